From an optimization exercise on the open Yosys and OpenROAD flow, aimed at small area and a short achievable clock period; shortcuts taken in it are not production practice. Function was checked by simulation only, so behaviour that the tests miss may differ from the original. Order is by start time. A run may have started before the one above it ended, and the first run may already hold edits. Not every run is shown, and edits may drop behaviour that the tests do not exercise.

===== design/flow/run.sh =====
#!/bin/bash
# synth_recipe.tcl (not shown) runs the flow's synth.tcl, then flattens the netlist and writes it again
# the make line also repeats each setting of config.mk as NAME=value (left out here)
make -C /OpenROAD-flow-scripts/flow DESIGN_CONFIG=/design/flow/config.mk WORK_HOME=/design/flow/orfs CLKGATE_MAP_FILE= SYNTH_SCRIPT=/design/flow/synth_recipe.tcl finish

===== design/flow/config.mk =====
export PLATFORM = sky130hd
export DESIGN_NAME = fp64_mul
export DESIGN_NICKNAME = fp64_mul
export VERILOG_FILES = /design/flow/design.v
export SDC_FILE = /design/flow/constraint.sdc
export NUM_CORES = 4
export LEC_CHECK = 0
export CAP_MARGIN = 20
export CORE_MARGIN = 2
export CORE_UTILIZATION = 50
export CTS_CLUSTER_DIAMETER = 60
export CTS_CLUSTER_SIZE = 10
export SLEW_MARGIN = 20

===== design/flow/constraint.sdc =====
create_clock -name core_clock -period 30.0 [get_ports {clk}]
set_input_delay 6.0000 -clock core_clock [delete_from_list [all_inputs] [get_ports {clk}]]
set_output_delay 6.0000 -clock core_clock [all_outputs]
set_load 0.01 [all_outputs]

===== design/flow/design.v =====
module FA_Structural(a,b,cin,sum,cout);
	input a,b,cin;
    output sum,cout;
    wire x,y,z;
    xor(x,a,b);
    xor(sum,x,cin);
    and(y,cin,x);
    and(z,a,b);
    or(cout,y,z);
endmodule
module RPA(a,b,cin,sum,cout);
	input [63:0] a,b;
    input cin;
    output wire [63:0] sum;
    output wire cout;
	wire c0,c1,c2,c3,c4,c5,c6,c7,c8,c9,c10,c11,c12,c13,c14,c15,c16,c17,c18,c19,c20,c21,c22,c23,c24,c25,c26,c27,c28,c29,c30,c31,c32,c33,c34,c35,c36,c37,c38,c39,c40,c41,c42,c43,c44,c45,c46,c47,c48,c49,c50,c51,c52,c53,c54,c55,c56,c57,c58,c59,c60,c61,c62;
	FA_Structural fa1(a[0],b[0],cin,sum[0],c0);
	FA_Structural fa2(a[1],b[1],c0,sum[1],c1);
	FA_Structural fa3(a[2],b[2],c1,sum[2],c2);
	FA_Structural fa4(a[3],b[3],c2,sum[3],c3);
    FA_Structural fa5(a[4],b[4],c3,sum[4],c4);
    FA_Structural fa6(a[5],b[5],c4,sum[5],c5);
    FA_Structural fa7(a[6],b[6],c5,sum[6],c6);
    FA_Structural fa8(a[7],b[7],c6,sum[7],c7);
    FA_Structural fa9(a[8],b[8],c7,sum[8],c8);
    FA_Structural fa10(a[9],b[9],c8,sum[9],c9);
    FA_Structural fa11(a[10],b[10],c9,sum[10],c10);
    FA_Structural fa12(a[11],b[11],c10,sum[11],c11);
    FA_Structural fa13(a[12],b[12],c11,sum[12],c12);
    FA_Structural fa14(a[13],b[13],c12,sum[13],c13);
    FA_Structural fa15(a[14],b[14],c13,sum[14],c14);
    FA_Structural fa16(a[15],b[15],c14,sum[15],c15);
    FA_Structural fa17(a[16],b[16],c15,sum[16],c16);
    FA_Structural fa18(a[17],b[17],c16,sum[17],c17);
    FA_Structural fa19(a[18],b[18],c17,sum[18],c18);
    FA_Structural fa20(a[19],b[19],c18,sum[19],c19);
    FA_Structural fa21(a[20],b[20],c19,sum[20],c20);
    FA_Structural fa22(a[21],b[21],c20,sum[21],c21);
    FA_Structural fa23(a[22],b[22],c21,sum[22],c22);
    FA_Structural fa24(a[23],b[23],c22,sum[23],c23);
    FA_Structural fa25(a[24],b[24],c23,sum[24],c24);
    FA_Structural fa26(a[25],b[25],c24,sum[25],c25);
    FA_Structural fa27(a[26],b[26],c25,sum[26],c26);
    FA_Structural fa28(a[27],b[27],c26,sum[27],c27);
    FA_Structural fa29(a[28],b[28],c27,sum[28],c28);
    FA_Structural fa30(a[29],b[29],c28,sum[29],c29);
    FA_Structural fa31(a[30],b[30],c29,sum[30],c30);
    FA_Structural fa32(a[31],b[31],c30,sum[31],c31);
    FA_Structural fa33(a[32],b[32],c31,sum[32],c32);
    FA_Structural fa34(a[33],b[33],c32,sum[33],c33);
    FA_Structural fa35(a[34],b[34],c33,sum[34],c34);
    FA_Structural fa36(a[35],b[35],c34,sum[35],c35);
    FA_Structural fa37(a[36],b[36],c35,sum[36],c36);	
    FA_Structural fa38(a[37],b[37],c36,sum[37],c37);
    FA_Structural fa39(a[38],b[38],c37,sum[38],c38);
    FA_Structural fa40(a[39],b[39],c38,sum[39],c39);
    FA_Structural fa41(a[40],b[40],c39,sum[40],c40);
    FA_Structural fa42(a[41],b[41],c40,sum[41],c41);
    FA_Structural fa43(a[42],b[42],c41,sum[42],c42);
    FA_Structural fa44(a[43],b[43],c42,sum[43],c43);
    FA_Structural fa45(a[44],b[44],c43,sum[44],c44);
    FA_Structural fa46(a[45],b[45],c44,sum[45],c45);
    FA_Structural fa47(a[46],b[46],c45,sum[46],c46);
    FA_Structural fa48(a[47],b[47],c46,sum[47],c47);
    FA_Structural fa49(a[48],b[48],c47,sum[48],c48);
    FA_Structural fa50(a[49],b[49],c48,sum[49],c49);
    FA_Structural fa51(a[50],b[50],c49,sum[50],c50);
    FA_Structural fa52(a[51],b[51],c50,sum[51],c51);
    FA_Structural fa53(a[52],b[52],c51,sum[52],c52);
    FA_Structural fa54(a[53],b[53],c52,sum[53],c53);
    FA_Structural fa55(a[54],b[54],c53,sum[54],c54);
    FA_Structural fa56(a[55],b[55],c54,sum[55],c55);
    FA_Structural fa57(a[56],b[56],c55,sum[56],c56);
    FA_Structural fa58(a[57],b[57],c56,sum[57],c57);
    FA_Structural fa59(a[58],b[58],c57,sum[58],c58);
    FA_Structural fa60(a[59],b[59],c58,sum[59],c59);
    FA_Structural fa61(a[60],b[60],c59,sum[60],c60);
    FA_Structural fa62(a[61],b[61],c60,sum[61],c61);
    FA_Structural fa63(a[62],b[62],c61,sum[62],c62);
    FA_Structural fa64(a[63],b[63],c62,sum[63],cout);
endmodule
module FullAdder(A,B,Cin, Sum);
	input A,B, Cin;
	output Sum;
	assign Sum= A^B^Cin;
endmodule
module partial_products (
	input [63:0]a,
	input [63:0]b,
	output reg [63:0][127:0]p_prods
);
	integer i;
	always @(a or b)
	begin
		for(i=0; i<64; i=i+1)begin
			if(b[i] == 1)begin
				p_prods[i] = a << i;
			end
			else
				p_prods[i] = 128'h00000000;
		end
	end
endmodule
module FA (
	input [127:0] x,
	input [127:0] y,
	input [127:0] z,
	output[127:0] u,
	output[127:0] v);
assign u = x^y^z;
assign v[0] = 0;
assign v[127:1] = (x&y) | (y&z) | (z&x);
endmodule
module wallace (
	input [63:0] a,
	input [63:0] b,
	output[127:0] out
);
	wire [63:0][127:0]p_prods;
	integer i;
	partial_products pp (a, b, p_prods);
	wire [127:0] u_l11, v_l11, u_l12, v_l12, u_l13, v_l13, u_l14, v_l14, u_l15, v_l15, u_l16, v_l16, u_l17, v_l17, u_l18, v_l18, u_l19, v_l19, u_l110, v_l110 ,
				 u_l111 ,v_l111 ,u_l112 ,v_l112 ,u_l113 ,v_l113 ,u_l114 ,v_l114 ,u_l115 ,v_l115 ,u_l116 ,v_l116 ,u_l117 ,v_l117 ,u_l118 ,v_l118 ,u_l119 ,v_l119 ,u_l120 ,v_l120,u_l121 ,v_l121 ;
	FA l11  (p_prods[0 ][127:0], p_prods[1 ][127:0], p_prods[2 ][127:0], u_l11[127:0],   v_l11[127:0]);
	FA l12  (p_prods[3 ][127:0], p_prods[4 ][127:0], p_prods[5 ][127:0], u_l12[127:0],   v_l12[127:0]);
	FA l13  (p_prods[6 ][127:0], p_prods[7 ][127:0], p_prods[8 ][127:0], u_l13[127:0],   v_l13[127:0]);
	FA l14  (p_prods[9 ][127:0], p_prods[10][127:0], p_prods[11][127:0], u_l14[127:0],   v_l14[127:0]);
	FA l15  (p_prods[12][127:0], p_prods[13][127:0], p_prods[14][127:0], u_l15[127:0],   v_l15[127:0]);
	FA l16  (p_prods[15][127:0], p_prods[16][127:0], p_prods[17][127:0], u_l16[127:0],   v_l16[127:0]);
	FA l17  (p_prods[18][127:0], p_prods[19][127:0], p_prods[20][127:0], u_l17[127:0],   v_l17[127:0]);
	FA l18  (p_prods[21][127:0], p_prods[22][127:0], p_prods[23][127:0], u_l18[127:0],   v_l18[127:0]);
	FA l19  (p_prods[24][127:0], p_prods[25][127:0], p_prods[26][127:0], u_l19[127:0],   v_l19[127:0]);
	FA l110 (p_prods[27][127:0], p_prods[28][127:0], p_prods[29][127:0], u_l110[127:0], v_l110[127:0]);
	FA l111 (p_prods[30][127:0], p_prods[31][127:0], p_prods[32][127:0], u_l111[127:0], v_l111[127:0]);
	FA l112 (p_prods[33][127:0], p_prods[34][127:0], p_prods[35][127:0], u_l112[127:0], v_l112[127:0]);
	FA l113 (p_prods[36][127:0], p_prods[37][127:0], p_prods[38][127:0], u_l113[127:0], v_l113[127:0]);
	FA l114 (p_prods[39][127:0], p_prods[40][127:0], p_prods[41][127:0], u_l114[127:0], v_l114[127:0]);
	FA l115 (p_prods[42][127:0], p_prods[43][127:0], p_prods[44][127:0], u_l115[127:0], v_l115[127:0]);
	FA l116 (p_prods[45][127:0], p_prods[46][127:0], p_prods[47][127:0], u_l116[127:0], v_l116[127:0]);
	FA l117 (p_prods[48][127:0], p_prods[49][127:0], p_prods[50][127:0], u_l117[127:0], v_l117[127:0]);
	FA l118 (p_prods[51][127:0], p_prods[52][127:0], p_prods[53][127:0], u_l118[127:0], v_l118[127:0]);
	FA l119 (p_prods[54][127:0], p_prods[55][127:0], p_prods[56][127:0], u_l119[127:0], v_l119[127:0]);
	FA l120 (p_prods[57][127:0], p_prods[58][127:0], p_prods[59][127:0], u_l120[127:0], v_l120[127:0]);
	FA l121 (p_prods[60][127:0], p_prods[61][127:0], p_prods[62][127:0], u_l121[127:0], v_l121[127:0]);
	wire [127:0] u_l21, v_l21, u_l22, v_l22, u_l23, v_l23, u_l24, v_l24, u_l25, v_l25, u_l26, v_l26, u_l27, v_l27, u_l28, v_l28, u_l29, v_l29, u_l210, v_l210 ,
				 u_l211 ,v_l211 ,u_l212 ,v_l212 ,u_l213 ,v_l213 ,u_l214 ,v_l214 ;
	FA l21 (u_l11 [127:0], v_l11[127:0],  u_l12[127:0],  u_l21[127:0],  v_l21[127:0]);
	FA l22 (v_l12 [127:0], u_l13[127:0],  v_l13[127:0],  u_l22[127:0],  v_l22[127:0]);
	FA l23 (u_l14 [127:0], v_l14[127:0],  u_l15[127:0],  u_l23[127:0],  v_l23[127:0]);
	FA l24 (v_l15 [127:0], u_l16[127:0],  v_l16[127:0],  u_l24[127:0],  v_l24[127:0]);
	FA l25 (u_l17 [127:0], v_l17[127:0],  u_l18[127:0],  u_l25[127:0],  v_l25[127:0]);
	FA l26 (v_l18 [127:0], u_l19[127:0],  v_l19[127:0],  u_l26[127:0],  v_l26[127:0]);
	FA l27 (u_l110[127:0], v_l110[127:0], u_l111[127:0], u_l27[127:0],  v_l27[127:0]);
	FA l28 (v_l111[127:0], u_l112[127:0], v_l112[127:0], u_l28[127:0],  v_l28[127:0]);
	FA l29 (u_l113[127:0], v_l113[127:0], u_l114[127:0], u_l29[127:0],  v_l29[127:0]);
	FA l210(v_l114[127:0], u_l115[127:0], v_l115[127:0], u_l210[127:0], v_l210[127:0]);
	FA l211(u_l116[127:0], v_l116[127:0], u_l117[127:0], u_l211[127:0], v_l211[127:0]);
	FA l212(v_l117[127:0], u_l118[127:0], v_l118[127:0], u_l212[127:0], v_l212[127:0]);
	FA l213(u_l119[127:0], v_l119[127:0], u_l120[127:0], u_l213[127:0], v_l213[127:0]);
	FA l214(v_l120[127:0], u_l121[127:0], v_l121[127:0], u_l214[127:0], v_l214[127:0]);
	wire [127:0] u_l31, v_l31, u_l32, v_l32, u_l33, v_l33, u_l34, v_l34, u_l35, v_l35, u_l36, v_l36, u_l37, v_l37, u_l38, v_l38, u_l39, v_l39;
	FA l31 (u_l21[127:0],  v_l21[127:0],   u_l22[127:0], u_l31[127:0], v_l31[127:0]);
	FA l32 (v_l22[127:0],  u_l23[127:0],   v_l23[127:0], u_l32[127:0], v_l32[127:0]);
	FA l33 (u_l24[127:0],  v_l24[127:0],   u_l25[127:0], u_l33[127:0], v_l33[127:0]);
	FA l34 (v_l25[127:0],  u_l26[127:0],   v_l26[127:0], u_l34[127:0], v_l34[127:0]);
	FA l35 (u_l27[127:0],  v_l27[127:0],   u_l28[127:0], u_l35[127:0], v_l35[127:0]);
	FA l36 (v_l28[127:0],  u_l29[127:0],   v_l29[127:0], u_l36[127:0], v_l36[127:0]);
	FA l37 (u_l210[127:0], v_l210[127:0], u_l211[127:0], u_l37[127:0], v_l37[127:0]);
	FA l38 (v_l211[127:0], u_l212[127:0], v_l212[127:0], u_l38[127:0], v_l38[127:0]);
	FA l39 (u_l213[127:0], v_l213[127:0], u_l214[127:0], u_l39[127:0], v_l39[127:0]);
	wire [127:0] u_l41, v_l41, u_l42, v_l42, u_l43, v_l43, u_l44, v_l44, u_l45, v_l45, u_l46, v_l46;
	FA l41 (u_l31[127:0], v_l31[127:0], u_l32[127:0], u_l41[127:0], v_l41[127:0]);
	FA l42 (v_l32[127:0], u_l33[127:0], v_l33[127:0], u_l42[127:0], v_l42[127:0]);
	FA l43 (u_l34[127:0], v_l34[127:0], u_l35[127:0], u_l43[127:0], v_l43[127:0]);
	FA l44 (v_l35[127:0], u_l36[127:0], v_l36[127:0], u_l44[127:0], v_l44[127:0]);
	FA l45 (u_l37[127:0], v_l37[127:0], u_l38[127:0], u_l45[127:0], v_l45[127:0]);
	FA l46 (v_l38[127:0], u_l39[127:0], v_l39[127:0], u_l46[127:0], v_l46[127:0]);
	wire [127:0] u_l51, v_l51, u_l52, v_l52, u_l53, v_l53, u_l54, v_l54, u_l55, v_l55;
	FA l51 (u_l41[127:0], v_l41[127:0], u_l42[127:0], u_l51[127:0], v_l51[127:0]);
	FA l52 (v_l42[127:0], u_l43[127:0], v_l43[127:0], u_l52[127:0], v_l52[127:0]);
	FA l53 (u_l44[127:0], v_l44[127:0], u_l45[127:0], u_l53[127:0], v_l53[127:0]);
	FA l54 (v_l45[127:0], u_l46[127:0], v_l46[127:0], u_l54[127:0], v_l54[127:0]);
	wire [127:0] u_l61, v_l61, u_l62, v_l62, u_l63, v_l63, u_l64, v_l64;
	FA l61 (u_l51[127:0], v_l51[127:0], u_l52[127:0], u_l61[127:0], v_l61[127:0]);
	FA l62 (v_l52[127:0], u_l53[127:0], v_l53[127:0], u_l62[127:0], v_l62[127:0]);
	FA l63(u_l54[127:0],v_l54[127:0],p_prods[63][127:0],u_l63[127:0],v_l63[127:0]);
	wire [127:0] u_l71, v_l71, u_l72, v_l72;
	FA l71 (u_l61[127:0], v_l61[127:0], u_l62[127:0], u_l71[127:0], v_l71[127:0]);
	FA l72 (v_l62[127:0], u_l63[127:0], v_l63[127:0], u_l72[127:0], v_l72[127:0]);
	wire [127:0] u_l81, v_l81 , u_l82, v_l82,u;
	FA l81 (u_l71[127:0],v_l71[127:0], u_l72[127:0], u_l81[127:0], v_l81[127:0]);
	wire [127:0] u_l91, v_l91;
	FA l91 (u_l81[127:0], v_l81[127:0], v_l72[127:0], u_l91[127:0], v_l91[127:0]);
    wire [127:0] u_l101, v_l101;
	FA l101 (u_l91[127:0], v_l91[127:0], v_l214[127:0], u_l101[127:0], v_l101[127:0]);
	wire c;
	RPA l1111 (u_l101[63:0]  , v_l101[63:0], 1'b0,out[63:0],  c);
	RPA l1112 (u_l101[127:64], v_l101[127:64],c,out[127:64],  );
endmodule
module Split(input [63:0]A, output sign, output [10:0]exp, output [51:0]man);
    assign sign = A[63];
    assign exp  = A[62:52];
    assign man  = A[51:0];
endmodule
module dpm(input [63:0] Exp1, input [63:0] Exp2, output reg [63:0] Final_exp);
    wire S1,S2,S3;           
    wire [10:0] E1,E2;        
    wire [51:0] M1,M2;       
    reg [51:0]M3;        
    reg [10:0]E3;         
    Split SP1(Exp1,S1,E1,M1);
    Split SP2(Exp2,S2,E2,M2);
    wire [63:0] N1,N2;    
	wire [127:0] N3;
    wire [10:0] temp_E3;
    assign N1 = {{11'b0},|E1,M1};    
    assign N2 = {{11'b0},|E2,M2};    
    assign temp_E3=E1+E2-1023;  
    assign S3=S1^S2;  
    wallace w(N2,N1,N3);
	always@(*)	
	begin
		if(N3[105]==1)
		begin
            M3=N3[104:53];  
            E3=temp_E3+1;  
        end
        else
        begin
            M3=N3[103:52];  
            E3=temp_E3;
        end
        if(temp_E3>=2047)
            E3=11'b11111111111;
	end
    always@(*)
    begin
        if(&E1 == 1'b1 && |M1 == 1'b0)               
            Final_exp={1'b0,11'b11111111111,52'b0};
        else if(&E2 == 1'b1 && |M2 == 1'b0)          
            Final_exp={1'b0,11'b11111111111,52'b0};
        else if(|E1 == 1'b0 && |M1 == 1'b0)          
            Final_exp={64'b0};
        else if(|E2 == 1'b0 && |M2 == 1'b0)          
            Final_exp={64'b0};
        else                                         
            Final_exp={S3,E3,M3};
    end
endmodule
module fp64_mul(input clk, input [63:0] a, input [63:0] b, output reg [63:0] p);
    reg  [63:0] a_q, b_q;
    wire [63:0] prod;
    dpm u_dpm(.Exp1(a_q), .Exp2(b_q), .Final_exp(prod));
    always @(posedge clk) begin
        a_q <= a;
        b_q <= b;
        p   <= prod;
    end
endmodule

==> impl_metrics.env, run 1 <==
export IMPL_crit_slowest_cell="fa_1"
export IMPL_setup_viol=0
export IMPL_portBuffers=192
export IMPL_max_clock_path_buffers=2
export IMPL_die_x_um=445
export IMPL_area_growth_pct=9.35
export IMPL_vias_per_cell=5.16
export IMPL_worst_slew_pin_slew_ns=1.03
export IMPL_num_fill_cells=17600
export IMPL_period_share=0.975
export IMPL_rows=161
export IMPL_synth_cell_area_um2=97100
export IMPL_drt_initial_drc_count=3618
export IMPL_multi_input_comb_area_um2=79500
export IMPL_worstSetupStartpointType="flop"
export IMPL_root_buffer="clkbuf_16"
export IMPL_antenna_found_initial=22
export IMPL_dp_cells=13000
export IMPL_drv_slew=0
export IMPL_grt_ovfl_total=0
export IMPL_core_um2=193000
export IMPL_crit_path_end_kind="flop"
export IMPL_min_delay_path_class="reg2reg"
export IMPL_maxCapViolCount=0
export IMPL_drive_above_1_share=0.0671
export IMPL_grt_max_degree=53
export IMPL_syn_area_per_cell_um2=9.37
export IMPL_stdcell_count=13100
export IMPL_drc=0
export IMPL_syn_instance_count=10400
export IMPL_die_h_um=445
export IMPL_path_max_fanout=36
export IMPL_cts_setup_buffers=0
export IMPL_design_area_um2=106000
export IMPL_dr_pass1_iters=5
export IMPL_seqCellArea_um2=4000
export IMPL_wl_per_cell_um=22.6
export IMPL_clk_pin_slew_ns=0.10
export IMPL_boundaryPins=193
export IMPL_dp_slack_ns=-0.704
export IMPL_synthDistinctLibCells=51
export IMPL_relSlewSlack=0.306
export IMPL_clock_latency_ns=0.59
export IMPL_criticalPathCategory="reg2reg"
export IMPL_fin_skew_ns=0.0342
export IMPL_cts_tree="done"
export IMPL_async_flop_share=0
export IMPL_finalCriticalPeriod_ns=29.26
export IMPL_htreeDepth=4
export IMPL_grt_use_total=0.315
export IMPL_vias=67400
export IMPL_synth_edf_count=0
export IMPL_clock_sinks=192
export IMPL_ant_nets=0
export IMPL_fin_ws_ns=0.743
export IMPL_grt_setup_unrepaired="false"
export IMPL_die_area_um2=198000
export IMPL_gp_congestion=0.937
export IMPL_nets=13900
export IMPL_dp_hpwl_um=246000
export IMPL_synth_seq_area_share=0.0396
export IMPL_cp_arrival_ns=29.72
export IMPL_hold_violations=0
export IMPL_synth_seq_cells=192
export IMPL_cp_data_required_time_ns=30.47
export IMPL_outcome="timing/DRC/antenna clean"
export IMPL_fmax_mhz=34.2
export IMPL_placed_cell_area_um2=105000
export IMPL_start_util=0.504
export IMPL_cts_inserted_buffers=17
export IMPL_ys_flop_type="dfxtp_1"
export IMPL_cpPeakStageDelay_ns=0.56
export IMPL_path_common_cell="fa_1"
export IMPL_drt_wl_total_um=295000
export IMPL_yosys_warnings=3
export IMPL_grt_pass1_vias=77100
export IMPL_grt_pass1_wl_um=462000
==> worst max-delay path, delay by kind of cell, from the launching register on <==
family	cells	cell delay (ns)
XOR/XNOR	3	0.48
AO/OA/AOI/OAI	4	0.40
buffers and inverters	12	1.36
AND/OR/NAND/NOR	4	0.62
flip-flops	1	0.40
adder cells (fa/ha/maj)	64	25.75
==> layer usage <==
metal | up-vias | routed length (um) | track usage
li1 | 28700 | - | -
met1 | 35800 | 108000 | 0.373
met2 | 2199 | 153000 | 0.554
met3 | 760 | 16000 | 0.0425
met4 | 12 | 18500 | 0.173
met5 | - | 77 | 0
==> stage by stage <==
stage | hold slack, ns | util | TNS [ns]
after floorplan | 0.563 | - | 0
after global placement | 0.573 | 0.546 | -15.98
after detailed placement | 0.588 | 0.546 | -33.93
after CTS | 0.602 | 0.550 | 0
after global routing | 0.617 | 0.550 | 0
final | 0.596 | 0.551 | 0
==> state kept, by name (all words and copies together) (netlist names) <==
signal and flops:
a_q 64, b_q 64, p 64
==> repair_timing <==
| item | in CTS | in global routing |
|---|---|---|
| setup endpoints to repair | 63 | 63 |
| hold buffers | 0 | 0 |
| pin swaps | 3 | 8 |
| gates resized for setup | 19 | 19 |
| cloned | 0 | 0 |
==> synthesized netlist by cell type (2+ instances only) <==
cell,n,area [um^2]
fa_1,2661,53300
o21ai_1,8,40.0
a2111oi_0,7,61.3
a21oi_1,14,70.1
and3_1,54,338
nand4_1,14,87.6
o21a_1,9,67.6
o2111ai_1,6,52.6
o21ai_0,8,40.0
nor2b_1,4,25.0
inv_1,3078,11600
ha_1,628,7860
clkbuf_1,611,2290
nand3_1,9,45.0
xor2_1,8,70.1
xnor2_1,15,131
o31ai_1,2,15.0
and2_1,2208,13800
nor4_1,34,213
a211o_1,2,17.5
dfxtp_1,192,3840
nor2_1,18,67.6
nor3_1,7,35.0
a22oi_1,2,15.0
buf_1,2,7.51
nor3b_1,2,15.0
nand2_1,718,2700
nand2b_1,2,12.5
a211oi_1,3,22.5
a21o_1,8,60.1
==> placed cells by master, fill, tap and decap left out, types with 3 or more instances in the layout <==
master	instances
ha_1	628
diode_2	32
xnor2_1	13
and3_1	53
inv_8	5
clkinv_8	3
fa_1	2640
clkbuf_16	17
dfxtp_1	88
and2_1	2207
nor2b_1	4
buf_12	106
nor2_1	18
o21ai_1	8
dfxtp_2	95
nor4_1	34
nand4_1	14
o21ai_0	8
fa_2	21
a21oi_1	14
a211oi_1	3
nand3_1	7
buf_4	424
inv_1	3078
nand2_1	717
o21a_1	9
a21o_1	8
dfxtp_4	9
nor3_1	5
o2111ai_1	5
xor2_1	7
a2111oi_0	6
clkdlybuf4s50_1	192
==> cell families after synthesis <==
family | count (synthesis) | share of synthesized area
buf+inv | 3693 | 0.143
fa+ha+maj | 3289 | 0.630
simple gates | 3075 | 0.179
flops | 192 | 0.0396
compound gates | 83 | 0.00648
xor+xnor | 23 | 0.00208
==> cell type report <==
| class | count | area share |
|---|---|---|
| diodes | 32 | 0.000754 |
| clock buffers | 17 | 0.00401 |
| clock inverters | 14 | 0.00196 |
| inverters | 3078 | 0.109 |
| multi-input cells | 6470 | 0.749 |
| flip-flops and latches | 192 | 0.0377 |
| well taps | 2526 | 0.0298 |
| repair buffers | 723 | 0.0682 |
==> path summary, 6_finish.rpt <==
check	to	startpoint	depth (start not counted)	slack, ns
min	p[63]$_SDFF_PP0_	a_q[63]$_DFF_P_	2	0.60
min reg2reg	p[63]$_SDFF_PP0_	a_q[63]$_DFF_P_	2	0.60
max	p[15]$_SDFF_PP0_	b_q[7]$_DFF_P_	87	0.74
max reg2reg	p[15]$_SDFF_PP0_	b_q[7]$_DFF_P_	87	0.74
Power of run 1 is left out: the tool's default activity adds up to more than one toggle a clock period on the data nets, which glitch-free logic cannot reach.
--- run 2: outline of the changes from run 1 ---
design/flow/design.v: 259 -> 6682 lines; modules unchanged: 0
  fa: new, 4 lines
  ha: new, 4 lines
  pgn: new, 4 lines
  bsel: new, 3 lines
  mul53: new, 6619 lines, shown in part
  dpm: edited, 45 -> 11 lines
  booth_enc: new, 10 lines
  fp64_mul: edited, 10 -> 27 lines
  removed: FA_Structural, RPA, FullAdder, partial_products, FA, wallace, Split
==> module fa as of run 2 <==
module fa(input a, input b, input ci, output s, output co);
    assign s  = a ^ b ^ ci;
    assign co = (a & b) | (ci & (a ^ b));
endmodule
==> module ha as of run 2 <==
module ha(input a, input b, output s, output co);
    assign s  = ~(a ^ b);
    assign co = a | b;
endmodule
==> module pgn as of run 2 <==
module pgn(input a, input b, output g, output p);
    assign g = ~(a | b);
    assign p = a ^ b;
endmodule
==> module bsel as of run 2 <==
module bsel(input one, input two, input x1, input x0, output y);
    assign y = ~((one & x1) | (two & x0));
endmodule
==> module mul53 as of run 2, first 61 of 6619 lines <==
module mul53(input [52:0] A, input [26:0] ONE, input [26:0] TWO, input [26:0] NEG, output [105:0] P);
  wire one0 = ONE[0];
  wire two0 = TWO[0];
  wire neg0 = NEG[0];
  wire [53:0] x0 = {1'b0, A} ^ {54{neg0}};
  wire one1 = ONE[1];
  wire two1 = TWO[1];
  wire neg1 = NEG[1];
  wire [53:0] x1 = {1'b0, A} ^ {54{neg1}};
  wire one2 = ONE[2];
  wire two2 = TWO[2];
  wire neg2 = NEG[2];
  wire [53:0] x2 = {1'b0, A} ^ {54{neg2}};
  wire one3 = ONE[3];
  wire two3 = TWO[3];
  wire neg3 = NEG[3];
  wire [53:0] x3 = {1'b0, A} ^ {54{neg3}};
  wire one4 = ONE[4];
  wire two4 = TWO[4];
  wire neg4 = NEG[4];
  wire [53:0] x4 = {1'b0, A} ^ {54{neg4}};
  wire one5 = ONE[5];
  wire two5 = TWO[5];
  wire neg5 = NEG[5];
  wire [53:0] x5 = {1'b0, A} ^ {54{neg5}};
  wire one6 = ONE[6];
  wire two6 = TWO[6];
  wire neg6 = NEG[6];
  wire [53:0] x6 = {1'b0, A} ^ {54{neg6}};
  wire one7 = ONE[7];
  wire two7 = TWO[7];
  wire neg7 = NEG[7];
  wire [53:0] x7 = {1'b0, A} ^ {54{neg7}};
  wire one8 = ONE[8];
  wire two8 = TWO[8];
  wire neg8 = NEG[8];
  wire [53:0] x8 = {1'b0, A} ^ {54{neg8}};
  wire one9 = ONE[9];
  wire two9 = TWO[9];
  wire neg9 = NEG[9];
  wire [53:0] x9 = {1'b0, A} ^ {54{neg9}};
  wire one10 = ONE[10];
  wire two10 = TWO[10];
  wire neg10 = NEG[10];
  wire [53:0] x10 = {1'b0, A} ^ {54{neg10}};
  wire one11 = ONE[11];
  wire two11 = TWO[11];
  wire neg11 = NEG[11];
  wire [53:0] x11 = {1'b0, A} ^ {54{neg11}};
  wire one12 = ONE[12];
  wire two12 = TWO[12];
  wire neg12 = NEG[12];
  wire [53:0] x12 = {1'b0, A} ^ {54{neg12}};
  wire one13 = ONE[13];
  wire two13 = TWO[13];
  wire neg13 = NEG[13];
  wire [53:0] x13 = {1'b0, A} ^ {54{neg13}};
  wire one14 = ONE[14];
  wire two14 = TWO[14];
  wire neg14 = NEG[14];
  wire [53:0] x14 = {1'b0, A} ^ {54{neg14}};
==> module dpm as of run 2 <==
module dpm(input [52:0] A, input [26:0] ONE, input [26:0] TWO, input [26:0] NEG,
           input [10:0] T, input S, input INF, input ZERO, output [63:0] Final_exp);
    wire [105:0] N3;
    mul53 u_mul(.A(A), .ONE(ONE), .TWO(TWO), .NEG(NEG), .P(N3));
    wire [10:0] T1 = T + 11'd1;
    wire [51:0] M3 = N3[105] ? N3[104:53] : N3[103:52];
    wire [10:0] E3 = (&T) ? 11'h7ff : (N3[105] ? T1 : T);
    assign Final_exp = INF  ? {1'b0, 11'h7ff, 52'd0} :
                       ZERO ? 64'd0 :
                              {S, E3, M3};
endmodule
==> module booth_enc as of run 2 <==
module booth_enc(input [52:0] y, output [26:0] one, output [26:0] two, output [26:0] neg);
    wire [55:0] z = {2'b00, y, 1'b0};
    genvar j;
    generate for (j = 0; j < 27; j = j + 1) begin : g
        wire y2 = z[2*j+2], y1 = z[2*j+1], y0 = z[2*j];
        assign one[j] = y1 ^ y0;
        assign two[j] = (y2 & ~y1 & ~y0) | (~y2 & y1 & y0);
        assign neg[j] = y2 & ~(y1 & y0);
    end endgenerate
endmodule
==> module fp64_mul as of run 2 <==
module fp64_mul(input clk, input [63:0] a, input [63:0] b, output reg [63:0] p);
    wire [10:0] ea = a[62:52], eb = b[62:52];
    wire [51:0] ma = a[51:0],  mb = b[51:0];
    wire [26:0] one, two, neg;
    booth_enc u_enc(.y({|eb, mb}), .one(one), .two(two), .neg(neg));
    wire inf  = ((&ea) & ~(|ma)) | ((&eb) & ~(|mb));
    wire zero = (~(|ea) & ~(|ma)) | (~(|eb) & ~(|mb));
    reg  [52:0] a_q;
    reg  [26:0] one_q, two_q;
    reg  [25:0] neg_q;
    reg  [10:0] t_q;
    reg         s_q, inf_q, zero_q;
    wire [63:0] prod;
    dpm u_dpm(.A(a_q), .ONE(one_q), .TWO(two_q), .NEG({1'b0, neg_q}),
              .T(t_q), .S(s_q), .INF(inf_q), .ZERO(zero_q), .Final_exp(prod));
    always @(posedge clk) begin
        a_q    <= {|ea, ma};
        one_q  <= one;
        two_q  <= two;
        neg_q  <= neg[25:0];
        t_q    <= ea + eb - 11'd1023;
        s_q    <= a[63] ^ b[63];
        inf_q  <= inf;
        zero_q <= zero;
        p      <= prod;
    end
endmodule
removed: design/flow/run.sh
==> design/flow/flow/run.sh (new file) <==
#!/bin/bash
# Own layout flow: the standard ORFS flow, with two changes.
#  1. Before synthesis, the generated leaf modules fa and bsel get the
#     library full adder / AND-OR-invert cell as their body (premap.py), so
#     synthesis keeps them instead of re-deriving them from gates.
#  2. Optional repair knobs (knobs.txt) are passed to ORFS's make.
# Every tool's output goes to a log file in this folder.
set -euo pipefail
cd "$(dirname "$0")/.."
W=$PWD
python3 flow/premap.py design.v design_premap.v > premap.log 2>&1
{
  echo "include $W/config.mk"
  echo "export VERILOG_FILES = $W/design_premap.v"
} > config_own.mk
KNOBS=""
if [[ -f flow/knobs.txt ]]; then KNOBS=$(grep -v '^#' flow/knobs.txt | tr '\n' ' '); fi
sed -e "s|DESIGN_CONFIG=[^ ]*|DESIGN_CONFIG=$W/config_own.mk $KNOBS|" standard.sh > standard_own.sh
bash standard_own.sh finish > flow.log 2>&1
test -f out/final.def
==> design/flow/flow/knobs.txt (new file) <==
SETUP_SLACK_MARGIN=21
==> design/flow/flow/premap.py (new file) <==
#!/usr/bin/env python3
"""Replace the bodies of the generated leaf modules (fa, bsel) in design.v with
instances of the matching sky130_fd_sc_hd cells, so synthesis keeps them as is."""
import re, sys
src, dst = sys.argv[1], sys.argv[2]
txt = open(src).read()
BODIES = {
    'fa': "  sky130_fd_sc_hd__fa_1 u_c (.A(a), .B(b), .CIN(ci), .SUM(s), .COUT(co));\n",
    'bsel_n': "  sky130_fd_sc_hd__a22oi_1 u_c (.A1(one), .A2(x1), .B1(two), .B2(x0), .Y(y));\n",
    'bsel_p': "  sky130_fd_sc_hd__a22o_1 u_c (.A1(one), .A2(x1), .B1(two), .B2(x0), .X(y));\n",
}
def repl(m):
    name, ports, body = m.group(1), m.group(2), m.group(3)
    if name == 'fa':
        b = BODIES['fa']
    elif name == 'pgn':
        b = ("  sky130_fd_sc_hd__nor2_1 u_g (.A(a), .B(b), .Y(g));\n"
             "  sky130_fd_sc_hd__xor2_1 u_p (.A(a), .B(b), .X(p));\n")
    elif name == 'ha' and '~' in body:
        b = ("  sky130_fd_sc_hd__xnor2_1 u_s (.A(a), .B(b), .Y(s));\n"
             "  sky130_fd_sc_hd__or2_1 u_c (.A(a), .B(b), .X(co));\n")
    elif name == 'bsel':
        b = BODIES['bsel_n'] if '~' in body else BODIES['bsel_p']
    else:
        return m.group(0)
    return f"module {name}({ports});\n{b}endmodule"
out = re.sub(r"module\s+(\w+)\s*\((.*?)\);(.*?)endmodule", repl, txt, flags=re.S)
open(dst, 'w').write(out)
==> design/flow/standard.sh (new file) <==
#!/bin/bash
# synth_recipe.tcl (not shown) runs the flow's synth.tcl, then flattens the netlist and writes it again
# the make line also repeats each setting of config.mk as NAME=value (left out here)
make -C /OpenROAD-flow-scripts/flow DESIGN_CONFIG=/design/flow/config.mk WORK_HOME=/design/flow/orfs CLKGATE_MAP_FILE= SYNTH_SCRIPT=/design/flow/synth_recipe.tcl "${@:-finish}"
--- a/design/flow/config.mk
+++ b/design/flow/config.mk
@@ -5,9 +5,10 @@
 export SDC_FILE = /design/flow/constraint.sdc
 export NUM_CORES = 4
 export LEC_CHECK = 0
+export ABC_AREA = 1
 export CAP_MARGIN = 20
 export CORE_MARGIN = 2
-export CORE_UTILIZATION = 50
+export CORE_UTILIZATION = 60
 export CTS_CLUSTER_DIAMETER = 60
 export CTS_CLUSTER_SIZE = 10
 export SLEW_MARGIN = 20
==> run 2 against run 1 <==
Compared with the run above:
- die area is 44% lower
- register-to-register slack better by 20 ns
- largest cell class unchanged
- still clean on timing, DRC and antenna
- sequential cell count up 19
- cell count shrank 39%
- wire length fell by 7.3%
- highest routed layer unchanged
- maximum frequency rose to 3.3 times the previous value
==> impl_metrics.env, run 2 <==
export IMPL_final_util=0.649
export IMPL_whs_path_depth=2
export IMPL_final_common_cell="xor2_1"
export IMPL_max_clock_path_buffers=3
export IMPL_start_util=0.603
export IMPL_finalCriticalPeriod_ns=8.91
export IMPL_multi_input_comb_area_um2=57800
export IMPL_die_x_um=331
export IMPL_fin_skew_ns=0.0191
export IMPL_synth_largest_area_cell="fa_1"
export IMPL_hold_buffers=0
export IMPL_period_share=0.297
export IMPL_largest_reg_flops=64
export IMPL_drt_wl_total_um=274000
export IMPL_relSlewSlack=0.260
export IMPL_fmax_mhz=112
export IMPL_crit_slowest_cell="xor2_1"
export IMPL_criticalPathCategory="reg2reg"
export IMPL_ant_nets=0
export IMPL_grt_use_total=0.490
export IMPL_die_h_um=331
export IMPL_path_max_fanout=54
export IMPL_top_regs="p x64, a_q x53"
export IMPL_synth_cell_area_um2=64300
export IMPL_dr_pass1_iters=15
export IMPL_path_delay_family="adder cells"
export IMPL_grt_setup_unrepaired="false"
export IMPL_placed_cell_area_um2=67900
export IMPL_synth_seq_cells=211
export IMPL_clock_sinks=211
export IMPL_grt_max_degree=58
export IMPL_synth_seq_area_share=0.0657
export IMPL_synth_commonest_cells="xor2_1 (1520), a22oi_1 (1404), fa_1 (1326)"
export IMPL_hp_start="s_q$_DFF_P_"
export IMPL_drt_initial_drc_count=11200
export IMPL_core_um2=107000
export IMPL_grt_pass1_vias=59400
export IMPL_num_fill_cells=8943
export IMPL_wl_per_cell_um=34.6
export IMPL_root_buffer="clkbuf_16"
export IMPL_htreeDepth=2
export IMPL_drv_slew=0
export IMPL_cp_num_buf_inv=1
export IMPL_synth_edf_count=0
export IMPL_synthDistinctLibCells=51
export IMPL_synthTopCellsByArea="fa_1 (41%), xor2_1 (21%), a22oi_1 (16%)"
export IMPL_clk_pin_slew_ns=0.05
export IMPL_outcome="timing/DRC/antenna clean"
export IMPL_regMostFlops="p"
export IMPL_ff2ff_path_depth=27
export IMPL_syn_area_per_cell_um2=10.0
export IMPL_yosys_cell_count_top_type="xor2_1"
export IMPL_cp_data_required_time_ns=30.52
export IMPL_design_area_um2=69200
export IMPL_crit_path_end_kind="flop"
export IMPL_vias_per_cell=7.39
export IMPL_critical_path_startpoint="a_q[30]$_DFF_P_"
export IMPL_r2r_start="a_q[30]$_DFF_P_"
export IMPL_worst_slew_pin_slew_ns=1.10
export IMPL_rows=120
export IMPL_cp_arrival_ns=9.43
export IMPL_async_flop_share=0
export IMPL_area_growth_pct=7.67
export IMPL_seqCellArea_um2=4460
export IMPL_drive_above_1_share=0.0619
export IMPL_antenna_found_initial=6
export IMPL_drc=0
export IMPL_nets=7970
export IMPL_cts_tree="done"
export IMPL_clock_latency_ns=0.60
export IMPL_final_setup_tns_ns=0
export IMPL_hold_violations=0
export IMPL_setup_viol=0
export IMPL_die_area_um2=110000
export IMPL_gp_congestion=0.998
export IMPL_dp_hpwl_um=192000
export IMPL_boundaryPins=193
export IMPL_cts_inserted_buffers=34
export IMPL_portBuffers=192
export IMPL_ys_flop_type="dfxtp_1"
export IMPL_layout_common_cells="xor2_1 (1518), a22oi_1 (1404), fa_1 (1326), nand2_1 (358), nor2_1 (270)"
export IMPL_grt_ovfl_total=0
export IMPL_maxCapViolCount=0
export IMPL_worstSetupStartpointType="flop"
export IMPL_vias=58400
export IMPL_yosys_warnings=1
export IMPL_min_delay_path_class="reg2reg"
export IMPL_grt_pass1_wl_um=395000
export IMPL_syn_instance_count=6426
export IMPL_cpPeakStageDelay_ns=0.68
export IMPL_cp_depth=27
export IMPL_synthDominantCellAreaShare=0.413
[run 2: changes by cell type in the layout (fill, tap and decap cells not counted), moves of 68 or more]
| cell | previous run | this run |
|---|---|---|
| ha_1 | 628 | 47 |
| inv_1 | 3078 | 256 |
| a21oi_1 | 14 | 101 |
| or2_1 | 1 | 76 |
| nor2_1 | 18 | 270 |
| a22oi_1 | 2 | 1404 |
| fa_1 | 2640 | 1326 |
| xnor2_1 | 13 | 81 |
| nand3_1 | 7 | 152 |
| xor2_1 | 7 | 1518 |
| nand2_1 | 717 | 358 |
| buf_4 | 424 | 126 |
| buf_12 | 106 | 3 |
| and2_1 | 2207 | 1 |
[run 2: path summary, 6_finish.rpt]
kind / endpoint / slack [ns]
worst max-delay path: p[6]$_SDFF_PP0_ / 21.09
worst min-delay path: p[63]$_SDFF_PP0_ / 0.41
worst max register to register: p[6]$_SDFF_PP0_ / 21.09
worst min register to register: p[63]$_SDFF_PP0_ / 0.41
[run 2: cell families (layout without fill, tap and decap cells)]
logic type	Yosys count	count (layout)	share of synthesized area
simple gates	993	993	0.0711
fa+ha+maj	1373	1373	0.422
compound gates	1623	1623	0.184
buf+inv	619	657	0.0378
xor+xnor	1605	1605	0.219
other cells	2	34	0.000117
flops	211	211	0.0657
[run 2: worst reg2reg max path, cell delays in order, from the launching register on]
cell and delay, ns:
dfxtp_2 0.31, buf_4 0.65, xor2_1 0.70, a22oi_1 0.33
fa_1 0.49, fa_1 0.43, fa_1 0.51, fa_1 0.58
fa_1 0.51, fa_1 0.53, fa_1 0.46, or2_1 0.27
xor2_1 0.19, nand2_1 0.09, nand2_1 0.08, nand2_1 0.07
nand2_1 0.30, nand2_1 0.19, nand3_2 0.17, nand2_1 0.11
nand2_1 0.19, nor2_4 0.25, nand2_8 0.21, nand2_2 0.22
nand3_2 0.25, nand2_8 0.39, o21ai_0 0.21, nor2_1 0.16
[run 2: layout make-up]
| cell class | count | share of cell area |
|---|---|---|
| antenna | 5 | 0.000181 |
| clock buffer | 42 | 0.0132 |
| multi-input combinational | 5623 | 0.835 |
| timing repair buffer | 333 | 0.0444 |
| clock inverter | 17 | 0.00298 |
| tap | 1403 | 0.0254 |
| sequential | 211 | 0.0645 |
| inverter | 265 | 0.0145 |
[run 2: through the flow]
stage	hold WS [ns]	std cells	setup slack (ns)
after floorplan	0.394	6453	22.20
after global placement	0.395	7833	21.06
after detailed placement	0.404	7833	20.90
after CTS	0.411	7892	21.02
after global routing	0.438	7897	21.08
final	0.409	7899	21.09
[run 2: timing repair]
item,4_1_cts,5_1_grt
pin swaps,0,0
endpoints found under the setup margin,53,62
buffers inserted,0,2
resized for setup,5,24
[run 2: metal layers]
metal  vias up  GRT usage  share of wire
li1      22300          -              -
met3      1391      0.261           0.18
met4        30      0.272          0.074
met5         -     0.0343         0.0024
met2      6145      0.661           0.39
met1     28500      0.624           0.36
Power of run 2 is left out for the same reason.
## Run 3: large edit since run 2, in outline
design/flow/design.v: 6682 -> 7002 lines; modules unchanged: 5
  gcn_g: new, 3 lines
  gcn_p: new, 3 lines
  gcp_g: new, 3 lines
  gcp_p: new, 3 lines
  mul53: edited, 6619 -> 6916 lines, shown in part
  dpm: edited, 11 -> 8 lines
  fp64_mul: edited, 27 -> 41 lines
==> module gcn_g as of run 3 <==
module gcn_g(input gh, input ph, input gl, output g);
    assign g = ~(gh | (ph & gl));
endmodule
==> module gcn_p as of run 3 <==
module gcn_p(input ph, input pl, output p);
    assign p = ~(ph & pl);
endmodule
==> module gcp_g as of run 3 <==
module gcp_g(input gh, input ph, input gl, output g);
    assign g = ~(gh & (ph | gl));
endmodule
==> module gcp_p as of run 3 <==
module gcp_p(input ph, input pl, output p);
    assign p = ~(ph | pl);
endmodule
==> module mul53, changes in run 3, first 42 of 4867 lines <==
@@ -3026,55 +3026,55 @@
   wire hs1, hc1;
   ha u_ha2 (.a(bn3), .b(bn57), .s(hs1), .co(hc1));
   wire s0, c0;
-  fa u_fa1 (.a(bn166), .b(bn112), .ci(bn4), .s(s0), .co(c0));
+  fa u_fa1 (.a(bn166), .b(bn4), .ci(bn58), .s(s0), .co(c0));
   wire hs2, hc2;
-  ha u_ha3 (.a(bn58), .b(hc1), .s(hs2), .co(hc2));
+  ha u_ha3 (.a(bn112), .b(hc1), .s(hs2), .co(hc2));
   wire s1, c1;
-  fa u_fa2 (.a(bn113), .b(bn5), .ci(bn59), .s(s1), .co(c1));
+  fa u_fa2 (.a(bn5), .b(bn59), .ci(bn113), .s(s1), .co(c1));
   wire hs3, hc3;
-  ha u_ha4 (.a(c0), .b(hc2), .s(hs3), .co(hc3));
+  ha u_ha4 (.a(c0), .b(s1), .s(hs3), .co(hc3));
   wire s2, c2;
-  fa u_fa3 (.a(bn222), .b(bn114), .ci(bn168), .s(s2), .co(c2));
+  fa u_fa3 (.a(bn222), .b(bn6), .ci(bn60), .s(s2), .co(c2));
   wire s3, c3;
-  fa u_fa4 (.a(bn6), .b(bn60), .ci(c1), .s(s3), .co(c3));
+  fa u_fa4 (.a(bn114), .b(bn168), .ci(c1), .s(s3), .co(c3));
   wire hs4, hc4;
   ha u_ha5 (.a(s2), .b(hc3), .s(hs4), .co(hc4));
   wire s4, c4;
-  fa u_fa5 (.a(bn115), .b(bn169), .ci(bn61), .s(s4), .co(c4));
+  fa u_fa5 (.a(bn7), .b(bn61), .ci(bn115), .s(s4), .co(c4));
   wire s5, c5;
-  fa u_fa6 (.a(bn7), .b(c2), .ci(s4), .s(s5), .co(c5));
+  fa u_fa6 (.a(bn169), .b(c2), .ci(s4), .s(s5), .co(c5));
   wire hs5, hc5;
   ha u_ha6 (.a(c3), .b(hc4), .s(hs5), .co(hc5));
   wire s6, c6;
-  fa u_fa7 (.a(bn278), .b(bn116), .ci(bn170), .s(s6), .co(c6));
+  fa u_fa7 (.a(bn278), .b(bn8), .ci(bn62), .s(s6), .co(c6));
   wire s7, c7;
-  fa u_fa8 (.a(bn224), .b(bn62), .ci(bn8), .s(s7), .co(c7));
+  fa u_fa8 (.a(bn116), .b(bn170), .ci(bn224), .s(s7), .co(c7));
   wire s8, c8;
   fa u_fa9 (.a(c4), .b(s6), .ci(s7), .s(s8), .co(c8));
   wire hs6, hc6;
   ha u_ha7 (.a(c5), .b(s8), .s(hs6), .co(hc6));
   wire s9, c9;
==> module dpm as of run 3 <==
module dpm(input [52:0] A, input [26:0] ONE, input [26:0] TWO, input [26:0] NEG,
           input [10:0] T, output [53:0] MH, output [10:0] E0, output [10:0] E1);
    wire [105:0] N3;
    mul53 u_mul(.A(A), .ONE(ONE), .TWO(TWO), .NEG(NEG), .P(N3));
    assign MH = N3[105:52];
    assign E0 = (&T) ? 11'h7ff : T;
    assign E1 = (&T) ? 11'h7ff : T + 11'd1;
endmodule
==> module fp64_mul as of run 3 <==
module fp64_mul(input clk, input [63:0] a, input [63:0] b, output [63:0] p);
    wire [10:0] ea = a[62:52], eb = b[62:52];
    wire [51:0] ma = a[51:0],  mb = b[51:0];
    wire [26:0] one, two, neg;
    booth_enc u_enc(.y({|eb, mb}), .one(one), .two(two), .neg(neg));
    wire inf  = ((&ea) & ~(|ma)) | ((&eb) & ~(|mb));
    wire zero = (~(|ea) & ~(|ma)) | (~(|eb) & ~(|mb));
    reg  [52:0] a_q;
    reg  [26:0] one_q, two_q;
    reg  [25:0] neg_q;
    reg  [10:0] t_q;
    reg         s_q, inf_q, zero_q;
    wire [53:0] mh;
    wire [10:0] e0, e1;
    dpm u_dpm(.A(a_q), .ONE(one_q), .TWO(two_q), .NEG({1'b0, neg_q}),
              .T(t_q), .MH(mh), .E0(e0), .E1(e1));
    reg  [53:0] mh_q;
    reg  [10:0] e0_q, e1_q;
    reg         s2_q, inf2_q, zero2_q;
    always @(posedge clk) begin
        a_q     <= {|ea, ma};
        one_q   <= one;
        two_q   <= two;
        neg_q   <= neg[25:0];
        t_q     <= ea + eb - 11'd1023;
        s_q     <= a[63] ^ b[63];
        inf_q   <= inf;
        zero_q  <= zero;
        mh_q    <= mh;
        e0_q    <= e0;
        e1_q    <= e1;
        s2_q    <= s_q;
        inf2_q  <= inf_q;
        zero2_q <= zero_q;
    end
    wire [51:0] m3 = mh_q[53] ? mh_q[52:1] : mh_q[51:0];
    wire [10:0] e3 = mh_q[53] ? e1_q : e0_q;
    assign p = inf2_q  ? {1'b0, 11'h7ff, 52'd0} :
               zero2_q ? 64'd0 :
                         {s2_q, e3, m3};
endmodule
==> design/flow/flow/knobs.txt (replaced) <==
SETUP_SLACK_MARGIN=22.5
--- a/design/flow/flow/premap.py
+++ b/design/flow/flow/premap.py
@@ -19,6 +19,14 @@
     elif name == 'ha' and '~' in body:
         b = ("  sky130_fd_sc_hd__xnor2_1 u_s (.A(a), .B(b), .Y(s));\n"
              "  sky130_fd_sc_hd__or2_1 u_c (.A(a), .B(b), .X(co));\n")
+    elif name == 'gcn_g':
+        b = "  sky130_fd_sc_hd__a21oi_1 u_c (.A1(ph), .A2(gl), .B1(gh), .Y(g));\n"
+    elif name == 'gcp_g':
+        b = "  sky130_fd_sc_hd__o21ai_1 u_c (.A1(ph), .A2(gl), .B1(gh), .Y(g));\n"
+    elif name == 'gcn_p':
+        b = "  sky130_fd_sc_hd__nand2_1 u_c (.A(ph), .B(pl), .Y(p));\n"
+    elif name == 'gcp_p':
+        b = "  sky130_fd_sc_hd__nor2_1 u_c (.A(ph), .B(pl), .Y(p));\n"
     elif name == 'bsel':
         b = BODIES['bsel_n'] if '~' in body else BODIES['bsel_p']
     else:
--- a/design/flow/config.mk
+++ b/design/flow/config.mk
@@ -5,10 +5,9 @@
 export SDC_FILE = /design/flow/constraint.sdc
 export NUM_CORES = 4
 export LEC_CHECK = 0
-export ABC_AREA = 1
 export CAP_MARGIN = 20
 export CORE_MARGIN = 2
-export CORE_UTILIZATION = 60
+export CORE_UTILIZATION = 55
 export CTS_CLUSTER_DIAMETER = 60
 export CTS_CLUSTER_SIZE = 10
 export SLEW_MARGIN = 20
==> run 3 against run 2 <==
Compared with the run above:
- synthesized cell count decreased by 5.3%
- final area increased by 4.9%
- critical path depth decreased by 21
- register-to-register slack improved by 1.4 ns
- sequential share of layout area increased by 0.21 points
- still clean
- first-iteration DRC count decreased by 20%
- non-clock buffer count increased by 176
==> impl_metrics.env, run 3 <==
export IMPL_top_regs="mh_q x54, a_q x53"
export IMPL_gp_congestion=1.00
export IMPL_largest_reg_flops=54
export IMPL_synth_edf_count=0
export IMPL_fmax_mhz=127
export IMPL_vias=57200
export IMPL_maxCapViolCount=0
export IMPL_die_area_um2=119000
export IMPL_yosys_warnings=1
export IMPL_drive_above_1_share=0.105
export IMPL_cts_inserted_buffers=35
export IMPL_hold_violations=0
export IMPL_period_share=0.263
export IMPL_path_max_fanout=7
export IMPL_hold_end="zero2_q$_DFF_P_"
export IMPL_ff2ff_path_depth=23
export IMPL_grt_pass1_vias=60200
export IMPL_finalCriticalPeriod_ns=7.90
export IMPL_setup_viol=0
export IMPL_final_setup_tns_ns=0
export IMPL_drt_initial_drc_count=8939
export IMPL_boundaryPins=193
export IMPL_seqCellArea_um2=4830
export IMPL_synth_largest_area_cell="fa_1"
export IMPL_hold_buffers=0
export IMPL_r2r_start="neg_q[5]$_DFF_P_"
export IMPL_met2_usage=0.717
export IMPL_vias_per_cell=7.29
export IMPL_grt_setup_unrepaired="true"
export IMPL_area_growth_pct=13.5
export IMPL_final_common_cell="xor2_1"
export IMPL_drv_slew=0
export IMPL_clk_pin_slew_ns=0.06
export IMPL_dp_hpwl_um=188000
export IMPL_cts_tree="done"
export IMPL_synth_seq_cells=226
export IMPL_dr_pass1_iters=14
export IMPL_crit_path_end_kind="output port"
export IMPL_cp_data_required_time_ns=24.00
export IMPL_clock_sinks=226
export IMPL_synthTopCellsByArea="fa_1 (42%), xor2_1 (21%), a22oi_1 (17%)"
export IMPL_synth_seq_area_share=0.0708
export IMPL_grt_pass1_wl_um=404000
export IMPL_regMostFlops="mh_q"
export IMPL_grt_met3_usage=0.178
export IMPL_yosys_cell_count_top_type="xor2_1"
export IMPL_rows=125
export IMPL_wl_per_cell_um=36.7
export IMPL_start_util=0.552
export IMPL_htreeDepth=2
export IMPL_grt_max_degree=58
export IMPL_synth_commonest_cells="xor2_1 (1517), a22oi_1 (1456), fa_1 (1326)"
export IMPL_synth_cell_area_um2=63900
export IMPL_design_area_um2=72600
export IMPL_drc=0
export IMPL_outcome="timing/DRC/antenna clean"
export IMPL_layout_common_cells="xor2_1 (1486), a22oi_1 (1454), fa_1 (1323), nor2_1 (227), a21oi_1 (145)"
export IMPL_rr_endpoint="mh_q[52]$_DFF_P_"
export IMPL_worstSetupStartpointType="flop"
export IMPL_syn_area_per_cell_um2=10.5
export IMPL_r2r_slack_ns=22.48
export IMPL_worst_slew_pin_slew_ns=0.962
export IMPL_placed_cell_area_um2=67600
export IMPL_syn_instance_count=6088
export IMPL_die_h_um=345
export IMPL_root_buffer="clkbuf_16"
export IMPL_clock_latency_ns=0.64
export IMPL_max_clock_path_buffers=3
export IMPL_antenna_found_initial=3
export IMPL_synthDominantCellAreaShare=0.415
export IMPL_async_flop_share=0
export IMPL_whs_path_depth=0
export IMPL_synthDistinctLibCells=40
export IMPL_grt_use_total=0.474
export IMPL_criticalPathCategory="reg2out"
export IMPL_ys_flop_type="dfxtp_1"
export IMPL_relSlewSlack=0.354
export IMPL_die_x_um=345
export IMPL_fin_skew_ns=0.0552
export IMPL_nets=7811
export IMPL_grt_use_met1=0.552
export IMPL_min_delay_path_class="reg2reg"
export IMPL_grt_ovfl_total=0
export IMPL_num_fill_cells=9719
export IMPL_multi_input_comb_area_um2=58100
export IMPL_hp_start="zero_q$_DFF_P_"
export IMPL_portBuffers=192
export IMPL_grt_busiest_layer="met2"
export IMPL_ant_nets=0
export IMPL_core_um2=116000
export IMPL_cp_arrival_ns=1.90
export IMPL_drt_wl_total_um=288000
==> run 3: cell types whose count changed after synthesis, sizes merged, moves of 44 or more <==
cell	change
a22oi	+52
buf	+109
clkbuf	-110
inv	-169
mux2i	+63
nand2	-257
nand3	-153
nor2	-44
o21ai	+100
o22ai	-49
==> run 3: worst max path at each step <==
stage	end	from
floorplan	t_q[8]$_DFF_P_	a[54]
global placement	mh_q[44]$_DFF_P_	neg_q[0]$_DFF_P_
detailed placement	mh_q[48]$_DFF_P_	neg_q[0]$_DFF_P_
CTS	p[11]	mh_q[53]$_DFF_P_
global route	p[24]	mh_q[53]$_DFF_P_
finish	p[5]	mh_q[53]$_DFF_P_
==> run 3: logic make-up (layout without fill, tap and decap cells) <==
logic type               Yosys count  after routing  share of synthesized area
adder cells (fa/ha/maj)         1372           1372                      0.424
multiplexers                      63             63                    0.00986
XOR/XNOR                        1631           1631                      0.223
AO/OA/AOI/OAI                   1756           1756                      0.195
flip-flops                       226            226                     0.0708
other                              2             30                   0.000117
buffers and inverters            444            658                     0.0318
AND/OR/NAND/NOR                  594            595                     0.0443
==> run 3: metrics by stage <==
| stage | setup WS (ns) | instances | hold slack [ns] | util |
|---|---|---|---|---|
| after detailed placement | 21.33 | 7619 | 0.315 | 0.584 |
| after CTS | 22.11 | 7774 | 0.328 | 0.613 |
| after floorplan | 22.46 | 6115 | 0.310 | - |
| final | 22.10 | 7855 | 0.335 | 0.627 |
| after global placement | 21.37 | 7619 | 0.311 | 0.584 |
| after global routing | 22.07 | 7854 | 0.331 | 0.627 |
==> run 3: final cells by class <==
cell class,count,area share
repair buffers,509,0.0860
well taps,1524,0.0263
clock inverters,12,0.00205
clock buffers,45,0.0133
flip-flops and latches,226,0.0666
multi-input cells,5446,0.801
inverters,91,0.00476
diodes,1,0.0000345
repair inverters,1,0.000103
==> run 3: critical path, cell delays in order, from the launching register on <==
cell and delay, ns:
dfxtp_4 0.41, buf_12 0.12, buf_16 0.11, buf_16 0.18
mux2i_2 0.25, nor2_1 0.06, buf_2 0.14
==> run 3: routing by layer <==
layer  wire [um]  up-vias
met3       39200     1607
met1       96100    28800
met2      126000     4936
met5         163        -
met4       26700        6
li1            -    21900
==> run 3: repair_timing <==
| action | CTS | global route |
|---|---|---|
| pin swaps | 9 | 21 |
| setup buffers | 86 | 73 |
| gates resized for setup | 469 | 206 |
| cloned | 12 | 7 |
| setup endpoints to repair | 111 | 109 |
Power of run 3 is left out for the same reason.
==> run 4, diff against run 3 <==
--- a/design/flow/design.v
+++ b/design/flow/design.v
@@ -6942,12 +6942,17 @@
   assign P[51:0] = pa[51:0] + pb[51:0];
 endmodule
 module dpm(input [52:0] A, input [26:0] ONE, input [26:0] TWO, input [26:0] NEG,
-           input [10:0] T, output [53:0] MH, output [10:0] E0, output [10:0] E1);
+           input [10:0] T, input S, input INF, input ZERO,
+           output [53:0] MH, output [10:0] E0, output [10:0] E1, output SO);
     wire [105:0] N3;
     mul53 u_mul(.A(A), .ONE(ONE), .TWO(TWO), .NEG(NEG), .P(N3));
-    assign MH = N3[105:52];
-    assign E0 = (&T) ? 11'h7ff : T;
-    assign E1 = (&T) ? 11'h7ff : T + 11'd1;
+    wire kill = INF | ZERO;
+    wire [10:0] ex0 = (&T) ? 11'h7ff : T;
+    wire [10:0] ex1 = (&T) ? 11'h7ff : T + 11'd1;
+    assign MH = kill ? 54'd0 : N3[105:52];
+    assign E0 = INF ? 11'h7ff : ZERO ? 11'd0 : ex0;
+    assign E1 = INF ? 11'h7ff : ZERO ? 11'd0 : ex1;
+    assign SO = S & ~kill;
 endmodule
 module booth_enc(input [52:0] y, output [26:0] one, output [26:0] two, output [26:0] neg);
     wire [55:0] z = {2'b00, y, 1'b0};
@@ -6973,11 +6978,13 @@
     reg         s_q, inf_q, zero_q;
     wire [53:0] mh;
     wire [10:0] e0, e1;
+    wire        so;
     dpm u_dpm(.A(a_q), .ONE(one_q), .TWO(two_q), .NEG({1'b0, neg_q}),
-              .T(t_q), .MH(mh), .E0(e0), .E1(e1));
+              .T(t_q), .S(s_q), .INF(inf_q), .ZERO(zero_q),
+              .MH(mh), .E0(e0), .E1(e1), .SO(so));
     reg  [53:0] mh_q;
     reg  [10:0] e0_q, e1_q;
-    reg         s2_q, inf2_q, zero2_q;
+    reg         s2_q;
     always @(posedge clk) begin
         a_q     <= {|ea, ma};
         one_q   <= one;
@@ -6990,13 +6997,9 @@
         mh_q    <= mh;
         e0_q    <= e0;
         e1_q    <= e1;
-        s2_q    <= s_q;
-        inf2_q  <= inf_q;
-        zero2_q <= zero_q;
+        s2_q    <= so;
     end
     wire [51:0] m3 = mh_q[53] ? mh_q[52:1] : mh_q[51:0];
     wire [10:0] e3 = mh_q[53] ? e1_q : e0_q;
-    assign p = inf2_q  ? {1'b0, 11'h7ff, 52'd0} :
-               zero2_q ? 64'd0 :
-                         {s2_q, e3, m3};
+    assign p = {s2_q, e3, m3};
 endmodule
==> design/flow/config.mk (replaced) <==
export PLATFORM = sky130hd
export DESIGN_NAME = fp64_mul
export DESIGN_NICKNAME = fp64_mul
export VERILOG_FILES = /design/flow/design.v
export SDC_FILE = /design/flow/constraint.sdc
export NUM_CORES = 4
export LEC_CHECK = 0
export CAP_MARGIN = 40
export CORE_MARGIN = 2
export CORE_UTILIZATION = 60
export CTS_CLUSTER_DIAMETER = 60
export CTS_CLUSTER_SIZE = 10
export SLEW_MARGIN = 30
==> run 4 against run 3 <==
Compared with the run above:
- final area decreased by 1.3%
- worst setup slack got worse by 0.21 ns
- global-route usage is 0.77 points higher
- synthesized cell count unchanged
- first-iteration DRC count fell by 0.53%
- sequential cell count decreased by 2
- clock-buffer cell count fell by 5
- die area shrank 8.1%
- utilization grew 5.1 points
- still clean
- maximum frequency is 2.6% lower
- non-clock buffer count is 26 lower
- register-to-register slack better by 0.19 ns
- critical endpoint is now p[40]
==> impl_metrics.env, run 4 <==
export IMPL_outcome="timing/DRC/antenna clean"
export IMPL_drt_initial_drc_count=8892
export IMPL_drc=0
export IMPL_rows=119
export IMPL_whs_ns=0.417
export IMPL_vias_per_cell=7.39
export IMPL_synthDistinctLibCells=40
export IMPL_regMostFlops="mh_q"
export IMPL_synthTopCellsByArea="fa_1 (41%), xor2_1 (21%), a22oi_1 (17%)"
export IMPL_final_util=0.678
export IMPL_clock_sinks=224
export IMPL_top_regs="mh_q x54, a_q x53"
export IMPL_root_buffer="clkbuf_16"
export IMPL_yosys_warnings=1
export IMPL_clock_latency_ns=0.63
export IMPL_crit_path_end_kind="output port"
export IMPL_antenna_found_initial=1
export IMPL_grt_use_total=0.481
export IMPL_worstSetupStartpointType="flop"
export IMPL_wl_per_cell_um=34.6
export IMPL_dr_pass1_iters=10
export IMPL_synth_cell_area_um2=64000
export IMPL_grt_setup_unrepaired="true"
export IMPL_largest_reg_flops=54
export IMPL_drv_slew=0
export IMPL_die_area_um2=109000
export IMPL_final_setup_tns_ns=0
export IMPL_die_h_um=331
export IMPL_fmax_mhz=123
export IMPL_maxCapViolCount=0
export IMPL_grt_max_degree=55
export IMPL_area_growth_pct=11.9
export IMPL_placed_cell_area_um2=67500
export IMPL_grt_ovfl_total=0
export IMPL_syn_area_per_cell_um2=10.5
export IMPL_hold_violations=0
export IMPL_cp_arrival_ns=2.11
export IMPL_synthDominantCellAreaShare=0.415
export IMPL_path_max_fanout=16
export IMPL_ant_nets=0
export IMPL_cp_data_required_time_ns=24.00
export IMPL_fin_skew_ns=0.0229
export IMPL_gp_congestion=1.08
export IMPL_synth_seq_cells=224
export IMPL_htreeDepth=1
export IMPL_min_delay_path_class="reg2reg"
export IMPL_grt_pass1_vias=59700
export IMPL_synth_commonest_cells="xor2_1 (1518), a22oi_1 (1456), fa_1 (1326)"
export IMPL_boundaryPins=193
export IMPL_period_share=0.270
export IMPL_setup_viol=0
export IMPL_synth_edf_count=0
export IMPL_design_area_um2=71600
export IMPL_vias=56800
export IMPL_clk_pin_slew_ns=0.06
export IMPL_finalCriticalPeriod_ns=8.11
export IMPL_ys_flop_type="dfxtp_1"
export IMPL_async_flop_share=0
export IMPL_die_x_um=331
export IMPL_relSlewSlack=0.380
export IMPL_core_um2=106000
export IMPL_worst_slew_pin_slew_ns=0.930
export IMPL_grt_pass1_wl_um=384000
export IMPL_synth_largest_area_cell="fa_1"
export IMPL_dp_hpwl_um=178000
export IMPL_portBuffers=192
export IMPL_cts_inserted_buffers=30
export IMPL_yosys_cell_count_top_type="xor2_1"
export IMPL_start_util=0.606
export IMPL_nets=7786
export IMPL_hold_buffers=0
export IMPL_criticalPathCategory="reg2out"
export IMPL_max_clock_path_buffers=3
export IMPL_layout_common_cells="xor2_1 (1503), a22oi_1 (1455), fa_1 (1323), nor2_1 (244), clkdlybuf4s50_1 (170)"
export IMPL_cts_tree="done"
export IMPL_drive_above_1_share=0.0948
export IMPL_drt_wl_total_um=266000
export IMPL_synth_seq_area_share=0.0701
export IMPL_syn_instance_count=6088
export IMPL_final_common_cell="xor2_1"
==> run 4: cell types whose count changed in the layout (fill, tap and decap cells not counted), moves of 16 or more <==
cell | previous run | this run
mux2i_1 | 53 | 1
xor2_1 | 1486 | 1503
clkdlybuf4s50_1 | 105 | 170
xor2_2 | 31 | 15
nor2_1 | 227 | 244
buf_2 | 48 | 0
mux2_2 | 0 | 49
==> run 4: timing repair <==
action	in CTS	in global routing
gates resized for setup	198	285
setup buffers	38	95
cloned	1	7
setup endpoints to repair	113	110
pin swaps	1	2
==> run 4: cell type report <==
type	count	area [um^2]
Clock inverter	7	100
Sequential cell	224	4770
Multi-Input combinational cell	5456	57900
Antenna cell	1	2.50
Timing Repair Buffer	483	5840
Fill cell	8473	34000
Tap cell	1391	1740
Inverter	90	343
Clock buffer	40	852
==> run 4: worst paths after layout <==
path	startpoint	endpoint	slack (ns)	cells after the start
min	s_q$_DFF_P_	s2_q$_DFF_P_	0.42	2
min reg2reg	s_q$_DFF_P_	s2_q$_DFF_P_	0.42	2
max reg2reg	a_q[10]$_DFF_P_	mh_q[21]$_SDFF_PP0_	22.67	23
max	mh_q[53]$_SDFF_PP0_	p[40]	21.89	3
==> run 4: cells by family (layout without fill, tap and decap cells) <==
group,Yosys count,after routing,share of synthesized area
xor gates and xnor gates,1631,1631,0.223
buffers and inverters,435,620,0.0315
DFF,224,224,0.0701
and+or+nand+nor,597,597,0.0443
AOI/OAI and AO/OA,1763,1763,0.196
other,2,30,0.000117
muxes,64,64,0.0112
adders and majority gates,1372,1372,0.424
==> run 4: per-stage QoR <==
stage                     instances  worst slack (ns)
after floorplan                6115             22.50
after global placement         7500             21.20
after detailed placement       7502             21.61
after CTS                      7588             21.88
after global routing           7691             21.85
final                          7692             21.89
==> run 4: worst max-delay path: stages, from the launching register on <==
cell and delay [ns]:
dfxtp_4 0.41, buf_12 0.21, mux2_2 0.35, clkdlybuf4s50_1 0.50
==> run 4: per-layer routing <==
layer	track usage	vias up	routed length (um)
li1	-	21800	-
met1	0.567	28100	89400
met2	0.718	5324	115000
met3	0.194	1552	37900
met4	0.338	2	23200
met5	0	-	16
Power of run 4 is left out for the same reason.
==> run 5, diff against run 4 <==
--- a/design/flow/design.v
+++ b/design/flow/design.v
@@ -5963,983 +5963,686 @@
   pgn u_pg103 (.a(ra[103]), .b(rb[103]), .g(g0[103]), .p(p0[103]));
   pgn u_pg104 (.a(ra[104]), .b(rb[104]), .g(g0[104]), .p(p0[104]));
   pgn u_pg105 (.a(ra[105]), .b(rb[105]), .g(g0[105]), .p(p0[105]));
-  wire cg3;
-  gcn_g u_cg3 (.gh(g0[51]), .ph(p0[51]), .gl(g0[50]), .g(cg3));
-  wire cp3;
-  gcn_p u_cp3 (.ph(p0[51]), .pl(p0[50]), .p(cp3));
-  wire cg4;
-  gcn_g u_cg4 (.gh(g0[49]), .ph(p0[49]), .gl(g0[48]), .g(cg4));
-  wire cp4;
-  gcn_p u_cp4 (.ph(p0[49]), .pl(p0[48]), .p(cp4));
-  wire cg2;
-  gcp_g u_cg2 (.gh(cg3), .ph(cp3), .gl(cg4), .g(cg2));
-  wire cp2;
-  gcp_p u_cp2 (.ph(cp3), .pl(cp4), .p(cp2));
-  wire cg8;
-  gcn_g u_cg8 (.gh(g0[47]), .ph(p0[47]), .gl(g0[46]), .g(cg8));
-  wire cp8;
-  gcn_p u_cp8 (.ph(p0[47]), .pl(p0[46]), .p(cp8));
-  wire cg9;
-  gcn_g u_cg9 (.gh(g0[45]), .ph(p0[45]), .gl(g0[44]), .g(cg9));
-  wire cp9;
-  gcn_p u_cp9 (.ph(p0[45]), .pl(p0[44]), .p(cp9));
-  wire cg7;
-  gcp_g u_cg7 (.gh(cg8), .ph(cp8), .gl(cg9), .g(cg7));
-  wire cp7;
-  gcp_p u_cp7 (.ph(cp8), .pl(cp9), .p(cp7));
-  wire cg11;
-  gcn_g u_cg11 (.gh(g0[43]), .ph(p0[43]), .gl(g0[42]), .g(cg11));
-  wire cp11;
-  gcn_p u_cp11 (.ph(p0[43]), .pl(p0[42]), .p(cp11));
-  wire cg12;
-  gcn_g u_cg12 (.gh(g0[41]), .ph(p0[41]), .gl(g0[40]), .g(cg12));
-  wire cp12;
-  gcn_p u_cp12 (.ph(p0[41]), .pl(p0[40]), .p(cp12));
-  wire cg10;
-  gcp_g u_cg10 (.gh(cg11), .ph(cp11), .gl(cg12), .g(cg10));
-  wire cp10;
-  gcp_p u_cp10 (.ph(cp11), .pl(cp12), .p(cp10));
-  wire cg6;
-  gcn_g u_cg6 (.gh(cg7), .ph(cp7), .gl(cg10), .g(cg6));
-  wire cp6;
-  gcn_p u_cp6 (.ph(cp7), .pl(cp10), .p(cp6));
-  wire cg15;
-  gcn_g u_cg15 (.gh(g0[39]), .ph(p0[39]), .gl(g0[38]), .g(cg15));
-  wire cp15;
-  gcn_p u_cp15 (.ph(p0[39]), .pl(p0[38]), .p(cp15));
-  wire cg16;
-  gcn_g u_cg16 (.gh(g0[37]), .ph(p0[37]), .gl(g0[36]), .g(cg16));
-  wire cp16;
-  gcn_p u_cp16 (.ph(p0[37]), .pl(p0[36]), .p(cp16));
-  wire cg14;
-  gcp_g u_cg14 (.gh(cg15), .ph(cp15), .gl(cg16), .g(cg14));
-  wire cp14;
-  gcp_p u_cp14 (.ph(cp15), .pl(cp16), .p(cp14));
-  wire cg18;
-  gcn_g u_cg18 (.gh(g0[35]), .ph(p0[35]), .gl(g0[34]), .g(cg18));
-  wire cp18;
-  gcn_p u_cp18 (.ph(p0[35]), .pl(p0[34]), .p(cp18));
-  wire cg19;
-  gcn_g u_cg19 (.gh(g0[33]), .ph(p0[33]), .gl(g0[32]), .g(cg19));
-  wire cp19;
-  gcn_p u_cp19 (.ph(p0[33]), .pl(p0[32]), .p(cp19));
-  wire cg17;
-  gcp_g u_cg17 (.gh(cg18), .ph(cp18), .gl(cg19), .g(cg17));
-  wire cp17;
-  gcp_p u_cp17 (.ph(cp18), .pl(cp19), .p(cp17));
-  wire cg13;
-  gcn_g u_cg13 (.gh(cg14), .ph(cp14), .gl(cg17), .g(cg13));
-  wire cp13;
-  gcn_p u_cp13 (.ph(cp14), .pl(cp17), .p(cp13));
-  wire cg5;
-  gcp_g u_cg5 (.gh(cg6), .ph(cp6), .gl(cg13), .g(cg5));
-  wire cp5;
-  gcp_p u_cp5 (.ph(cp6), .pl(cp13), .p(cp5));
-  wire cg1;
-  gcn_g u_cg1 (.gh(cg2), .ph(cp2), .gl(cg5), .g(cg1));
-  wire cp1;
-  gcn_p u_cp1 (.ph(cp2), .pl(cp5), .p(cp1));
-  wire cg24;
-  gcn_g u_cg24 (.gh(g0[31]), .ph(p0[31]), .gl(g0[30]), .g(cg24));
-  wire cp24;
-  gcn_p u_cp24 (.ph(p0[31]), .pl(p0[30]), .p(cp24));
-  wire cg25;
-  gcn_g u_cg25 (.gh(g0[29]), .ph(p0[29]), .gl(g0[28]), .g(cg25));
-  wire cp25;
-  gcn_p u_cp25 (.ph(p0[29]), .pl(p0[28]), .p(cp25));
-  wire cg23;
-  gcp_g u_cg23 (.gh(cg24), .ph(cp24), .gl(cg25), .g(cg23));
-  wire cp23;
-  gcp_p u_cp23 (.ph(cp24), .pl(cp25), .p(cp23));
-  wire cg27;
-  gcn_g u_cg27 (.gh(g0[27]), .ph(p0[27]), .gl(g0[26]), .g(cg27));
-  wire cp27;
-  gcn_p u_cp27 (.ph(p0[27]), .pl(p0[26]), .p(cp27));
-  wire cg28;
-  gcn_g u_cg28 (.gh(g0[25]), .ph(p0[25]), .gl(g0[24]), .g(cg28));
-  wire cp28;
-  gcn_p u_cp28 (.ph(p0[25]), .pl(p0[24]), .p(cp28));
-  wire cg26;
-  gcp_g u_cg26 (.gh(cg27), .ph(cp27), .gl(cg28), .g(cg26));
-  wire cp26;
-  gcp_p u_cp26 (.ph(cp27), .pl(cp28), .p(cp26));
-  wire cg22;
-  gcn_g u_cg22 (.gh(cg23), .ph(cp23), .gl(cg26), .g(cg22));
-  wire cp22;
-  gcn_p u_cp22 (.ph(cp23), .pl(cp26), .p(cp22));
-  wire cg31;
-  gcn_g u_cg31 (.gh(g0[23]), .ph(p0[23]), .gl(g0[22]), .g(cg31));
-  wire cp31;
-  gcn_p u_cp31 (.ph(p0[23]), .pl(p0[22]), .p(cp31));
-  wire cg32;
-  gcn_g u_cg32 (.gh(g0[21]), .ph(p0[21]), .gl(g0[20]), .g(cg32));
-  wire cp32;
-  gcn_p u_cp32 (.ph(p0[21]), .pl(p0[20]), .p(cp32));
-  wire cg30;
-  gcp_g u_cg30 (.gh(cg31), .ph(cp31), .gl(cg32), .g(cg30));
-  wire cp30;
-  gcp_p u_cp30 (.ph(cp31), .pl(cp32), .p(cp30));
-  wire cg34;
-  gcn_g u_cg34 (.gh(g0[19]), .ph(p0[19]), .gl(g0[18]), .g(cg34));
-  wire cp34;
-  gcn_p u_cp34 (.ph(p0[19]), .pl(p0[18]), .p(cp34));
-  wire cg35;
-  gcn_g u_cg35 (.gh(g0[17]), .ph(p0[17]), .gl(g0[16]), .g(cg35));
-  wire cp35;
-  gcn_p u_cp35 (.ph(p0[17]), .pl(p0[16]), .p(cp35));
-  wire cg33;
-  gcp_g u_cg33 (.gh(cg34), .ph(cp34), .gl(cg35), .g(cg33));
-  wire cp33;
-  gcp_p u_cp33 (.ph(cp34), .pl(cp35), .p(cp33));
-  wire cg29;
-  gcn_g u_cg29 (.gh(cg30), .ph(cp30), .gl(cg33), .g(cg29));
-  wire cp29;
-  gcn_p u_cp29 (.ph(cp30), .pl(cp33), .p(cp29));
-  wire cg21;
-  gcp_g u_cg21 (.gh(cg22), .ph(cp22), .gl(cg29), .g(cg21));
-  wire cp21;
-  gcp_p u_cp21 (.ph(cp22), .pl(cp29), .p(cp21));
-  wire cg39;
-  gcn_g u_cg39 (.gh(g0[15]), .ph(p0[15]), .gl(g0[14]), .g(cg39));
-  wire cp39;
-  gcn_p u_cp39 (.ph(p0[15]), .pl(p0[14]), .p(cp39));
-  wire cg40;
-  gcn_g u_cg40 (.gh(g0[13]), .ph(p0[13]), .gl(g0[12]), .g(cg40));
-  wire cp40;
-  gcn_p u_cp40 (.ph(p0[13]), .pl(p0[12]), .p(cp40));
-  wire cg38;
-  gcp_g u_cg38 (.gh(cg39), .ph(cp39), .gl(cg40), .g(cg38));
-  wire cp38;
-  gcp_p u_cp38 (.ph(cp39), .pl(cp40), .p(cp38));
-  wire cg42;
-  gcn_g u_cg42 (.gh(g0[11]), .ph(p0[11]), .gl(g0[10]), .g(cg42));
-  wire cp42;
-  gcn_p u_cp42 (.ph(p0[11]), .pl(p0[10]), .p(cp42));
-  wire cg43;
-  gcn_g u_cg43 (.gh(g0[9]), .ph(p0[9]), .gl(g0[8]), .g(cg43));
-  wire cp43;
-  gcn_p u_cp43 (.ph(p0[9]), .pl(p0[8]), .p(cp43));
-  wire cg41;
-  gcp_g u_cg41 (.gh(cg42), .ph(cp42), .gl(cg43), .g(cg41));
-  wire cp41;
-  gcp_p u_cp41 (.ph(cp42), .pl(cp43), .p(cp41));
-  wire cg37;
-  gcn_g u_cg37 (.gh(cg38), .ph(cp38), .gl(cg41), .g(cg37));
-  wire cp37;
-  gcn_p u_cp37 (.ph(cp38), .pl(cp41), .p(cp37));
-  wire cg46;
-  gcn_g u_cg46 (.gh(g0[7]), .ph(p0[7]), .gl(g0[6]), .g(cg46));
-  wire cp46;
-  gcn_p u_cp46 (.ph(p0[7]), .pl(p0[6]), .p(cp46));
-  wire cg47;
-  gcn_g u_cg47 (.gh(g0[5]), .ph(p0[5]), .gl(g0[4]), .g(cg47));
-  wire cp47;
-  gcn_p u_cp47 (.ph(p0[5]), .pl(p0[4]), .p(cp47));
-  wire cg45;
-  gcp_g u_cg45 (.gh(cg46), .ph(cp46), .gl(cg47), .g(cg45));
-  wire cp45;
-  gcp_p u_cp45 (.ph(cp46), .pl(cp47), .p(cp45));
-  wire cg49;
-  gcn_g u_cg49 (.gh(g0[3]), .ph(p0[3]), .gl(g0[2]), .g(cg49));
-  wire cp49;
-  gcn_p u_cp49 (.ph(p0[3]), .pl(p0[2]), .p(cp49));
-  wire cg50;
-  gcn_g u_cg50 (.gh(g0[1]), .ph(p0[1]), .gl(g0[0]), .g(cg50));
-  wire cg48;
-  gcp_g u_cg48 (.gh(cg49), .ph(cp49), .gl(cg50), .g(cg48));
-  wire cg44;
-  gcn_g u_cg44 (.gh(cg45), .ph(cp45), .gl(cg48), .g(cg44));
-  wire cg36;
-  gcp_g u_cg36 (.gh(cg37), .ph(cp37), .gl(cg44), .g(cg36));
-  wire cg20;
-  gcn_g u_cg20 (.gh(cg21), .ph(cp21), .gl(cg36), .g(cg20));
-  wire cg0;
-  gcp_g u_cg0 (.gh(cg1), .ph(cp1), .gl(cg20), .g(cg0));
-  assign P[52] = p0[52] ^ cg0;
-  wire cg53;
-  gcn_g u_cg53 (.gh(g0[52]), .ph(p0[52]), .gl(cg2), .g(cg53));
-  wire cp53;
-  gcn_p u_cp53 (.ph(p0[52]), .pl(cp2), .p(cp53));
-  wire ig54 = ~cg5;
-  wire ip54 = ~cp5;
-  wire cg52;
-  gcp_g u_cg52 (.gh(cg53), .ph(cp53), .gl(ig54), .g(cg52));
-  wire cp52;
-  gcp_p u_cp52 (.ph(cp53), .pl(ip54), .p(cp52));
-  wire ig55 = ~cg20;
-  wire cg51;
-  gcn_g u_cg51 (.gh(cg52), .ph(cp52), .gl(ig55), .g(cg51));
-  assign P[53] = ~(p0[53] ^ cg51);
-  wire cg59;
-  gcn_g u_cg59 (.gh(g0[53]), .ph(p0[53]), .gl(g0[52]), .g(cg59));
-  wire cp59;
-  gcn_p u_cp59 (.ph(p0[53]), .pl(p0[52]), .p(cp59));
-  wire ig60 = ~cg2;
-  wire ip60 = ~cp2;
-  wire cg58;
-  gcp_g u_cg58 (.gh(cg59), .ph(cp59), .gl(ig60), .g(cg58));
-  wire cp58;
-  gcp_p u_cp58 (.ph(cp59), .pl(ip60), .p(cp58));
-  wire cg57;
-  gcn_g u_cg57 (.gh(cg58), .ph(cp58), .gl(cg5), .g(cg57));
-  wire cp57;
-  gcn_p u_cp57 (.ph(cp58), .pl(cp5), .p(cp57));
-  wire cg56;
-  gcp_g u_cg56 (.gh(cg57), .ph(cp57), .gl(cg20), .g(cg56));
-  assign P[54] = p0[54] ^ cg56;
-  wire ig65 = ~cg59;
-  wire ip65 = ~cp59;
-  wire cg64;
-  gcn_g u_cg64 (.gh(g0[54]), .ph(p0[54]), .gl(ig65), .g(cg64));
-  wire cp64;
-  gcn_p u_cp64 (.ph(p0[54]), .pl(ip65), .p(cp64));
-  wire cg63;
-  gcp_g u_cg63 (.gh(cg64), .ph(cp64), .gl(ig60), .g(cg63));
-  wire cp63;
-  gcp_p u_cp63 (.ph(cp64), .pl(ip60), .p(cp63));
-  wire cg62;
-  gcn_g u_cg62 (.gh(cg63), .ph(cp63), .gl(cg5), .g(cg62));
-  wire cp62;
-  gcn_p u_cp62 (.ph(cp63), .pl(cp5), .p(cp62));
-  wire cg61;
-  gcp_g u_cg61 (.gh(cg62), .ph(cp62), .gl(cg20), .g(cg61));
-  assign P[55] = p0[55] ^ cg61;
-  wire cg70;
-  gcn_g u_cg70 (.gh(g0[55]), .ph(p0[55]), .gl(g0[54]), .g(cg70));
-  wire cp70;
-  gcn_p u_cp70 (.ph(p0[55]), .pl(p0[54]), .p(cp70));
-  wire cg69;
-  gcp_g u_cg69 (.gh(cg70), .ph(cp70), .gl(cg59), .g(cg69));
-  wire cp69;
-  gcp_p u_cp69 (.ph(cp70), .pl(cp59), .p(cp69));
-  wire cg68;
-  gcn_g u_cg68 (.gh(cg69), .ph(cp69), .gl(cg2), .g(cg68));
-  wire cp68;
-  gcn_p u_cp68 (.ph(cp69), .pl(cp2), .p(cp68));
-  wire cg67;
-  gcp_g u_cg67 (.gh(cg68), .ph(cp68), .gl(ig54), .g(cg67));
-  wire cp67;
-  gcp_p u_cp67 (.ph(cp68), .pl(ip54), .p(cp67));
-  wire cg66;
-  gcn_g u_cg66 (.gh(cg67), .ph(cp67), .gl(ig55), .g(cg66));
-  assign P[56] = ~(p0[56] ^ cg66);
-  wire ig74 = ~cg68;
-  wire ip74 = ~cp68;
-  wire cg73;
-  gcn_g u_cg73 (.gh(g0[56]), .ph(p0[56]), .gl(ig74), .g(cg73));
-  wire cp73;
-  gcn_p u_cp73 (.ph(p0[56]), .pl(ip74), .p(cp73));
-  wire cg72;
-  gcp_g u_cg72 (.gh(cg73), .ph(cp73), .gl(ig54), .g(cg72));
-  wire cp72;
-  gcp_p u_cp72 (.ph(cp73), .pl(ip54), .p(cp72));
-  wire cg71;
-  gcn_g u_cg71 (.gh(cg72), .ph(cp72), .gl(ig55), .g(cg71));
-  assign P[57] = ~(p0[57] ^ cg71);
-  wire cg78;
-  gcn_g u_cg78 (.gh(g0[57]), .ph(p0[57]), .gl(g0[56]), .g(cg78));
-  wire cp78;
-  gcn_p u_cp78 (.ph(p0[57]), .pl(p0[56]), .p(cp78));
-  wire cg77;
-  gcp_g u_cg77 (.gh(cg78), .ph(cp78), .gl(cg68), .g(cg77));
-  wire cp77;
-  gcp_p u_cp77 (.ph(cp78), .pl(cp68), .p(cp77));
-  wire cg76;
-  gcn_g u_cg76 (.gh(cg77), .ph(cp77), .gl(cg5), .g(cg76));
-  wire cp76;
-  gcn_p u_cp76 (.ph(cp77), .pl(cp5), .p(cp76));
-  wire cg75;
-  gcp_g u_cg75 (.gh(cg76), .ph(cp76), .gl(cg20), .g(cg75));
-  assign P[58] = p0[58] ^ cg75;
-  wire ig83 = ~cg78;
-  wire ip83 = ~cp78;
-  wire cg82;
-  gcn_g u_cg82 (.gh(g0[58]), .ph(p0[58]), .gl(ig83), .g(cg82));
-  wire cp82;
-  gcn_p u_cp82 (.ph(p0[58]), .pl(ip83), .p(cp82));
-  wire cg81;
-  gcp_g u_cg81 (.gh(cg82), .ph(cp82), .gl(cg68), .g(cg81));
-  wire cp81;
-  gcp_p u_cp81 (.ph(cp82), .pl(cp68), .p(cp81));
-  wire cg80;
-  gcn_g u_cg80 (.gh(cg81), .ph(cp81), .gl(cg5), .g(cg80));
-  wire cp80;
-  gcn_p u_cp80 (.ph(cp81), .pl(cp5), .p(cp80));
-  wire cg79;
-  gcp_g u_cg79 (.gh(cg80), .ph(cp80), .gl(cg20), .g(cg79));
-  assign P[59] = p0[59] ^ cg79;
-  wire cg88;
-  gcn_g u_cg88 (.gh(g0[59]), .ph(p0[59]), .gl(g0[58]), .g(cg88));
-  wire cp88;
-  gcn_p u_cp88 (.ph(p0[59]), .pl(p0[58]), .p(cp88));
-  wire cg87;
-  gcp_g u_cg87 (.gh(cg88), .ph(cp88), .gl(cg78), .g(cg87));
-  wire cp87;
-  gcp_p u_cp87 (.ph(cp88), .pl(cp78), .p(cp87));
-  wire cg86;
-  gcn_g u_cg86 (.gh(cg87), .ph(cp87), .gl(ig74), .g(cg86));
-  wire cp86;
-  gcn_p u_cp86 (.ph(cp87), .pl(ip74), .p(cp86));
-  wire cg85;
-  gcp_g u_cg85 (.gh(cg86), .ph(cp86), .gl(ig54), .g(cg85));
-  wire cp85;
-  gcp_p u_cp85 (.ph(cp86), .pl(ip54), .p(cp85));
-  wire cg84;
-  gcn_g u_cg84 (.gh(cg85), .ph(cp85), .gl(ig55), .g(cg84));
-  assign P[60] = ~(p0[60] ^ cg84);
-  wire cg92;
-  gcn_g u_cg92 (.gh(g0[60]), .ph(p0[60]), .gl(cg87), .g(cg92));
-  wire cp92;
-  gcn_p u_cp92 (.ph(p0[60]), .pl(cp87), .p(cp92));
-  wire cg91;
-  gcp_g u_cg91 (.gh(cg92), .ph(cp92), .gl(cg68), .g(cg91));
-  wire cp91;
-  gcp_p u_cp91 (.ph(cp92), .pl(cp68), .p(cp91));
-  wire cg90;
-  gcn_g u_cg90 (.gh(cg91), .ph(cp91), .gl(cg5), .g(cg90));
-  wire cp90;
-  gcn_p u_cp90 (.ph(cp91), .pl(cp5), .p(cp90));
-  wire cg89;
-  gcp_g u_cg89 (.gh(cg90), .ph(cp90), .gl(cg20), .g(cg89));
-  assign P[61] = p0[61] ^ cg89;
-  wire cg97;
-  gcn_g u_cg97 (.gh(g0[61]), .ph(p0[61]), .gl(g0[60]), .g(cg97));
-  wire cp97;
-  gcn_p u_cp97 (.ph(p0[61]), .pl(p0[60]), .p(cp97));
-  wire ig98 = ~cg87;
-  wire ip98 = ~cp87;
-  wire cg96;
-  gcp_g u_cg96 (.gh(cg97), .ph(cp97), .gl(ig98), .g(cg96));
-  wire cp96;
-  gcp_p u_cp96 (.ph(cp97), .pl(ip98), .p(cp96));
-  wire cg95;
-  gcn_g u_cg95 (.gh(cg96), .ph(cp96), .gl(ig74), .g(cg95));
-  wire cp95;
-  gcn_p u_cp95 (.ph(cp96), .pl(ip74), .p(cp95));
-  wire cg94;
-  gcp_g u_cg94 (.gh(cg95), .ph(cp95), .gl(ig54), .g(cg94));
-  wire cp94;
-  gcp_p u_cp94 (.ph(cp95), .pl(ip54), .p(cp94));
-  wire cg93;
-  gcn_g u_cg93 (.gh(cg94), .ph(cp94), .gl(ig55), .g(cg93));
-  assign P[62] = ~(p0[62] ^ cg93);
-  wire ig104 = ~cg97;
-  wire ip104 = ~cp97;
-  wire cg103;
-  gcn_g u_cg103 (.gh(g0[62]), .ph(p0[62]), .gl(ig104), .g(cg103));
-  wire cp103;
-  gcn_p u_cp103 (.ph(p0[62]), .pl(ip104), .p(cp103));
-  wire cg102;
-  gcp_g u_cg102 (.gh(cg103), .ph(cp103), .gl(ig98), .g(cg102));
-  wire cp102;
-  gcp_p u_cp102 (.ph(cp103), .pl(ip98), .p(cp102));
-  wire cg101;
-  gcn_g u_cg101 (.gh(cg102), .ph(cp102), .gl(ig74), .g(cg101));
-  wire cp101;
-  gcn_p u_cp101 (.ph(cp102), .pl(ip74), .p(cp101));
-  wire cg100;
-  gcp_g u_cg100 (.gh(cg101), .ph(cp101), .gl(ig54), .g(cg100));
-  wire cp100;
-  gcp_p u_cp100 (.ph(cp101), .pl(ip54), .p(cp100));
-  wire cg99;
-  gcn_g u_cg99 (.gh(cg100), .ph(cp100), .gl(ig55), .g(cg99));
-  assign P[63] = ~(p0[63] ^ cg99);
-  wire cg110;
-  gcn_g u_cg110 (.gh(g0[63]), .ph(p0[63]), .gl(g0[62]), .g(cg110));
-  wire cp110;
-  gcn_p u_cp110 (.ph(p0[63]), .pl(p0[62]), .p(cp110));
-  wire cg109;
-  gcp_g u_cg109 (.gh(cg110), .ph(cp110), .gl(cg97), .g(cg109));
-  wire cp109;
-  gcp_p u_cp109 (.ph(cp110), .pl(cp97), .p(cp109));
-  wire cg108;
-  gcn_g u_cg108 (.gh(cg109), .ph(cp109), .gl(cg87), .g(cg108));
-  wire cp108;
-  gcn_p u_cp108 (.ph(cp109), .pl(cp87), .p(cp108));
-  wire cg107;
-  gcp_g u_cg107 (.gh(cg108), .ph(cp108), .gl(cg68), .g(cg107));
-  wire cp107;
-  gcp_p u_cp107 (.ph(cp108), .pl(cp68), .p(cp107));
-  wire cg106;
-  gcn_g u_cg106 (.gh(cg107), .ph(cp107), .gl(cg5), .g(cg106));
-  wire cp106;
-  gcn_p u_cp106 (.ph(cp107), .pl(cp5), .p(cp106));
-  wire cg105;
-  gcp_g u_cg105 (.gh(cg106), .ph(cp106), .gl(cg20), .g(cg105));
-  assign P[64] = p0[64] ^ cg105;
-  wire cg111;
-  gcn_g u_cg111 (.gh(g0[64]), .ph(p0[64]), .gl(cg105), .g(cg111));
-  assign P[65] = ~(p0[65] ^ cg111);
-  wire cg113;
-  gcn_g u_cg113 (.gh(g0[65]), .ph(p0[65]), .gl(g0[64]), .g(cg113));
-  wire cp113;
-  gcn_p u_cp113 (.ph(p0[65]), .pl(p0[64]), .p(cp113));
-  wire ig114 = ~cg105;
-  wire cg112;
-  gcp_g u_cg112 (.gh(cg113), .ph(cp113), .gl(ig114), .g(cg112));
-  assign P[66] = p0[66] ^ cg112;
-  wire ig117 = ~cg113;
-  wire ip117 = ~cp113;
-  wire cg116;
-  gcn_g u_cg116 (.gh(g0[66]), .ph(p0[66]), .gl(ig117), .g(cg116));
-  wire cp116;
-  gcn_p u_cp116 (.ph(p0[66]), .pl(ip117), .p(cp116));
-  wire cg115;
-  gcp_g u_cg115 (.gh(cg116), .ph(cp116), .gl(ig114), .g(cg115));
-  assign P[67] = p0[67] ^ cg115;
-  wire cg120;
-  gcn_g u_cg120 (.gh(g0[67]), .ph(p0[67]), .gl(g0[66]), .g(cg120));
-  wire cp120;
-  gcn_p u_cp120 (.ph(p0[67]), .pl(p0[66]), .p(cp120));
-  wire cg119;
-  gcp_g u_cg119 (.gh(cg120), .ph(cp120), .gl(cg113), .g(cg119));
-  wire cp119;
-  gcp_p u_cp119 (.ph(cp120), .pl(cp113), .p(cp119));
-  wire cg118;
-  gcn_g u_cg118 (.gh(cg119), .ph(cp119), .gl(cg105), .g(cg118));
-  assign P[68] = ~(p0[68] ^ cg118);
-  wire cg122;
-  gcn_g u_cg122 (.gh(g0[68]), .ph(p0[68]), .gl(cg119), .g(cg122));
-  wire cp122;
-  gcn_p u_cp122 (.ph(p0[68]), .pl(cp119), .p(cp122));
-  wire cg121;
-  gcp_g u_cg121 (.gh(cg122), .ph(cp122), .gl(ig114), .g(cg121));
-  assign P[69] = p0[69] ^ cg121;
-  wire cg125;
-  gcn_g u_cg125 (.gh(g0[69]), .ph(p0[69]), .gl(g0[68]), .g(cg125));
-  wire cp125;
-  gcn_p u_cp125 (.ph(p0[69]), .pl(p0[68]), .p(cp125));
-  wire ig126 = ~cg119;
-  wire ip126 = ~cp119;
-  wire cg124;
-  gcp_g u_cg124 (.gh(cg125), .ph(cp125), .gl(ig126), .g(cg124));
-  wire cp124;
-  gcp_p u_cp124 (.ph(cp125), .pl(ip126), .p(cp124));
-  wire cg123;
-  gcn_g u_cg123 (.gh(cg124), .ph(cp124), .gl(cg105), .g(cg123));
-  assign P[70] = ~(p0[70] ^ cg123);
-  wire ig130 = ~cg125;
-  wire ip130 = ~cp125;
-  wire cg129;
-  gcn_g u_cg129 (.gh(g0[70]), .ph(p0[70]), .gl(ig130), .g(cg129));
-  wire cp129;
-  gcn_p u_cp129 (.ph(p0[70]), .pl(ip130), .p(cp129));
-  wire cg128;
-  gcp_g u_cg128 (.gh(cg129), .ph(cp129), .gl(ig126), .g(cg128));
-  wire cp128;
-  gcp_p u_cp128 (.ph(cp129), .pl(ip126), .p(cp128));
-  wire cg127;
-  gcn_g u_cg127 (.gh(cg128), .ph(cp128), .gl(cg105), .g(cg127));
-  assign P[71] = ~(p0[71] ^ cg127);
-  wire cg134;
-  gcn_g u_cg134 (.gh(g0[71]), .ph(p0[71]), .gl(g0[70]), .g(cg134));
-  wire cp134;
-  gcn_p u_cp134 (.ph(p0[71]), .pl(p0[70]), .p(cp134));
-  wire cg133;
-  gcp_g u_cg133 (.gh(cg134), .ph(cp134), .gl(cg125), .g(cg133));
-  wire cp133;
-  gcp_p u_cp133 (.ph(cp134), .pl(cp125), .p(cp133));
-  wire cg132;
-  gcn_g u_cg132 (.gh(cg133), .ph(cp133), .gl(cg119), .g(cg132));
-  wire cp132;
-  gcn_p u_cp132 (.ph(cp133), .pl(cp119), .p(cp132));
-  wire cg131;
-  gcp_g u_cg131 (.gh(cg132), .ph(cp132), .gl(ig114), .g(cg131));
-  assign P[72] = p0[72] ^ cg131;
-  wire ig137 = ~cg132;
-  wire ip137 = ~cp132;
-  wire cg136;
-  gcn_g u_cg136 (.gh(g0[72]), .ph(p0[72]), .gl(ig137), .g(cg136));
-  wire cp136;
-  gcn_p u_cp136 (.ph(p0[72]), .pl(ip137), .p(cp136));
-  wire cg135;
-  gcp_g u_cg135 (.gh(cg136), .ph(cp136), .gl(ig114), .g(cg135));
-  assign P[73] = p0[73] ^ cg135;
-  wire cg140;
-  gcn_g u_cg140 (.gh(g0[73]), .ph(p0[73]), .gl(g0[72]), .g(cg140));
-  wire cp140;
-  gcn_p u_cp140 (.ph(p0[73]), .pl(p0[72]), .p(cp140));
-  wire cg139;
-  gcp_g u_cg139 (.gh(cg140), .ph(cp140), .gl(cg132), .g(cg139));
-  wire cp139;
-  gcp_p u_cp139 (.ph(cp140), .pl(cp132), .p(cp139));
-  wire cg138;
-  gcn_g u_cg138 (.gh(cg139), .ph(cp139), .gl(cg105), .g(cg138));
-  assign P[74] = ~(p0[74] ^ cg138);
-  wire ig144 = ~cg140;
-  wire ip144 = ~cp140;
-  wire cg143;
-  gcn_g u_cg143 (.gh(g0[74]), .ph(p0[74]), .gl(ig144), .g(cg143));
-  wire cp143;
-  gcn_p u_cp143 (.ph(p0[74]), .pl(ip144), .p(cp143));
-  wire cg142;
-  gcp_g u_cg142 (.gh(cg143), .ph(cp143), .gl(cg132), .g(cg142));
-  wire cp142;
-  gcp_p u_cp142 (.ph(cp143), .pl(cp132), .p(cp142));
-  wire cg141;
-  gcn_g u_cg141 (.gh(cg142), .ph(cp142), .gl(cg105), .g(cg141));
-  assign P[75] = ~(p0[75] ^ cg141);
-  wire cg148;
-  gcn_g u_cg148 (.gh(g0[75]), .ph(p0[75]), .gl(g0[74]), .g(cg148));
-  wire cp148;
-  gcn_p u_cp148 (.ph(p0[75]), .pl(p0[74]), .p(cp148));
-  wire cg147;
-  gcp_g u_cg147 (.gh(cg148), .ph(cp148), .gl(cg140), .g(cg147));
-  wire cp147;
-  gcp_p u_cp147 (.ph(cp148), .pl(cp140), .p(cp147));
-  wire cg146;
-  gcn_g u_cg146 (.gh(cg147), .ph(cp147), .gl(ig137), .g(cg146));
-  wire cp146;
-  gcn_p u_cp146 (.ph(cp147), .pl(ip137), .p(cp146));
-  wire cg145;
-  gcp_g u_cg145 (.gh(cg146), .ph(cp146), .gl(ig114), .g(cg145));
-  assign P[76] = p0[76] ^ cg145;
-  wire cg151;
-  gcn_g u_cg151 (.gh(g0[76]), .ph(p0[76]), .gl(cg147), .g(cg151));
-  wire cp151;
-  gcn_p u_cp151 (.ph(p0[76]), .pl(cp147), .p(cp151));
-  wire cg150;
-  gcp_g u_cg150 (.gh(cg151), .ph(cp151), .gl(cg132), .g(cg150));
-  wire cp150;
-  gcp_p u_cp150 (.ph(cp151), .pl(cp132), .p(cp150));
-  wire cg149;
-  gcn_g u_cg149 (.gh(cg150), .ph(cp150), .gl(cg105), .g(cg149));
-  assign P[77] = ~(p0[77] ^ cg149);
-  wire cg155;
-  gcn_g u_cg155 (.gh(g0[77]), .ph(p0[77]), .gl(g0[76]), .g(cg155));
-  wire cp155;
-  gcn_p u_cp155 (.ph(p0[77]), .pl(p0[76]), .p(cp155));
-  wire ig156 = ~cg147;
-  wire ip156 = ~cp147;
-  wire cg154;
-  gcp_g u_cg154 (.gh(cg155), .ph(cp155), .gl(ig156), .g(cg154));
-  wire cp154;
-  gcp_p u_cp154 (.ph(cp155), .pl(ip156), .p(cp154));
-  wire cg153;
-  gcn_g u_cg153 (.gh(cg154), .ph(cp154), .gl(ig137), .g(cg153));
-  wire cp153;
-  gcn_p u_cp153 (.ph(cp154), .pl(ip137), .p(cp153));
-  wire cg152;
-  gcp_g u_cg152 (.gh(cg153), .ph(cp153), .gl(ig114), .g(cg152));
-  assign P[78] = p0[78] ^ cg152;
-  wire ig161 = ~cg155;
-  wire ip161 = ~cp155;
-  wire cg160;
-  gcn_g u_cg160 (.gh(g0[78]), .ph(p0[78]), .gl(ig161), .g(cg160));
-  wire cp160;
-  gcn_p u_cp160 (.ph(p0[78]), .pl(ip161), .p(cp160));
-  wire cg159;
-  gcp_g u_cg159 (.gh(cg160), .ph(cp160), .gl(ig156), .g(cg159));
-  wire cp159;
-  gcp_p u_cp159 (.ph(cp160), .pl(ip156), .p(cp159));
-  wire cg158;
-  gcn_g u_cg158 (.gh(cg159), .ph(cp159), .gl(ig137), .g(cg158));
-  wire cp158;
-  gcn_p u_cp158 (.ph(cp159), .pl(ip137), .p(cp158));
-  wire cg157;
-  gcp_g u_cg157 (.gh(cg158), .ph(cp158), .gl(ig114), .g(cg157));
-  assign P[79] = p0[79] ^ cg157;
-  wire cg166;
-  gcn_g u_cg166 (.gh(g0[79]), .ph(p0[79]), .gl(g0[78]), .g(cg166));
-  wire cp166;
-  gcn_p u_cp166 (.ph(p0[79]), .pl(p0[78]), .p(cp166));
-  wire cg165;
-  gcp_g u_cg165 (.gh(cg166), .ph(cp166), .gl(cg155), .g(cg165));
-  wire cp165;
-  gcp_p u_cp165 (.ph(cp166), .pl(cp155), .p(cp165));
-  wire cg164;
-  gcn_g u_cg164 (.gh(cg165), .ph(cp165), .gl(cg147), .g(cg164));
-  wire cp164;
-  gcn_p u_cp164 (.ph(cp165), .pl(cp147), .p(cp164));
-  wire cg163;
-  gcp_g u_cg163 (.gh(cg164), .ph(cp164), .gl(cg132), .g(cg163));
-  wire cp163;
-  gcp_p u_cp163 (.ph(cp164), .pl(cp132), .p(cp163));
-  wire cg162;
-  gcn_g u_cg162 (.gh(cg163), .ph(cp163), .gl(cg105), .g(cg162));
-  assign P[80] = ~(p0[80] ^ cg162);
-  wire cg168;
-  gcn_g u_cg168 (.gh(g0[80]), .ph(p0[80]), .gl(cg163), .g(cg168));
-  wire cp168;
-  gcn_p u_cp168 (.ph(p0[80]), .pl(cp163), .p(cp168));
-  wire cg167;
-  gcp_g u_cg167 (.gh(cg168), .ph(cp168), .gl(ig114), .g(cg167));
-  assign P[81] = p0[81] ^ cg167;
-  wire cg171;
-  gcn_g u_cg171 (.gh(g0[81]), .ph(p0[81]), .gl(g0[80]), .g(cg171));
-  wire cp171;
-  gcn_p u_cp171 (.ph(p0[81]), .pl(p0[80]), .p(cp171));
-  wire ig172 = ~cg163;
-  wire ip172 = ~cp163;
-  wire cg170;
-  gcp_g u_cg170 (.gh(cg171), .ph(cp171), .gl(ig172), .g(cg170));
-  wire cp170;
-  gcp_p u_cp170 (.ph(cp171), .pl(ip172), .p(cp170));
-  wire cg169;
-  gcn_g u_cg169 (.gh(cg170), .ph(cp170), .gl(cg105), .g(cg169));
-  assign P[82] = ~(p0[82] ^ cg169);
-  wire ig176 = ~cg171;
-  wire ip176 = ~cp171;
-  wire cg175;
-  gcn_g u_cg175 (.gh(g0[82]), .ph(p0[82]), .gl(ig176), .g(cg175));
-  wire cp175;
-  gcn_p u_cp175 (.ph(p0[82]), .pl(ip176), .p(cp175));
-  wire cg174;
-  gcp_g u_cg174 (.gh(cg175), .ph(cp175), .gl(ig172), .g(cg174));
-  wire cp174;
-  gcp_p u_cp174 (.ph(cp175), .pl(ip172), .p(cp174));
-  wire cg173;
-  gcn_g u_cg173 (.gh(cg174), .ph(cp174), .gl(cg105), .g(cg173));
-  assign P[83] = ~(p0[83] ^ cg173);
-  wire cg180;
-  gcn_g u_cg180 (.gh(g0[83]), .ph(p0[83]), .gl(g0[82]), .g(cg180));
-  wire cp180;
-  gcn_p u_cp180 (.ph(p0[83]), .pl(p0[82]), .p(cp180));
-  wire cg179;
-  gcp_g u_cg179 (.gh(cg180), .ph(cp180), .gl(cg171), .g(cg179));
-  wire cp179;
-  gcp_p u_cp179 (.ph(cp180), .pl(cp171), .p(cp179));
-  wire cg178;
-  gcn_g u_cg178 (.gh(cg179), .ph(cp179), .gl(cg163), .g(cg178));
-  wire cp178;
-  gcn_p u_cp178 (.ph(cp179), .pl(cp163), .p(cp178));
-  wire cg177;
-  gcp_g u_cg177 (.gh(cg178), .ph(cp178), .gl(ig114), .g(cg177));
-  assign P[84] = p0[84] ^ cg177;
-  wire cg183;
-  gcn_g u_cg183 (.gh(g0[84]), .ph(p0[84]), .gl(cg179), .g(cg183));
-  wire cp183;
-  gcn_p u_cp183 (.ph(p0[84]), .pl(cp179), .p(cp183));
-  wire cg182;
-  gcp_g u_cg182 (.gh(cg183), .ph(cp183), .gl(ig172), .g(cg182));
-  wire cp182;
-  gcp_p u_cp182 (.ph(cp183), .pl(ip172), .p(cp182));
-  wire cg181;
-  gcn_g u_cg181 (.gh(cg182), .ph(cp182), .gl(cg105), .g(cg181));
-  assign P[85] = ~(p0[85] ^ cg181);
-  wire cg187;
-  gcn_g u_cg187 (.gh(g0[85]), .ph(p0[85]), .gl(g0[84]), .g(cg187));
-  wire cp187;
-  gcn_p u_cp187 (.ph(p0[85]), .pl(p0[84]), .p(cp187));
-  wire ig188 = ~cg179;
-  wire ip188 = ~cp179;
-  wire cg186;
-  gcp_g u_cg186 (.gh(cg187), .ph(cp187), .gl(ig188), .g(cg186));
-  wire cp186;
-  gcp_p u_cp186 (.ph(cp187), .pl(ip188), .p(cp186));
-  wire cg185;
-  gcn_g u_cg185 (.gh(cg186), .ph(cp186), .gl(cg163), .g(cg185));
-  wire cp185;
-  gcn_p u_cp185 (.ph(cp186), .pl(cp163), .p(cp185));
-  wire cg184;
-  gcp_g u_cg184 (.gh(cg185), .ph(cp185), .gl(ig114), .g(cg184));
-  assign P[86] = p0[86] ^ cg184;
-  wire ig193 = ~cg187;
-  wire ip193 = ~cp187;
-  wire cg192;
-  gcn_g u_cg192 (.gh(g0[86]), .ph(p0[86]), .gl(ig193), .g(cg192));
-  wire cp192;
-  gcn_p u_cp192 (.ph(p0[86]), .pl(ip193), .p(cp192));
-  wire cg191;
-  gcp_g u_cg191 (.gh(cg192), .ph(cp192), .gl(ig188), .g(cg191));
-  wire cp191;
-  gcp_p u_cp191 (.ph(cp192), .pl(ip188), .p(cp191));
-  wire cg190;
-  gcn_g u_cg190 (.gh(cg191), .ph(cp191), .gl(cg163), .g(cg190));
-  wire cp190;
-  gcn_p u_cp190 (.ph(cp191), .pl(cp163), .p(cp190));
-  wire cg189;
-  gcp_g u_cg189 (.gh(cg190), .ph(cp190), .gl(ig114), .g(cg189));
-  assign P[87] = p0[87] ^ cg189;
-  wire cg198;
-  gcn_g u_cg198 (.gh(g0[87]), .ph(p0[87]), .gl(g0[86]), .g(cg198));
-  wire cp198;
-  gcn_p u_cp198 (.ph(p0[87]), .pl(p0[86]), .p(cp198));
-  wire cg197;
-  gcp_g u_cg197 (.gh(cg198), .ph(cp198), .gl(cg187), .g(cg197));
-  wire cp197;
-  gcp_p u_cp197 (.ph(cp198), .pl(cp187), .p(cp197));
-  wire cg196;
-  gcn_g u_cg196 (.gh(cg197), .ph(cp197), .gl(cg179), .g(cg196));
-  wire cp196;
-  gcn_p u_cp196 (.ph(cp197), .pl(cp179), .p(cp196));
-  wire cg195;
-  gcp_g u_cg195 (.gh(cg196), .ph(cp196), .gl(ig172), .g(cg195));
-  wire cp195;
-  gcp_p u_cp195 (.ph(cp196), .pl(ip172), .p(cp195));
-  wire cg194;
-  gcn_g u_cg194 (.gh(cg195), .ph(cp195), .gl(cg105), .g(cg194));
-  assign P[88] = ~(p0[88] ^ cg194);
-  wire ig202 = ~cg196;
-  wire ip202 = ~cp196;
-  wire cg201;
-  gcn_g u_cg201 (.gh(g0[88]), .ph(p0[88]), .gl(ig202), .g(cg201));
-  wire cp201;
-  gcn_p u_cp201 (.ph(p0[88]), .pl(ip202), .p(cp201));
-  wire cg200;
-  gcp_g u_cg200 (.gh(cg201), .ph(cp201), .gl(ig172), .g(cg200));
-  wire cp200;
-  gcp_p u_cp200 (.ph(cp201), .pl(ip172), .p(cp200));
-  wire cg199;
-  gcn_g u_cg199 (.gh(cg200), .ph(cp200), .gl(cg105), .g(cg199));
-  assign P[89] = ~(p0[89] ^ cg199);
-  wire cg206;
-  gcn_g u_cg206 (.gh(g0[89]), .ph(p0[89]), .gl(g0[88]), .g(cg206));
-  wire cp206;
-  gcn_p u_cp206 (.ph(p0[89]), .pl(p0[88]), .p(cp206));
-  wire cg205;
-  gcp_g u_cg205 (.gh(cg206), .ph(cp206), .gl(cg196), .g(cg205));
-  wire cp205;
-  gcp_p u_cp205 (.ph(cp206), .pl(cp196), .p(cp205));
-  wire cg204;
-  gcn_g u_cg204 (.gh(cg205), .ph(cp205), .gl(cg163), .g(cg204));
-  wire cp204;
-  gcn_p u_cp204 (.ph(cp205), .pl(cp163), .p(cp204));
-  wire cg203;
-  gcp_g u_cg203 (.gh(cg204), .ph(cp204), .gl(ig114), .g(cg203));
-  assign P[90] = p0[90] ^ cg203;
-  wire ig211 = ~cg206;
-  wire ip211 = ~cp206;
-  wire cg210;
-  gcn_g u_cg210 (.gh(g0[90]), .ph(p0[90]), .gl(ig211), .g(cg210));
-  wire cp210;
-  gcn_p u_cp210 (.ph(p0[90]), .pl(ip211), .p(cp210));
-  wire cg209;
-  gcp_g u_cg209 (.gh(cg210), .ph(cp210), .gl(cg196), .g(cg209));
-  wire cp209;
-  gcp_p u_cp209 (.ph(cp210), .pl(cp196), .p(cp209));
-  wire cg208;
-  gcn_g u_cg208 (.gh(cg209), .ph(cp209), .gl(cg163), .g(cg208));
-  wire cp208;
-  gcn_p u_cp208 (.ph(cp209), .pl(cp163), .p(cp208));
-  wire cg207;
-  gcp_g u_cg207 (.gh(cg208), .ph(cp208), .gl(ig114), .g(cg207));
-  assign P[91] = p0[91] ^ cg207;
-  wire cg216;
-  gcn_g u_cg216 (.gh(g0[91]), .ph(p0[91]), .gl(g0[90]), .g(cg216));
-  wire cp216;
-  gcn_p u_cp216 (.ph(p0[91]), .pl(p0[90]), .p(cp216));
-  wire cg215;
-  gcp_g u_cg215 (.gh(cg216), .ph(cp216), .gl(cg206), .g(cg215));
-  wire cp215;
-  gcp_p u_cp215 (.ph(cp216), .pl(cp206), .p(cp215));
-  wire cg214;
-  gcn_g u_cg214 (.gh(cg215), .ph(cp215), .gl(ig202), .g(cg214));
-  wire cp214;
-  gcn_p u_cp214 (.ph(cp215), .pl(ip202), .p(cp214));
-  wire cg213;
-  gcp_g u_cg213 (.gh(cg214), .ph(cp214), .gl(ig172), .g(cg213));
-  wire cp213;
-  gcp_p u_cp213 (.ph(cp214), .pl(ip172), .p(cp213));
-  wire cg212;
-  gcn_g u_cg212 (.gh(cg213), .ph(cp213), .gl(cg105), .g(cg212));
-  assign P[92] = ~(p0[92] ^ cg212);
-  wire cg220;
-  gcn_g u_cg220 (.gh(g0[92]), .ph(p0[92]), .gl(cg215), .g(cg220));
-  wire cp220;
-  gcn_p u_cp220 (.ph(p0[92]), .pl(cp215), .p(cp220));
-  wire cg219;
-  gcp_g u_cg219 (.gh(cg220), .ph(cp220), .gl(cg196), .g(cg219));
-  wire cp219;
-  gcp_p u_cp219 (.ph(cp220), .pl(cp196), .p(cp219));
-  wire cg218;
-  gcn_g u_cg218 (.gh(cg219), .ph(cp219), .gl(cg163), .g(cg218));
-  wire cp218;
-  gcn_p u_cp218 (.ph(cp219), .pl(cp163), .p(cp218));
-  wire cg217;
-  gcp_g u_cg217 (.gh(cg218), .ph(cp218), .gl(ig114), .g(cg217));
-  assign P[93] = p0[93] ^ cg217;
-  wire cg225;
-  gcn_g u_cg225 (.gh(g0[93]), .ph(p0[93]), .gl(g0[92]), .g(cg225));
-  wire cp225;
-  gcn_p u_cp225 (.ph(p0[93]), .pl(p0[92]), .p(cp225));
-  wire ig226 = ~cg215;
-  wire ip226 = ~cp215;
-  wire cg224;
-  gcp_g u_cg224 (.gh(cg225), .ph(cp225), .gl(ig226), .g(cg224));
-  wire cp224;
-  gcp_p u_cp224 (.ph(cp225), .pl(ip226), .p(cp224));
-  wire cg223;
-  gcn_g u_cg223 (.gh(cg224), .ph(cp224), .gl(ig202), .g(cg223));
-  wire cp223;
-  gcn_p u_cp223 (.ph(cp224), .pl(ip202), .p(cp223));
-  wire cg222;
-  gcp_g u_cg222 (.gh(cg223), .ph(cp223), .gl(ig172), .g(cg222));
-  wire cp222;
-  gcp_p u_cp222 (.ph(cp223), .pl(ip172), .p(cp222));
-  wire cg221;
-  gcn_g u_cg221 (.gh(cg222), .ph(cp222), .gl(cg105), .g(cg221));
-  assign P[94] = ~(p0[94] ^ cg221);
-  wire ig232 = ~cg225;
-  wire ip232 = ~cp225;
-  wire cg231;
-  gcn_g u_cg231 (.gh(g0[94]), .ph(p0[94]), .gl(ig232), .g(cg231));
-  wire cp231;
-  gcn_p u_cp231 (.ph(p0[94]), .pl(ip232), .p(cp231));
-  wire cg230;
-  gcp_g u_cg230 (.gh(cg231), .ph(cp231), .gl(ig226), .g(cg230));
-  wire cp230;
-  gcp_p u_cp230 (.ph(cp231), .pl(ip226), .p(cp230));
-  wire cg229;
-  gcn_g u_cg229 (.gh(cg230), .ph(cp230), .gl(ig202), .g(cg229));
-  wire cp229;
-  gcn_p u_cp229 (.ph(cp230), .pl(ip202), .p(cp229));
-  wire cg228;
-  gcp_g u_cg228 (.gh(cg229), .ph(cp229), .gl(ig172), .g(cg228));
-  wire cp228;
-  gcp_p u_cp228 (.ph(cp229), .pl(ip172), .p(cp228));
-  wire cg227;
-  gcn_g u_cg227 (.gh(cg228), .ph(cp228), .gl(cg105), .g(cg227));
-  assign P[95] = ~(p0[95] ^ cg227);
-  wire cg238;
-  gcn_g u_cg238 (.gh(g0[95]), .ph(p0[95]), .gl(g0[94]), .g(cg238));
-  wire cp238;
-  gcn_p u_cp238 (.ph(p0[95]), .pl(p0[94]), .p(cp238));
-  wire cg237;
-  gcp_g u_cg237 (.gh(cg238), .ph(cp238), .gl(cg225), .g(cg237));
-  wire cp237;
-  gcp_p u_cp237 (.ph(cp238), .pl(cp225), .p(cp237));
-  wire cg236;
-  gcn_g u_cg236 (.gh(cg237), .ph(cp237), .gl(cg215), .g(cg236));
-  wire cp236;
-  gcn_p u_cp236 (.ph(cp237), .pl(cp215), .p(cp236));
-  wire cg235;
-  gcp_g u_cg235 (.gh(cg236), .ph(cp236), .gl(cg196), .g(cg235));
-  wire cp235;
-  gcp_p u_cp235 (.ph(cp236), .pl(cp196), .p(cp235));
-  wire cg234;
-  gcn_g u_cg234 (.gh(cg235), .ph(cp235), .gl(cg163), .g(cg234));
-  wire cp234;
-  gcn_p u_cp234 (.ph(cp235), .pl(cp163), .p(cp234));
-  wire cg233;
-  gcp_g u_cg233 (.gh(cg234), .ph(cp234), .gl(ig114), .g(cg233));
-  assign P[96] = p0[96] ^ cg233;
-  wire ig241 = ~cg234;
-  wire ip241 = ~cp234;
-  wire cg240;
-  gcn_g u_cg240 (.gh(g0[96]), .ph(p0[96]), .gl(ig241), .g(cg240));
-  wire cp240;
-  gcn_p u_cp240 (.ph(p0[96]), .pl(ip241), .p(cp240));
-  wire cg239;
-  gcp_g u_cg239 (.gh(cg240), .ph(cp240), .gl(ig114), .g(cg239));
-  assign P[97] = p0[97] ^ cg239;
-  wire cg244;
-  gcn_g u_cg244 (.gh(g0[97]), .ph(p0[97]), .gl(g0[96]), .g(cg244));
-  wire cp244;
-  gcn_p u_cp244 (.ph(p0[97]), .pl(p0[96]), .p(cp244));
-  wire cg243;
-  gcp_g u_cg243 (.gh(cg244), .ph(cp244), .gl(cg234), .g(cg243));
-  wire cp243;
-  gcp_p u_cp243 (.ph(cp244), .pl(cp234), .p(cp243));
-  wire cg242;
-  gcn_g u_cg242 (.gh(cg243), .ph(cp243), .gl(cg105), .g(cg242));
-  assign P[98] = ~(p0[98] ^ cg242);
-  wire ig248 = ~cg244;
-  wire ip248 = ~cp244;
-  wire cg247;
-  gcn_g u_cg247 (.gh(g0[98]), .ph(p0[98]), .gl(ig248), .g(cg247));
-  wire cp247;
-  gcn_p u_cp247 (.ph(p0[98]), .pl(ip248), .p(cp247));
-  wire cg246;
-  gcp_g u_cg246 (.gh(cg247), .ph(cp247), .gl(cg234), .g(cg246));
-  wire cp246;
-  gcp_p u_cp246 (.ph(cp247), .pl(cp234), .p(cp246));
-  wire cg245;
-  gcn_g u_cg245 (.gh(cg246), .ph(cp246), .gl(cg105), .g(cg245));
-  assign P[99] = ~(p0[99] ^ cg245);
-  wire cg252;
-  gcn_g u_cg252 (.gh(g0[99]), .ph(p0[99]), .gl(g0[98]), .g(cg252));
-  wire cp252;
-  gcn_p u_cp252 (.ph(p0[99]), .pl(p0[98]), .p(cp252));
-  wire cg251;
-  gcp_g u_cg251 (.gh(cg252), .ph(cp252), .gl(cg244), .g(cg251));
-  wire cp251;
-  gcp_p u_cp251 (.ph(cp252), .pl(cp244), .p(cp251));
-  wire cg250;
-  gcn_g u_cg250 (.gh(cg251), .ph(cp251), .gl(ig241), .g(cg250));
-  wire cp250;
-  gcn_p u_cp250 (.ph(cp251), .pl(ip241), .p(cp250));
-  wire cg249;
-  gcp_g u_cg249 (.gh(cg250), .ph(cp250), .gl(ig114), .g(cg249));
-  assign P[100] = p0[100] ^ cg249;
-  wire cg255;
-  gcn_g u_cg255 (.gh(g0[100]), .ph(p0[100]), .gl(cg251), .g(cg255));
-  wire cp255;
-  gcn_p u_cp255 (.ph(p0[100]), .pl(cp251), .p(cp255));
-  wire cg254;
-  gcp_g u_cg254 (.gh(cg255), .ph(cp255), .gl(cg234), .g(cg254));
-  wire cp254;
-  gcp_p u_cp254 (.ph(cp255), .pl(cp234), .p(cp254));
-  wire cg253;
-  gcn_g u_cg253 (.gh(cg254), .ph(cp254), .gl(cg105), .g(cg253));
-  assign P[101] = ~(p0[101] ^ cg253);
-  wire cg259;
-  gcn_g u_cg259 (.gh(g0[101]), .ph(p0[101]), .gl(g0[100]), .g(cg259));
-  wire cp259;
-  gcn_p u_cp259 (.ph(p0[101]), .pl(p0[100]), .p(cp259));
-  wire ig260 = ~cg251;
-  wire ip260 = ~cp251;
-  wire cg258;
-  gcp_g u_cg258 (.gh(cg259), .ph(cp259), .gl(ig260), .g(cg258));
-  wire cp258;
-  gcp_p u_cp258 (.ph(cp259), .pl(ip260), .p(cp258));
-  wire cg257;
-  gcn_g u_cg257 (.gh(cg258), .ph(cp258), .gl(ig241), .g(cg257));
-  wire cp257;
-  gcn_p u_cp257 (.ph(cp258), .pl(ip241), .p(cp257));
-  wire cg256;
-  gcp_g u_cg256 (.gh(cg257), .ph(cp257), .gl(ig114), .g(cg256));
-  assign P[102] = p0[102] ^ cg256;
-  wire ig265 = ~cg259;
-  wire ip265 = ~cp259;
-  wire cg264;
-  gcn_g u_cg264 (.gh(g0[102]), .ph(p0[102]), .gl(ig265), .g(cg264));
-  wire cp264;
-  gcn_p u_cp264 (.ph(p0[102]), .pl(ip265), .p(cp264));
-  wire cg263;
-  gcp_g u_cg263 (.gh(cg264), .ph(cp264), .gl(ig260), .g(cg263));
-  wire cp263;
-  gcp_p u_cp263 (.ph(cp264), .pl(ip260), .p(cp263));
-  wire cg262;
-  gcn_g u_cg262 (.gh(cg263), .ph(cp263), .gl(ig241), .g(cg262));
-  wire cp262;
-  gcn_p u_cp262 (.ph(cp263), .pl(ip241), .p(cp262));
-  wire cg261;
-  gcp_g u_cg261 (.gh(cg262), .ph(cp262), .gl(ig114), .g(cg261));
-  assign P[103] = p0[103] ^ cg261;
-  wire cg270;
-  gcn_g u_cg270 (.gh(g0[103]), .ph(p0[103]), .gl(g0[102]), .g(cg270));
-  wire cp270;
-  gcn_p u_cp270 (.ph(p0[103]), .pl(p0[102]), .p(cp270));
-  wire cg269;
-  gcp_g u_cg269 (.gh(cg270), .ph(cp270), .gl(cg259), .g(cg269));
-  wire cp269;
-  gcp_p u_cp269 (.ph(cp270), .pl(cp259), .p(cp269));
-  wire cg268;
-  gcn_g u_cg268 (.gh(cg269), .ph(cp269), .gl(cg251), .g(cg268));
-  wire cp268;
-  gcn_p u_cp268 (.ph(cp269), .pl(cp251), .p(cp268));
-  wire cg267;
-  gcp_g u_cg267 (.gh(cg268), .ph(cp268), .gl(cg234), .g(cg267));
-  wire cp267;
-  gcp_p u_cp267 (.ph(cp268), .pl(cp234), .p(cp267));
-  wire cg266;
-  gcn_g u_cg266 (.gh(cg267), .ph(cp267), .gl(cg105), .g(cg266));
-  assign P[104] = ~(p0[104] ^ cg266);
-  wire ig274 = ~cg268;
-  wire ip274 = ~cp268;
-  wire cg273;
-  gcn_g u_cg273 (.gh(g0[104]), .ph(p0[104]), .gl(ig274), .g(cg273));
-  wire cp273;
-  gcn_p u_cp273 (.ph(p0[104]), .pl(ip274), .p(cp273));
-  wire cg272;
-  gcp_g u_cg272 (.gh(cg273), .ph(cp273), .gl(cg234), .g(cg272));
-  wire cp272;
-  gcp_p u_cp272 (.ph(cp273), .pl(cp234), .p(cp272));
-  wire cg271;
-  gcn_g u_cg271 (.gh(cg272), .ph(cp272), .gl(cg105), .g(cg271));
-  assign P[105] = ~(p0[105] ^ cg271);
-  assign P[51:0] = pa[51:0] + pb[51:0];
+  wire gg0 = g0[1] | (p0[1] & g0[0]);
+  wire pp0_ = p0[1] & p0[0];
+  wire gg1 = g0[3] | (p0[3] & g0[2]);
+  wire pp1_ = p0[3] & p0[2];
+  wire gg2 = g0[5] | (p0[5] & g0[4]);
+  wire pp2_ = p0[5] & p0[4];
+  wire gg3 = g0[7] | (p0[7] & g0[6]);
+  wire pp3_ = p0[7] & p0[6];
+  wire gg4 = g0[9] | (p0[9] & g0[8]);
+  wire pp4_ = p0[9] & p0[8];
+  wire gg5 = g0[11] | (p0[11] & g0[10]);
+  wire pp5_ = p0[11] & p0[10];
+  wire gg6 = g0[13] | (p0[13] & g0[12]);
+  wire pp6_ = p0[13] & p0[12];
+  wire gg7 = g0[15] | (p0[15] & g0[14]);
+  wire pp7_ = p0[15] & p0[14];
+  wire gg8 = g0[17] | (p0[17] & g0[16]);
+  wire pp8_ = p0[17] & p0[16];
+  wire gg9 = g0[19] | (p0[19] & g0[18]);
+  wire pp9_ = p0[19] & p0[18];
+  wire gg10 = g0[21] | (p0[21] & g0[20]);
+  wire pp10_ = p0[21] & p0[20];
+  wire gg11 = g0[23] | (p0[23] & g0[22]);
+  wire pp11_ = p0[23] & p0[22];
+  wire gg12 = g0[25] | (p0[25] & g0[24]);
+  wire pp12_ = p0[25] & p0[24];
+  wire gg13 = g0[27] | (p0[27] & g0[26]);
+  wire pp13_ = p0[27] & p0[26];
+  wire gg14 = g0[29] | (p0[29] & g0[28]);
+  wire pp14_ = p0[29] & p0[28];
+  wire gg15 = g0[31] | (p0[31] & g0[30]);
+  wire pp15_ = p0[31] & p0[30];
+  wire gg16 = g0[33] | (p0[33] & g0[32]);
+  wire pp16_ = p0[33] & p0[32];
+  wire gg17 = g0[35] | (p0[35] & g0[34]);
+  wire pp17_ = p0[35] & p0[34];
+  wire gg18 = g0[37] | (p0[37] & g0[36]);
+  wire pp18_ = p0[37] & p0[36];
+  wire gg19 = g0[39] | (p0[39] & g0[38]);
+  wire pp19_ = p0[39] & p0[38];
+  wire gg20 = g0[41] | (p0[41] & g0[40]);
+  wire pp20_ = p0[41] & p0[40];
+  wire gg21 = g0[43] | (p0[43] & g0[42]);
+  wire pp21_ = p0[43] & p0[42];
+  wire gg22 = g0[45] | (p0[45] & g0[44]);
+  wire pp22_ = p0[45] & p0[44];
+  wire gg23 = g0[47] | (p0[47] & g0[46]);
+  wire pp23_ = p0[47] & p0[46];
+  wire gg24 = g0[49] | (p0[49] & g0[48]);
+  wire pp24_ = p0[49] & p0[48];
+  wire gg25 = g0[51] | (p0[51] & g0[50]);
+  wire pp25_ = p0[51] & p0[50];
+  wire gg26 = g0[53] | (p0[53] & g0[52]);
+  wire pp26_ = p0[53] & p0[52];
+  wire gg27 = g0[55] | (p0[55] & g0[54]);
+  wire pp27_ = p0[55] & p0[54];
+  wire gg28 = g0[57] | (p0[57] & g0[56]);
+  wire pp28_ = p0[57] & p0[56];
+  wire gg29 = g0[59] | (p0[59] & g0[58]);
+  wire pp29_ = p0[59] & p0[58];
+  wire gg30 = g0[61] | (p0[61] & g0[60]);
+  wire pp30_ = p0[61] & p0[60];
+  wire gg31 = g0[63] | (p0[63] & g0[62]);
+  wire pp31_ = p0[63] & p0[62];
+  wire gg32 = g0[65] | (p0[65] & g0[64]);
+  wire pp32_ = p0[65] & p0[64];
+  wire gg33 = g0[67] | (p0[67] & g0[66]);
+  wire pp33_ = p0[67] & p0[66];
+  wire gg34 = g0[69] | (p0[69] & g0[68]);
+  wire pp34_ = p0[69] & p0[68];
+  wire gg35 = g0[71] | (p0[71] & g0[70]);
+  wire pp35_ = p0[71] & p0[70];
+  wire gg36 = g0[73] | (p0[73] & g0[72]);
+  wire pp36_ = p0[73] & p0[72];
+  wire gg37 = g0[75] | (p0[75] & g0[74]);
+  wire pp37_ = p0[75] & p0[74];
+  wire gg38 = g0[77] | (p0[77] & g0[76]);
+  wire pp38_ = p0[77] & p0[76];
+  wire gg39 = g0[79] | (p0[79] & g0[78]);
+  wire pp39_ = p0[79] & p0[78];
+  wire gg40 = g0[81] | (p0[81] & g0[80]);
+  wire pp40_ = p0[81] & p0[80];
+  wire gg41 = g0[83] | (p0[83] & g0[82]);
+  wire pp41_ = p0[83] & p0[82];
+  wire gg42 = g0[85] | (p0[85] & g0[84]);
+  wire pp42_ = p0[85] & p0[84];
+  wire gg43 = g0[87] | (p0[87] & g0[86]);
+  wire pp43_ = p0[87] & p0[86];
+  wire gg44 = g0[89] | (p0[89] & g0[88]);
+  wire pp44_ = p0[89] & p0[88];
+  wire gg45 = g0[91] | (p0[91] & g0[90]);
+  wire pp45_ = p0[91] & p0[90];
+  wire gg46 = g0[93] | (p0[93] & g0[92]);
+  wire pp46_ = p0[93] & p0[92];
+  wire gg47 = g0[95] | (p0[95] & g0[94]);
+  wire pp47_ = p0[95] & p0[94];
+  wire gg48 = g0[97] | (p0[97] & g0[96]);
+  wire pp48_ = p0[97] & p0[96];
+  wire gg49 = g0[99] | (p0[99] & g0[98]);
+  wire pp49_ = p0[99] & p0[98];
+  wire gg50 = g0[101] | (p0[101] & g0[100]);
+  wire pp50_ = p0[101] & p0[100];
+  wire gg51 = g0[103] | (p0[103] & g0[102]);
+  wire pp51_ = p0[103] & p0[102];
+  wire gg52 = g0[105] | (p0[105] & g0[104]);
+  wire pp52_ = p0[105] & p0[104];
+  wire gg53 = g0[2] | (p0[2] & gg0);
+  wire pp53_ = p0[2] & pp0_;
+  wire gg54 = gg1 | (pp1_ & gg0);
+  wire pp54_ = pp1_ & pp0_;
+  wire gg55 = g0[6] | (p0[6] & gg2);
+  wire pp55_ = p0[6] & pp2_;
+  wire gg56 = gg3 | (pp3_ & gg2);
+  wire pp56_ = pp3_ & pp2_;
+  wire gg57 = g0[10] | (p0[10] & gg4);
+  wire pp57_ = p0[10] & pp4_;
+  wire gg58 = gg5 | (pp5_ & gg4);
+  wire pp58_ = pp5_ & pp4_;
+  wire gg59 = g0[14] | (p0[14] & gg6);
+  wire pp59_ = p0[14] & pp6_;
+  wire gg60 = gg7 | (pp7_ & gg6);
+  wire pp60_ = pp7_ & pp6_;
+  wire gg61 = g0[18] | (p0[18] & gg8);
+  wire pp61_ = p0[18] & pp8_;
+  wire gg62 = gg9 | (pp9_ & gg8);
+  wire pp62_ = pp9_ & pp8_;
+  wire gg63 = g0[22] | (p0[22] & gg10);
+  wire pp63_ = p0[22] & pp10_;
+  wire gg64 = gg11 | (pp11_ & gg10);
+  wire pp64_ = pp11_ & pp10_;
+  wire gg65 = g0[26] | (p0[26] & gg12);
+  wire pp65_ = p0[26] & pp12_;
+  wire gg66 = gg13 | (pp13_ & gg12);
+  wire pp66_ = pp13_ & pp12_;
+  wire gg67 = g0[30] | (p0[30] & gg14);
+  wire pp67_ = p0[30] & pp14_;
+  wire gg68 = gg15 | (pp15_ & gg14);
+  wire pp68_ = pp15_ & pp14_;
+  wire gg69 = g0[34] | (p0[34] & gg16);
+  wire pp69_ = p0[34] & pp16_;
+  wire gg70 = gg17 | (pp17_ & gg16);
+  wire pp70_ = pp17_ & pp16_;
+  wire gg71 = g0[38] | (p0[38] & gg18);
+  wire pp71_ = p0[38] & pp18_;
+  wire gg72 = gg19 | (pp19_ & gg18);
+  wire pp72_ = pp19_ & pp18_;
+  wire gg73 = g0[42] | (p0[42] & gg20);
+  wire pp73_ = p0[42] & pp20_;
+  wire gg74 = gg21 | (pp21_ & gg20);
+  wire pp74_ = pp21_ & pp20_;
+  wire gg75 = g0[46] | (p0[46] & gg22);
+  wire pp75_ = p0[46] & pp22_;
+  wire gg76 = gg23 | (pp23_ & gg22);
+  wire pp76_ = pp23_ & pp22_;
+  wire gg77 = g0[50] | (p0[50] & gg24);
+  wire pp77_ = p0[50] & pp24_;
+  wire gg78 = gg25 | (pp25_ & gg24);
+  wire pp78_ = pp25_ & pp24_;
+  wire gg79 = g0[54] | (p0[54] & gg26);
+  wire pp79_ = p0[54] & pp26_;
+  wire gg80 = gg27 | (pp27_ & gg26);
+  wire pp80_ = pp27_ & pp26_;
+  wire gg81 = g0[58] | (p0[58] & gg28);
+  wire pp81_ = p0[58] & pp28_;
+  wire gg82 = gg29 | (pp29_ & gg28);
+  wire pp82_ = pp29_ & pp28_;
+  wire gg83 = g0[62] | (p0[62] & gg30);
+  wire pp83_ = p0[62] & pp30_;
+  wire gg84 = gg31 | (pp31_ & gg30);
+  wire pp84_ = pp31_ & pp30_;
+  wire gg85 = g0[66] | (p0[66] & gg32);
+  wire pp85_ = p0[66] & pp32_;
+  wire gg86 = gg33 | (pp33_ & gg32);
+  wire pp86_ = pp33_ & pp32_;
+  wire gg87 = g0[70] | (p0[70] & gg34);
+  wire pp87_ = p0[70] & pp34_;
+  wire gg88 = gg35 | (pp35_ & gg34);
+  wire pp88_ = pp35_ & pp34_;
+  wire gg89 = g0[74] | (p0[74] & gg36);
+  wire pp89_ = p0[74] & pp36_;
+  wire gg90 = gg37 | (pp37_ & gg36);
+  wire pp90_ = pp37_ & pp36_;
+  wire gg91 = g0[78] | (p0[78] & gg38);
+  wire pp91_ = p0[78] & pp38_;
+  wire gg92 = gg39 | (pp39_ & gg38);
+  wire pp92_ = pp39_ & pp38_;
+  wire gg93 = g0[82] | (p0[82] & gg40);
+  wire pp93_ = p0[82] & pp40_;
+  wire gg94 = gg41 | (pp41_ & gg40);
+  wire pp94_ = pp41_ & pp40_;
+  wire gg95 = g0[86] | (p0[86] & gg42);
+  wire pp95_ = p0[86] & pp42_;
+  wire gg96 = gg43 | (pp43_ & gg42);
+  wire pp96_ = pp43_ & pp42_;
+  wire gg97 = g0[90] | (p0[90] & gg44);
+  wire pp97_ = p0[90] & pp44_;
+  wire gg98 = gg45 | (pp45_ & gg44);
+  wire pp98_ = pp45_ & pp44_;
+  wire gg99 = g0[94] | (p0[94] & gg46);
+  wire pp99_ = p0[94] & pp46_;
+  wire gg100 = gg47 | (pp47_ & gg46);
+  wire pp100_ = pp47_ & pp46_;
+  wire gg101 = g0[98] | (p0[98] & gg48);
+  wire pp101_ = p0[98] & pp48_;
+  wire gg102 = gg49 | (pp49_ & gg48);
+  wire pp102_ = pp49_ & pp48_;
+  wire gg103 = g0[102] | (p0[102] & gg50);
+  wire pp103_ = p0[102] & pp50_;
+  wire gg104 = gg51 | (pp51_ & gg50);
+  wire pp104_ = pp51_ & pp50_;
+  wire gg105 = g0[4] | (p0[4] & gg54);
+  wire pp105_ = p0[4] & pp54_;
+  wire gg106 = gg2 | (pp2_ & gg54);
+  wire pp106_ = pp2_ & pp54_;
+  wire gg107 = gg55 | (pp55_ & gg54);
+  wire pp107_ = pp55_ & pp54_;
+  wire gg108 = gg56 | (pp56_ & gg54);
+  wire pp108_ = pp56_ & pp54_;
+  wire gg109 = g0[12] | (p0[12] & gg58);
+  wire pp109_ = p0[12] & pp58_;
+  wire gg110 = gg6 | (pp6_ & gg58);
+  wire pp110_ = pp6_ & pp58_;
+  wire gg111 = gg59 | (pp59_ & gg58);
+  wire pp111_ = pp59_ & pp58_;
+  wire gg112 = gg60 | (pp60_ & gg58);
+  wire pp112_ = pp60_ & pp58_;
+  wire gg113 = g0[20] | (p0[20] & gg62);
+  wire pp113_ = p0[20] & pp62_;
+  wire gg114 = gg10 | (pp10_ & gg62);
+  wire pp114_ = pp10_ & pp62_;
+  wire gg115 = gg63 | (pp63_ & gg62);
+  wire pp115_ = pp63_ & pp62_;
+  wire gg116 = gg64 | (pp64_ & gg62);
+  wire pp116_ = pp64_ & pp62_;
+  wire gg117 = g0[28] | (p0[28] & gg66);
+  wire pp117_ = p0[28] & pp66_;
+  wire gg118 = gg14 | (pp14_ & gg66);
+  wire pp118_ = pp14_ & pp66_;
+  wire gg119 = gg67 | (pp67_ & gg66);
+  wire pp119_ = pp67_ & pp66_;
+  wire gg120 = gg68 | (pp68_ & gg66);
+  wire pp120_ = pp68_ & pp66_;
+  wire gg121 = g0[36] | (p0[36] & gg70);
+  wire pp121_ = p0[36] & pp70_;
+  wire gg122 = gg18 | (pp18_ & gg70);
+  wire pp122_ = pp18_ & pp70_;
+  wire gg123 = gg71 | (pp71_ & gg70);
+  wire pp123_ = pp71_ & pp70_;
+  wire gg124 = gg72 | (pp72_ & gg70);
+  wire pp124_ = pp72_ & pp70_;
+  wire gg125 = g0[44] | (p0[44] & gg74);
+  wire pp125_ = p0[44] & pp74_;
+  wire gg126 = gg22 | (pp22_ & gg74);
+  wire pp126_ = pp22_ & pp74_;
+  wire gg127 = gg75 | (pp75_ & gg74);
+  wire pp127_ = pp75_ & pp74_;
+  wire gg128 = gg76 | (pp76_ & gg74);
+  wire pp128_ = pp76_ & pp74_;
+  wire gg129 = g0[52] | (p0[52] & gg78);
+  wire pp129_ = p0[52] & pp78_;
+  wire gg130 = gg26 | (pp26_ & gg78);
+  wire pp130_ = pp26_ & pp78_;
+  wire gg131 = gg79 | (pp79_ & gg78);
+  wire pp131_ = pp79_ & pp78_;
+  wire gg132 = gg80 | (pp80_ & gg78);
+  wire pp132_ = pp80_ & pp78_;
+  wire gg133 = g0[60] | (p0[60] & gg82);
+  wire pp133_ = p0[60] & pp82_;
+  wire gg134 = gg30 | (pp30_ & gg82);
+  wire pp134_ = pp30_ & pp82_;
+  wire gg135 = gg83 | (pp83_ & gg82);
+  wire pp135_ = pp83_ & pp82_;
+  wire gg136 = gg84 | (pp84_ & gg82);
+  wire pp136_ = pp84_ & pp82_;
+  wire gg137 = g0[68] | (p0[68] & gg86);
+  wire pp137_ = p0[68] & pp86_;
+  wire gg138 = gg34 | (pp34_ & gg86);
+  wire pp138_ = pp34_ & pp86_;
+  wire gg139 = gg87 | (pp87_ & gg86);
+  wire pp139_ = pp87_ & pp86_;
+  wire gg140 = gg88 | (pp88_ & gg86);
+  wire pp140_ = pp88_ & pp86_;
+  wire gg141 = g0[76] | (p0[76] & gg90);
+  wire pp141_ = p0[76] & pp90_;
+  wire gg142 = gg38 | (pp38_ & gg90);
+  wire pp142_ = pp38_ & pp90_;
+  wire gg143 = gg91 | (pp91_ & gg90);
+  wire pp143_ = pp91_ & pp90_;
+  wire gg144 = gg92 | (pp92_ & gg90);
+  wire pp144_ = pp92_ & pp90_;
+  wire gg145 = g0[84] | (p0[84] & gg94);
+  wire pp145_ = p0[84] & pp94_;
+  wire gg146 = gg42 | (pp42_ & gg94);
+  wire pp146_ = pp42_ & pp94_;
+  wire gg147 = gg95 | (pp95_ & gg94);
+  wire pp147_ = pp95_ & pp94_;
+  wire gg148 = gg96 | (pp96_ & gg94);
+  wire pp148_ = pp96_ & pp94_;
+  wire gg149 = g0[92] | (p0[92] & gg98);
+  wire pp149_ = p0[92] & pp98_;
+  wire gg150 = gg46 | (pp46_ & gg98);
+  wire pp150_ = pp46_ & pp98_;
+  wire gg151 = gg99 | (pp99_ & gg98);
+  wire pp151_ = pp99_ & pp98_;
+  wire gg152 = gg100 | (pp100_ & gg98);
+  wire pp152_ = pp100_ & pp98_;
+  wire gg153 = g0[100] | (p0[100] & gg102);
+  wire pp153_ = p0[100] & pp102_;
+  wire gg154 = gg50 | (pp50_ & gg102);
+  wire pp154_ = pp50_ & pp102_;
+  wire gg155 = gg103 | (pp103_ & gg102);
+  wire pp155_ = pp103_ & pp102_;
+  wire gg156 = gg104 | (pp104_ & gg102);
+  wire pp156_ = pp104_ & pp102_;
+  wire gg157 = g0[8] | (p0[8] & gg108);
+  wire pp157_ = p0[8] & pp108_;
+  wire gg158 = gg4 | (pp4_ & gg108);
+  wire pp158_ = pp4_ & pp108_;
+  wire gg159 = gg57 | (pp57_ & gg108);
+  wire pp159_ = pp57_ & pp108_;
+  wire gg160 = gg58 | (pp58_ & gg108);
+  wire pp160_ = pp58_ & pp108_;
+  wire gg161 = gg109 | (pp109_ & gg108);
+  wire pp161_ = pp109_ & pp108_;
+  wire gg162 = gg110 | (pp110_ & gg108);
+  wire pp162_ = pp110_ & pp108_;
+  wire gg163 = gg111 | (pp111_ & gg108);
+  wire pp163_ = pp111_ & pp108_;
+  wire gg164 = gg112 | (pp112_ & gg108);
+  wire pp164_ = pp112_ & pp108_;
+  wire gg165 = g0[24] | (p0[24] & gg116);
+  wire pp165_ = p0[24] & pp116_;
+  wire gg166 = gg12 | (pp12_ & gg116);
+  wire pp166_ = pp12_ & pp116_;
+  wire gg167 = gg65 | (pp65_ & gg116);
+  wire pp167_ = pp65_ & pp116_;
+  wire gg168 = gg66 | (pp66_ & gg116);
+  wire pp168_ = pp66_ & pp116_;
+  wire gg169 = gg117 | (pp117_ & gg116);
+  wire pp169_ = pp117_ & pp116_;
+  wire gg170 = gg118 | (pp118_ & gg116);
+  wire pp170_ = pp118_ & pp116_;
+  wire gg171 = gg119 | (pp119_ & gg116);
+  wire pp171_ = pp119_ & pp116_;
+  wire gg172 = gg120 | (pp120_ & gg116);
+  wire pp172_ = pp120_ & pp116_;
+  wire gg173 = g0[40] | (p0[40] & gg124);
+  wire pp173_ = p0[40] & pp124_;
+  wire gg174 = gg20 | (pp20_ & gg124);
+  wire pp174_ = pp20_ & pp124_;
+  wire gg175 = gg73 | (pp73_ & gg124);
+  wire pp175_ = pp73_ & pp124_;
+  wire gg176 = gg74 | (pp74_ & gg124);
+  wire pp176_ = pp74_ & pp124_;
+  wire gg177 = gg125 | (pp125_ & gg124);
+  wire pp177_ = pp125_ & pp124_;
+  wire gg178 = gg126 | (pp126_ & gg124);
+  wire pp178_ = pp126_ & pp124_;
+  wire gg179 = gg127 | (pp127_ & gg124);
+  wire pp179_ = pp127_ & pp124_;
+  wire gg180 = gg128 | (pp128_ & gg124);
+  wire pp180_ = pp128_ & pp124_;
+  wire gg181 = g0[56] | (p0[56] & gg132);
+  wire pp181_ = p0[56] & pp132_;
+  wire gg182 = gg28 | (pp28_ & gg132);
+  wire pp182_ = pp28_ & pp132_;
+  wire gg183 = gg81 | (pp81_ & gg132);
+  wire pp183_ = pp81_ & pp132_;
+  wire gg184 = gg82 | (pp82_ & gg132);
+  wire pp184_ = pp82_ & pp132_;
+  wire gg185 = gg133 | (pp133_ & gg132);
+  wire pp185_ = pp133_ & pp132_;
+  wire gg186 = gg134 | (pp134_ & gg132);
+  wire pp186_ = pp134_ & pp132_;
+  wire gg187 = gg135 | (pp135_ & gg132);
+  wire pp187_ = pp135_ & pp132_;
+  wire gg188 = gg136 | (pp136_ & gg132);
+  wire pp188_ = pp136_ & pp132_;
+  wire gg189 = g0[72] | (p0[72] & gg140);
+  wire pp189_ = p0[72] & pp140_;
+  wire gg190 = gg36 | (pp36_ & gg140);
+  wire pp190_ = pp36_ & pp140_;
+  wire gg191 = gg89 | (pp89_ & gg140);
+  wire pp191_ = pp89_ & pp140_;
+  wire gg192 = gg90 | (pp90_ & gg140);
+  wire pp192_ = pp90_ & pp140_;
+  wire gg193 = gg141 | (pp141_ & gg140);
+  wire pp193_ = pp141_ & pp140_;
+  wire gg194 = gg142 | (pp142_ & gg140);
+  wire pp194_ = pp142_ & pp140_;
+  wire gg195 = gg143 | (pp143_ & gg140);
+  wire pp195_ = pp143_ & pp140_;
+  wire gg196 = gg144 | (pp144_ & gg140);
+  wire pp196_ = pp144_ & pp140_;
+  wire gg197 = g0[88] | (p0[88] & gg148);
+  wire pp197_ = p0[88] & pp148_;
+  wire gg198 = gg44 | (pp44_ & gg148);
+  wire pp198_ = pp44_ & pp148_;
+  wire gg199 = gg97 | (pp97_ & gg148);
+  wire pp199_ = pp97_ & pp148_;
+  wire gg200 = gg98 | (pp98_ & gg148);
+  wire pp200_ = pp98_ & pp148_;
+  wire gg201 = gg149 | (pp149_ & gg148);
+  wire pp201_ = pp149_ & pp148_;
+  wire gg202 = gg150 | (pp150_ & gg148);
+  wire pp202_ = pp150_ & pp148_;
+  wire gg203 = gg151 | (pp151_ & gg148);
+  wire pp203_ = pp151_ & pp148_;
+  wire gg204 = gg152 | (pp152_ & gg148);
+  wire pp204_ = pp152_ & pp148_;
+  wire gg205 = g0[104] | (p0[104] & gg156);
+  wire pp205_ = p0[104] & pp156_;
+  wire gg206 = gg52 | (pp52_ & gg156);
+  wire pp206_ = pp52_ & pp156_;
+  wire gg207 = g0[16] | (p0[16] & gg164);
+  wire pp207_ = p0[16] & pp164_;
+  wire gg208 = gg8 | (pp8_ & gg164);
+  wire pp208_ = pp8_ & pp164_;
+  wire gg209 = gg61 | (pp61_ & gg164);
+  wire pp209_ = pp61_ & pp164_;
+  wire gg210 = gg62 | (pp62_ & gg164);
+  wire pp210_ = pp62_ & pp164_;
+  wire gg211 = gg113 | (pp113_ & gg164);
+  wire pp211_ = pp113_ & pp164_;
+  wire gg212 = gg114 | (pp114_ & gg164);
+  wire pp212_ = pp114_ & pp164_;
+  wire gg213 = gg115 | (pp115_ & gg164);
+  wire pp213_ = pp115_ & pp164_;
+  wire gg214 = gg116 | (pp116_ & gg164);
+  wire pp214_ = pp116_ & pp164_;
+  wire gg215 = gg165 | (pp165_ & gg164);
+  wire pp215_ = pp165_ & pp164_;
+  wire gg216 = gg166 | (pp166_ & gg164);
+  wire pp216_ = pp166_ & pp164_;
+  wire gg217 = gg167 | (pp167_ & gg164);
+  wire pp217_ = pp167_ & pp164_;
+  wire gg218 = gg168 | (pp168_ & gg164);
+  wire pp218_ = pp168_ & pp164_;
+  wire gg219 = gg169 | (pp169_ & gg164);
+  wire pp219_ = pp169_ & pp164_;
+  wire gg220 = gg170 | (pp170_ & gg164);
+  wire pp220_ = pp170_ & pp164_;
+  wire gg221 = gg171 | (pp171_ & gg164);
+  wire pp221_ = pp171_ & pp164_;
+  wire gg222 = gg172 | (pp172_ & gg164);
+  wire pp222_ = pp172_ & pp164_;
+  wire gg223 = g0[48] | (p0[48] & gg180);
+  wire pp223_ = p0[48] & pp180_;
+  wire gg224 = gg24 | (pp24_ & gg180);
+  wire pp224_ = pp24_ & pp180_;
+  wire gg225 = gg77 | (pp77_ & gg180);
+  wire pp225_ = pp77_ & pp180_;
+  wire gg226 = gg78 | (pp78_ & gg180);
+  wire pp226_ = pp78_ & pp180_;
+  wire gg227 = gg129 | (pp129_ & gg180);
+  wire pp227_ = pp129_ & pp180_;
+  wire gg228 = gg130 | (pp130_ & gg180);
+  wire pp228_ = pp130_ & pp180_;
+  wire gg229 = gg131 | (pp131_ & gg180);
+  wire pp229_ = pp131_ & pp180_;
+  wire gg230 = gg132 | (pp132_ & gg180);
+  wire pp230_ = pp132_ & pp180_;
+  wire gg231 = gg181 | (pp181_ & gg180);
+  wire pp231_ = pp181_ & pp180_;
+  wire gg232 = gg182 | (pp182_ & gg180);
+  wire pp232_ = pp182_ & pp180_;
+  wire gg233 = gg183 | (pp183_ & gg180);
+  wire pp233_ = pp183_ & pp180_;
+  wire gg234 = gg184 | (pp184_ & gg180);
+  wire pp234_ = pp184_ & pp180_;
+  wire gg235 = gg185 | (pp185_ & gg180);
+  wire pp235_ = pp185_ & pp180_;
+  wire gg236 = gg186 | (pp186_ & gg180);
+  wire pp236_ = pp186_ & pp180_;
+  wire gg237 = gg187 | (pp187_ & gg180);
+  wire pp237_ = pp187_ & pp180_;
+  wire gg238 = gg188 | (pp188_ & gg180);
+  wire pp238_ = pp188_ & pp180_;
+  wire gg239 = g0[80] | (p0[80] & gg196);
+  wire pp239_ = p0[80] & pp196_;
+  wire gg240 = gg40 | (pp40_ & gg196);
+  wire pp240_ = pp40_ & pp196_;
+  wire gg241 = gg93 | (pp93_ & gg196);
+  wire pp241_ = pp93_ & pp196_;
+  wire gg242 = gg94 | (pp94_ & gg196);
+  wire pp242_ = pp94_ & pp196_;
+  wire gg243 = gg145 | (pp145_ & gg196);
+  wire pp243_ = pp145_ & pp196_;
+  wire gg244 = gg146 | (pp146_ & gg196);
+  wire pp244_ = pp146_ & pp196_;
+  wire gg245 = gg147 | (pp147_ & gg196);
+  wire pp245_ = pp147_ & pp196_;
+  wire gg246 = gg148 | (pp148_ & gg196);
+  wire pp246_ = pp148_ & pp196_;
+  wire gg247 = gg197 | (pp197_ & gg196);
+  wire pp247_ = pp197_ & pp196_;
+  wire gg248 = gg198 | (pp198_ & gg196);
+  wire pp248_ = pp198_ & pp196_;
+  wire gg249 = gg199 | (pp199_ & gg196);
+  wire pp249_ = pp199_ & pp196_;
+  wire gg250 = gg200 | (pp200_ & gg196);
+  wire pp250_ = pp200_ & pp196_;
+  wire gg251 = gg201 | (pp201_ & gg196);
+  wire pp251_ = pp201_ & pp196_;
+  wire gg252 = gg202 | (pp202_ & gg196);
+  wire pp252_ = pp202_ & pp196_;
+  wire gg253 = gg203 | (pp203_ & gg196);
+  wire pp253_ = pp203_ & pp196_;
+  wire gg254 = gg204 | (pp204_ & gg196);
+  wire pp254_ = pp204_ & pp196_;
+  wire gg255 = g0[32] | (p0[32] & gg222);
+  wire pp255_ = p0[32] & pp222_;
+  wire gg256 = gg16 | (pp16_ & gg222);
+  wire pp256_ = pp16_ & pp222_;
+  wire gg257 = gg69 | (pp69_ & gg222);
+  wire pp257_ = pp69_ & pp222_;
+  wire gg258 = gg70 | (pp70_ & gg222);
+  wire pp258_ = pp70_ & pp222_;
+  wire gg259 = gg121 | (pp121_ & gg222);
+  wire pp259_ = pp121_ & pp222_;
+  wire gg260 = gg122 | (pp122_ & gg222);
+  wire pp260_ = pp122_ & pp222_;
+  wire gg261 = gg123 | (pp123_ & gg222);
+  wire pp261_ = pp123_ & pp222_;
+  wire gg262 = gg124 | (pp124_ & gg222);
+  wire pp262_ = pp124_ & pp222_;
+  wire gg263 = gg173 | (pp173_ & gg222);
+  wire pp263_ = pp173_ & pp222_;
+  wire gg264 = gg174 | (pp174_ & gg222);
+  wire pp264_ = pp174_ & pp222_;
+  wire gg265 = gg175 | (pp175_ & gg222);
+  wire pp265_ = pp175_ & pp222_;
+  wire gg266 = gg176 | (pp176_ & gg222);
+  wire pp266_ = pp176_ & pp222_;
+  wire gg267 = gg177 | (pp177_ & gg222);
+  wire pp267_ = pp177_ & pp222_;
+  wire gg268 = gg178 | (pp178_ & gg222);
+  wire pp268_ = pp178_ & pp222_;
+  wire gg269 = gg179 | (pp179_ & gg222);
+  wire pp269_ = pp179_ & pp222_;
+  wire gg270 = gg180 | (pp180_ & gg222);
+  wire pp270_ = pp180_ & pp222_;
+  wire gg271 = gg223 | (pp223_ & gg222);
+  wire pp271_ = pp223_ & pp222_;
+  wire gg272 = gg224 | (pp224_ & gg222);
+  wire pp272_ = pp224_ & pp222_;
+  wire gg273 = gg225 | (pp225_ & gg222);
+  wire pp273_ = pp225_ & pp222_;
+  wire gg274 = gg226 | (pp226_ & gg222);
+  wire pp274_ = pp226_ & pp222_;
+  wire gg275 = gg227 | (pp227_ & gg222);
+  wire pp275_ = pp227_ & pp222_;
+  wire gg276 = gg228 | (pp228_ & gg222);
+  wire pp276_ = pp228_ & pp222_;
+  wire gg277 = gg229 | (pp229_ & gg222);
+  wire pp277_ = pp229_ & pp222_;
+  wire gg278 = gg230 | (pp230_ & gg222);
+  wire pp278_ = pp230_ & pp222_;
+  wire gg279 = gg231 | (pp231_ & gg222);
+  wire pp279_ = pp231_ & pp222_;
+  wire gg280 = gg232 | (pp232_ & gg222);
+  wire pp280_ = pp232_ & pp222_;
+  wire gg281 = gg233 | (pp233_ & gg222);
+  wire pp281_ = pp233_ & pp222_;
+  wire gg282 = gg234 | (pp234_ & gg222);
+  wire pp282_ = pp234_ & pp222_;
+  wire gg283 = gg235 | (pp235_ & gg222);
+  wire pp283_ = pp235_ & pp222_;
+  wire gg284 = gg236 | (pp236_ & gg222);
+  wire pp284_ = pp236_ & pp222_;
+  wire gg285 = gg237 | (pp237_ & gg222);
+  wire pp285_ = pp237_ & pp222_;
+  wire gg286 = gg238 | (pp238_ & gg222);
+  wire pp286_ = pp238_ & pp222_;
+  wire gg287 = g0[96] | (p0[96] & gg254);
+  wire pp287_ = p0[96] & pp254_;
+  wire gg288 = gg48 | (pp48_ & gg254);
+  wire pp288_ = pp48_ & pp254_;
+  wire gg289 = gg101 | (pp101_ & gg254);
+  wire pp289_ = pp101_ & pp254_;
+  wire gg290 = gg102 | (pp102_ & gg254);
+  wire pp290_ = pp102_ & pp254_;
+  wire gg291 = gg153 | (pp153_ & gg254);
+  wire pp291_ = pp153_ & pp254_;
+  wire gg292 = gg154 | (pp154_ & gg254);
+  wire pp292_ = pp154_ & pp254_;
+  wire gg293 = gg155 | (pp155_ & gg254);
+  wire pp293_ = pp155_ & pp254_;
+  wire gg294 = gg156 | (pp156_ & gg254);
+  wire pp294_ = pp156_ & pp254_;
+  wire gg295 = gg205 | (pp205_ & gg254);
+  wire pp295_ = pp205_ & pp254_;
+  wire gg296 = gg206 | (pp206_ & gg254);
+  wire pp296_ = pp206_ & pp254_;
+  wire gg297 = g0[64] | (p0[64] & gg286);
+  wire pp297_ = p0[64] & pp286_;
+  wire gg298 = gg32 | (pp32_ & gg286);
+  wire pp298_ = pp32_ & pp286_;
+  wire gg299 = gg85 | (pp85_ & gg286);
+  wire pp299_ = pp85_ & pp286_;
+  wire gg300 = gg86 | (pp86_ & gg286);
+  wire pp300_ = pp86_ & pp286_;
+  wire gg301 = gg137 | (pp137_ & gg286);
+  wire pp301_ = pp137_ & pp286_;
+  wire gg302 = gg138 | (pp138_ & gg286);
+  wire pp302_ = pp138_ & pp286_;
+  wire gg303 = gg139 | (pp139_ & gg286);
+  wire pp303_ = pp139_ & pp286_;
+  wire gg304 = gg140 | (pp140_ & gg286);
+  wire pp304_ = pp140_ & pp286_;
+  wire gg305 = gg189 | (pp189_ & gg286);
+  wire pp305_ = pp189_ & pp286_;
+  wire gg306 = gg190 | (pp190_ & gg286);
+  wire pp306_ = pp190_ & pp286_;
+  wire gg307 = gg191 | (pp191_ & gg286);
+  wire pp307_ = pp191_ & pp286_;
+  wire gg308 = gg192 | (pp192_ & gg286);
+  wire pp308_ = pp192_ & pp286_;
+  wire gg309 = gg193 | (pp193_ & gg286);
+  wire pp309_ = pp193_ & pp286_;
+  wire gg310 = gg194 | (pp194_ & gg286);
+  wire pp310_ = pp194_ & pp286_;
+  wire gg311 = gg195 | (pp195_ & gg286);
+  wire pp311_ = pp195_ & pp286_;
+  wire gg312 = gg196 | (pp196_ & gg286);
+  wire pp312_ = pp196_ & pp286_;
+  wire gg313 = gg239 | (pp239_ & gg286);
+  wire pp313_ = pp239_ & pp286_;
+  wire gg314 = gg240 | (pp240_ & gg286);
+  wire pp314_ = pp240_ & pp286_;
+  wire gg315 = gg241 | (pp241_ & gg286);
+  wire pp315_ = pp241_ & pp286_;
+  wire gg316 = gg242 | (pp242_ & gg286);
+  wire pp316_ = pp242_ & pp286_;
+  wire gg317 = gg243 | (pp243_ & gg286);
+  wire pp317_ = pp243_ & pp286_;
+  wire gg318 = gg244 | (pp244_ & gg286);
+  wire pp318_ = pp244_ & pp286_;
+  wire gg319 = gg245 | (pp245_ & gg286);
+  wire pp319_ = pp245_ & pp286_;
+  wire gg320 = gg246 | (pp246_ & gg286);
+  wire pp320_ = pp246_ & pp286_;
+  wire gg321 = gg247 | (pp247_ & gg286);
+  wire pp321_ = pp247_ & pp286_;
+  wire gg322 = gg248 | (pp248_ & gg286);
+  wire pp322_ = pp248_ & pp286_;
+  wire gg323 = gg249 | (pp249_ & gg286);
+  wire pp323_ = pp249_ & pp286_;
+  wire gg324 = gg250 | (pp250_ & gg286);
+  wire pp324_ = pp250_ & pp286_;
+  wire gg325 = gg251 | (pp251_ & gg286);
+  wire pp325_ = pp251_ & pp286_;
+  wire gg326 = gg252 | (pp252_ & gg286);
+  wire pp326_ = pp252_ & pp286_;
+  wire gg327 = gg253 | (pp253_ & gg286);
+  wire pp327_ = pp253_ & pp286_;
+  wire gg328 = gg254 | (pp254_ & gg286);
+  wire pp328_ = pp254_ & pp286_;
+  wire gg329 = gg287 | (pp287_ & gg286);
+  wire pp329_ = pp287_ & pp286_;
+  wire gg330 = gg288 | (pp288_ & gg286);
+  wire pp330_ = pp288_ & pp286_;
+  wire gg331 = gg289 | (pp289_ & gg286);
+  wire pp331_ = pp289_ & pp286_;
+  wire gg332 = gg290 | (pp290_ & gg286);
+  wire pp332_ = pp290_ & pp286_;
+  wire gg333 = gg291 | (pp291_ & gg286);
+  wire pp333_ = pp291_ & pp286_;
+  wire gg334 = gg292 | (pp292_ & gg286);
+  wire pp334_ = pp292_ & pp286_;
+  wire gg335 = gg293 | (pp293_ & gg286);
+  wire pp335_ = pp293_ & pp286_;
+  wire gg336 = gg294 | (pp294_ & gg286);
+  wire pp336_ = pp294_ & pp286_;
+  wire gg337 = gg295 | (pp295_ & gg286);
+  wire pp337_ = pp295_ & pp286_;
+  wire gg338 = gg296 | (pp296_ & gg286);
+  wire pp338_ = pp296_ & pp286_;
+  wire [105:0] cc = {gg338, gg337, gg336, gg335, gg334, gg333, gg332, gg331, gg330, gg329, gg328, gg327, gg326, gg325, gg324, gg323, gg322, gg321, gg320, gg319, gg318, gg317, gg316, gg315, gg314, gg313, gg312, gg311, gg310, gg309, gg308, gg307, gg306, gg305, gg304, gg303, gg302, gg301, gg300, gg299, gg298, gg297, gg286, gg285, gg284, gg283, gg282, gg281, gg280, gg279, gg278, gg277, gg276, gg275, gg274, gg273, gg272, gg271, gg270, gg269, gg268, gg267, gg266, gg265, gg264, gg263, gg262, gg261, gg260, gg259, gg258, gg257, gg256, gg255, gg222, gg221, gg220, gg219, gg218, gg217, gg216, gg215, gg214, gg213, gg212, gg211, gg210, gg209, gg208, gg207, gg164, gg163, gg162, gg161, gg160, gg159, gg158, gg157, gg108, gg107, gg106, gg105, gg54, gg53, gg0, g0[0]};
+  assign P = p0 ^ {cc[104:0], 1'b0};
 endmodule
 module dpm(input [52:0] A, input [26:0] ONE, input [26:0] TWO, input [26:0] NEG,
            input [10:0] T, input S, input INF, input ZERO,
==> design/flow/config.mk (replaced) <==
export PLATFORM = sky130hd
export DESIGN_NAME = fp64_mul
export DESIGN_NICKNAME = fp64_mul
export VERILOG_FILES = /design/flow/design.v
export SDC_FILE = /design/flow/constraint.sdc
export NUM_CORES = 4
export LEC_CHECK = 0
export CAP_MARGIN = 30
export CORE_MARGIN = 2
export CORE_UTILIZATION = 55
export CTS_CLUSTER_DIAMETER = 60
export CTS_CLUSTER_SIZE = 10
export SLEW_MARGIN = 20
==> run 5 against run 4 <==
Compared with the run above:
- clock skew rose by 0.044 ns
- critical path depth rose by 2
- non-clock buffer count rose by 278
- worst hold slack improved by 0.0045 ns
- still clean
- synthesized cell count fell by 3.2%
- first-iteration DRC count rose by 21%
- cell count rose by 2.9%
- sequential share of layout area fell by 0.63 points
==> impl_metrics.env, run 5 <==
export IMPL_outcome="timing/DRC/antenna clean"
export IMPL_clock_latency_ns=0.67
export IMPL_die_area_um2=118000
export IMPL_maxCapViolCount=0
export IMPL_die_x_um=343
export IMPL_seqCellArea_um2=4850
export IMPL_vias_per_cell=7.44
export IMPL_drt_initial_drc_count=10800
export IMPL_grt_pass1_vias=58700
export IMPL_start_util=0.553
export IMPL_synth_commonest_cells="xor2_1 (1490), a22oi_1 (1456), fa_1 (1326)"
export IMPL_criticalPathCategory="reg2out"
export IMPL_drive_above_1_share=0.253
export IMPL_cts_tree="done"
export IMPL_clock_sinks=224
export IMPL_hold_violations=0
export IMPL_grt_ovfl_total=0
export IMPL_yosys_warnings=1
export IMPL_multi_input_comb_area_um2=61700
export IMPL_worst_slew_pin_slew_ns=0.973
export IMPL_crit_end="p[9]"
export IMPL_portBuffers=192
export IMPL_final_setup_tns_ns=0
export IMPL_r2r_slack_ns=22.26
export IMPL_top_regs="mh_q x54, a_q x53"
export IMPL_min_delay_path_class="reg2reg"
export IMPL_htreeDepth=2
export IMPL_synth_seq_cells=224
export IMPL_synthDistinctLibCells=64
export IMPL_boundaryPins=193
export IMPL_path_max_fanout=8
export IMPL_regMostFlops="mh_q"
export IMPL_num_fill_cells=8401
export IMPL_layout_common_cells="a22oi_1 (1354), xor2_1 (1222), fa_1 (1097), xor2_2 (239), buf_4 (237)"
export IMPL_critical_path_startpoint="mh_q[53]$_SDFF_PP0_"
export IMPL_gp_congestion=1.05
export IMPL_nets=7872
export IMPL_setup_viol=0
export IMPL_dr_pass1_iters=10
export IMPL_synth_largest_area_cell="fa_1"
export IMPL_fmax_mhz=127
export IMPL_cp_data_required_time_ns=24.00
export IMPL_synthTopCellsByArea="fa_1 (42%), xor2_1 (21%), a22oi_1 (17%)"
export IMPL_ys_flop_type="dfxtp_1"
export IMPL_yosys_cell_count_top_type="xor2_1"
export IMPL_antenna_found_initial=10
export IMPL_period_share=0.262
export IMPL_grt_max_degree=55
export IMPL_drt_wl_total_um=304000
export IMPL_relSlewSlack=0.350
export IMPL_synth_cell_area_um2=63200
export IMPL_grt_use_total=0.498
export IMPL_root_buffer="clkbuf_16"
export IMPL_cp_arrival_ns=1.87
export IMPL_syn_instance_count=5893
export IMPL_grt_pass1_wl_um=419000
export IMPL_rows=124
export IMPL_syn_area_per_cell_um2=10.7
export IMPL_worstSetupStartpointType="flop"
export IMPL_synth_edf_count=0
export IMPL_clk_pin_slew_ns=0.05
export IMPL_finalCriticalPeriod_ns=7.87
export IMPL_wl_per_cell_um=38.4
export IMPL_drv_slew=0
export IMPL_final_common_cell="a22oi_1"
export IMPL_rr_endpoint="mh_q[42]$_SDFF_PP0_"
export IMPL_fin_skew_ns=0.0672
export IMPL_cts_inserted_buffers=39
export IMPL_largest_reg_flops=54
export IMPL_vias=58900
export IMPL_synth_seq_area_share=0.0710
export IMPL_core_um2=114000
export IMPL_async_flop_share=0
export IMPL_dp_hpwl_um=197000
export IMPL_max_clock_path_buffers=3
export IMPL_r2r_start="a_q[23]$_DFF_P_"
export IMPL_grt_setup_unrepaired="true"
export IMPL_area_growth_pct=27.3
export IMPL_ant_nets=0
export IMPL_drc=0
export IMPL_ff2ff_path_depth=26
export IMPL_die_h_um=343
export IMPL_crit_path_end_kind="output port"
export IMPL_synthDominantCellAreaShare=0.420
run 5: cell types whose count changed after synthesis, sizes merged, moves of 71 or more:
cell	delta
o21ai	-89
a21oi	-90
clkbuf	+143
buf	-135
nand2	-71
nor2	-96
run 5: how the worst min path moves through the flow:
stage                              end   startpoint  cells past startpoint  slack (ns)
final                     s2_q$_DFF_P_  s_q$_DFF_P_                      1        0.42
after detailed placement  s2_q$_DFF_P_  s_q$_DFF_P_                      1        0.41
after floorplan           s2_q$_DFF_P_  s_q$_DFF_P_                      1        0.41
after global routing      s2_q$_DFF_P_  s_q$_DFF_P_                      1        0.44
after global placement    s2_q$_DFF_P_  s_q$_DFF_P_                      1        0.41
after CTS                 s2_q$_DFF_P_  s_q$_DFF_P_                      1        0.42
run 5: critical path, cell delays in order (launching register included):
cell	delay, ns
dfxtp_4	0.41
buf_12	0.13
buf_12	0.11
buf_16	0.16
mux2_4	0.33
buf_6	0.12
run 5: kinds of logic (layout without fill, tap and decap cells):
| logic type | count (synthesis) | after routing | synth area share |
|---|---|---|---|
| and+or+nand+nor | 547 | 548 | 0.0456 |
| other | 2 | 34 | 0.000119 |
| xor gates and xnor gates | 1599 | 1599 | 0.222 |
| buffers and inverters | 404 | 882 | 0.0242 |
| adders and majority gates | 1373 | 1373 | 0.429 |
| AOI/OAI and AO/OA | 1671 | 1671 | 0.195 |
| DFF | 224 | 224 | 0.0710 |
| muxes | 73 | 73 | 0.0128 |
run 5: repair_timing:
item / in CTS / in global routing
resized for setup: 1044 / 588
pin swaps: 72 / 136
gates cloned: 53 / 12
hold buffers: 0 / 0
setup buffers: 216 / 131
hold endpoints to repair: 0 / 0
setup endpoints to repair: 123 / 119
run 5: layout make-up:
class,count,area share
well taps,1512,0.0235
flip-flops and latches,224,0.0603
diodes,5,0.000155
multi-input cells,5293,0.767
repair buffers,761,0.130
inverters,51,0.00238
clock inverters,21,0.00294
clock buffers,49,0.0132
run 5: stage by stage:
step	instance area [um^2]	worst slack [ns]	std cells	hold WS, ns	utilization
after global routing	80500	22.11	7912	0.436	0.705
after detailed placement	67300	20.46	7429	0.412	0.589
after global placement	67300	19.87	7424	0.408	0.589
final	80500	22.13	7916	0.422	0.705
after CTS	76000	22.13	7768	0.424	0.665
after floorplan	63400	22.24	5920	0.406	-
run 5: layer usage:
metal,vias to the layer above,track usage,wire [um],share of wire
li1,21800,-,-,-
met4,12,0.339,27600,0.091
met3,1503,0.217,49400,0.16
met2,6116,0.696,123000,0.40
met1,29400,0.621,104000,0.34
met5,-,0.0160,460,0.0015
Power of run 5 is left out for the same reason.
==> run 6, diff against run 5 <==
==> design/flow/flow/knobs.txt (replaced) <==
SETUP_SLACK_MARGIN=22
==> run 6 against run 5 <==
Compared with the run above:
- global-route usage fell by 3.8 points
- sequential share of layout area rose by 0.54 points
- worst hold slack improved by 0.012 ns
- register-to-register slack worse by 0.28 ns
- via count fell by 4.5%
- clock-buffer cell count down 1
- utilization shrank 6.4 points
- first-iteration DRC count shrank 8.2%
- final area decreased by 9.1%
- worst setup slack got worse by 0.26 ns
==> impl_metrics.env, run 6 <==
export IMPL_worst_slew_pin_slew_ns=0.972
export IMPL_ys_flop_type="dfxtp_1"
export IMPL_path_max_fanout=14
export IMPL_vias=56200
export IMPL_drive_above_1_share=0.127
export IMPL_dp_slack_ns=20.24
export IMPL_core_um2=114000
export IMPL_clk_pin_slew_ns=0.05
export IMPL_regMostFlops="mh_q"
export IMPL_worstSetupStartpointType="flop"
export IMPL_nets=7690
export IMPL_fin_skew_ns=0.0510
export IMPL_drv_slew=0
export IMPL_criticalPathCategory="reg2out"
export IMPL_grt_pass1_vias=56700
export IMPL_period_share=0.271
export IMPL_setup_viol=0
export IMPL_drc=0
export IMPL_synth_seq_cells=224
export IMPL_clock_sinks=224
export IMPL_grt_setup_unrepaired="true"
export IMPL_root_buffer="clkbuf_16"
export IMPL_synth_commonest_cells="xor2_1 (1490), a22oi_1 (1456), fa_1 (1326)"
export IMPL_syn_area_per_cell_um2=10.7
export IMPL_max_clock_path_buffers=3
export IMPL_cts_inserted_buffers=38
export IMPL_grt_pass1_wl_um=392000
export IMPL_yosys_cell_count_top_type="xor2_1"
export IMPL_finalCriticalPeriod_ns=8.13
export IMPL_synth_cell_area_um2=63200
export IMPL_min_delay_path_class="reg2reg"
export IMPL_cp_arrival_ns=2.13
export IMPL_synth_largest_area_cell="fa_1"
export IMPL_relSlewSlack=0.346
export IMPL_gp_congestion=1.07
export IMPL_yosys_warnings=1
export IMPL_hold_end="s2_q$_DFF_P_"
export IMPL_drt_initial_drc_count=9869
export IMPL_dr_pass1_iters=14
export IMPL_maxCapViolCount=0
export IMPL_final_common_cell="a22oi_1"
export IMPL_synth_seq_area_share=0.0710
export IMPL_hp_start="s_q$_DFF_P_"
export IMPL_portBuffers=192
export IMPL_grt_max_degree=55
export IMPL_layout_common_cells="a22oi_1 (1450), xor2_1 (1435), fa_1 (1299), buf_4 (200), clkdlybuf4s50_1 (184)"
export IMPL_dp_cells=7424
export IMPL_grt_ovfl_total=0
export IMPL_htreeDepth=2
export IMPL_boundaryPins=193
export IMPL_fin_ws_ns=21.87
export IMPL_dp_hpwl_um=196000
export IMPL_ff2ff_path_depth=24
export IMPL_area_growth_pct=15.7
export IMPL_outcome="timing/DRC/antenna clean"
export IMPL_fmax_mhz=123
export IMPL_r2r_start="neg_q[1]$_DFF_P_"
export IMPL_grt_use_total=0.460
export IMPL_final_setup_tns_ns=0
export IMPL_r2r_slack_ns=21.98
export IMPL_wl_per_cell_um=36.2
export IMPL_die_x_um=343
export IMPL_whs_path_depth=1
export IMPL_die_h_um=343
export IMPL_synth_edf_count=0
export IMPL_stdcell_count=7731
export IMPL_largest_reg_flops=54
export IMPL_rr_endpoint="mh_q[50]$_SDFF_PP0_"
export IMPL_hold_violations=0
export IMPL_async_flop_share=0
export IMPL_synthTopCellsByArea="fa_1 (42%), xor2_1 (21%), a22oi_1 (17%)"
export IMPL_clock_latency_ns=0.63
export IMPL_vias_per_cell=7.27
export IMPL_cts_tree="done"
export IMPL_drt_wl_total_um=280000
export IMPL_rows=124
export IMPL_synthDominantCellAreaShare=0.420
export IMPL_start_util=0.553
export IMPL_top_regs="mh_q x54, a_q x53"
export IMPL_crit_path_end_kind="output port"
export IMPL_antenna_found_initial=3
export IMPL_synthDistinctLibCells=64
export IMPL_cp_data_required_time_ns=24.00
export IMPL_ant_nets=0
export IMPL_syn_instance_count=5893
export IMPL_die_area_um2=118000
## run 6: cell counts after synthesis
No cell type changed its count.
## run 6: critical path: stages (launching register included)
cell	delay, ns
dfxtp_4	0.45
buf_12	0.21
mux2_2	0.36
clkdlybuf4s50_1	0.50
## run 6: kinds of logic (layout without fill, tap and decap cells)
family          Yosys count  after routing  synth area share
simple gates            547            548            0.0456
mux                      73             73            0.0128
flops                   224            224            0.0710
fa+ha+maj              1373           1373             0.429
other cells               2             34          0.000119
compound gates         1671           1671             0.195
xor+xnor               1599           1599             0.222
buf+inv                 404            697            0.0242
## run 6: worst max path at each step
stage / start / endpoint / cells past startpoint
after floorplan: a[54] / t_q[10]$_DFF_P_ / 12
final: mh_q[53]$_SDFF_PP0_ / p[9] / 3
after detailed placement: neg_q[9]$_DFF_P_ / mh_q[50]$_SDFF_PP0_ / 22
after global placement: neg_q[16]$_DFF_P_ / mh_q[50]$_SDFF_PP0_ / 22
after CTS: mh_q[53]$_SDFF_PP0_ / p[49] / 3
after global routing: mh_q[53]$_SDFF_PP0_ / p[25] / 3
## run 6: per-layer routing
layer	GRT usage	vias up	share of wire
met5	0.00801	-	0.0016
met4	0.259	10	0.074
met3	0.177	1091	0.16
met2	0.662	5308	0.41
met1	0.595	28200	0.36
li1	-	21600	-
## run 6: final cells by class
cell class | count | area, um^2
antenna | 5 | 12.5
clock buffer | 48 | 1030
clock inverter | 18 | 198
fill | 9413 | 41100
inverter | 51 | 191
multi-input combinational | 5293 | 58100
sequential | 224 | 4810
tap | 1512 | 1890
timing repair buffer | 580 | 6900
## run 6: stage by stage
step	hold WS, ns	util	instance area (um^2)
3_5_place_dp	0.432	0.589	67200
2_1_floorplan	0.406	-	63300
6_report	0.433	0.640	73100
4_1_cts	0.441	0.612	69900
5_1_grt	0.448	0.640	73100
3_3_place_gp	0.410	0.588	67200
## run 6: timing repair
item                       CTS  global route
hold buffers                 0             0
cloned                       5            18
gates resized for setup    177           323
setup endpoints to repair  121           113
setup buffers               50           163
pin swaps                    6            20
Power of run 6 is left out for the same reason.
==> run 7, diff against run 6 <==
==> design/flow/design.v: back to that of run 3 <==
==> design/flow/flow/knobs.txt (replaced) <==
SETUP_SLACK_MARGIN=22.5
--- a/design/flow/config.mk
+++ b/design/flow/config.mk
@@ -7,7 +7,7 @@
 export LEC_CHECK = 0
 export CAP_MARGIN = 30
 export CORE_MARGIN = 2
-export CORE_UTILIZATION = 55
+export CORE_UTILIZATION = 65
 export CTS_CLUSTER_DIAMETER = 60
 export CTS_CLUSTER_SIZE = 10
 export SLEW_MARGIN = 20
==> run 7 against run 6 <==
Compared with the run above:
- synthesized cell count rose by 3.3%
- synthesized area rose by 1.2%
- final area fell by 0.63%
- first-iteration DRC count rose by 7.8%
- die area fell by 14%
- cell count fell by 1.5%
- sequential cell count rose by 2
- maximum frequency rose by 2.3%
- non-clock buffer count fell by 75
==> impl_metrics.env, run 7 <==
export IMPL_outcome="timing/DRC/antenna clean"
export IMPL_die_area_um2=101000
export IMPL_final_common_cell="xor2_1"
export IMPL_core_um2=98000
export IMPL_drc=0
export IMPL_synth_largest_area_cell="fa_1"
export IMPL_synthTopCellsByArea="fa_1 (42%), xor2_1 (21%), a22oi_1 (17%)"
export IMPL_hold_buffers=0
export IMPL_cts_tree="done"
export IMPL_drv_slew=0
export IMPL_syn_area_per_cell_um2=10.5
export IMPL_path_max_fanout=7
export IMPL_relSlewSlack=0.276
export IMPL_ff2ff_path_depth=23
export IMPL_synth_seq_area_share=0.0708
export IMPL_fin_skew_ns=0.0396
export IMPL_synth_commonest_cells="xor2_1 (1517), a22oi_1 (1456), fa_1 (1326)"
export IMPL_die_h_um=318
export IMPL_nets=7806
export IMPL_worstSetupStartpointType="flop"
export IMPL_whs_path_depth=0
export IMPL_setup_viol=0
export IMPL_layout_common_cells="xor2_1 (1503), a22oi_1 (1455), fa_1 (1324), nor2_1 (198), a21oi_1 (146)"
export IMPL_synthDistinctLibCells=40
export IMPL_seqCellArea_um2=4820
export IMPL_max_clock_path_buffers=3
export IMPL_drt_initial_drc_count=10600
export IMPL_htreeDepth=2
export IMPL_period_share=0.265
export IMPL_top_regs="mh_q x54, a_q x53"
export IMPL_maxCapViolCount=0
export IMPL_yosys_cell_count_top_type="xor2_1"
export IMPL_grt_use_total=0.535
export IMPL_criticalPathCategory="reg2out"
export IMPL_portBuffers=192
export IMPL_syn_instance_count=6088
export IMPL_gp_congestion=1.03
export IMPL_crit_path_end_kind="output port"
export IMPL_regMostFlops="mh_q"
export IMPL_worst_slew_pin_slew_ns=1.09
export IMPL_grt_ovfl_total=0
export IMPL_cp_arrival_ns=1.95
export IMPL_wl_per_cell_um=36.7
export IMPL_fmax_mhz=126
export IMPL_drive_above_1_share=0.106
export IMPL_min_delay_path_class="reg2reg"
export IMPL_grt_setup_unrepaired="true"
export IMPL_clock_sinks=226
export IMPL_start_util=0.652
export IMPL_grt_max_degree=55
export IMPL_synthDominantCellAreaShare=0.415
export IMPL_cp_data_required_time_ns=24.00
export IMPL_clk_pin_slew_ns=0.06
export IMPL_async_flop_share=0
export IMPL_boundaryPins=193
export IMPL_largest_reg_flops=54
export IMPL_num_fill_cells=7045
export IMPL_root_buffer="clkbuf_16"
export IMPL_grt_pass1_vias=61700
export IMPL_final_setup_tns_ns=0
export IMPL_hold_violations=0
export IMPL_clock_latency_ns=0.61
export IMPL_ys_flop_type="dfxtp_1"
export IMPL_rows=115
export IMPL_synth_cell_area_um2=63900
export IMPL_multi_input_comb_area_um2=58300
export IMPL_finalCriticalPeriod_ns=7.95
export IMPL_ant_nets=0
export IMPL_yosys_warnings=1
export IMPL_vias_per_cell=7.76
export IMPL_synth_seq_cells=226
export IMPL_cts_inserted_buffers=35
export IMPL_dr_pass1_iters=11
export IMPL_antenna_found_initial=3
export IMPL_area_growth_pct=13.6
export IMPL_grt_pass1_wl_um=395000
export IMPL_drt_wl_total_um=280000
export IMPL_vias=59000
export IMPL_synth_edf_count=0
export IMPL_die_x_um=318
export IMPL_dp_hpwl_um=178000
==> run 7: changes by cell type after synthesis, sizes merged, moves of 27 or more <==
cell / previous run / this run
buf: 169 / 304
clkbuf: 184 / 49
a21oi: 60 / 149
nor2: 151 / 239
o21ai: 44 / 128
nand2: 58 / 131
mux2: 63 / 0
mux2i: 10 / 63
inv: 51 / 91
a21o: 37 / 3
nor3: 36 / 5
xor2: 1490 / 1517
==> run 7: timing repair <==
item	in CTS	in global routing
pin swaps	19	32
resized for setup	472	354
endpoints found under the setup margin	110	111
hold endpoints to repair	0	0
setup buffers	53	93
gates cloned	14	13
==> run 7: area by class of cell <==
type,count,share of cell area
multi-input combinational,5445,0.803
timing repair buffer,505,0.0894
sequential,226,0.0663
tap,1287,0.0222
clock buffer,44,0.0128
inverter,91,0.00475
clock inverter,12,0.00179
timing repair inverter,1,0.000103
antenna,3,0.000103
==> run 7: worst max-delay path: stages (launching register included) <==
cell     delay (ns)
dfxtp_4        0.34
or2_4          0.27
buf_12         0.16
buf_12         0.16
buf_16         0.16
nor2_1         0.11
buf_2          0.13
==> run 7: layer usage <==
layer | up-vias | global-route usage | part of all wire
met5 | - | 0.0151 | 0.0015
met4 | 10 | 0.441 | 0.11
met3 | 2172 | 0.246 | 0.16
met2 | 6252 | 0.780 | 0.42
met1 | 28700 | 0.600 | 0.31
li1 | 21900 | - | -
==> run 7: path summary, 6_finish.rpt <==
kind,startpoint,end,slack [ns]
setup / recovery,zero2_q$_DFF_P_,p[0],22.05
hold reg to reg,s_q$_DFF_P_,s2_q$_DFF_P_,0.32
setup reg to reg,a_q[36]$_DFF_P_,mh_q[38]$_DFF_P_,22.44
hold / removal,s_q$_DFF_P_,s2_q$_DFF_P_,0.32
==> run 7: cell families (layout without fill, tap and decap cells) <==
group	Yosys count	in the layout	synth area share
simple gates	594	594	0.0443
compound gates	1756	1756	0.195
buf+inv	444	653	0.0318
xor+xnor	1631	1631	0.223
flops	226	226	0.0708
mux	63	63	0.00986
other cells	2	32	0.000117
fa+ha+maj	1372	1372	0.424
==> run 7: through the flow <==
stage	hold WS, ns	setup slack (ns)	utilization	instances	instance area, um^2
after floorplan	0.310	22.46	-	6115	64200
after global placement	0.310	21.53	0.687	7382	67300
after detailed placement	0.313	21.42	0.687	7382	67300
after CTS	0.320	22.10	0.715	7505	70100
after global routing	0.323	22.03	0.741	7611	72600
final	0.319	22.05	0.741	7614	72700
Power of run 7 is left out for the same reason.

-- port drivers added, routing unchanged --
The results above use ideal ports. As a check the final layouts listed here were re-extracted and re-timed, cells and wires unchanged. Step 1 (the two cells are an assumption about what drives the block):
set clk [get_ports {clk}]
set_driving_cell -lib_cell sky130_fd_sc_hd__clkbuf_16 $clk
set_driving_cell -lib_cell sky130_fd_sc_hd__buf_2 [delete_from_list [all_inputs] $clk]
Step 2 moves the port delays by t, midway between the first and last clock arrival at a register: inputs arrive t later, outputs are due t later. That takes back most of the time a late clock gives input paths. a / b / c = ideal ports / drivers / drivers and shift; a / b = the first two.
run	shift t [ns]	slack for setup (ns)	slew at the worst register clock pin (ns)
run 1	0.659	0.743 / 0.743 / 0.743	0.12 / 0.12
run 2	0.671	21.092 / 21.092 / 21.092	0.06 / 0.06
run 3	0.685	22.105 / 22.029 / 21.785	0.06 / 0.06
run 4	0.688	21.895 / 21.829 / 21.891	0.06 / 0.06
run 5	0.718	22.126 / 22.045 / 21.844	0.06 / 0.06
run 6	0.691	21.871 / 21.788 / 21.294	0.06 / 0.06
run 7	0.662	22.053 / 21.978 / 21.938	0.06 / 0.06
After both steps setup and hold are still met in every run listed. The setup slack of run 6, which loses most, moves by -0.083 ns with the drivers and by -0.577 ns with both steps.
